Source: an optimization exercise on an open RTL-to-GDS flow (aim: small area). Production flows keep margins and buffers that such runs may drop.
Only simulation tests tie the RTL to the original design; equivalence was not proved.
The runs stand in the order in which they began. Some may have run side by side, so a run need not build on the results above it, and the first need not be the original design.
Not every run is shown, and edits may drop behaviour that the tests do not exercise.
The clock cells of run 23 come from the design's own scripts or RTL, not from TritonCTS.
The clock port is modelled as an ideal driver, which makes a skipped or thinned clock tree look cheaper than it is; a real chip needs a root buffer or a tree.
Power and IR drop assume default switching activity.

==> flow/run.sh <==
#!/bin/bash
# synth_recipe.tcl (not shown) runs the flow's synth.tcl, then flattens the netlist and writes it again
# the make line also repeats each setting of config.mk as NAME=value (left out here)
make -C /OpenROAD-flow-scripts/flow DESIGN_CONFIG=/design/flow/config.mk WORK_HOME=/design/flow/orfs CLKGATE_MAP_FILE= SYNTH_SCRIPT=/design/flow/synth_recipe.tcl finish
==> flow/config.mk <==
export PLATFORM = sky130hd
export DESIGN_NAME = Lab2
export DESIGN_NICKNAME = Lab2
export VERILOG_FILES = /design/flow/design.v
export SDC_FILE = /design/flow/constraint.sdc
export NUM_CORES = 4
export LEC_CHECK = 0
export CAP_MARGIN = 20
export CORE_MARGIN = 2
export CORE_UTILIZATION = 40
export SLEW_MARGIN = 20
==> flow/constraint.sdc <==
create_clock -name core_clock -period 5.0 [get_ports {clk}]
set_input_delay 1.0000 -clock core_clock [delete_from_list [all_inputs] [get_ports {clk}]]
set_output_delay 1.0000 -clock core_clock [all_outputs]
set_load 0.01 [all_outputs]
==> flow/design.v <==
module blockDecoder(level, out, shape, pos, char, enable, delVals, sta,boss, lasPos, fire, win, lose);
	input [1:0] level;
	input [1:0] shape;
	input [5:0] pos;
	input [1:0] char;
	input fire;
	input lasPos;
	input sta;
	input boss;
	input win, lose;
	output [41:0] out;
	output [3:0] delVals;
	input enable;
	wire l0, l1, r0, r1, e;
	assign l0 = level[0];
	assign l1 = level[1];
	assign r0 = shape[0];
	assign r1 = shape[1];
	assign e = enable;
	assign out[0] = ~win&~lose&(e | (~pos[0]| ((l1|l0|r0|r1)&(l1|~l0|r1|r0)&(~l1|l0|r0|r1)&(~l1|l0|~r1|r0))));
	assign out[1] = ~win;
	assign out[2] = ~win;
	assign out[3] = ~lose&(e | (~pos[0] | (l1|l0|~r1|~r0)&(l1|~l0|r1|~r0)&(l1|~l0|~r1|r0)&(~l1|l0|~r1|r0)&(~l1|l0|~r1|~r0)));
	assign out[4] = ~win&~lose&~boss&(e | (~pos[0] | (~l1&~l0&~r1&~r0)|(~l1&~l0&~r1&r0)|(~l1&~l0&r1&r0)|(~l1&l0&~r1&~r0)|(~l1&l0&r1&~r0)));
	assign out[5] = ~win&~lose&~boss&(e | (~pos[0] | (~l1&~l0&~r1&~r0)|(~l1&~l0&r1&~r0)|(~l1&~l0&r1&r0)|(~l1&l0&~r1&r0)|(l1&~l0&r1&~r0)));
	assign out[6] = ~lose&~boss;
	assign out[7] = ~lose&~boss&(e|~pos[1] | ((l1|l0|r0|r1)&(l1|~l0|r1|r0)&(~l1|l0|r0|r1)&(~l1|l0|~r1|r0)));
	assign out[8] = ~win&~boss;
	assign out[9] = ~win&~lose&~boss;
	assign out[10] = ~lose&~boss&(e|~pos[1] | (l1|l0|~r1|~r0)&(l1|~l0|r1|~r0)&(l1|~l0|~r1|r0)&(~l1|l0|~r1|r0)&(~l1|l0|~r1|~r0));
	assign out[11] = ~boss&(e|~pos[1] | (~l1&~l0&~r1&~r0)|(~l1&~l0&~r1&r0)|(~l1&~l0&r1&r0)|(~l1&l0&~r1&~r0)|(~l1&l0&r1&~r0));
	assign out[12] = ~lose&~boss&(e|~pos[1] | (~l1&~l0&~r1&~r0)|(~l1&~l0&r1&~r0)|(~l1&~l0&r1&r0)|(~l1&l0&~r1&r0)|(l1&~l0&r1&~r0));
	assign out[13] = ~lose&~boss;
	assign out[14] = ~lose& (~boss|~fire|~lasPos)&(e|~pos[2] | ((l1|l0|r0|r1)&(l1|~l0|r1|r0)&(~l1|l0|r0|r1)&(~l1|l0|~r1|r0)));
	assign out[15] = ~win&~lose;
	assign out[16] = ~win&~lose;
	assign out[17] = ~win&~lose&(~boss|~fire|lasPos)&(e|~pos[2] | (l1|l0|~r1|~r0)&(l1|~l0|r1|~r0)&(l1|~l0|~r1|r0)&(~l1|l0|~r1|r0)&(~l1|l0|~r1|~r0));
	assign out[18] = ~lose&(e|~pos[2] | (~l1&~l0&~r1&~r0)|(~l1&~l0&~r1&r0)|(~l1&~l0&r1&r0)|(~l1&l0&~r1&~r0)|(~l1&l0&r1&~r0));
	assign out[19] = ~lose&(e|~pos[2] | (~l1&~l0&~r1&~r0)|(~l1&~l0&r1&~r0)|(~l1&~l0&r1&r0)|(~l1&l0&~r1&r0)|(l1&~l0&r1&~r0));
	assign out[20] = (~boss|~fire);
	assign out[21] = (~boss|~fire|~lasPos)&(e|~pos[3] | ((l1|l0|r0|r1)&(l1|~l0|r1|r0)&(~l1|l0|r0|r1)&(~l1|l0|~r1|r0)));
	assign out[22] = ~win;
	assign out[23] = ~win;
	assign out[24] = ~win&~lose&(~boss|~fire|lasPos)&(e|~pos[3] | (l1|l0|~r1|~r0)&(l1|~l0|r1|~r0)&(l1|~l0|~r1|r0)&(~l1|l0|~r1|r0)&(~l1|l0|~r1|~r0));
	assign out[25] = ~win&~lose&(e|~pos[3] | (~l1&~l0&~r1&~r0)|(~l1&~l0&~r1&r0)|(~l1&~l0&r1&r0)|(~l1&l0&~r1&~r0)|(~l1&l0&r1&~r0));
	assign out[26] = ~win&~lose&(e|~pos[3] | (~l1&~l0&~r1&~r0)|(~l1&~l0&r1&~r0)|(~l1&~l0&r1&r0)|(~l1&l0&~r1&r0)|(l1&~l0&r1&~r0));
	assign out[27] = (~boss|~fire);
	assign out[28] = (~boss|~fire|~lasPos)&(e|~pos[4] | ((l1|l0|r0|r1)&(l1|~l0|r1|r0)&(~l1|l0|r0|r1)&(~l1|l0|~r1|r0)));
	assign out[29] = 1'b1;
	assign out[30] = 1'b1;
	assign out[31] = (~boss|~fire|lasPos)&(e|~pos[4] | (l1|l0|~r1|~r0)&(l1|~l0|r1|~r0)&(l1|~l0|~r1|r0)&(~l1|l0|~r1|r0)&(~l1|l0|~r1|~r0));
	assign out[32] = e|~pos[4] | (~l1&~l0&~r1&~r0)|(~l1&~l0&~r1&r0)|(~l1&~l0&r1&r0)|(~l1&l0&~r1&~r0)|(~l1&l0&r1&~r0);
	assign out[33] = e|~pos[4] | (~l1&~l0&~r1&~r0)|(~l1&~l0&r1&~r0)|(~l1&~l0&r1&r0)|(~l1&l0&~r1&r0)|(l1&~l0&r1&~r0);
	assign out[34] = (~boss|~fire);
	assign out[35] = (~boss|~fire|~lasPos)&((char[0]|char[1]|sta) & (e|(~pos[5] | ((l1|l0|r0|r1)&(l1|~l0|r1|r0)&(~l1|l0|r0|r1)&(~l1|l0|~r1|r0)))));
	assign out[36] = 1'b1;
	assign out[37] = 1'b1;
	assign out[38] = (~boss|~fire|lasPos)&((~char[0]|~char[1]|sta) & (e|(~pos[5] | (l1|l0|~r1|~r0)&(l1|~l0|r1|~r0)&(l1|~l0|~r1|r0)&(~l1|l0|~r1|r0)&(~l1|l0|~r1|~r0))));
	assign out[39] = (~boss|~fire|lasPos)&((char[0]|~char[1]|sta) & (e|(~pos[5] | (~l1&~l0&~r1&~r0)|(~l1&~l0&~r1&r0)|(~l1&~l0&r1&r0)|(~l1&l0&~r1&~r0)|(~l1&l0&r1&~r0))));
	assign out[40] = (~boss|~fire|~lasPos)&((~char[0]|char[1]|sta) & (e|(~pos[5] | (~l1&~l0&~r1&~r0)|(~l1&~l0&r1&~r0)|(~l1&~l0&r1&r0)|(~l1&l0&~r1&r0)|(l1&~l0&r1&~r0))));
	assign out[41] = (~boss|~fire);
	assign delVals[0] =(~boss|~fire|~lasPos)&((l1|l0|r0|r1)&(l1|~l0|r1|r0)&(~l1|l0|r0|r1)&(~l1|l0|~r1|r0));
	assign delVals[1] =(~boss|~fire|lasPos)&((l1|l0|~r1|~r0)&(l1|~l0|r1|~r0)&(l1|~l0|~r1|r0)&(~l1|l0|~r1|r0)&(~l1|l0|~r1|~r0));
	assign delVals[2] =(~boss|~fire|lasPos)&((~l1&~l0&~r1&~r0)|(~l1&~l0&~r1&r0)|(~l1&~l0&r1&r0)|(~l1&l0&~r1&~r0)|(~l1&l0&r1&~r0));
	assign delVals[3] =(~boss|~fire|~lasPos)&((~l1&~l0&~r1&~r0)|(~l1&~l0&r1&~r0)|(~l1&~l0&r1&r0)|(~l1&l0&~r1&r0)|(l1&~l0&r1&~r0));
endmodule
module collisionDectector(char, blockPos, dmg);
	input [1:0] char;
	input [3:0] blockPos;
	output dmg;
	wire c1, c2, c3, c4;
	assign c1 = (char[0]|char[1]);
	assign c2 = (~char[0]|~char[1]);
	assign c3 = (char[0]|~char[1]);
	assign c4 = (~char[0]|char[1]);
	assign dmg = (~c1 & ~blockPos[0]) | (~c2 & ~blockPos[1]) | (~c3 & ~blockPos[2]) | (~c4 & ~blockPos[3]);
endmodule
module healthDecoder(health, out, bossHealth,boss);
	input[1:0] health;
	input[2:0] bossHealth;
	input boss;
	output[9:0] out;
	wire b2, b1, b0;
	assign b2=bossHealth[2];
	assign b1=bossHealth[1];
	assign b0=bossHealth[0];
	assign out[0] = (health[1] & health[0])|(~health[1] & health[0])|(health[1] & ~health[0]);
	assign out[1] = (health[1] & health[0])|(health[1] & ~health[0]);
	assign out[2] = (health[1] & health[0]);
	assign out[3]= 1'b0;
	assign out[4]= boss&(b2&b1&~b0);
	assign out[5]= boss&((b2&b1&~b0)|(b2&~b1&b0));
	assign out[6]= boss&((b2&b1&~b0)|(b2&~b1&b0)|(b2&~b1&~b0));
	assign out[7]= boss&((b2&b1&~b0)|(b2&~b1&b0)|(b2&~b1&~b0)|(~b2&b1&b0));
	assign out[8]= boss&((b2&b1&~b0)|(b2&~b1&b0)|(b2&~b1&~b0)|(~b2&b1&b0)|(~b2&b1&~b0));
	assign out[9]= boss&((b2&b1&~b0)|(b2&~b1&b0)|(b2&~b1&~b0)|(~b2&b1&b0)|(~b2&b1&~b0)|(~b2&~b1&b0));
endmodule
module loop(cin, rst, button, posVal, charVal, level,power,control,lvlLight,dmg, health, lose, win, player, boss, bossHealth,laserInd,laserPos,fireLaser, shape);
	input cin, rst, power;
	input [1:0] button;
	input dmg;
	output reg player;
	output reg lvlLight;
	output reg control;
	output reg boss;
	output reg[1:0] level;
	output reg[1:0] charVal;
	output reg[1:0] shape;
	output reg[5:0] posVal;
	output reg [1:0] health;
	output reg [2:0] bossHealth;
	output reg [1:0] laserInd;
	output reg laserPos;
	output reg fireLaser;
	output reg lose;
	output reg win;
	reg[31:0] count;
	reg[22:0] delayCount;
	reg[31:0] blinkCount;
	reg[31:0] bossCount;
	reg[31:0] laserCount;
	reg delay;
	reg[3:0] lvlCounter;
	reg[3:0] bossHits;
	reg gen;
	reg[3:0] val1;
	reg[3:0] val2;
	parameter C = 32'd500;
	parameter D = 23'd50;
	parameter E = 32'd100;
	parameter F = 32'd450;
	parameter G = 2'd3;
	reg [3:0] lvl;
	integer j;
	parameter k = 80;
	always @(posedge cin) begin
	if(rst)begin
		player <= 1'b0;
		lvlLight <= 1'b1;
		control = 1'b0;
		boss <= 1'b0;
		level = 2'd0;
		charVal <= 2'd0;
		shape <= 2'd0;
		posVal <= 6'd0;
		health = 2'd3;
		bossHealth <= 3'd6;
		laserInd <= 2'b11;
		laserPos <= 1'b0;
		fireLaser <= 1'b0;
		lose <= 1'b0;
		win <= 1'b0;
		count <= 32'd0;
		delayCount <= 23'b0;
		blinkCount <= 32'd0;
		bossCount <= 32'd0;
		laserCount <= 32'd0;
		delay <= 0;
		lvlCounter <= 4'd0;
		bossHits <= 4'd0;
		gen <= 0;
		val1 <= 4'd0;
		val2 <= 4'd2;
		lvl <= 4'd4;
		j = 240;
	end
	else begin
		if(power == 1 && win == 1'b0 && lose == 1'b0)begin
			if(button[1] == 0 && delay == 0)begin
				if(charVal < 2'd3)begin
					delay <= 1;
					charVal <= charVal + 1;
				end
			end
			if(button[0] == 0 && delay == 0)begin
				if(charVal > 2'd0) begin
					delay <=1 ;
					charVal <= charVal - 1;
				end
			end
			if(delay == 1)
				delayCount <= delayCount + 23'b1;
			if(delayCount >= D-1)begin
				delayCount <= 23'd0;
				delay <= 0;
			end
			blinkCount <= blinkCount + 32'd1;
			if(blinkCount >= E-1)begin
				blinkCount <= 32'd0;
				if(player == 1'b1)
					player <= 1'b0;
				else if(player == 1'b0)
					player <= 1'b1;
			end
			count <= count + 32'd1;
			if (count  >= C-j && control == 1'b0)
			begin
				if(lvlCounter == lvl && level < 3)begin
					level = level + 2'd1;
					if(level >= 3)
						control = 1'b1;
					lvlCounter <= 4'd0;
					j = j+k;
					lvl <= lvl+4'd4;
				end
				count <= 32'd0;
				if(posVal == 6'd0)begin
					posVal <= 6'd1;
					if(lvlCounter == lvl-1)
						lvlLight <= 1'b0;
				end
				else if(posVal == 6'd1)
					posVal <= 6'd2;
				else if(posVal == 6'd2)
					posVal <= 6'd4;
				else if(posVal == 6'd4)
					posVal <= 6'd8;
				else if(posVal == 6'd8)
					posVal <= 6'd16;
				else if(posVal == 6'd16)
					posVal <= 6'd32;
				else if(posVal == 6'd32) begin
					posVal <= 6'd0;
					lvlLight <= 1'b1;
					lvlCounter <= lvlCounter + 4'd1;
					if(dmg == 1 && power == 1)
						health = health - 1;
					shape <= val1 ^ val2;
					if(charVal < 3)
						val1 <= charVal+1;
					else
						val1 <= charVal;
					val2 <= val2 + 1;
				end
			end
			if(control == 1'b1 && level >= 3)begin
				boss <= 1'b1;
				bossCount <= bossCount + 32'd1;
				laserCount <= laserCount +32'd1;
				if(bossCount >= C-1)begin
					bossHits <= bossHits + 1;
					bossCount <= 32'd0;
				end
				if(bossHits >= 4'd4)begin
					if(bossHealth > 3'd0)
						bossHealth <= bossHealth - 3'd1;
					bossHits <= 4'd0;
				end
				if(laserCount >= F-1)begin
					laserCount <= 32'd0;
					if(gen == 1)begin
						fireLaser <= 1'b1;
						laserInd <= 2'b11;
						gen <= 0;
					end
					if(gen == 0)begin
						if(dmg == 1)
							health = health - 1;
						laserPos <= ~laserPos;
						fireLaser <= 1'b0;
						gen <= 1;
						if(laserPos == 1)
							laserInd <= 2'b01;
						if(laserPos == 0)
							laserInd <= 2'b10;
					end
				end	
			end
		end
		if(health <= 2'b0)begin
			lose <= 1'b1;
			boss <= 1'b0;
			laserInd <= 2'b11;
		end
		if(bossHealth <= 3'd0)begin
			win <= 1'b1;
			boss <= 1'b0;
			laserInd <= 2'b11;
		end
	end
	end
endmodule
module Lab2(clk, rst, button, light, dis, switch,levelLight,laserLight);
	input clk, rst, switch;
	input [1:0] button;
	output levelLight;
	output[1:0] laserLight;
	output [41:0] dis;
	output [9:0] light;
	wire p0, p1, p2, p3, p4, p5;
	wire char0, char1;
	wire s1, s0;
	wire l1, l0;
	wire control;
	wire dmg;
	wire del1, del2, del3, del4;
	wire h1, h0;
	wire win, lose;
	wire plstat;
	wire boss;
	wire bh2, bh1, bh0;
	wire lasPos;
	wire fire;
	loop cont(clk, rst, {button[1], button[0]},{p5, p4, p3, p2, p1, p0},
	{char1, char0},{l1, l0},switch,control,levelLight,dmg, {h1, h0},
	lose, win,plstat,boss,{bh2, bh1, bh0},{laserLight[1],laserLight[0]}, lasPos, fire,{s1, s0});
	blockDecoder dec({l1, l0}, {dis[41:0]}, {s1, s0},{p5, p4, p3, p2, p1, p0},
	{char1, char0},control, {del4, del3, del2, del1}, plstat, boss, lasPos, fire, win, lose);
	collisionDectector dect({char1, char0},{del4, del3, del2, del1}, dmg);
	healthDecoder hlthDec({h1, h0},
	{light[9],light[8],light[7],light[6],light[5],light[4],light[3],light[2],light[1],light[0]},{bh2,bh1,bh0},boss);
	endmodule
==> impl_results.md, run 1 <==
- Outcome: no timing/DRC/antenna violations
- Comb pwr share: 0.020
- Die Wd: 174 µm
- Leading area contributor after synthesis: dfxtp_1
- Worst-path maximum fanout: 15
- Slew @ Worst Pin: 1.11 ns
- Synth Warn #: 1
- P_sw: 0.793 mW
- Yosys top cell area share: 0.384
- Die Ht: 174 µm
- Die area: 0.0303 mm²
- XOR/XNOR Fraction of Synth Area: 0.0816
- # fillers: 2848
- # setup viols final: 0
- Gp weighted congestion: 0.807
- Net Sw Frac: 0.215
- CP Launch Type: flop
- Post-synthesis mux area share: 0.00389
- Initial Util: 0.405
- Clock buffer depth: 3
- I/O Pins: 60
- GRT Total Usage: 0.172
- Vias per std cell: 5.32
- Avg Inst Size Synth: 8.20 µm²
- Hold_buf cts: 0
- Iter 0 DRT Violations: 684
- Yosys cell types: 81
- Synth async-reset ratio: 0
- Hold WS: 0.468 ns
- Yosys reg bits: 222
- PostCTS Resize Cnt: 0
- Post-synthesis adder-cell area fraction: 0.0583
- CP Class: reg -> reg
- Register clock-pin slew on the reported worst setup and hold paths: 0.06 ns
- Setup crit end kind: flop
- Crit-path max cell delay: 0.60 ns
- Final wirelength: 26700 µm
- WL/cell: 14.5 µm
- Ratio of final minimum period to clock period: 0.891
- Clock share of power: 0.496
- Mapped Area: 0.0116 mm²
- Post-synthesis sequential area ratio: 0.384
- Global-route wire length before repair: 44300 µm
- Worst slew margin relative to its limit: 0.258
- Final Hold Viols: 0
- Cts bufs inserted: 25
- Final Critical Period: 4.45 ns
- Placed Area: 0.0123 mm²
- Total number of vias: 9757
- Cell area after layout: 0.0132 mm²
- Nets: 1493
- Number of routed nets with antenna violations: 0
- CTS root buffer: clkbuf_16
- Drt pass-1 iters: 5
- PD cells: 280 mW/mm²
- Fmax: 0.224 GHz
- Crit path cell chain: or4_1 > or3_1 > nor2_1 > nand3b_1 > xnor2_1 > ha_1 > nand4_1 > nor3_1 > nand4_1 > o22a_1 > a21oi_2 > buf_4 > nand4_4 > or3_1 > a21oi_1
- Hold Crit Class: reg -> reg
- RSZ-0062 raised after global routing: false
- Ys flop type: dfxtp_1
- Setup TNS: 0 ns
- Row count: 62
- Setup ws final: 0.545 ns
- P&R area growth vs syn: 13.7%
- Vias in the first global route: 8842
- Core area: 0.0286 mm²
- Critical path required time: 5.47 ns
- Maximum vdd ir drop: 283 µV
- Leakage: 4.98 nW
- Worst clock skew: 0.0172 ns
- Pint: 2.89 mW
- DRC Markers: 0
- Htree depth: 1
- Antenna diodes: 0
- Slew Viols, Final: 0
- Top delay family on crit path: simple AND/OR/NAND/NOR gates
- Pre-CTS setup slack: 0.581 ns
- Largest family of logic cells by synthesized area: simple AND/OR/NAND/NOR gates
- Crit path buf inv count: 1
- CTS tree: yes
- MaxCap Viol Count: 0
- Slowest cell on the critical path: or4_1
- Post-synth EDFFs: 0
- Overflow after GRT: 0
- Synth area leaders: dfxtp_1, nor2_1, ha_1
- Post-CTS setup buffer count: 0
- CTS Sinks: 222
- Worst Path Arrival: 4.92 ns
- Clock Latency Late Sink: 0.54 ns
- Largest net degree at the start of global routing: 62
- Complex-gate fraction of the synthesized area: 0.143
- Synth Instances: 1412
- # port buffers: 54
- Dpl hpwl: 19100 µm
- Seq pwr share: 0.484
- Initial antenna violation count: 0
- Simple-Gate Fraction of Synth Area: 0.282
- Ratio of cells with drive above 1 in the final layout: 0.0579
-- logic make-up (layout without fill, tap and decap cells) --
kind of cell,count (synthesis),in the layout
mux,4,4
compound gates,251,251
other cells,2,5
buf+inv,121,157
simple gates,651,651
flops,222,222
fa+ha+maj,54,54
xor+xnor,107,107
-- cells in the mapped netlist (3+ instances only) --
cell type  count
a211o_1        3
a211oi_1       6
a21oi_1      100
a21oi_2        3
a221oi_1       5
a31oi_1       30
a41oi_1        9
and2_1        23
and3_1        37
and4_1        25
buf_1          3
buf_2         21
buf_4         14
clkbuf_1      36
dfxtp_1      222
ha_1          54
inv_1         44
mux2i_1        3
nand2_1      109
nand3_1       45
nand3b_1       4
nand4_1       34
nor2_1       242
nor2b_1       15
nor3_1        30
nor4_1        31
nor4_2         3
nor4b_1        3
o211ai_1       6
o21a_1         7
o21ai_0       31
o21ai_1       10
o31ai_1        5
or2_2          4
or3_1         27
or4_1          7
xnor2_1       55
xor2_1        51
-- per-layer routing --
layer  up-vias  share of wire  global-route usage
met5         -              0                   0
met4         0          0.016              0.0368
met3        34          0.036              0.0247
met2       147           0.47               0.289
met1      4555           0.48               0.236
li1       5021              -                   -
-- worst paths after layout --
| kind | start | end | slack, ns | depth (start not counted) |
|---|---|---|---|---|
| setup / recovery | cont.j[15]$_SDFFE_PP0P_ | cont.bossCount[12]$_SDFFE_PP0P_ | 0.55 | 15 |
| hold / removal | cont.blinkCount[31]$_SDFFE_PP0P_ | cont.blinkCount[31]$_SDFFE_PP0P_ | 0.47 | 2 |
| hold reg to reg | cont.blinkCount[31]$_SDFFE_PP0P_ | cont.blinkCount[31]$_SDFFE_PP0P_ | 0.47 | 2 |
| setup reg to reg | cont.j[15]$_SDFFE_PP0P_ | cont.bossCount[12]$_SDFFE_PP0P_ | 0.55 | 15 |
-- power groups by stage --
stage	clock network, mW	logic [mW]	registers [mW]
global placement	0	0.0734	1.82
finish	1.83	0.0732	1.78
detailed placement	0	0.0737	1.82
CTS	1.88	0.0738	1.78
global route	1.94	0.0818	1.78
floorplan	0	0.0552	1.82
-- flip-flops by register name, indices dropped and copies added (netlist names), 2 cells and up, named ones only --
register / cells
cont.health: 2
cont.blinkCount: 32
cont.laserInd: 2
cont.j: 28
cont.lvlCounter: 4
cont.shape: 2
cont.bossCount: 32
cont.count: 32
cont.bossHealth: 3
cont.laserCount: 32
cont.delayCount: 23
cont.level: 2
cont.val1: 2
cont.val2: 2
cont.bossHits: 4
cont.posVal: 6
cont.lvl: 2
-- worst min-delay path, delay by kind of cell, from the launching register on --
kind             cells  cell delay, ns
AND/OR/NAND/NOR      1            0.07
flip-flops           1            0.32
AO/OA/AOI/OAI        1            0.04
-- through the flow --
stage          std cells  power [mW]   util
2_1_floorplan       1415        1.87      -
3_3_place_gp        1791        1.89  0.431
3_5_place_dp        1791        1.89  0.431
4_1_cts             1835        3.74  0.460
5_1_grt             1835        3.80  0.460
6_report            1835        3.68  0.460
-- area by class of cell --
cell class / count / area, µm² / area share
multi-input cells: 1072 / 6610 / 0.502
flip-flops and latches: 222 / 4440 / 0.338
repair buffers: 68 / 641 / 0.0487
clock inverters: 4 / 60.1 / 0.00456
well taps: 384 / 480 / 0.0365
inverters: 45 / 169 / 0.0128
clock buffers: 40 / 762 / 0.0579
-- cells in the final DEF, fill, tap and decap left out, types with 31 or more instances in the layout --
master	synthesis	final
and3_1	37	37
nor2_1	242	242
a21oi_1	100	100
nor4_1	31	31
xnor2_1	55	55
o21ai_0	31	31
ha_1	54	54
dfxtp_1	222	222
xor2_1	51	51
inv_1	44	44
nand4_1	34	34
nand2_1	109	109
clkdlybuf4s50_1	0	53
nand3_1	45	45
==> run 2, diff against run 1 <==
==> flow/design.v (replaced) <==
module Lab2(clk, rst, button, light, dis, switch, levelLight, laserLight);
	input clk, rst, switch;
	input [1:0] button;
	output levelLight;
	output [1:0] laserLight;
	output [41:0] dis;
	output [9:0] light;
	reg [1:0] cv;      
	reg [5:0] dc;      
	reg [6:0] bc;      
	reg pl;            
	reg [1:0] lv;      
	reg [1:0] hp;      
	reg [2:0] bh;      
	reg gen, fire, lpos;
	reg [8:0] cnt;     
	reg [5:0] pos;     
	reg [3:0] lc;      
	reg [1:0] shape, v1, v2;
	reg [2:0] hits;
	reg [8:0] bcnt;
	reg [8:0] lcnt;
	wire win = (bh == 3'd7);
	wire lose = (hp == 2'd0);
	wire ctrl = (lv == 2'd3);
	wire boss = ctrl & ~win & ~lose;
	wire run = switch & ~win & ~lose;
	wire l1 = lv[1], l0 = lv[0], r1 = shape[1], r0 = shape[0];
	wire b0 = (l1|l0|r0|r1)&(l1|~l0|r1|r0)&(~l1|l0|r0|r1)&(~l1|l0|~r1|r0);
	wire b1 = (l1|l0|~r1|~r0)&(l1|~l0|r1|~r0)&(l1|~l0|~r1|r0)&(~l1|l0|~r1|r0)&(~l1|l0|~r1|~r0);
	wire b2 = (~l1&~l0&~r1&~r0)|(~l1&~l0&~r1&r0)|(~l1&~l0&r1&r0)|(~l1&l0&~r1&~r0)|(~l1&l0&r1&~r0);
	wire b3 = (~l1&~l0&~r1&~r0)|(~l1&~l0&r1&~r0)|(~l1&~l0&r1&r0)|(~l1&l0&~r1&r0)|(l1&~l0&r1&~r0);
	wire bf = boss & fire;
	wire m0 = ~(bf & lpos);
	wire m1 = ~(bf & ~lpos);
	wire [3:0] del = {m0 & b3, m1 & b2, m1 & b1, m0 & b0};
	wire dmg = (cv == 2'd0 & ~del[0]) | (cv == 2'd3 & ~del[1]) | (cv == 2'd2 & ~del[2]) | (cv == 2'd1 & ~del[3]);
	wire [8:0] thr = (lv == 2'd0) ? 9'd260 : (lv == 2'd1) ? 9'd180 : 9'd100;
	wire step = run & ~ctrl & (cnt == thr);
	wire lup = step & (lc == {lv + 2'd1, 2'b00});
	wire [1:0] lvn = lup ? lv + 2'd1 : lv;
	wire bact = run & (lvn == 2'd3);
	wire las = bact & (lcnt == 9'd448 + 9'd1) & ctrl;
	wire [1:0] hpn = hp - {1'b0, ((step & pos[5]) | (las & ~gen)) & dmg};
	always @(posedge clk) begin
		if (rst) begin
			cv <= 0; dc <= 0; bc <= 0; pl <= 0; lv <= 0; hp <= 3; bh <= 6;
			gen <= 0; fire <= 0; lpos <= 0; cnt <= 0; pos <= 0; lc <= 0;
			shape <= 0; v1 <= 0; v2 <= 2; hits <= 0; bcnt <= 0; lcnt <= 0;
		end else begin
			if (run) begin
				if (~button[1] && dc == 0 && cv < 3) begin dc <= 1; cv <= cv + 1; end
				if (~button[0] && dc == 0 && cv > 0) begin dc <= 1; cv <= cv - 1; end
				if (dc != 0) dc <= (dc == 6'd50) ? 6'd0 : dc + 6'd1;
				bc <= (bc == 7'd99) ? 7'd0 : bc + 7'd1;
				if (bc == 7'd99) pl <= ~pl;
				if (~ctrl) cnt <= cnt + 9'd1;
			end
			if (step) begin
				cnt <= 0;
				if (lup) begin lv <= lvn; lc <= 0; end
				if (pos == 0) pos <= 6'd1;
				else pos <= {pos[4:0], 1'b0};
				if (pos[5]) begin
					lc <= lc + 4'd1;
					shape <= v1 ^ v2;
					v1 <= (cv < 3) ? cv + 2'd1 : cv;
					v2 <= v2 + 2'd1;
				end
			end
			if (bact) begin
				bcnt <= (bcnt == 9'd499) ? 9'd0 : bcnt + 9'd1;
				if (bcnt == 9'd499) hits <= hits + 3'd1;
				if (hits == 3'd4) begin
					hits <= 0;
					if (bh != 0) bh <= bh - 3'd1;
				end
				lcnt <= (lcnt == 9'd449) ? 9'd0 : lcnt + 9'd1;
				if (lcnt == 9'd449) begin
					if (gen) begin fire <= 1; gen <= 0; end
					else begin lpos <= ~lpos; fire <= 0; gen <= 1; end
				end
			end
			hp <= hpn;
			if (bh == 0) bh <= 3'd7;
		end
	end
	wire e = ctrl;
	wire [5:0] p = pos;
	wire wl = ~win & ~lose;
	wire ba = ~bf | ~lpos;
	wire bb = ~bf | lpos;
	wire sta = pl;
	assign dis[0] = wl & (e | ~p[0] | b0);
	assign dis[1] = ~win;
	assign dis[2] = ~win;
	assign dis[3] = ~lose & (e | ~p[0] | b1);
	assign dis[4] = wl & ~boss & (e | ~p[0] | b2);
	assign dis[5] = wl & ~boss & (e | ~p[0] | b3);
	assign dis[6] = ~lose & ~boss;
	assign dis[7] = ~lose & ~boss & (e | ~p[1] | b0);
	assign dis[8] = ~win & ~boss;
	assign dis[9] = wl & ~boss;
	assign dis[10] = ~lose & ~boss & (e | ~p[1] | b1);
	assign dis[11] = ~boss & (e | ~p[1] | b2);
	assign dis[12] = ~lose & ~boss & (e | ~p[1] | b3);
	assign dis[13] = ~lose & ~boss;
	assign dis[14] = ~lose & ba & (e | ~p[2] | b0);
	assign dis[15] = wl;
	assign dis[16] = wl;
	assign dis[17] = wl & bb & (e | ~p[2] | b1);
	assign dis[18] = ~lose & (e | ~p[2] | b2);
	assign dis[19] = ~lose & (e | ~p[2] | b3);
	assign dis[20] = ~bf;
	assign dis[21] = ba & (e | ~p[3] | b0);
	assign dis[22] = ~win;
	assign dis[23] = ~win;
	assign dis[24] = wl & bb & (e | ~p[3] | b1);
	assign dis[25] = wl & (e | ~p[3] | b2);
	assign dis[26] = wl & (e | ~p[3] | b3);
	assign dis[27] = ~bf;
	assign dis[28] = ba & (e | ~p[4] | b0);
	assign dis[29] = 1'b1;
	assign dis[30] = 1'b1;
	assign dis[31] = bb & (e | ~p[4] | b1);
	assign dis[32] = e | ~p[4] | b2;
	assign dis[33] = e | ~p[4] | b3;
	assign dis[34] = ~bf;
	assign dis[35] = ba & (cv[0] | cv[1] | sta) & (e | ~p[5] | b0);
	assign dis[36] = 1'b1;
	assign dis[37] = 1'b1;
	assign dis[38] = bb & (~cv[0] | ~cv[1] | sta) & (e | ~p[5] | b1);
	assign dis[39] = bb & (cv[0] | ~cv[1] | sta) & (e | ~p[5] | b2);
	assign dis[40] = ba & (~cv[0] | cv[1] | sta) & (e | ~p[5] | b3);
	assign dis[41] = ~bf;
	assign light[0] = hp != 0;
	assign light[1] = hp[1];
	assign light[2] = hp[1] & hp[0];
	assign light[3] = 1'b0;
	assign light[4] = boss & (bh == 3'd6);
	assign light[5] = boss & (bh == 3'd6 | bh == 3'd5);
	assign light[6] = boss & (bh == 3'd6 | bh == 3'd5 | bh == 3'd4);
	assign light[7] = boss & (bh == 3'd6 | bh == 3'd5 | bh == 3'd4 | bh == 3'd3);
	assign light[8] = boss & (bh == 3'd6 | bh == 3'd5 | bh == 3'd4 | bh == 3'd3 | bh == 3'd2);
	assign light[9] = boss & (bh == 3'd6 | bh == 3'd5 | bh == 3'd4 | bh == 3'd3 | bh == 3'd2 | bh == 3'd1);
	assign levelLight = ~((pos != 0) & (lc == {lv, 2'b11}));
	assign laserLight = (gen & ~win & ~lose) ? (lpos ? 2'b10 : 2'b01) : 2'b11;
endmodule
==> run 2 against run 1 <==
  * Flip-flop and latch count shrank 150
  * Sequential power fell by 67%
  * Critical path depth decreased by 8
  * Highest routed layer unchanged
==> impl_results.md, run 2 <==
- R2R depth: 13
- CP Class: reg -> out
- Final Hold Viols: 0
- Ys flop type: dfxtp_1
- Crit path depth: 7
- Global-route wire length before repair: 17000 µm
- I/O Pins: 60
- Leakage: 1.86 nW
- Overflow after GRT: 0
- Slew Viols, Final: 0
- CTS root buffer: clkbuf_8
- Most instantiated cells after synthesis: dfxtp_1, nor2_1, a21oi_1, nand2_1, inv_1
- Critical path required time: 4.00 ns
- Multi-input logic area: 0.00264 mm²
- Ratio of final minimum period to clock period: 0.824
- Synth async-reset ratio: 0
- Crit. Startpoint: bh[0]$_SDFFE_PP0P_
- PD cells: 215 mW/mm²
- Setup crit end kind: output pin
- Iter 0 DRT Violations: 213
- Slowest cell on the critical path: clkdlybuf4s50_1
- Setup TNS: 0 ns
- Die Ht: 109 µm
- Vias in the first global route: 3552
- DRC Markers: 0
- Leading area contributor after synthesis: dfxtp_1
- Row count: 38
- Gp weighted congestion: 0.841
- Count leader, synth: dfxtp_1
- Synth area leaders: dfxtp_1, ha_1, nor2_1
- Worst clock skew: 0.00839 ns
- Total number of vias: 3817
- Maximum vdd ir drop: 143 µV
- Largest net degree at the start of global routing: 40
- Post-synth EDFFs: 0
- Top flop regs: bcnt x9, cnt x9, lcnt x9
- Reg2reg end: hp[1]$_SDFF_PP1_
- Final wirelength: 10400 µm
- Antenna diodes: 0
- Crit path buf inv count: 2
- MaxCap Viol Count: 0
- CTS tree: yes
- Worst slew margin relative to its limit: 0.358
- WL/cell: 14.3 µm
- Initial antenna violation count: 0
- Register area: 0.00144 mm²
- RR Startpoint: lv[0]$_SDFFE_PP0P_
- PostCTS Resize Cnt: 0
- Top delay family on crit path: buffers and inverters
- CTS Sinks: 72
- Synth Instances: 542
- Ratio of cells with drive above 1 in the final layout: 0.0493
- Core area: 0.0107 mm²
- Register clock-pin slew on the reported worst setup and hold paths: 0.07 ns
- Worst Path Arrival: 3.12 ns
- GRT Total Usage: 0.180
- Initial Util: 0.407
- Worst-path maximum fanout: 14
- Vias per std cell: 5.24
- Hold WS: 0.483 ns
- Hold_buf cts: 0
- # port buffers: 54
- Slew @ Worst Pin: 0.950 ns
- Htree depth: 3
- Avg Inst Size Synth: 8.06 µm²
- Number of routed nets with antenna violations: 0
- CP Launch Type: flop
- Die area: 0.0118 mm²
- # fillers: 1069
- Post-layout util: 0.477
- R2r setup slk: 1.77 ns
- Clock buffer depth: 2
- Post-CTS setup buffer count: 0
- Clock Latency Late Sink: 0.35 ns
- Outcome: no timing/DRC/antenna violations
- # setup viols final: 0
- Mapped Area: 0.00437 mm²
- Dpl hpwl: 7830 µm
- P&R area growth vs syn: 17.3%
- Nets: 620
- CP endpoint: dis[35]
- Hold Crit Class: reg -> reg
- Final Critical Period: 4.12 ns
- Yosys reg bits: 72
- Crit-path max cell delay: 0.60 ns
- Synth Warn #: 1
- Commonest non-fill, non-tap cell in the layout: dfxtp_1
- Drt pass-1 iters: 4
- Cts bufs inserted: 9
- Yosys top cell area share: 0.330
- Die Wd: 109 µm
- Crit path cell chain: ha_1 > o2bb2ai_2 > inv_1 > and2_0 > and3_1 > a221oi_1 > clkdlybuf4s50_1
- Yosys cell types: 51
- Most frequent cells in the layout: dfxtp_1, nor2_1, clkdlybuf4s50_1
- RSZ-0062 raised after global routing: false
- Fmax: 0.243 GHz
- Post-synthesis sequential area ratio: 0.330
[run 2: cell types whose count changed after synthesis, sizes merged, moves of 30 or more]
cell	change
nand3	-33
xnor2	-35
nor2	-173
nand2	-71
xor2	-36
and3	-30
dfxtp	-150
a21oi	-61
nor4	-32
[run 2: kinds of logic (layout without fill, tap and decap cells)]
family          Yosys count  in the layout  synth area share
fa+ha+maj                31             31            0.0887
mux                      16             16            0.0369
compound gates          105            105             0.145
xor+xnor                 36             36            0.0721
other cells               2              5           0.00172
flops                    72             72             0.330
simple gates            217            217             0.256
buf+inv                  63            106            0.0693
[run 2: report_power, final]
| part | internal [mW] | leakage, nW | switching, mW |
|---|---|---|---|
| sequential | 0.581 | 0.581 | 0.00935 |
| clock | 0.203 | 0.0882 | 0.212 |
| combinational | 0.0395 | 1.19 | 0.0552 |
[run 2: layout make-up]
cell class,instances,share of cell area
Sequential cell,72,0.281
Clock buffer,12,0.0303
Inverter,32,0.0234
Tap cell,140,0.0342
Multi-Input combinational cell,410,0.515
Timing Repair Buffer,59,0.113
Clock inverter,3,0.00342
[run 2: worst register-to-register path, stage by stage, from the launching register on]
cell and delay [ns]:
dfxtp_1 0.50, inv_1 0.16, ha_1 0.27, xor2_1 0.22, o2111ai_1 0.24, nor4b_4 0.30, buf_4 0.24, mux2i_1 0.10
buf_4 0.21, nor4b_1 0.38, o21a_1 0.17, ha_1 0.16, xnor2_1 0.11, nand2_1 0.06
[run 2: worst min-delay path by stage]
| stage | start | endpoint | slack [ns] | cells after the start |
|---|---|---|---|---|
| after detailed placement | lcnt[8]$_SDFFE_PP0N_ | lcnt[8]$_SDFFE_PP0N_ | 0.48 | 2 |
| after global placement | lcnt[8]$_SDFFE_PP0N_ | lcnt[8]$_SDFFE_PP0N_ | 0.46 | 2 |
| after CTS | bcnt[1]$_SDFFE_PP0N_ | bcnt[1]$_SDFFE_PP0N_ | 0.49 | 2 |
| after global routing | lcnt[8]$_SDFFE_PP0N_ | lcnt[8]$_SDFFE_PP0N_ | 0.51 | 2 |
| after floorplan | lcnt[8]$_SDFFE_PP0N_ | lcnt[8]$_SDFFE_PP0N_ | 0.45 | 2 |
| final | bcnt[1]$_SDFFE_PP0N_ | bcnt[1]$_SDFFE_PP0N_ | 0.48 | 2 |
[run 2: through the flow]
| stage | cells | power (mW) | worst slack, ns | cell area, µm² |
|---|---|---|---|---|
| 6_report | 728 | 1.10 | 0.882 | 5120 |
| 5_1_grt | 728 | 1.15 | 0.762 | 5120 |
| 4_1_cts | 728 | 1.11 | 0.851 | 5120 |
| 3_5_place_dp | 713 | 0.698 | 1.15 | 4950 |
| 3_3_place_gp | 713 | 0.696 | 1.26 | 4950 |
| 2_1_floorplan | 545 | 0.667 | 1.96 | 4380 |
[run 2: routing by layer]
layer	routed length (µm)	vias to the layer above	track usage
met4	133	0	0.0522
met2	5110	56	0.307
met3	331	13	0.0404
met5	0	-	0
li1	-	1950	-
met1	4870	1798	0.228
==> run 3, diff against run 2 <==
--- a/flow/design.v
+++ b/flow/design.v
@@ -13,13 +13,11 @@
 	reg [1:0] hp;      
 	reg [2:0] bh;      
 	reg gen, fire, lpos;
-	reg [8:0] cnt;     
-	reg [5:0] pos;     
+	reg [5:0] lo;
+	reg [2:0] hi;
+	reg [2:0] pos;     
 	reg [3:0] lc;      
-	reg [1:0] shape, v1, v2;
-	reg [2:0] hits;
-	reg [8:0] bcnt;
-	reg [8:0] lcnt;
+	reg [1:0] shape, v1;
 	wire win = (bh == 3'd7);
 	wire lose = (hp == 2'd0);
 	wire ctrl = (lv == 2'd3);
@@ -35,18 +33,21 @@
 	wire m1 = ~(bf & ~lpos);
 	wire [3:0] del = {m0 & b3, m1 & b2, m1 & b1, m0 & b0};
 	wire dmg = (cv == 2'd0 & ~del[0]) | (cv == 2'd3 & ~del[1]) | (cv == 2'd2 & ~del[2]) | (cv == 2'd1 & ~del[3]);
-	wire [8:0] thr = (lv == 2'd0) ? 9'd260 : (lv == 2'd1) ? 9'd180 : 9'd100;
-	wire step = run & ~ctrl & (cnt == thr);
+	wire thit = (lv == 2'd0) ? (hi == 3'd5 && lo == 6'd10) :
+	            (lv == 2'd1) ? (hi == 3'd3 && lo == 6'd30) : (hi == 3'd2 && lo == 6'd0);
+	wire step = run & ~ctrl & thit;
 	wire lup = step & (lc == {lv + 2'd1, 2'b00});
-	wire [1:0] lvn = lup ? lv + 2'd1 : lv;
-	wire bact = run & (lvn == 2'd3);
-	wire las = bact & (lcnt == 9'd448 + 9'd1) & ctrl;
-	wire [1:0] hpn = hp - {1'b0, ((step & pos[5]) | (las & ~gen)) & dmg};
+	wire exitb = step & (pos == 3'd6);
+	wire lw = (lo == 6'd49);
+	wire brun = run & ctrl;
+	wire bev = brun & lw & (hi == 3'd7) & (pos == 3'd5);
+	wire las = brun & (lo == 6'd48) & (lc == 4'd8);
+	wire [1:0] hpn = hp - {1'b0, (exitb | (las & ~gen)) & dmg};
 	always @(posedge clk) begin
 		if (rst) begin
 			cv <= 0; dc <= 0; bc <= 0; pl <= 0; lv <= 0; hp <= 3; bh <= 6;
-			gen <= 0; fire <= 0; lpos <= 0; cnt <= 0; pos <= 0; lc <= 0;
-			shape <= 0; v1 <= 0; v2 <= 2; hits <= 0; bcnt <= 0; lcnt <= 0;
+			gen <= 0; fire <= 0; lpos <= 0; lo <= 0; hi <= 0; pos <= 0; lc <= 0;
+			shape <= 0; v1 <= 0;
 		end else begin
 			if (run) begin
 				if (~button[1] && dc == 0 && cv < 3) begin dc <= 1; cv <= cv + 1; end
@@ -54,39 +55,34 @@
 				if (dc != 0) dc <= (dc == 6'd50) ? 6'd0 : dc + 6'd1;
 				bc <= (bc == 7'd99) ? 7'd0 : bc + 7'd1;
 				if (bc == 7'd99) pl <= ~pl;
-				if (~ctrl) cnt <= cnt + 9'd1;
+				lo <= lw ? 6'd0 : lo + 6'd1;
+				hi <= hi + {2'b0, lw};
 			end
 			if (step) begin
-				cnt <= 0;
-				if (lup) begin lv <= lvn; lc <= 0; end
-				if (pos == 0) pos <= 6'd1;
-				else pos <= {pos[4:0], 1'b0};
-				if (pos[5]) begin
+				lo <= 0;
+				hi <= 0;
+				if (lup) begin lv <= lv + 2'd1; lc <= 0; end
+				pos <= (pos == 3'd6) ? 3'd0 : pos + 3'd1;
+				if (exitb) begin
 					lc <= lc + 4'd1;
-					shape <= v1 ^ v2;
-					v1 <= (cv < 3) ? cv + 2'd1 : cv;
-					v2 <= v2 + 2'd1;
+					shape <= v1 ^ (lc[1:0] + 2'd2);
+					v1 <= (cv == 2'd3) ? cv : cv + 2'd1;
 				end
 			end
-			if (bact) begin
-				bcnt <= (bcnt == 9'd499) ? 9'd0 : bcnt + 9'd1;
-				if (bcnt == 9'd499) hits <= hits + 3'd1;
-				if (hits == 3'd4) begin
-					hits <= 0;
-					if (bh != 0) bh <= bh - 3'd1;
-				end
-				lcnt <= (lcnt == 9'd449) ? 9'd0 : lcnt + 9'd1;
-				if (lcnt == 9'd449) begin
-					if (gen) begin fire <= 1; gen <= 0; end
-					else begin lpos <= ~lpos; fire <= 0; gen <= 1; end
-				end
+			if (brun & lw) begin
+				lc <= (lc == 4'd8) ? 4'd0 : lc + 4'd1;
+				if (hi == 3'd7) pos <= (pos == 3'd5) ? 3'd1 : pos + 3'd1;
+			end
+			if (las) begin
+				if (gen) begin fire <= 1; gen <= 0; end
+				else begin lpos <= ~lpos; fire <= 0; gen <= 1; end
 			end
 			hp <= hpn;
-			if (bh == 0) bh <= 3'd7;
+			bh <= bh - {2'b0, bev | (bh == 3'd0)};
 		end
 	end
 	wire e = ctrl;
-	wire [5:0] p = pos;
+	wire [5:0] p = {pos == 3'd6, pos == 3'd5, pos == 3'd4, pos == 3'd3, pos == 3'd2, pos == 3'd1};
 	wire wl = ~win & ~lose;
 	wire ba = ~bf | ~lpos;
 	wire bb = ~bf | lpos;
==> run 3 against run 2 <==
  * Register-to-register slack better by 0.16 ns
  * Via count down 21%
  * Area after synthesis down 27%
  * Synthesized cell count down 22%
  * Final cell count down 23%
  * Setup slack better by 0.049 ns
  * Count of clock-buffer cells in the layout down 7
  * Worst hold slack better by 0.010 ns
  * Die area down 26%
  * Sequential power down 35%
  * Critical path depth unchanged
  * Largest power group unchanged
==> impl_results.md, run 3 <==
- Setup ws final: 0.931 ns
- Synth Instances: 424
- Nets: 492
- Worst-path maximum fanout: 13
- # port buffers: 54
- Placed Area: 0.00371 mm²
- Final Instance Count excl. Fillers: 564
- Top flop regs: bc x7, dc x6, lo x6
- Net Sw Frac: 0.282
- CTS Sinks: 46
- CP Class: reg -> out
- Worst Path Arrival: 3.07 ns
- RSZ-0062 raised after global routing: false
- Drt pass-1 iters: 5
- Die area: 0.00873 mm²
- Die Wd: 93.4 µm
- Crit path cell chain: ha_1 > o21ai_0 > nor2_1 > nand2_1 > nor2_1 > a221oi_1 > clkdlybuf4s50_1
- Worst clock skew: 0.0120 ns
- Most instantiated cells after synthesis: nor2_1, dfxtp_1, a21oi_1, nand2_1, ha_1
- Ratio of final minimum period to clock period: 0.814
- Slew @ Worst Pin: 0.776 ns
- Slowest cell on the critical path: clkdlybuf4s50_1
- Critical path required time: 4.00 ns
- Setup crit end kind: output pin
- Post-CTS setup buffer count: 0
- Hold depth: 2
- Ys flop type: dfxtp_1
- PD cells: 189 mW/mm²
- Mapped Area: 0.00320 mm²
- Setup TNS: 0 ns
- Clock buffer depth: 2
- Number of routed nets with antenna violations: 0
- Die Ht: 93.4 µm
- Overflow after GRT: 0
- CP Launch Type: flop
- Synth Warn #: 1
- Largest net degree at the start of global routing: 25
- Vias per std cell: 5.33
- GRT Total Usage: 0.204
- Post-synth EDFFs: 0
- Fmax: 0.246 GHz
- Pint: 0.517 mW
- Count leader, synth: nor2_1
- Dpl hpwl: 6710 µm
- Number of flip-flops under the largest register name: 7
- P&R area growth vs syn: 18.9%
- Outcome: no timing/DRC/antenna violations
- Cell area after layout: 0.00380 mm²
- # fillers: 769
- Placed insts: 556
- Antenna diodes: 0
- Post-synthesis sequential area ratio: 0.288
- Comb pwr share: 0.135
- Hold Crit Class: reg -> reg
- Slew Viols, Final: 0
- Crit path top cell by count: nor2_1
- Final Hold Viols: 0
- I/O Pins: 60
- Htree depth: 2
- Seq pwr share: 0.535
- Clock Latency Late Sink: 0.30 ns
- Leakage: 1.45 nW
- Cts bufs inserted: 5
- Final wirelength: 8620 µm
- # setup viols final: 0
- Vias in the first global route: 2894
- Final Critical Period: 4.07 ns
- Leading area contributor after synthesis: dfxtp_1
- Hold_buf cts: 0
- Avg Inst Size Synth: 7.54 µm²
- MaxCap Viol Count: 0
- R2R depth: 10
- Synth async-reset ratio: 0
- Crit-path max cell delay: 0.52 ns
- Gp weighted congestion: 0.875
- Iter 0 DRT Violations: 158
- Ratio of cells with drive above 1 in the final layout: 0.0455
- Yosys cell types: 52
- Yosys top cell area share: 0.288
- Core area: 0.00773 mm²
- Tot Pwr: 0.719 mW
- Clock share of power: 0.330
- Worst slew margin relative to its limit: 0.478
- Pre-CTS setup slack: 1.30 ns
- Synth area leaders: dfxtp_1, ha_1, a21oi_1
- Initial antenna violation count: 0
- Register clock-pin slew on the reported worst setup and hold paths: 0.10 ns
- WL/cell: 15.3 µm
- PostCTS Resize Cnt: 0
- Row count: 32
- Initial Util: 0.414
- Total number of vias: 3004
- Yosys reg bits: 46
- DRC Markers: 0
- CTS tree: yes
- Most frequent cells in the layout: clkdlybuf4s50_1, nor2_1, dfxtp_1
- Maximum vdd ir drop: 140 µV
- CTS root buffer: clkbuf_8
- P_sw: 0.203 mW
- Global-route wire length before repair: 14100 µm
- Commonest non-fill, non-tap cell in the layout: clkdlybuf4s50_1
- Largest register by flop count: bc
-- run 3: path summary, 6_finish.rpt --
kind	start	to	slack, ns
worst max-delay path	lv[0]$_SDFFE_PP0P_	dis[39]	0.93
worst min-delay path	bc[1]$_SDFFE_PP0P_	bc[1]$_SDFFE_PP0P_	0.49
worst max register to register	lv[0]$_SDFFE_PP0P_	hp[1]$_SDFF_PP1_	1.93
worst min register to register	bc[1]$_SDFFE_PP0P_	bc[1]$_SDFFE_PP0P_	0.49
-- run 3: area by class of cell --
cell class / instances / area [µm²] / area share
clock buffers: 5 / 68.8 / 0.0181
repair buffers: 56 / 556 / 0.146
multi-input cells: 326 / 2010 / 0.528
well taps: 102 / 128 / 0.0336
inverters: 26 / 97.6 / 0.0257
clock inverters: 3 / 23.8 / 0.00625
flip-flops and latches: 46 / 921 / 0.242
-- run 3: critical path: cells and delay by family (launching register included) --
kind	cells	cell delay (ns)
AO/OA/AOI/OAI	2	0.42
adder cells (fa/ha/maj)	1	0.48
buffers and inverters	1	0.52
flip-flops	1	0.44
AND/OR/NAND/NOR	3	0.92
-- run 3: layer usage --
| metal | wire, µm | global-route usage | vias up |
|---|---|---|---|
| met5 | 0 | 0 | - |
| met4 | 86 | 0.0551 | 0 |
| met3 | 284 | 0.0306 | 6 |
| met2 | 4340 | 0.351 | 63 |
| met1 | 3910 | 0.264 | 1419 |
| li1 | - | - | 1516 |
-- run 3: per-stage QoR --
stage                     utilization  hold slack [ns]
after floorplan                     -            0.454
after global placement          0.480            0.462
after detailed placement        0.480            0.480
after CTS                       0.492            0.496
after global routing            0.492            0.525
final                           0.492            0.493
-- run 3: power groups by stage --
stage	clock network, mW	registers [mW]	logic (mW)
detailed placement	0	0.393	0.0968
global route	0.265	0.386	0.110
global placement	0	0.393	0.0963
floorplan	0	0.390	0.0670
CTS	0.244	0.385	0.0977
finish	0.237	0.385	0.0973
-- run 3: cell families after synthesis --
kind of cell             synth area share
other                             0.00235
AND/OR/NAND/NOR                     0.275
AO/OA/AOI/OAI                       0.161
buffers and inverters              0.0872
multiplexers                       0.0157
adder cells (fa/ha/maj)             0.102
XOR/XNOR                           0.0685
flip-flops                          0.288
==> run 4, diff against run 3 <==
==> flow/flow/run.sh (new file) <==
#!/bin/bash
export BUFFER_PORTS_ARGS="-buffer_cell sky130_fd_sc_hd__buf_1"
bash standard.sh > standard_run.log 2>&1
==> flow/standard.sh (new file) <==
#!/bin/bash
# synth_recipe.tcl (not shown) runs the flow's synth.tcl, then flattens the netlist and writes it again
# the make line also repeats each setting of config.mk as NAME=value (left out here)
make -C /OpenROAD-flow-scripts/flow DESIGN_CONFIG=/design/flow/config.mk WORK_HOME=/design/flow/orfs CLKGATE_MAP_FILE= SYNTH_SCRIPT=/design/flow/synth_recipe.tcl "${@:-finish}"
removed: flow/run.sh
==> run 4 against run 3 <==
  * Die area stayed put
  * Register-to-register slack improved by 0.05 ns
  * Area after synthesis did not move
  * Combinational power decreased by 11%
  * Via count up 1.0%
  * Final cell count down 0.18%
  * Count of clock-buffer cells in the layout is the same
  * Flip-flop and latch count is the same
  * Non-clock buffer count down 1
  * Clock skew down 0.0032 ns
  * Critical path depth unchanged
  * Power fell by 2.5%
  * Critical endpoint unchanged
  * Largest power group unchanged
  * Highest routed layer unchanged
==> impl_results.md, run 4 <==
- Synth Instances: 424
- Cell area after layout: 0.00346 mm²
- Yosys reg bits: 46
- Die Ht: 93.4 µm
- Final Instance Count excl. Fillers: 563
- RSZ-0062 raised after global routing: false
- Synth Warn #: 1
- Critical path required time: 4.00 ns
- Vias per std cell: 5.39
- MaxCap Viol Count: 0
- Global-route wire length before repair: 13400 µm
- Hold endpoint: bc[1]$_SDFFE_PP0P_
- Die Wd: 93.4 µm
- Dpl hpwl: 6210 µm
- Final wirelength: 8100 µm
- Pre-CTS setup slack: 1.66 ns
- Yosys cell types: 52
- Worst Path Arrival: 2.72 ns
- Clock buffer depth: 2
- Crit-path max cell delay: 0.47 ns
- Avg Inst Size Synth: 7.54 µm²
- Tot Pwr: 0.702 mW
- PD cells: 203 mW/mm²
- Fmax: 0.268 GHz
- CP Class: reg -> out
- Number of flip-flops under the largest register name: 7
- Outcome: no timing/DRC/antenna violations
- Number of routed nets with antenna violations: 0
- Vias in the first global route: 2875
- Crit path top cell by count: nor2_1
- Post-synthesis sequential area ratio: 0.288
- Hold Crit Class: reg -> reg
- Leading area contributor after synthesis: dfxtp_1
- Post-layout util: 0.447
- Initial Util: 0.414
- I/O Pins: 60
- Synth async-reset ratio: 0
- RR Startpoint: lv[0]$_SDFFE_PP0P_
- Core area: 0.00773 mm²
- Post-CTS setup buffer count: 0
- Met2 usage: 0.322
- # setup viols final: 0
- Yosys top cell area share: 0.288
- Top flop regs: bc x7, dc x6, lo x6
- Ratio of cells with drive above 1 in the final layout: 0.0434
- GRT Total Usage: 0.190
- Ys flop type: dfxtp_1
- Maximum vdd ir drop: 124 µV
- Crit path cell chain: ha_1 > o21ai_0 > nor2_1 > nand2_1 > nor2_1 > a221oi_1 > buf_1
- Ratio of final minimum period to clock period: 0.745
- Largest register by flop count: bc
- Setup crit end kind: output pin
- Met3 Track Usage GR: 0.0427
- Slew @ Worst Pin: 0.774 ns
- Htree depth: 2
- Mapped Area: 0.00320 mm²
- Hold wc startpoint: bc[1]$_SDFFE_PP0P_
- Slowest cell on the critical path: ha_1
- Placed Area: 0.00337 mm²
- Hold depth: 2
- Post-synth EDFFs: 0
- Hold_buf cts: 0
- Commonest non-fill, non-tap cell in the layout: buf_1
- Overflow after GRT: 0
- Total number of vias: 3034
- Placed insts: 555
- Multi-input logic area: 0.00201 mm²
- Register area: 921 µm²
- Worst clock skew: 0.00878 ns
- Count leader, synth: nor2_1
- Nets: 491
- WL/cell: 14.4 µm
- PostCTS Resize Cnt: 0
- # port buffers: 54
- Initial antenna violation count: 0
- # fillers: 795
- R2r setup slk: 1.98 ns
- Worst-path maximum fanout: 13
- Final Critical Period: 3.72 ns
- DRC Markers: 0
- Most instantiated cells after synthesis: nor2_1, dfxtp_1, a21oi_1, nand2_1, ha_1
- Row count: 32
- CP Launch Type: flop
- Cts bufs inserted: 5
- Register clock-pin slew on the reported worst setup and hold paths: 0.09 ns
- Die area: 0.00873 mm²
- Gp weighted congestion: 0.949
- R2R depth: 10
- Slew Viols, Final: 0
- Most frequent cells in the layout: buf_1, nor2_1, dfxtp_1
- Clock Latency Late Sink: 0.30 ns
- Iter 0 DRT Violations: 184
- Hold WS: 0.491 ns
- Setup TNS: 0 ns
- CTS root buffer: clkbuf_8
- Grt peak-use layer: met2
- Antenna diodes: 0
- Setup ws final: 1.28 ns
- P&R area growth vs syn: 8.06%
- CTS Sinks: 46
- Largest net degree at the start of global routing: 25
- Final Hold Viols: 0
- Worst slew margin relative to its limit: 0.479
- CTS tree: yes
- Synth area leaders: dfxtp_1, ha_1, a21oi_1
- Drt pass-1 iters: 5
- Leakage: 1.28 nW
- Reg2reg end: hp[1]$_SDFF_PP1_
- Met1 usage: 0.240
run 4: worst max-delay path, delay by kind of cell, from the launching register on:
family / cells / cell delay [ns]
and+or+nand+nor: 3 / 0.92
AOI/OAI and AO/OA: 2 / 0.43
DFF: 1 / 0.43
buffers and inverters: 1 / 0.18
adders and majority gates: 1 / 0.47
run 4: logic make-up (layout without fill, tap and decap cells):
kind of cell               Yosys count  in the layout  share of synthesized area
and+or+nand+nor                    177            177                      0.275
AOI/OAI and AO/OA                   88             88                      0.161
buffers and inverters               55             89                     0.0872
DFF                                 46             46                      0.288
adders and majority gates           26             26                      0.102
xor gates and xnor gates            25             25                     0.0685
muxes                                5              5                     0.0157
other                                2              5                    0.00235
run 4: worst max-delay path by stage:
stage / start / cells past startpoint / endpoint / slack (ns)
6_report: lv[0]$_SDFFE_PP0P_ / 7 / dis[39] / 1.28
5_1_grt: lv[0]$_SDFFE_PP0P_ / 7 / dis[39] / 0.95
4_1_cts: lv[0]$_SDFFE_PP0P_ / 7 / dis[39] / 1.31
3_5_place_dp: lv[0]$_SDFFE_PP0P_ / 7 / dis[39] / 1.66
3_3_place_gp: lv[0]$_SDFFE_PP0P_ / 7 / dis[39] / 1.81
2_1_floorplan: lv[0]$_SDFFE_PP0P_ / 6 / dis[38] / 2.39
run 4: layer usage:
| layer | part of all wire | vias up | wire, µm |
|---|---|---|---|
| li1 | - | 1518 | - |
| met1 | 0.44 | 1421 | 3560 |
| met2 | 0.50 | 83 | 4030 |
| met3 | 0.052 | 12 | 425 |
| met4 | 0.010 | 0 | 83 |
| met5 | 0 | - | 0 |
run 4: where the power goes:
group          switching [mW]  total [mW]  internal (mW)
registers              0.0104       0.384          0.374
clock network           0.132       0.231         0.0984
logic                  0.0537      0.0867         0.0331
total                   0.196       0.702          0.505
run 4: cell type report:
type                    instances  area share
clock buffers                   5      0.0199
inverters                      26      0.0282
multi-input cells             326       0.581
repair buffers                 55      0.0608
well taps                     102      0.0369
clock inverters                 3     0.00615
flip-flops and latches         46       0.266
==> run 5, diff against run 4 <==
==> flow/flow/run.sh (replaced) <==
#!/bin/bash
export BUFFER_PORTS_ARGS="-buffer_cell sky130_fd_sc_hd__buf_1"
export CTS_ARGS="-sink_clustering_enable -repair_clock_nets -dont_use_dummy_load -sink_clustering_size 50 -sink_clustering_max_diameter 500 -buf_list sky130_fd_sc_hd__clkbuf_8 -root_buf sky130_fd_sc_hd__clkbuf_8"
bash standard.sh > standard_run.log 2>&1
==> run 5 against run 4 <==
  * Clock skew rose by 0.013 ns
  * Via count fell by 0.46%
  * Final cell count fell by 0.53%
  * Maximum frequency rose by 0.92%
  * Worst hold slack barely moved
  * Area after synthesis did not move
  * Cell area fell by 0.62%
  * First-iteration DRC count rose by 17%
  * Power fell by 3.9%
  * Non-clock buffer count did not move
  * Core utilization fell by 0.28 points
  * Global-route usage fell by 0.051 points
==> impl_results.md, run 5 <==
- CTS tree: yes
- Register area: 921 µm²
- MaxCap Viol Count: 0
- Top flop regs: bc x7, dc x6, lo x6
- Post-synthesis sequential area ratio: 0.288
- Hold wc startpoint: bc[1]$_SDFFE_PP0P_
- # fillers: 798
- Crit-path max cell delay: 0.47 ns
- CTS Sinks: 46
- Setup crit end kind: output pin
- Iter 0 DRT Violations: 216
- Largest register by flop count: bc
- Ratio of cells with drive above 1 in the final layout: 0.0371
- Commonest non-fill, non-tap cell in the layout: buf_1
- # port buffers: 54
- Yosys cell types: 52
- Mapped Area: 0.00320 mm²
- Htree depth: 2
- Antenna diodes: 0
- Cts bufs inserted: 5
- Nets: 491
- Worst slew margin relative to its limit: 0.473
- Register clock-pin slew on the reported worst setup and hold paths: 0.09 ns
- Slowest cell on the critical path: ha_1
- Worst Path Arrival: 2.69 ns
- CTS root buffer: clkbuf_8
- Vias per std cell: 5.39
- Fmax: 0.271 GHz
- Post-synth EDFFs: 0
- CP Class: reg -> out
- Setup TNS: 0 ns
- Most instantiated cells after synthesis: nor2_1, dfxtp_1, a21oi_1, nand2_1, ha_1
- Final Hold Viols: 0
- P&R area growth vs syn: 7.39%
- Multi-input logic area: 0.00201 mm²
- Yosys top cell area share: 0.288
- I/O Pins: 60
- Maximum vdd ir drop: 124 µV
- Overflow after GRT: 0
- Die Ht: 93.4 µm
- Worst clock skew: 0.0221 ns
- Initial Util: 0.414
- Slew Viols, Final: 0
- Crit. Startpoint: lv[0]$_SDFFE_PP0P_
- DRC Markers: 0
- Slew @ Worst Pin: 0.783 ns
- Total number of vias: 3020
- Synth area leaders: dfxtp_1, ha_1, a21oi_1
- Die Wd: 93.4 µm
- Dpl hpwl: 6210 µm
- Post-CTS setup buffer count: 0
- PD cells: 196 mW/mm²
- Clock Latency Late Sink: 0.30 ns
- # setup viols final: 0
- Synth async-reset ratio: 0
- Synth Instances: 424
- Row count: 32
- Leakage: 1.27 nW
- Crit path cell chain: ha_1 > o21ai_0 > nor2_1 > nand2_1 > nor2_1 > a221oi_1 > buf_1
- Ys flop type: dfxtp_1
- Avg Inst Size Synth: 7.54 µm²
- Count leader, synth: nor2_1
- Largest net degree at the start of global routing: 25
- Number of routed nets with antenna violations: 0
- Hold_buf cts: 0
- Global-route wire length before repair: 13400 µm
- GRT Total Usage: 0.189
- Synth Warn #: 1
- Die area: 0.00873 mm²
- Number of flip-flops under the largest register name: 7
- Gp weighted congestion: 0.949
- CP Launch Type: flop
- RR Startpoint: lv[0]$_SDFFE_PP0P_
- Yosys reg bits: 46
- Vias in the first global route: 2846
- Outcome: no timing/DRC/antenna violations
- Leading area contributor after synthesis: dfxtp_1
- Worst-path maximum fanout: 13
- Final Critical Period: 3.69 ns
- PostCTS Resize Cnt: 0
- Final wirelength: 8100 µm
- Tot Pwr: 0.675 mW
- Most frequent cells in the layout: buf_1, nor2_1, dfxtp_1
- Drt pass-1 iters: 4
- Hold Crit Class: reg -> reg
- Critical path required time: 4.00 ns
- Core area: 0.00773 mm²
- Crit path top cell by count: nor2_1
- Clock buffer depth: 2
- Hold WS: 0.491 ns
- RSZ-0062 raised after global routing: false
- WL/cell: 14.5 µm
- Ratio of final minimum period to clock period: 0.738
- Initial antenna violation count: 0
run 5: final cells by class:
class | instances | share of cell area
Tap cell | 102 | 0.0372
Clock buffer | 5 | 0.0200
Timing Repair Buffer | 55 | 0.0612
Sequential cell | 46 | 0.268
Multi-Input combinational cell | 326 | 0.585
Inverter | 26 | 0.0284
run 5: critical path: cells and delay by family (launching register included):
family | cells | cell delay, ns
adders and majority gates | 1 | 0.47
and+or+nand+nor | 3 | 0.93
AOI/OAI and AO/OA | 2 | 0.41
buffers and inverters | 1 | 0.17
DFF | 1 | 0.43
run 5: final timing paths:
kind / end / slack [ns] / cells past startpoint
worst max-delay path: dis[39] / 1.31 / 7
worst min-delay path: bc[1]$_SDFFE_PP0P_ / 0.49 / 2
worst min register to register: bc[1]$_SDFFE_PP0P_ / 0.49 / 2
worst max register to register: hp[1]$_SDFF_PP1_ / 1.97 / 10
run 5: layer usage:
layer  vias up  share of wire  track usage
li1       1513              -            -
met1      1412           0.45        0.247
met2        85           0.50        0.321
met3        10          0.046       0.0371
met4         0         0.0052       0.0478
met5         -              0            0
run 5: report_power, final:
group	total, mW	switching, mW	internal [mW]	leakage, nW
Clock	0.204	0.114	0.0903	0.0359
Combinational	0.0860	0.0531	0.0329	0.863
Sequential	0.384	0.0104	0.374	0.372
Total	0.675	0.177	0.497	1.27
run 5: cells by family (layout without fill, tap and decap cells):
group                    after synthesis  after routing  synth area share
AO/OA/AOI/OAI                         88             88             0.161
XOR/XNOR                              25             25            0.0685
adder cells (fa/ha/maj)               26             26             0.102
buffers and inverters                 55             86            0.0872
flip-flops                            46             46             0.288
multiplexers                           5              5            0.0157
other                                  2              5           0.00235
AND/OR/NAND/NOR                      177            177             0.275
run 5: through the flow:
step	instances	setup slack (ns)	util	area, µm²
after detailed placement	555	1.66	0.436	3370
after global routing	560	0.967	0.444	3430
after CTS	560	1.33	0.444	3430
after global placement	555	1.81	0.436	3370
final	560	1.31	0.444	3430
after floorplan	427	2.39	-	3210
==> run 6, diff against run 5 <==
--- a/flow/design.v
+++ b/flow/design.v
@@ -18,9 +18,9 @@
 	reg [2:0] pos;     
 	reg [3:0] lc;      
 	reg [1:0] shape, v1;
-	wire win = (bh == 3'd7);
-	wire lose = (hp == 2'd0);
-	wire ctrl = (lv == 2'd3);
+	wire win = bh[2] & bh[1] & bh[0];
+	wire lose = ~hp[1] & ~hp[0];
+	wire ctrl = lv[1] & lv[0];
 	wire boss = ctrl & ~win & ~lose;
 	wire run = switch & ~win & ~lose;
 	wire l1 = lv[1], l0 = lv[0], r1 = shape[1], r0 = shape[0];
@@ -32,52 +32,50 @@
 	wire m0 = ~(bf & lpos);
 	wire m1 = ~(bf & ~lpos);
 	wire [3:0] del = {m0 & b3, m1 & b2, m1 & b1, m0 & b0};
-	wire dmg = (cv == 2'd0 & ~del[0]) | (cv == 2'd3 & ~del[1]) | (cv == 2'd2 & ~del[2]) | (cv == 2'd1 & ~del[3]);
-	wire thit = (lv == 2'd0) ? (hi == 3'd5 && lo == 6'd10) :
-	            (lv == 2'd1) ? (hi == 3'd3 && lo == 6'd30) : (hi == 3'd2 && lo == 6'd0);
+	wire dmg = (~cv[1] & ~cv[0] & ~del[0]) | (cv[1] & cv[0] & ~del[1]) | (cv[1] & ~cv[0] & ~del[2]) | (~cv[1] & cv[0] & ~del[3]);
+	wire thit = (~lv[1] & ~lv[0] & hi[2] & hi[0] & lo[3] & lo[1]) |
+	            (~lv[1] & lv[0] & hi[1] & hi[0] & lo[4] & lo[3] & lo[2] & lo[1]) |
+	            (lv[1] & hi[1]);
 	wire step = run & ~ctrl & thit;
-	wire lup = step & (lc == {lv + 2'd1, 2'b00});
-	wire exitb = step & (pos == 3'd6);
-	wire lw = (lo == 6'd49);
-	wire brun = run & ctrl;
-	wire bev = brun & lw & (hi == 3'd7) & (pos == 3'd5);
-	wire las = brun & (lo == 6'd48) & (lc == 4'd8);
-	wire [1:0] hpn = hp - {1'b0, (exitb | (las & ~gen)) & dmg};
+	wire lcm = ~lv[1] & ~lv[0] ? lc[2] : ~lv[1] ? lc[3] : lc[3] & lc[2];
+	wire lup = step & lcm;
+	wire exitb = step & pos[2] & pos[1];
+	wire lwr = run & lo[5] & lo[4] & lo[0];
+	wire blw = ctrl & lwr;
+	wire bhw = blw & hi[2];
+	wire bev = bhw & (pos == 3'd0);
+	wire las = run & ctrl & lo[5] & lo[4] & ~lo[0] & lc[3];
+	wire dmgev = (exitb | (las & ~gen)) & dmg;
+	wire idle = ~dc[5] & ~dc[4] & ~dc[3];
+	wire up = ~button[1] & ~(cv[1] & cv[0]);
+	wire dn = ~button[0] & (cv[1] | cv[0]);
+	wire mv = run & idle & (up | dn);
+	wire [7:0] bcs = {1'b0, bc} + {7'd0, run};
 	always @(posedge clk) begin
 		if (rst) begin
-			cv <= 0; dc <= 0; bc <= 0; pl <= 0; lv <= 0; hp <= 3; bh <= 6;
+			cv <= 0; dc <= 0; bc <= 7'd28; pl <= 0; lv <= 0; hp <= 3; bh <= 6;
 			gen <= 0; fire <= 0; lpos <= 0; lo <= 0; hi <= 0; pos <= 0; lc <= 0;
 			shape <= 0; v1 <= 0;
 		end else begin
-			if (run) begin
-				if (~button[1] && dc == 0 && cv < 3) begin dc <= 1; cv <= cv + 1; end
-				if (~button[0] && dc == 0 && cv > 0) begin dc <= 1; cv <= cv - 1; end
-				if (dc != 0) dc <= (dc == 6'd50) ? 6'd0 : dc + 6'd1;
-				bc <= (bc == 7'd99) ? 7'd0 : bc + 7'd1;
-				if (bc == 7'd99) pl <= ~pl;
-				lo <= lw ? 6'd0 : lo + 6'd1;
-				hi <= hi + {2'b0, lw};
-			end
-			if (step) begin
-				lo <= 0;
-				hi <= 0;
-				if (lup) begin lv <= lv + 2'd1; lc <= 0; end
-				pos <= (pos == 3'd6) ? 3'd0 : pos + 3'd1;
-				if (exitb) begin
-					lc <= lc + 4'd1;
-					shape <= v1 ^ (lc[1:0] + 2'd2);
-					v1 <= (cv == 2'd3) ? cv : cv + 2'd1;
-				end
-			end
-			if (brun & lw) begin
-				lc <= (lc == 4'd8) ? 4'd0 : lc + 4'd1;
-				if (hi == 3'd7) pos <= (pos == 3'd5) ? 3'd1 : pos + 3'd1;
+			if (mv) cv <= dn ? cv - 2'd1 : cv + 2'd1;
+			dc <= (dc + {5'd0, run & ~idle}) | {2'b0, mv, mv, mv, 1'b0};
+			bc <= bcs[7] ? 7'd28 : bcs[6:0];
+			pl <= pl ^ bcs[7];
+			lo <= (step | lwr) ? 6'd0 : lo + {5'd0, run};
+			hi <= (step | bhw) ? 3'd0 : hi + {2'd0, lwr};
+			if (exitb) pos <= 0;
+			else if (step | bhw) pos <= pos + 3'd1;
+			if (lup | (blw & lc[3])) lc <= 0;
+			else if (exitb | blw) lc <= lc + 4'd1;
+			lv <= lv + {1'b0, lup};
+			if (exitb) begin
+				shape <= {v1[1] ^ ~lc[1], v1[0] ^ lc[0]};
+				v1 <= (cv[1] & cv[0]) ? cv : cv + 2'd1;
 			end
 			if (las) begin
-				if (gen) begin fire <= 1; gen <= 0; end
-				else begin lpos <= ~lpos; fire <= 0; gen <= 1; end
+				gen <= ~gen; fire <= gen; lpos <= lpos ^ ~gen;
 			end
-			hp <= hpn;
+			hp <= hp - {1'b0, dmgev};
 			bh <= bh - {2'b0, bev | (bh == 3'd0)};
 		end
 	end
@@ -139,6 +137,6 @@
 	assign light[7] = boss & (bh == 3'd6 | bh == 3'd5 | bh == 3'd4 | bh == 3'd3);
 	assign light[8] = boss & (bh == 3'd6 | bh == 3'd5 | bh == 3'd4 | bh == 3'd3 | bh == 3'd2);
 	assign light[9] = boss & (bh == 3'd6 | bh == 3'd5 | bh == 3'd4 | bh == 3'd3 | bh == 3'd2 | bh == 3'd1);
-	assign levelLight = ~((pos != 0) & (lc == {lv, 2'b11}));
+	assign levelLight = ~(~ctrl & (pos != 0) & ((~lv[1] & ~lv[0]) ? lc[1] & lc[0] : ~lv[1] ? lc[2] & lc[1] & lc[0] : lc[3] & lc[1] & lc[0]));
 	assign laserLight = (gen & ~win & ~lose) ? (lpos ? 2'b10 : 2'b01) : 2'b11;
 endmodule
==> flow/flow/run.sh (replaced) <==
#!/bin/bash
export BUFFER_PORTS_ARGS="-buffer_cell sky130_fd_sc_hd__buf_1"
export CTS_ARGS="-sink_clustering_enable -repair_clock_nets -dont_use_dummy_load -sink_clustering_size 50 -sink_clustering_max_diameter 500 -buf_list sky130_fd_sc_hd__clkbuf_16 -root_buf sky130_fd_sc_hd__clkbuf_16"
bash standard.sh > standard_run.log 2>&1
==> run 6 against run 5 <==
  * Still clean on timing, DRC and antenna
  * Via count shrank 20%
  * Setup slack improved by 0.22 ns
  * Non-clock buffer count stayed put
  * Die area decreased by 9.1%
  * Worst hold slack improved by 0.023 ns
  * Combinational power fell by 32%
  * Count of clock-buffer cells in the layout unchanged
  * Largest cell class unchanged
==> impl_results.md, run 6 <==
- Outcome: no timing/DRC/antenna violations
- Top flop regs: bc x7, dc x6, lo x6
- Final wirelength: 6310 µm
- Cell area after layout: 0.00318 mm²
- CP Launch Type: flop
- Post-synth EDFFs: 0
- Count leader, synth: dfxtp_1
- Mapped Area: 0.00289 mm²
- Crit-path max cell delay: 0.63 ns
- Row count: 31
- Clock Latency Late Sink: 0.29 ns
- Critical path required time: 4.00 ns
- Placed Area: 0.00306 mm²
- Hold_buf cts: 0
- Dpl hpwl: 4740 µm
- Yosys top cell area share: 0.318
- Leading area contributor after synthesis: dfxtp_1
- Slew @ Worst Pin: 0.881 ns
- Final Critical Period: 3.48 ns
- Worst clock skew: 0.00819 ns
- Post-synthesis sequential area ratio: 0.318
- Yosys cell types: 55
- Setup crit end kind: output pin
- Ys flop type: dfxtp_1
- Final Hold Viols: 0
- Core area: 0.00714 mm²
- Clock buffer depth: 2
- Number of routed nets with antenna violations: 0
- Cts bufs inserted: 5
- Global-route wire length before repair: 9760 µm
- Register clock-pin slew on the reported worst setup and hold paths: 0.06 ns
- Largest register by flop count: bc
- Final Instance Count excl. Fillers: 477
- Post-CTS setup buffer count: 0
- Ratio of cells with drive above 1 in the final layout: 0.0476
- Die area: 0.00793 mm²
- Iter 0 DRT Violations: 136
- Setup TNS: 0 ns
- Htree depth: 2
- Die Wd: 89.0 µm
- Initial antenna violation count: 0
- Synth Warn #: 1
- CTS Sinks: 46
- Gp weighted congestion: 0.848
- CTS root buffer: clkbuf_16
- Vias in the first global route: 1976
- Hold Crit Class: reg -> reg
- Slew Viols, Final: 0
- PD cells: 234 mW/mm²
- Fmax: 0.288 GHz
- CP Class: reg -> out
- RSZ-0062 raised after global routing: false
- Commonest non-fill, non-tap cell in the layout: buf_1
- Synth area leaders: dfxtp_1, ha_1, xnor2_1
- Antenna diodes: 0
- Die Ht: 89.0 µm
- Synth async-reset ratio: 0
- I/O Pins: 60
- # setup viols final: 0
- Most frequent cells in the layout: buf_1, dfxtp_1, a21oi_1
- Synth Instances: 342
- Overflow after GRT: 0
- Worst slew margin relative to its limit: 0.408
- GRT Total Usage: 0.160
- Number of flip-flops under the largest register name: 7
- # port buffers: 54
- Placed insts: 472
- Crit path cell chain: nand2_1 > nor3_4 > and3b_1 > a221oi_1 > buf_1
- Worst Path Arrival: 2.48 ns
- Drt pass-1 iters: 4
- Worst-path maximum fanout: 17
- DRC Markers: 0
- Nets: 409
- Yosys reg bits: 46
- Leakage: 1.19 nW
- Ratio of final minimum period to clock period: 0.695
- Vias per std cell: 5.09
- Total number of vias: 2426
- Hold WS: 0.514 ns
- Avg Inst Size Synth: 8.46 µm²
- CTS tree: yes
- Initial Util: 0.405
- Maximum vdd ir drop: 114 µV
- P&R area growth vs syn: 10.1%
- Largest net degree at the start of global routing: 33
- WL/cell: 13.2 µm
- MaxCap Viol Count: 0
- Slowest cell on the critical path: dfxtp_1
- Most instantiated cells after synthesis: dfxtp_1, a21oi_1, nor2_1, ha_1
- PostCTS Resize Cnt: 0
[run 6: cell count changes after synthesis, sizes merged, moves of 4 or more]
cell,change
xor2,-6
nand4,-8
nor3,-4
clkbuf,-4
nor2,-29
a21oi,-13
o21ai,-5
xnor2,+5
and3,+7
nand2,-21
[run 6: routing by layer]
layer  global-route usage  part of all wire  wire length [µm]  vias to the layer above
met5                    0                 0                 0                        -
met3               0.0305             0.044               279                        7
met4               0.0448             0.012                73                        0
met1                0.227              0.50              3160                     1098
li1                     -                 -                 -                     1248
met2                0.249              0.44              2790                       73
[run 6: area by class of cell]
type	instances	area (µm²)
multi-input cells	249	1720
inverters	23	86.3
flip-flops and latches	46	921
fillers	724	3950
repair buffers	55	210
clock buffers	5	125
well taps	99	124
[run 6: worst paths after layout]
check,slack [ns],cells after the start,from,end
setup / recovery,1.52,5,lv[0]$_SDFF_PP0_,dis[39]
hold / removal,0.51,2,v1[1]$_SDFFE_PP0P_,v1[1]$_SDFFE_PP0P_
setup reg to reg,2.24,8,lv[0]$_SDFF_PP0_,hp[1]$_SDFF_PP1_
hold reg to reg,0.51,2,v1[1]$_SDFFE_PP0P_,v1[1]$_SDFFE_PP0P_
[run 6: kinds of logic after synthesis]
| logic type | synth area share |
|---|---|
| and+or+nand+nor | 0.230 |
| AOI/OAI and AO/OA | 0.170 |
| buffers and inverters | 0.0917 |
| DFF | 0.318 |
| adders and majority gates | 0.107 |
| xor gates and xnor gates | 0.0727 |
| other | 0.00260 |
| muxes | 0.00692 |
[run 6: power by group]
part	internal (mW)	switching [mW]	leakage [nW]
logic	0.0245	0.0344	0.753
registers	0.376	0.00696	0.373
clock network	0.177	0.126	0.0616
[run 6: critical path: cells and delay by family, from the launching register on]
kind / cells / cell delay (ns)
simple gates: 3 / 1.29
flops: 1 / 0.63
buf+inv: 1 / 0.18
compound gates: 1 / 0.08
[run 6: stage by stage]
| stage | total power [mW] | setup slack (ns) | util |
|---|---|---|---|
| global route | 0.778 | 1.30 | 0.446 |
| global placement | 0.449 | 1.87 | 0.429 |
| detailed placement | 0.449 | 1.82 | 0.429 |
| finish | 0.744 | 1.52 | 0.446 |
| CTS | 0.751 | 1.53 | 0.446 |
| floorplan | 0.437 | 2.48 | - |
==> run 7, diff against run 6 <==
==> flow/flow/run.sh (replaced) <==
#!/bin/bash
export BUFFER_PORTS_ARGS="-buffer_cell sky130_fd_sc_hd__buf_1"
export CTS_ARGS="-sink_clustering_enable -repair_clock_nets -dont_use_dummy_load -sink_clustering_size 50 -sink_clustering_max_diameter 500 -buf_list sky130_fd_sc_hd__clkbuf_8 -root_buf sky130_fd_sc_hd__clkbuf_8"
bash standard.sh > standard_run.log 2>&1
==> run 7 against run 6 <==
  * Still clean on timing, DRC and antenna
  * Sequential share of layout area grew 0.52 points
  * Core utilization shrank 0.79 points
  * Area after synthesis is the same
  * First-iteration DRC count shrank 3.7%
  * Global-route usage shrank 0.19 points
  * Setup slack lost 0.019 ns
  * Count of clock-buffer cells in the layout is the same
  * Non-clock buffer count is the same
  * Register-to-register slack is essentially flat
  * Largest power group unchanged
==> impl_results.md, run 7 <==
- Htree depth: 2
- Initial antenna violation count: 0
- # setup viols final: 0
- Ys flop type: dfxtp_1
- CTS Sinks: 46
- Number of flip-flops under the largest register name: 7
- MaxCap Viol Count: 0
- Clock Latency Late Sink: 0.29 ns
- Slowest cell on the critical path: dfxtp_1
- Largest net degree at the start of global routing: 33
- RR Startpoint: lv[0]$_SDFF_PP0_
- Post-synthesis mux area share: 0.00692
- Setup TNS: 0 ns
- Cell area after layout: 0.00313 mm²
- CP Launch Type: flop
- Largest register by flop count: bc
- Complex-gate fraction of the synthesized area: 0.170
- R2R depth: 8
- Synth Instances: 342
- Final Hold Viols: 0
- Synth async-reset ratio: 0
- Global-route wire length before repair: 9710 µm
- Register clock-pin slew on the reported worst setup and hold paths: 0.08 ns
- GRT Total Usage: 0.158
- Placed Area: 0.00306 mm²
- Synth Warn #: 1
- DRC Markers: 0
- Die area: 0.00793 mm²
- Hold Crit Class: reg -> reg
- CP Class: reg -> out
- Slew Viols, Final: 0
- Iter 0 DRT Violations: 131
- Final Critical Period: 3.49 ns
- Hold_buf cts: 0
- P&R area growth vs syn: 8.13%
- XOR/XNOR Fraction of Synth Area: 0.0727
- Mapped Area: 0.00289 mm²
- Largest family of logic cells by synthesized area: simple AND/OR/NAND/NOR gates
- Maximum vdd ir drop: 104 µV
- Count leader, synth: dfxtp_1
- Clock buffer depth: 2
- Final wirelength: 6260 µm
- Crit path buf inv count: 1
- Leading area contributor after synthesis: dfxtp_1
- Crit-path max cell delay: 0.63 ns
- I/O Pins: 60
- Hold depth: 2
- Reg2reg end: hp[1]$_SDFF_PP1_
- Vias in the first global route: 1975
- Simple-Gate Fraction of Synth Area: 0.230
- Antenna diodes: 0
- Critical path required time: 4.00 ns
- PostCTS Resize Cnt: 0
- Fmax: 0.286 GHz
- Yosys reg bits: 46
- Yosys top cell area share: 0.318
- RSZ-0062 raised after global routing: false
- # port buffers: 54
- Row count: 31
- Top flop regs: bc x7, dc x6, lo x6
- Hold endpoint: v1[1]$_SDFFE_PP0P_
- Dpl hpwl: 4740 µm
- Leakage: 1.16 nW
- Slew @ Worst Pin: 0.891 ns
- Cts bufs inserted: 5
- Initial Util: 0.405
- Worst slew margin relative to its limit: 0.401
- Most frequent cells in the layout: buf_1, dfxtp_1, a21oi_1
- Post-synthesis adder-cell area fraction: 0.107
- WL/cell: 13.1 µm
- Avg Inst Size Synth: 8.46 µm²
- Drt pass-1 iters: 6
- Overflow after GRT: 0
- Number of routed nets with antenna violations: 0
- Worst clock skew: 0.0113 ns
- R2r setup slk: 2.24 ns
- CTS tree: yes
- Synth area leaders: dfxtp_1, ha_1, xnor2_1
- Hold wc startpoint: v1[1]$_SDFFE_PP0P_
- Gp weighted congestion: 0.848
- Die Wd: 89.0 µm
- Ratio of cells with drive above 1 in the final layout: 0.0476
- Outcome: no timing/DRC/antenna violations
- PD cells: 206 mW/mm²
- Post-synthesis sequential area ratio: 0.318
- Top delay family on crit path: simple AND/OR/NAND/NOR gates
- Yosys cell types: 55
- Core area: 0.00714 mm²
- Ratio of final minimum period to clock period: 0.699
- Total number of vias: 2426
- Setup crit end kind: output pin
- Die Ht: 89.0 µm
- Commonest non-fill, non-tap cell in the layout: buf_1
- Worst-path maximum fanout: 17
- Most instantiated cells after synthesis: dfxtp_1, a21oi_1, nor2_1, ha_1
- CTS root buffer: clkbuf_8
- Vias per std cell: 5.09
- Nets: 409
- Post-synth EDFFs: 0
- # fillers: 733
- Post-CTS setup buffer count: 0
- Crit path cell chain: nand2_1 > nor3_4 > and3_1 > a221oi_1 > buf_1
- Worst Path Arrival: 2.49 ns
==> run 7: routing by layer <==
layer,GRT usage,part of all wire
met5,0,0
met4,0.0461,0.012
met3,0.0314,0.055
met2,0.246,0.44
met1,0.223,0.49
==> run 7: tightest hold or removal path, stage by stage (launching register included) <==
cell,delay [ns]
dfxtp_1,0.32
nor2_1,0.10
a211oi_1,0.05
==> run 7: per-stage QoR <==
| step | setup WS, ns | total power, mW | utilization | hold slack [ns] | std cells |
|---|---|---|---|---|---|
| 4_1_cts | 1.52 | 0.654 | 0.438 | 0.519 | 477 |
| 5_1_grt | 1.28 | 0.678 | 0.438 | 0.547 | 477 |
| 2_1_floorplan | 2.48 | 0.437 | - | 0.469 | 345 |
| 3_3_place_gp | 1.87 | 0.449 | 0.429 | 0.492 | 472 |
| 3_5_place_dp | 1.82 | 0.449 | 0.429 | 0.501 | 472 |
| 6_report | 1.51 | 0.645 | 0.438 | 0.518 | 477 |
==> run 7: report_power, final <==
group | internal, mW | total, mW | switching (mW) | leakage, nW
logic | 0.0245 | 0.0588 | 0.0343 | 0.753
registers | 0.375 | 0.382 | 0.00692 | 0.373
clock network | 0.0903 | 0.204 | 0.114 | 0.0359
==> run 7: how the worst max path moves through the flow <==
stage	start	end	slack (ns)	cells after the start
5_1_grt	lv[0]$_SDFF_PP0_	dis[40]	1.28	5
3_3_place_gp	lv[0]$_SDFF_PP0_	dis[39]	1.87	5
4_1_cts	lv[0]$_SDFF_PP0_	dis[39]	1.52	5
3_5_place_dp	lv[0]$_SDFF_PP0_	dis[35]	1.82	5
6_report	lv[0]$_SDFF_PP0_	dis[35]	1.51	5
2_1_floorplan	bh[2]$_SDFF_PP1_	dis[14]	2.48	7
==> run 7: kinds of logic after synthesis <==
family                     Yosys count
buffers and inverters               50
muxes                                2
AOI/OAI and AO/OA                   76
DFF                                 46
xor gates and xnor gates            24
adders and majority gates           25
and+or+nand+nor                    117
other                                2
==> run 7: area by class of cell <==
| type | instances | area, µm² | share of cell area |
|---|---|---|---|
| timing repair buffer | 55 | 210 | 0.0672 |
| multi-input combinational | 249 | 1720 | 0.549 |
| clock buffer | 5 | 68.8 | 0.0220 |
| tap | 99 | 124 | 0.0396 |
| sequential | 46 | 921 | 0.294 |
| inverter | 23 | 86.3 | 0.0276 |
==> run 8, diff against run 7 <==
==> flow/flow/run.sh (replaced) <==
#!/bin/bash
set -euo pipefail
export BUFFER_PORTS_ARGS="-buffer_cell sky130_fd_sc_hd__buf_1"
export CTS_ARGS="-sink_clustering_enable -repair_clock_nets -dont_use_dummy_load -sink_clustering_size 50 -sink_clustering_max_diameter 500 -buf_list sky130_fd_sc_hd__clkbuf_8 -root_buf sky130_fd_sc_hd__clkbuf_8"
R=orfs/results/${FLOW_PLATFORM:-sky130hd}/Lab2/base
bash standard.sh synth > std_synth.log 2>&1
cp $R/1_2_yosys.v std_1_2_yosys.v
LIB=$FLOW_HOME/platforms/sky130hd/lib/sky130_fd_sc_hd__tt_025C_1v80.lib
YOSYS=$(command -v yosys || echo /OpenROAD-flow-scripts/tools/install/yosys/bin/yosys)
sed "s#@LIB@#$LIB#g; s#@IN@#std_1_2_yosys.v#; s#@SCR@#flow/area.scr#; s#@OUT@#resynth.v#; s#@STAT@#resynth_stat.log#" flow/resynth.ys > resynth_run.ys
$YOSYS -s resynth_run.ys > resynth.log 2>&1
test "$(grep -c dfxtp std_1_2_yosys.v)" = "$(grep -c dfxtp resynth.v)"
cp resynth.v $R/1_2_yosys.v
rm -f $R/1_synth.odb $R/1_synth.sdc
bash standard.sh finish > std_finish.log 2>&1
==> flow/flow/area.scr (new file) <==
strash
dch -f
amap
strash
dch -f
amap
strash
dch -f
amap
topo
==> flow/flow/resynth.ys (new file) <==
# Re-map the combinational logic of the standard synthesis for area.
# The flip-flops are kept as they are (same cells, same instance names).
read_liberty -ignore_miss_func @LIB@
read_verilog -defer @IN@
hierarchy -top Lab2
setattr -mod -set keep_hierarchy 1 sky130_fd_sc_hd__dfxtp_1
flatten
opt_clean -purge
techmap
opt -purge
abc -liberty @LIB@ -dont_use sky130_fd_sc_hd__probe_p_8 -dont_use sky130_fd_sc_hd__probec_p_8 -dont_use sky130_fd_sc_hd__lpflow_bleeder_1 -dont_use sky130_fd_sc_hd__lpflow_clkbufkapwr_1 -dont_use sky130_fd_sc_hd__lpflow_clkbufkapwr_16 -dont_use sky130_fd_sc_hd__lpflow_clkbufkapwr_2 -dont_use sky130_fd_sc_hd__lpflow_clkbufkapwr_4 -dont_use sky130_fd_sc_hd__lpflow_clkbufkapwr_8 -dont_use sky130_fd_sc_hd__lpflow_clkinvkapwr_1 -dont_use sky130_fd_sc_hd__lpflow_clkinvkapwr_16 -dont_use sky130_fd_sc_hd__lpflow_clkinvkapwr_2 -dont_use sky130_fd_sc_hd__lpflow_clkinvkapwr_4 -dont_use sky130_fd_sc_hd__lpflow_clkinvkapwr_8 -dont_use sky130_fd_sc_hd__lpflow_decapkapwr_12 -dont_use sky130_fd_sc_hd__lpflow_decapkapwr_3 -dont_use sky130_fd_sc_hd__lpflow_decapkapwr_4 -dont_use sky130_fd_sc_hd__lpflow_decapkapwr_6 -dont_use sky130_fd_sc_hd__lpflow_decapkapwr_8 -dont_use sky130_fd_sc_hd__lpflow_inputiso0n_1 -dont_use sky130_fd_sc_hd__lpflow_inputiso0p_1 -dont_use sky130_fd_sc_hd__lpflow_inputiso1n_1 -dont_use sky130_fd_sc_hd__lpflow_inputiso1p_1 -dont_use sky130_fd_sc_hd__lpflow_inputisolatch_1 -dont_use sky130_fd_sc_hd__lpflow_isobufsrc_1 -dont_use sky130_fd_sc_hd__lpflow_isobufsrc_16 -dont_use sky130_fd_sc_hd__lpflow_isobufsrc_2 -dont_use sky130_fd_sc_hd__lpflow_isobufsrc_4 -dont_use sky130_fd_sc_hd__lpflow_isobufsrc_8 -dont_use sky130_fd_sc_hd__lpflow_isobufsrckapwr_16 -dont_use sky130_fd_sc_hd__lpflow_lsbuf_lh_hl_isowell_tap_1 -dont_use sky130_fd_sc_hd__lpflow_lsbuf_lh_hl_isowell_tap_2 -dont_use sky130_fd_sc_hd__lpflow_lsbuf_lh_hl_isowell_tap_4 -dont_use sky130_fd_sc_hd__lpflow_lsbuf_lh_isowell_4 -dont_use sky130_fd_sc_hd__lpflow_lsbuf_lh_isowell_tap_1 -dont_use sky130_fd_sc_hd__lpflow_lsbuf_lh_isowell_tap_2 -dont_use sky130_fd_sc_hd__lpflow_lsbuf_lh_isowell_tap_4  -script @SCR@
opt_clean -purge
splitnets
opt_clean -purge
hilomap -singleton -hicell sky130_fd_sc_hd__conb_1 HI -locell sky130_fd_sc_hd__conb_1 LO
insbuf -buf sky130_fd_sc_hd__buf_4 A X
opt_clean -purge
select Lab2
tee -o @STAT@ stat -liberty @LIB@
write_verilog -noattr -nohex -nodec -selected @OUT@
==> run 8 against run 7 <==
  * Final cell count shrank 0.42%
  * Largest cell class unchanged
  * Critical endpoint unchanged
  * First-iteration DRC count shrank 18%
  * Setup slack lost 0.48 ns
  * Worst hold slack lost 0.042 ns
  * Highest routed layer unchanged
  * Synthesized cell count grew 2.6%
  * Core utilization grew 1.8 points
  * Critical path depth grew 3
  * Largest power group unchanged
  * Clock skew grew 0.0062 ns
  * Power shrank 3.8%
==> impl_results.md, run 8 <==
- Drt pass-1 iters: 6
- PD cells: 232 mW/mm²
- # setup viols final: 0
- Worst Path Arrival: 2.97 ns
- Leakage: 0.869 nW
- RR Startpoint: bh[1]$_SDFF_PP1_
- Iter 0 DRT Violations: 108
- Commonest non-fill, non-tap cell in the layout: nor2_1
- PostCTS Resize Cnt: 0
- Outcome: no timing/DRC/antenna violations
- Met1 Wirelength: 2800 µm
- Die area: 0.00661 mm²
- Global-route wire length before repair: 9380 µm
- Crit path buf inv count: 3
- Dpl hpwl: 4610 µm
- Avg Inst Size Synth: 6.81 µm²
- Most frequent cells in the layout: nor2_1, buf_1, dfxtp_1
- Wire length on met2: 2730 µm
- Initial antenna violation count: 0
- Maximum vdd ir drop: 111 µV
- Max Used Layer: met4
- Final Hold Viols: 0
- Number of routed nets with antenna violations: 0
- Initial Util: 0.409
- Crit path cell chain: clkinv_1 > nor2_1 > clkinv_1 > nor2_1 > nand2_1 > nor2_1 > nor2_1 > buf_1
- Antenna diodes: 0
- WL/cell: 12.6 µm
- Critical path required time: 4.00 ns
- Top delay family on crit path: simple AND/OR/NAND/NOR gates
- Slew @ Worst Pin: 0.990 ns
- Core area: 0.00585 mm²
- DRC Markers: 0
- Largest register by flop count: bc
- Vias per std cell: 5.14
- Slew Viols, Final: 0
- Fmax: 0.252 GHz
- Nets: 407
- Met3 wire len: 365 µm
- CTS Sinks: 46
- Hold wc startpoint: dc[5]$_SDFF_PP0_
- Die Wd: 81.3 µm
- # port buffers: 54
- MaxCap Viol Count: 0
- Ratio of final minimum period to clock period: 0.795
- Slowest cell on the critical path: nor2_1
- Final Critical Period: 3.97 ns
- Largest net degree at the start of global routing: 16
- CP Launch Type: flop
- Setup TNS: 0 ns
- CTS tree: yes
- # fillers: 645
- Clock Latency Late Sink: 0.30 ns
- Worst slew margin relative to its limit: 0.334
- R2r setup slk: 1.60 ns
- Crit path top cell by count: nor2_1
- Gp weighted congestion: 0.875
- Setup crit end kind: output pin
- Hold WS: 0.475 ns
- Synth Warn #: 1
- Register clock-pin slew on the reported worst setup and hold paths: 0.09 ns
- Hold Crit Class: reg -> reg
- Cts bufs inserted: 5
- Worst clock skew: 0.0176 ns
- CP Class: reg -> out
- Final Instance Count excl. Fillers: 475
- P&R area growth vs syn: 11.7%
- Clock buffer depth: 2
- GRT Total Usage: 0.183
- Synth Instances: 351
- Placed insts: 470
- CTS root buffer: clkbuf_8
- Crit-path max cell delay: 0.56 ns
- Total number of vias: 2441
- RSZ-0062 raised after global routing: false
- Mapped Area: 0.00239 mm²
- Ratio of cells with drive above 1 in the final layout: 0.0150
- Worst-path maximum fanout: 9
- Htree depth: 2
- Row count: 28
- Final wirelength: 5990 µm
- Vias in the first global route: 2081
- Top flop regs: bc x7, dc x6, lo x6
- Die Ht: 81.3 µm
- Overflow after GRT: 0
- Post-CTS setup buffer count: 0
- Hold_buf cts: 0
- Number of flip-flops under the largest register name: 7
- I/O Pins: 60
- Crit. Startpoint: lv[0]$_SDFF_PP0_
==> run 8: layout make-up <==
type / instances / area [µm²] / share of cell area
well taps: 75 / 93.8 / 0.0351
clock buffers: 5 / 68.8 / 0.0258
multi-input cells: 253 / 1220 / 0.458
repair buffers: 55 / 210 / 0.0787
flip-flops and latches: 46 / 921 / 0.345
inverters: 41 / 154 / 0.0576
==> run 8: routing by layer <==
metal | vias to the layer above | track usage
li1 | 1267 | -
met1 | 1082 | 0.225
met2 | 83 | 0.315
met3 | 9 | 0.0367
met4 | 0 | 0.0695
met5 | - | 0
==> run 8: worst paths after layout <==
kind	endpoint	cells past startpoint
min	dc[5]$_SDFF_PP0_	1
max	dis[35]	8
max reg2reg	lc[3]$_SDFFE_PP0P_	13
min reg2reg	dc[5]$_SDFF_PP0_	1
==> run 8: power breakdown <==
group / internal (mW) / switching, mW
Sequential: 0.373 / 0.00454
Clock: 0.0903 / 0.114
Combinational: 0.0123 / 0.0263
==> run 8: stage by stage <==
| step | cell area, µm² | util | setup WS [ns] | total power, mW |
|---|---|---|---|---|
| 4_1_cts | 2670 | 0.456 | 1.08 | 0.632 |
| 3_3_place_gp | 2600 | 0.445 | 1.62 | 0.424 |
| 2_1_floorplan | 2400 | - | 1.83 | 0.414 |
| 3_5_place_dp | 2600 | 0.445 | 1.43 | 0.425 |
| 5_1_grt | 2670 | 0.456 | 0.733 | 0.648 |
| 6_report | 2670 | 0.456 | 1.03 | 0.620 |
==> run 9, diff against run 8 <==
==> flow/design.v (replaced) <==
module Lab2(clk, rst, button, light, dis, switch, levelLight, laserLight);
	input clk, rst, switch;
	input [1:0] button;
	output levelLight;
	output [1:0] laserLight;
	output [41:0] dis;
	output [9:0] light;
	reg [1:0] cv;      
	reg [5:0] dc;      
	reg [6:0] bc;      
	reg pl;            
	reg [1:0] lv;      
	reg [1:0] hp;      
	reg [2:0] bh;      
	reg [5:0] lo;
	reg [2:0] hi;
	reg [2:0] pos;     
	reg [3:0] lc;      
	reg [1:0] sh, nx;
	wire win = bh[2] & bh[1] & bh[0];
	wire lose = ~hp[1] & ~hp[0];
	wire ctrl = lv[1] & lv[0];
	wire over = win | lose;
	wire boss = ctrl & ~over;
	wire run = switch & ~over;
	wire lpos = sh[0];
	wire gen = nx[0];
	wire fire = nx[1];
	wire bf = boss & fire;
	wire l1 = lv[1], l0 = lv[0], r1 = sh[1], r0 = sh[0];
	wire b0 = (l1|l0|r0|r1)&(l1|~l0|r1|r0)&(~l1|l0|r0|r1)&(~l1|l0|~r1|r0);
	wire b1 = (l1|l0|~r1|~r0)&(l1|~l0|r1|~r0)&(l1|~l0|~r1|r0)&(~l1|l0|~r1|r0)&(~l1|l0|~r1|~r0);
	wire b2 = (~l1&~l0&~r1&~r0)|(~l1&~l0&~r1&r0)|(~l1&~l0&r1&r0)|(~l1&l0&~r1&~r0)|(~l1&l0&r1&~r0);
	wire b3 = (~l1&~l0&~r1&~r0)|(~l1&~l0&r1&~r0)|(~l1&~l0&r1&r0)|(~l1&l0&~r1&r0)|(l1&~l0&r1&~r0);
	wire c0 = ~cv[1] & ~cv[0], c1 = ~cv[1] & cv[0], c2 = cv[1] & ~cv[0], c3 = cv[1] & cv[0];
	wire dmg1 = (c0 & ~b0) | (c3 & ~b1) | (c2 & ~b2) | (c1 & ~b3);
	wire dmgb = c1 | c2 | (bf & ((c0 & lpos) | (c3 & ~lpos)));
	wire thit = (~lv[1] & ~lv[0] & hi[2] & hi[0] & lo[3] & lo[1]) |
	            (~lv[1] & lv[0] & hi[1] & hi[0] & lo[4] & lo[3] & lo[2] & lo[1]) |
	            (lv[1] & hi[1]);
	wire step = run & ~ctrl & thit;
	wire lcm = ~lv[1] & ~lv[0] ? lc[2] : ~lv[1] ? lc[3] : lc[3] & lc[2];
	wire lup = step & lcm;
	wire trans = lup & lv[1];
	wire exitb = step & pos[2] & pos[1];
	wire lwr = run & lo[5] & lo[4] & lo[0];
	wire blw = ctrl & lwr;
	wire bhw = blw & hi[2];
	wire bev = bhw & ~pos[2] & ~pos[1] & ~pos[0];
	wire las = run & ctrl & lo[5] & lo[4] & ~lo[0] & lc[3];
	wire dmgev = (exitb & dmg1) | (las & ~gen & dmgb);
	wire idle = ~dc[5] & ~dc[4] & ~dc[3];
	wire up = ~button[1] & ~c3;
	wire dn = ~button[0] & ~c0;
	wire mv = run & idle & (up | dn);
	wire [7:0] bcs = {1'b0, bc} + {7'd0, run};
	always @(posedge clk) begin
		if (rst) begin
			cv <= 0; dc <= 0; bc <= 7'd28; pl <= 0; lv <= 0; hp <= 3; bh <= 6;
			lo <= 0; hi <= 0; pos <= 0; lc <= 0; sh <= 0; nx <= 0;
		end else begin
			if (mv) cv <= dn ? cv - 2'd1 : cv + 2'd1;
			dc <= (dc + {5'd0, run & ~idle}) | {2'b0, mv, mv, mv, 1'b0};
			bc <= bcs[7] ? 7'd28 : bcs[6:0];
			pl <= pl ^ bcs[7];
			lo <= (step | lwr) ? 6'd0 : lo + {5'd0, run};
			hi <= (step | bhw) ? 3'd0 : hi + {2'd0, lwr};
			if (exitb) pos <= 0;
			else if (step | bhw) pos <= pos + 3'd1;
			if (lup | (blw & lc[3])) lc <= 0;
			else if (exitb | blw) lc <= lc + 4'd1;
			lv <= lv + {1'b0, lup};
			if (exitb) begin
				sh <= {nx[1] ^ ~lc[1], nx[0] ^ lc[0]};
				nx <= c3 ? cv : cv + 2'd1;
			end else if (trans) begin
				sh[0] <= 1'b0;
				nx <= 2'b00;
			end else if (las) begin
				nx <= {gen, ~gen};
				sh[0] <= lpos ^ ~gen;
			end
			hp <= hp - {1'b0, dmgev};
			bh <= bh - {2'b0, bev | (bh == 3'd0)};
		end
	end
	wire [5:0] p = {pos == 3'd6, pos == 3'd5, pos == 3'd4, pos == 3'd3, pos == 3'd2, pos == 3'd1};
	wire nl = ~lose, nw = ~win;
	wire la = ~(bf & lpos);    
	wire lb = ~(bf & ~lpos);   
	wire nf = ~bf;
	wire wnl = win & nl;
	wire [3:0] bb = {b3, b2, b1, b0};
	wire [5:0] t0, t1, t2, t3;
	genvar d;
	generate for (d = 0; d < 6; d = d + 1) begin : g
		assign t0[d] = ~p[d] | b0;
		assign t1[d] = ~p[d] | b1;
		assign t2[d] = ~p[d] | b2;
		assign t3[d] = ~p[d] | b3;
	end endgenerate
	wire s0 = c1 | c2 | c3 | pl;
	wire s3 = ~c3 | pl;
	wire s2 = ~c2 | pl;
	wire s1 = ~c1 | pl;
	assign dis[0]  = ctrl ? nw & nl : nl & t0[0];
	assign dis[1]  = nw;
	assign dis[2]  = nw;
	assign dis[3]  = ctrl ? nl : nl & t1[0];
	assign dis[4]  = ~ctrl & nl & t2[0];
	assign dis[5]  = ~ctrl & nl & t3[0];
	assign dis[6]  = ctrl ? wnl : nl;
	assign dis[7]  = ctrl ? wnl : nl & t0[1];
	assign dis[8]  = ctrl ? nw & lose : 1'b1;
	assign dis[9]  = ~ctrl & nl;
	assign dis[10] = ctrl ? wnl : nl & t1[1];
	assign dis[11] = ctrl ? over : t2[1];
	assign dis[12] = ctrl ? wnl : nl & t3[1];
	assign dis[13] = ctrl ? wnl : nl;
	assign dis[14] = ctrl ? nl & la : nl & t0[2];
	assign dis[15] = nw & nl;
	assign dis[16] = nw & nl;
	assign dis[17] = ctrl ? nw & nl & lb : nl & t1[2];
	assign dis[18] = nl & (ctrl | t2[2]);
	assign dis[19] = nl & (ctrl | t3[2]);
	assign dis[20] = nf;
	assign dis[21] = ctrl ? la : t0[3];
	assign dis[22] = nw;
	assign dis[23] = nw;
	assign dis[24] = ctrl ? nw & nl & lb : nl & t1[3];
	assign dis[25] = ctrl ? nw & nl : nl & t2[3];
	assign dis[26] = ctrl ? nw & nl : nl & t3[3];
	assign dis[27] = nf;
	assign dis[28] = ctrl ? la : t0[4];
	assign dis[29] = 1'b1;
	assign dis[30] = 1'b1;
	assign dis[31] = ctrl ? lb : t1[4];
	assign dis[32] = ctrl | t2[4];
	assign dis[33] = ctrl | t3[4];
	assign dis[34] = nf;
	assign dis[35] = s0 & (ctrl ? la : t0[5]);
	assign dis[36] = 1'b1;
	assign dis[37] = 1'b1;
	assign dis[38] = s3 & (ctrl ? lb : t1[5]);
	assign dis[39] = s2 & (ctrl ? lb : t2[5]);
	assign dis[40] = s1 & (ctrl ? la : t3[5]);
	assign dis[41] = nf;
	assign light[0] = ~lose;
	assign light[1] = hp[1];
	assign light[2] = hp[1] & hp[0];
	assign light[3] = 1'b0;
	assign light[4] = boss & bh[2] & bh[1];
	assign light[5] = boss & bh[2] & (bh[1] | bh[0]);
	assign light[6] = boss & bh[2];
	assign light[7] = boss & (bh[2] | (bh[1] & bh[0]));
	assign light[8] = boss & (bh[2] | bh[1]);
	assign light[9] = boss & (bh[2] | bh[1] | bh[0]);
	assign levelLight = ~(~ctrl & (pos != 0) & ((~lv[1] & ~lv[0]) ? lc[1] & lc[0] : ~lv[1] ? lc[2] & lc[1] & lc[0] : lc[3] & lc[1] & lc[0]));
	assign laserLight = (boss & gen) ? (lpos ? 2'b10 : 2'b01) : 2'b11;
endmodule
--- a/flow/config.mk
+++ b/flow/config.mk
@@ -7,5 +7,5 @@
 export LEC_CHECK = 0
 export CAP_MARGIN = 20
 export CORE_MARGIN = 2
-export CORE_UTILIZATION = 40
+export CORE_UTILIZATION = 70
 export SLEW_MARGIN = 20
==> run 9 against run 8 <==
  * Still clean on timing, DRC and antenna
  * Clock skew shrank 0.0053 ns
  * Core utilization grew 34 points
  * Global-route usage grew 13 points
  * Non-clock buffer count grew 2
  * Via count grew 4.7%
  * Wire length shrank 2.2%
  * Largest cell class unchanged
  * Highest routed layer unchanged
  * Critical path depth shrank 1
  * Flip-flop and latch count shrank 3
  * Synthesized cell count shrank 1.4%
  * Count of clock-buffer cells in the layout is the same
==> impl_results.md, run 9 <==
- Outcome: no timing/DRC/antenna violations
- Seq pwr share: 0.600
- Comb pwr share: 0.064
- Leakage: 0.885 nW
- Htree depth: 2
- Fmax: 0.294 GHz
- CTS tree: yes
- CTS Sinks: 43
- Cell area after layout: 0.00262 mm²
- Post-CTS setup buffer count: 0
- Final Instance Count excl. Fillers: 443
- Ratio of final minimum period to clock period: 0.680
- Clock share of power: 0.336
- Placed Area: 0.00255 mm²
- DRC Markers: 0
- Pint: 0.451 mW
- Antenna diodes: 0
- Die Wd: 62.1 µm
- CP Class: reg -> out
- Number of flip-flops under the largest register name: 7
- Number of routed nets with antenna violations: 0
- Clock buffer depth: 2
- Critical path required time: 4.00 ns
- Tot Pwr: 0.588 mW
- Net Sw Frac: 0.233
- WL/cell: 13.2 µm
- Initial antenna violation count: 0
- Synth Warn #: 1
- Die Ht: 62.1 µm
- Top flop regs: bc x7, dc x6, lo x6
- Gp weighted congestion: 0.950
- Slew Viols, Final: 0
- Most frequent cells in the layout: nor2_1, buf_1, clkinv_1, dfxtp_1, nor3_1
- Avg Inst Size Synth: 6.83 µm²
- Worst Path Arrival: 2.40 ns
- Worst slew margin relative to its limit: 0.414
- Nets: 404
- Hold Crit Class: reg -> reg
- Core area: 0.00328 mm²
- Die area: 0.00386 mm²
- GRT Total Usage: 0.313
- Slew @ Worst Pin: 0.869 ns
- Synth Instances: 346
- Dpl hpwl: 4480 µm
- Largest register by flop count: bc
- Commonest non-fill, non-tap cell in the layout: nor2_1
- Setup crit end kind: output pin
- MaxCap Viol Count: 0
- Pre-CTS setup slack: 1.92 ns
- Vias per std cell: 5.77
- PD cells: 224 mW/mm²
- CTS root buffer: clkbuf_8
- Overflow after GRT: 0
- Final Hold Viols: 0
- Cts bufs inserted: 5
- Worst-path maximum fanout: 8
- Vias in the first global route: 2251
- PostCTS Resize Cnt: 0
- CP Launch Type: flop
- Final Critical Period: 3.40 ns
- Drt pass-1 iters: 5
- I/O Pins: 60
- Clock Latency Late Sink: 0.30 ns
- # fillers: 271
- RSZ-0062 raised after global routing: false
- Register clock-pin slew on the reported worst setup and hold paths: 0.07 ns
- Ratio of cells with drive above 1 in the final layout: 0.0202
- Setup ws final: 1.60 ns
- Mapped Area: 0.00236 mm²
- # setup viols final: 0
- # port buffers: 54
- Total number of vias: 2555
- Setup TNS: 0 ns
- Final wirelength: 5860 µm
- Worst clock skew: 0.0122 ns
- P&R area growth vs syn: 10.9%
- Initial Util: 0.720
- P_sw: 0.137 mW
- Maximum vdd ir drop: 288 µV
- Row count: 21
- Placed insts: 438
- Iter 0 DRT Violations: 167
- Hold_buf cts: 0
- Largest net degree at the start of global routing: 23
- Global-route wire length before repair: 9780 µm
## run 9: cell count changes in the layout (fill, tap and decap cells not counted), sizes merged, moves of 4 or more
| cell | change |
|---|---|
| nand2 | -9 |
| a31oi | +4 |
| nor2 | -6 |
| a211oi | +4 |
## run 9: per-stage QoR
| step | utilization | hold WS [ns] |
|---|---|---|
| global placement | 0.777 | 0.453 |
| global route | 0.798 | 0.493 |
| finish | 0.798 | 0.467 |
| CTS | 0.798 | 0.470 |
| detailed placement | 0.777 | 0.460 |
| floorplan | - | 0.435 |
## run 9: path summary, 6_finish.rpt
check / startpoint / endpoint / slack [ns] / cells after the start
max: sh[0]$_SDFFE_PP0P_ / dis[26] / 1.60 / 7
min: lo[1]$_SDFF_PP0_ / lo[1]$_SDFF_PP0_ / 0.47 / 2
max reg2reg: hp[0]$_SDFF_PP1_ / pos[2]$_SDFFE_PP0P_ / 2.01 / 15
min reg2reg: lo[1]$_SDFF_PP0_ / lo[1]$_SDFF_PP0_ / 0.47 / 2
## run 9: critical path: stages (launching register included)
cell and delay, ns:
dfxtp_1 0.49, clkinv_1 0.24, nor2_1 0.22, o22ai_1 0.09, a21oi_1 0.49, nor2_1 0.12, o31ai_1 0.27, buf_1 0.19
## run 9: area by class of cell
cell class / count / area (µm²) / share of cell area
Clock buffer: 5 / 68.8 / 0.0263
Timing Repair Buffer: 57 / 225 / 0.0859
Multi-Input combinational cell: 249 / 1250 / 0.476
Sequential cell: 43 / 861 / 0.328
Tap cell: 46 / 57.6 / 0.0220
Inverter: 43 / 161 / 0.0616
## run 9: power by group through the flow
stage | Combinational, mW | Clock [mW] | Sequential [mW]
finish | 0.0377 | 0.198 | 0.353
global route | 0.0423 | 0.208 | 0.354
CTS | 0.0372 | 0.195 | 0.353
detailed placement | 0.0368 | 0 | 0.361
global placement | 0.0361 | 0 | 0.361
floorplan | 0.0283 | 0 | 0.360
## run 9: routing by layer
metal	wire length, µm	track usage	vias up
met3	534	0.0670	10
met1	2460	0.386	1120
met5	0	0	-
met4	107	0.111	0
met2	2750	0.542	141
li1	-	-	1284
==> run 10, diff against run 9 <==
--- a/flow/flow/run.sh
+++ b/flow/flow/run.sh
@@ -1,7 +1,7 @@
 #!/bin/bash
 set -euo pipefail
 export BUFFER_PORTS_ARGS="-buffer_cell sky130_fd_sc_hd__buf_1"
-export CTS_ARGS="-sink_clustering_enable -repair_clock_nets -dont_use_dummy_load -sink_clustering_size 50 -sink_clustering_max_diameter 500 -buf_list sky130_fd_sc_hd__clkbuf_8 -root_buf sky130_fd_sc_hd__clkbuf_8"
+export CTS_ARGS="-sink_clustering_enable -repair_clock_nets -dont_use_dummy_load -sink_clustering_size 50 -sink_clustering_max_diameter 500 -buf_list sky130_fd_sc_hd__clkbuf_4 -root_buf sky130_fd_sc_hd__clkbuf_4"
 R=orfs/results/${FLOW_PLATFORM:-sky130hd}/Lab2/base
 bash standard.sh synth > std_synth.log 2>&1
 cp $R/1_2_yosys.v std_1_2_yosys.v
==> run 10 against run 9 <==
  * Wire length fell by 2.0%
  * Critical path depth rose by 2
  * Sequential share of layout area rose by 0.40 points
  * Flip-flop and latch count did not move
  * Setup slack got worse by 0.076 ns
  * Critical path type unchanged
  * Largest cell class unchanged
  * Largest power group unchanged
==> impl_results.md, run 10 <==
- Final wirelength: 5740 µm
- MaxCap Viol Count: 0
- R2R depth: 15
- Crit path cell chain: clkinv_1 > nor2_1 > nor2_1 > nand2_1 > clkinv_1 > nand2_1 > nor2_1 > a311oi_1 > buf_1
- PostCTS Resize Cnt: 0
- Iter 0 DRT Violations: 190
- I/O Pins: 60
- CP Class: reg -> out
- Critical path required time: 4.00 ns
- Htree depth: 2
- Maximum vdd ir drop: 251 µV
- Final Critical Period: 3.47 ns
- Cts bufs inserted: 5
- Initial antenna violation count: 0
- Synth Instances: 346
- Die Wd: 62.1 µm
- RR Startpoint: hp[0]$_SDFF_PP1_
- Most frequent cells in the layout: nor2_1, buf_1, clkinv_1, dfxtp_1, nor3_1
- Hold endpoint: lo[1]$_SDFF_PP0_
- Drt pass-1 iters: 5
- Worst Path Arrival: 2.47 ns
- WL/cell: 12.9 µm
- Slew Viols, Final: 0
- Synth Warn #: 1
- Post-CTS setup buffer count: 0
- Clock Latency Late Sink: 0.36 ns
- Pre-CTS setup slack: 1.92 ns
- Worst slew margin relative to its limit: 0.409
- Setup TNS: 0 ns
- Die Ht: 62.1 µm
- Vias per std cell: 5.76
- CP Launch Type: flop
- Number of routed nets with antenna violations: 0
- Ratio of cells with drive above 1 in the final layout: 0.0202
- R2r setup slk: 2.04 ns
- Initial Util: 0.720
- Largest register by flop count: bc
- Crit path depth: 9
- Setup ws final: 1.53 ns
- Core area: 0.00328 mm²
- Crit path top cell by count: nor2_1
- Leakage: 0.872 nW
- Commonest non-fill, non-tap cell in the layout: nor2_1
- Die area: 0.00386 mm²
- Top delay family on crit path: simple AND/OR/NAND/NOR gates
- Slowest cell on the critical path: dfxtp_1
- Gp weighted congestion: 0.950
- Dpl hpwl: 4480 µm
- Total number of vias: 2553
- DRC Markers: 0
- Ratio of final minimum period to clock period: 0.695
- Worst clock skew: 0.0165 ns
- Final Hold Viols: 0
- Global-route wire length before repair: 9640 µm
- Crit path buf inv count: 3
- Hold depth: 2
- Mapped Area: 0.00236 mm²
- P&R area growth vs syn: 9.58%
- Outcome: no timing/DRC/antenna violations
- PD cells: 207 mW/mm²
- Largest net degree at the start of global routing: 23
- Avg Inst Size Synth: 6.83 µm²
- Slew @ Worst Pin: 0.877 ns
- Overflow after GRT: 0
- CTS tree: yes
- Fmax: 0.288 GHz
- Worst-path maximum fanout: 10
- Register clock-pin slew on the reported worst setup and hold paths: 0.10 ns
- Setup crit end kind: output pin
- Reg2reg end: pos[2]$_SDFFE_PP0P_
- Antenna diodes: 0
- Hold Crit Class: reg -> reg
- Top flop regs: bc x7, dc x6, lo x6
- Hold_buf cts: 0
- Vias in the first global route: 2201
- Clock buffer depth: 2
- Crit-path max cell delay: 0.34 ns
- Crit. Startpoint: bh[2]$_SDFF_PP1_
- CTS Sinks: 43
- Row count: 21
- Number of flip-flops under the largest register name: 7
- # setup viols final: 0
- Nets: 404
- RSZ-0062 raised after global routing: false
- CTS root buffer: clkbuf_4
- # port buffers: 54
- Hold wc startpoint: lo[1]$_SDFF_PP0_
- GRT Total Usage: 0.309
## run 10: worst min-delay path, cell delays in order (launching register included)
cell	delay [ns]
dfxtp_1	0.32
clkinv_1	0.06
a211oi_1	0.06
## run 10: area by class of cell
class	count	area, µm²
multi-input combinational	249	1250
fill	280	694
timing repair buffer	57	225
sequential	43	861
inverter	43	161
clock buffer	5	37.5
tap	46	57.6
## run 10: power by group
group / internal [mW] / switching (mW) / total (mW)
clock: 0.0471 / 0.0994 / 0.147
combinational: 0.0121 / 0.0254 / 0.0375
sequential: 0.349 / 0.00391 / 0.353
total: 0.408 / 0.129 / 0.537
## run 10: how the worst max path moves through the flow
stage	endpoint	slack, ns
6_report	dis[39]	1.53
5_1_grt	dis[39]	1.32
3_3_place_gp	dis[39]	1.95
4_1_cts	dis[39]	1.54
3_5_place_dp	dis[39]	1.92
2_1_floorplan	dis[39]	1.94
## run 10: through the flow
stage	total power, mW	utilization	hold slack [ns]	cells	instance area [µm²]
global route	0.555	0.789	0.499	443	2590
detailed placement	0.398	0.777	0.460	438	2550
floorplan	0.388	-	0.435	349	2370
CTS	0.537	0.789	0.475	443	2590
global placement	0.397	0.777	0.453	438	2550
finish	0.537	0.789	0.473	443	2590
## run 10: per-layer routing
metal | routed length, µm | vias up | part of all wire | track usage
li1 | - | 1285 | - | -
met2 | 2680 | 137 | 0.47 | 0.537
met4 | 93 | 0 | 0.016 | 0.106
met3 | 502 | 11 | 0.088 | 0.0616
met5 | 0 | - | 0 | 0
met1 | 2460 | 1120 | 0.43 | 0.385
==> run 11, diff against run 10 <==
==> flow/flow/run.sh (replaced) <==
#!/bin/bash
set -euo pipefail
export BUFFER_PORTS_ARGS="-buffer_cell sky130_fd_sc_hd__buf_1"
export SKIP_REPAIR_TIE_FANOUT=1
export CTS_ARGS="-sink_clustering_enable -repair_clock_nets -dont_use_dummy_load -sink_clustering_size 50 -sink_clustering_max_diameter 500 -buf_list sky130_fd_sc_hd__clkbuf_8 -root_buf sky130_fd_sc_hd__clkbuf_8"
R=orfs/results/${FLOW_PLATFORM:-sky130hd}/Lab2/base
bash standard.sh synth > std_synth.log 2>&1
cp $R/1_2_yosys.v std_1_2_yosys.v
LIB=$FLOW_HOME/platforms/sky130hd/lib/sky130_fd_sc_hd__tt_025C_1v80.lib
YOSYS=$(command -v yosys || echo /OpenROAD-flow-scripts/tools/install/yosys/bin/yosys)
nff=$(grep -c dfxtp std_1_2_yosys.v)
best=""; barea=""
for scr in flow/abc_*.scr; do
  n=$(basename $scr .scr)
  sed "s#@LIB@#$LIB#g; s#@IN@#std_1_2_yosys.v#; s#@SCR@#$scr#; s#@OUT@#resynth_$n.v#; s#@STAT@#resynth_stat_$n.log#" flow/resynth.ys > resynth_$n.ys
  if $YOSYS -s resynth_$n.ys > resynth_$n.log 2>&1 && [ "$(grep -c dfxtp resynth_$n.v)" = "$nff" ]; then
    a=$(grep "Chip area" resynth_stat_$n.log | awk '{print $NF}')
    echo "$n $a" >> resynth_areas.log
    if [ -z "$barea" ] || awk "BEGIN{exit !($a < $barea)}"; then best=$n; barea=$a; fi
  fi
done
echo "best $best $barea" >> resynth_areas.log
cp resynth_$best.v $R/1_2_yosys.v
rm -f $R/1_synth.odb $R/1_synth.sdc
bash standard.sh finish > std_finish.log 2>&1
==> flow/flow/abc_amap1.scr (new file) <==
strash
dch -f
amap
topo
==> flow/flow/abc_dc2.scr (new file) <==
strash
dc2
dch -f
amap
topo
==> flow/flow/abc_fraig.scr (new file) <==
strash
ifraig
dch -f
amap
strash
dch -f
amap
topo
==> flow/flow/abc_it2.scr (new file) <==
strash
dch -f
amap
strash
dch -f
amap
strash
dch -f
amap
topo
==> flow/flow/abc_it6.scr (new file) <==
strash
dch -f
amap
strash
dch -f
amap
strash
dch -f
amap
strash
dch -f
amap
strash
dch -f
amap
strash
dch -f
amap
topo
==> flow/flow/abc_rfz.scr (new file) <==
strash
refactor -z
rewrite -z
balance
dch -f
amap
strash
dch -f
amap
topo
==> flow/flow/abc_rs2.scr (new file) <==
strash
balance
rewrite -l
refactor -l
balance
rewrite -l
rewrite -z -l
balance
refactor -z -l
rewrite -z -l
balance
dch -f
amap
strash
dch -f
amap
topo
removed: flow/flow/area.scr
==> run 11 against run 10 <==
  * Synthesized cell count shrank 0.87%
  * Worst hold slack gained 0.010 ns
  * Area after synthesis shrank 1.0%
  * Core utilization grew 3.3 points
  * First-iteration DRC count grew 23%
  * Non-clock buffer count shrank 2
  * Die area shrank 0.93%
  * Critical path type unchanged
  * Critical endpoint is now dis[40]
  * Largest cell class unchanged
==> impl_results.md, run 11 <==
- Outcome: no timing/DRC/antenna violations
- Die area: 0.00382 mm²
- Top flop regs: bc x7, dc x6, lo x6
- Slew @ Worst Pin: 0.671 ns
- CTS Sinks: 43
- Global-route wire length before repair: 9730 µm
- Setup TNS: 0 ns
- Hold wc startpoint: bc[6]$_SDFF_PP0_
- GRT Total Usage: 0.344
- Iter 0 DRT Violations: 234
- Fmax: 0.253 GHz
- P&R area growth vs syn: 9.79%
- I/O Pins: 60
- CTS tree: yes
- Die Ht: 61.8 µm
- CP Launch Type: flop
- Nets: 396
- Number of flip-flops under the largest register name: 7
- Avg Inst Size Synth: 6.82 µm²
- Row count: 20
- Maximum vdd ir drop: 264 µV
- Hold endpoint: bc[6]$_SDFF_PP0_
- Gp weighted congestion: 0.939
- Initial antenna violation count: 0
- Mapped Area: 0.00234 mm²
- Worst clock skew: 0.0122 ns
- Drt pass-1 iters: 6
- Antenna diodes: 0
- Crit-path max cell delay: 0.47 ns
- Commonest non-fill, non-tap cell in the layout: nor2_1
- DRC Markers: 0
- Final wirelength: 6020 µm
- Setup crit end kind: output pin
- CP Class: reg -> out
- Final Critical Period: 3.95 ns
- Slowest cell on the critical path: dfxtp_1
- RR Startpoint: hp[1]$_SDFF_PP1_
- Clock buffer depth: 2
- Worst slew margin relative to its limit: 0.552
- Largest register by flop count: bc
- Crit path cell chain: clkinv_1 > nor2_1 > nand2_1 > clkinv_1 > nand2_1 > nor2_1 > nor2_1 > nor2_1 > a21oi_1 > buf_1
- Ratio of cells with drive above 1 in the final layout: 0.0154
- Worst-path maximum fanout: 10
- Cell area after layout: 0.00257 mm²
- # setup viols final: 0
- Htree depth: 2
- Core area: 0.00313 mm²
- RSZ-0062 raised after global routing: false
- Dpl hpwl: 4670 µm
- Total number of vias: 2566
- MaxCap Viol Count: 0
- Top delay family on crit path: simple AND/OR/NAND/NOR gates
- Ratio of final minimum period to clock period: 0.790
- Synth Warn #: 1
- # port buffers: 54
- Critical path required time: 4.00 ns
- Crit path buf inv count: 3
- Largest net degree at the start of global routing: 22
- R2r setup slk: 1.62 ns
- Vias per std cell: 5.93
- Synth Instances: 343
- Hold_buf cts: 0
- Post-CTS setup buffer count: 0
- Leakage: 0.864 nW
- Register clock-pin slew on the reported worst setup and hold paths: 0.07 ns
- Slew Viols, Final: 0
- R2R depth: 11
- CTS root buffer: clkbuf_8
- Overflow after GRT: 0
- Initial Util: 0.748
- Hold Crit Class: reg -> reg
- Number of routed nets with antenna violations: 0
- Reg2reg end: hp[0]$_SDFF_PP1_
- Worst Path Arrival: 2.95 ns
- Vias in the first global route: 2211
- Crit path top cell by count: nor2_1
- Clock Latency Late Sink: 0.30 ns
- Crit path depth: 10
- Placed Area: 0.00250 mm²
- PD cells: 232 mW/mm²
- Final Hold Viols: 0
- Hold depth: 2
- WL/cell: 13.9 µm
- Die Wd: 61.8 µm
- PostCTS Resize Cnt: 0
- Most frequent cells in the layout: nor2_1, buf_1, clkinv_1
- Cts bufs inserted: 5
-- run 11: layout make-up --
type	instances	area, µm²
Multi-Input combinational cell	240	1200
Tap cell	44	55.1
Fill cell	238	559
Timing Repair Buffer	55	210
Sequential cell	43	861
Inverter	46	173
Clock buffer	5	68.8
-- run 11: worst min-delay path, stage by stage, from the launching register on --
cell	delay [ns]
dfxtp_1	0.33
nor2_1	0.05
nor2_1	0.07
-- run 11: routing by layer --
layer  up-vias  routed length [µm]  global-route usage
met5         -                   0                   0
met4         0                 173               0.152
met3        23                 525              0.0745
met2       153                2770               0.562
met1      1126                2550               0.437
li1       1264                   -                   -
-- run 11: worst max-delay path by stage --
stage | from | to | slack, ns
after global placement | lv[1]$_SDFF_PP0_ | dis[39] | 1.52
after detailed placement | lv[1]$_SDFF_PP0_ | dis[39] | 1.46
final | lv[0]$_SDFF_PP0_ | dis[40] | 1.05
after floorplan | hp[1]$_SDFF_PP1_ | dis[40] | 1.98
after global routing | lv[0]$_SDFF_PP0_ | dis[40] | 0.79
after CTS | lv[1]$_SDFF_PP0_ | dis[39] | 1.14
-- run 11: metrics by stage --
stage                util  setup slack, ns  hold WS, ns  power, mW  std cells
finish              0.821             1.05        0.483      0.597        433
CTS                 0.821             1.14        0.484      0.594        433
global placement    0.799             1.52        0.450      0.405        428
global route        0.821            0.786        0.510      0.616        433
floorplan               -             1.98        0.435      0.395        343
detailed placement  0.799             1.46        0.472      0.407        428
-- run 11: where the power goes --
group          switching (mW)  total (mW)  internal, mW
clock network           0.107       0.197        0.0900
registers             0.00530       0.355         0.350
logic                  0.0295      0.0444        0.0149
total                   0.142       0.597         0.455
==> run 12, diff against run 11 <==
--- a/flow/flow/run.sh
+++ b/flow/flow/run.sh
@@ -2,7 +2,11 @@
 set -euo pipefail
 export BUFFER_PORTS_ARGS="-buffer_cell sky130_fd_sc_hd__buf_1"
 export SKIP_REPAIR_TIE_FANOUT=1
-export CTS_ARGS="-sink_clustering_enable -repair_clock_nets -dont_use_dummy_load -sink_clustering_size 50 -sink_clustering_max_diameter 500 -buf_list sky130_fd_sc_hd__clkbuf_8 -root_buf sky130_fd_sc_hd__clkbuf_8"
+# Clock tree built before CTS by flow/mantree.tcl (a root buffer driving two
+# leaf buffers, each driving half of the flip-flops); CTS then has no net left
+# to buffer.
+export PRE_CTS_TCL="$PWD/flow/mantree.tcl"
+export CTS_ARGS="-clk_nets clk"
 R=orfs/results/${FLOW_PLATFORM:-sky130hd}/Lab2/base
 bash standard.sh synth > std_synth.log 2>&1
 cp $R/1_2_yosys.v std_1_2_yosys.v
==> flow/flow/mantree.tcl (new file) <==
# Manual clock tree: one root buffer at the clock's sinks centroid driving
# two leaf buffers, each driving the flip-flops of one vertical half.
set block [ord::get_db_block]
set db [ord::get_db]
set clknet [$block findNet clk]
set sinks {}
foreach it [$clknet getITerms] { lappend sinks [list [lindex [[$it getInst] getLocation] 0] $it] }
set sinks [lsort -integer -index 0 $sinks]
set n [llength $sinks]
set nleaf 2
set rootm [$db findMaster sky130_fd_sc_hd__clkbuf_1]
set leafm [$db findMaster sky130_fd_sc_hd__clkbuf_16]
set root [odb::dbInst_create $block $rootm clkbuf_root]
set rnet [odb::dbNet_create $block clk_root]
$rnet setSigType CLOCK
[$root findITerm A] connect $clknet
[$root findITerm X] connect $rnet
set rx 0; set ry 0
for {set k 0} {$k < $nleaf} {incr k} {
  set leaf [odb::dbInst_create $block $leafm clkbuf_leaf_$k]
  set lnet [odb::dbNet_create $block clk_leaf_$k]
  $lnet setSigType CLOCK
  [$leaf findITerm A] connect $rnet
  [$leaf findITerm X] connect $lnet
  set lo [expr {$k * $n / $nleaf}]; set hi [expr {($k + 1) * $n / $nleaf}]
  set sx 0; set sy 0
  for {set i $lo} {$i < $hi} {incr i} {
    set it [lindex [lindex $sinks $i] 1]
    set loc [[$it getInst] getLocation]
    incr sx [lindex $loc 0]; incr sy [lindex $loc 1]
    $it disconnect
    $it connect $lnet
  }
  set cx [expr {$sx / ($hi - $lo)}]; set cy [expr {$sy / ($hi - $lo)}]
  $leaf setLocation $cx $cy
  $leaf setPlacementStatus PLACED
  incr rx $cx; incr ry $cy
}
$root setLocation [expr {$rx / $nleaf}] [expr {$ry / $nleaf}]
$root setPlacementStatus PLACED
$clknet setSigType CLOCK
==> run 12 against run 11 <==
  * Still clean
  * Wire length is 2.4% higher
  * Largest power group unchanged
  * Core utilization decreased by 0.48 points
  * Sequential power is essentially flat
  * Largest cell class unchanged
  * Global-route usage decreased by 0.73 points
  * Flip-flop and latch count is the same
  * Final cell count fell by 0.46%
  * Cell area down 0.58%
  * Power down 3.2%
  * Combinational power about the same
  * Worst hold slack improved by 0.0063 ns
  * Clock power is about 10% lower
==> impl_results.md, run 12 <==
- Outcome: no timing/DRC/antenna violations
- Fmax: 0.244 GHz
- # setup viols final: 0
- Gp weighted congestion: 0.939
- Worst clock skew: 0.00998 ns
- Avg Inst Size Synth: 6.82 µm²
- Largest net degree at the start of global routing: 23
- Post-layout util: 0.816
- GRT Total Usage: 0.337
- PostCTS Resize Cnt: 0
- # port buffers: 54
- Final wirelength: 6170 µm
- Worst Path Arrival: 3.09 ns
- CP Launch Type: flop
- Die area: 0.00382 mm²
- Initial antenna violation count: 0
- Number of routed nets with antenna violations: 0
- Hold Crit Class: reg -> reg
- MaxCap Viol Count: 0
- Crit-path max cell delay: 0.51 ns
- Largest register by flop count: bc
- Setup TNS: 0 ns
- Overflow after GRT: 0
- Setup crit end kind: output pin
- Slew @ Worst Pin: 0.677 ns
- Iter 0 DRT Violations: 263
- Leakage: 0.854 nW
- Crit path top cell by count: nor2_1
- P&R area growth vs syn: 9.14%
- Slowest cell on the critical path: dfxtp_1
- WL/cell: 14.3 µm
- Most frequent cells in the layout: nor2_1, buf_1, clkinv_1
- Commonest non-fill, non-tap cell in the layout: nor2_1
- Vias per std cell: 6.00
- Worst-path maximum fanout: 10
- Total number of vias: 2584
- Initial Util: 0.748
- Global-route wire length before repair: 9870 µm
- Mapped Area: 0.00234 mm²
- Top flop regs: bc x7, dc x6, lo x6
- Placed insts: 428
- # fillers: 243
- Number of flip-flops under the largest register name: 7
- Clock Latency Late Sink: 0.48 ns
- Post-CTS setup buffer count: 0
- Register clock-pin slew on the reported worst setup and hold paths: 0.09 ns
- Hold WS: 0.489 ns
- Worst slew margin relative to its limit: 0.549
- Drt pass-1 iters: 7
- Final Hold Viols: 0
- PD cells: 226 mW/mm²
- Nets: 394
- Die Wd: 61.8 µm
- Synth Instances: 343
- Core area: 0.00313 mm²
- Slew Viols, Final: 0
- Die Ht: 61.8 µm
- Final Critical Period: 4.09 ns
- Synth Warn #: 1
- Final Instance Count excl. Fillers: 431
- Ratio of cells with drive above 1 in the final layout: 0.00775
- DRC Markers: 0
- Antenna diodes: 0
- Row count: 20
- Vias in the first global route: 2228
- Dpl hpwl: 4670 µm
- I/O Pins: 60
- CP Class: reg -> out
- Crit path cell chain: clkinv_1 > nor2_1 > nand2_1 > clkinv_1 > nand2_1 > nor2_1 > nor2_1 > nor2_1 > a21oi_1 > buf_1
- Ratio of final minimum period to clock period: 0.819
- Hold_buf cts: 0
- RSZ-0062 raised after global routing: false
- Maximum vdd ir drop: 338 µV
- Critical path required time: 4.00 ns
==> run 12: layout make-up <==
| cell class | count | area [µm²] | area share |
|---|---|---|---|
| multi-input cells | 240 | 1200 | 0.470 |
| inverters | 46 | 173 | 0.0676 |
| flip-flops and latches | 43 | 861 | 0.337 |
| plain buffers | 3 | 53.8 | 0.0211 |
| well taps | 44 | 55.1 | 0.0216 |
| repair buffers | 55 | 210 | 0.0823 |
==> run 12: worst paths after layout <==
| kind | from | to | slack (ns) | cells after the start |
|---|---|---|---|---|
| max | lv[1]$_SDFF_PP0_ | dis[40] | 0.91 | 10 |
| min | bc[6]$_SDFF_PP0_ | bc[6]$_SDFF_PP0_ | 0.49 | 2 |
| max reg2reg | hp[1]$_SDFF_PP1_ | hp[0]$_SDFF_PP1_ | 1.53 | 11 |
| min reg2reg | bc[6]$_SDFF_PP0_ | bc[6]$_SDFF_PP0_ | 0.49 | 2 |
==> run 12: where the power goes <==
group / total (mW) / leakage (nW) / switching (mW) / internal [mW]
Sequential: 0.355 / 0.349 / 0.00551 / 0.350
Clock: 0.177 / 0.0258 / 0.104 / 0.0736
Combinational: 0.0447 / 0.479 / 0.0298 / 0.0149
Total: 0.577 / 0.854 / 0.139 / 0.438
==> run 12: worst max-delay path, delay by kind of cell (launching register included) <==
family                 cells  cell delay [ns]
AOI/OAI and AO/OA          1             0.06
DFF                        1             0.51
and+or+nand+nor            6             1.54
buffers and inverters      3             0.51
==> run 12: stage by stage <==
stage          cell area (µm²)  power [mW]  setup WS [ns]
2_1_floorplan             2340       0.395           1.98
3_3_place_gp              2500       0.405           1.52
3_5_place_dp              2500       0.407           1.46
4_1_cts                   2550       0.545           1.44
5_1_grt                   2550       0.594          0.567
6_report                  2550       0.577          0.906
==> run 12: routing by layer <==
metal  global-route usage  routed length, µm  vias to the layer above
li1                     -                  -                     1260
met1                0.446               2580                     1146
met2                0.586               2950                      158
met3               0.0248                500                       20
met4                0.103                131                        0
met5                    0                  0                        -
==> run 13, diff against run 12 <==
--- a/flow/flow/run.sh
+++ b/flow/flow/run.sh
@@ -2,9 +2,10 @@
 set -euo pipefail
 export BUFFER_PORTS_ARGS="-buffer_cell sky130_fd_sc_hd__buf_1"
 export SKIP_REPAIR_TIE_FANOUT=1
-# Clock tree built before CTS by flow/mantree.tcl (a root buffer driving two
-# leaf buffers, each driving half of the flip-flops); CTS then has no net left
-# to buffer.
+# Clock tree built before CTS by flow/mantree.tcl (a root buffer driving
+# three leaf buffers, each driving a third of the flip-flops); CTS then has no
+# net left to buffer.
+export CLK_NLEAF=3 CLK_LEAF_BUF=sky130_fd_sc_hd__clkbuf_8 CLK_ROOT_BUF=sky130_fd_sc_hd__clkbuf_1
 export PRE_CTS_TCL="$PWD/flow/mantree.tcl"
 export CTS_ARGS="-clk_nets clk"
 R=orfs/results/${FLOW_PLATFORM:-sky130hd}/Lab2/base
--- a/flow/flow/mantree.tcl
+++ b/flow/flow/mantree.tcl
@@ -1,5 +1,6 @@
-# Manual clock tree: one root buffer at the clock's sinks centroid driving
-# two leaf buffers, each driving the flip-flops of one vertical half.
+# Manual clock tree: one root buffer (CLK_ROOT_BUF) driving CLK_NLEAF leaf
+# buffers (CLK_LEAF_BUF), each driving the flip-flops of one vertical slice,
+# placed at the centroid of its flip-flops.
 set block [ord::get_db_block]
 set db [ord::get_db]
 set clknet [$block findNet clk]
@@ -7,9 +8,9 @@
 foreach it [$clknet getITerms] { lappend sinks [list [lindex [[$it getInst] getLocation] 0] $it] }
 set sinks [lsort -integer -index 0 $sinks]
 set n [llength $sinks]
-set nleaf 2
-set rootm [$db findMaster sky130_fd_sc_hd__clkbuf_1]
-set leafm [$db findMaster sky130_fd_sc_hd__clkbuf_16]
+set nleaf $::env(CLK_NLEAF)
+set rootm [$db findMaster $::env(CLK_ROOT_BUF)]
+set leafm [$db findMaster $::env(CLK_LEAF_BUF)]
 set root [odb::dbInst_create $block $rootm clkbuf_root]
 set rnet [odb::dbNet_create $block clk_root]
 $rnet setSigType CLOCK
--- a/flow/config.mk
+++ b/flow/config.mk
@@ -7,5 +7,5 @@
 export LEC_CHECK = 0
 export CAP_MARGIN = 20
 export CORE_MARGIN = 2
-export CORE_UTILIZATION = 70
+export CORE_UTILIZATION = 90
 export SLEW_MARGIN = 20
==> run 13 against run 12 <==
  * The run now fails in global placement without I/O
  * Synthesized cell count unchanged
  * Area after synthesis is the same
==> impl_results.md, run 13 <==
- Error: [ERROR GPL-0301] Utilization 111.337 % exceeds 100%.
- Synth Instances: 343
- Die Wd: 55.0 µm
- Die Ht: 55.0 µm
- Stopped at: global placement without I/O
- Row count: 18
- Outcome: aborted with a tool error
- Synth Warn #: 1
- Initial Util: 0.944
- Avg Inst Size Synth: 6.82 µm²
- Mapped Area: 0.00234 mm²
==> run 14, diff against run 13 <==
--- a/flow/design.v
+++ b/flow/design.v
@@ -84,66 +84,63 @@
 			bh <= bh - {2'b0, bev | (bh == 3'd0)};
 		end
 	end
-	wire [5:0] p = {pos == 3'd6, pos == 3'd5, pos == 3'd4, pos == 3'd3, pos == 3'd2, pos == 3'd1};
-	wire nl = ~lose, nw = ~win;
+	wire [5:0] pg;
+	assign pg[0] = ~ctrl & ~pos[2] & ~pos[1] & pos[0];
+	assign pg[1] = ~ctrl & ~pos[2] & pos[1] & ~pos[0];
+	assign pg[2] = ~ctrl & ~pos[2] & pos[1] & pos[0];
+	assign pg[3] = ~ctrl & pos[2] & ~pos[1] & ~pos[0];
+	assign pg[4] = ~ctrl & pos[2] & ~pos[1] & pos[0];
+	assign pg[5] = ~ctrl & pos[2] & pos[1];
+	wire kb0 = ~b0, kb1 = ~b1, kb2 = ~b2, kb3 = ~b3;
+	wire nw = ~win, nl = ~lose, nb = ~boss;
 	wire la = ~(bf & lpos);    
 	wire lb = ~(bf & ~lpos);   
 	wire nf = ~bf;
-	wire wnl = win & nl;
-	wire [3:0] bb = {b3, b2, b1, b0};
-	wire [5:0] t0, t1, t2, t3;
-	genvar d;
-	generate for (d = 0; d < 6; d = d + 1) begin : g
-		assign t0[d] = ~p[d] | b0;
-		assign t1[d] = ~p[d] | b1;
-		assign t2[d] = ~p[d] | b2;
-		assign t3[d] = ~p[d] | b3;
-	end endgenerate
 	wire s0 = c1 | c2 | c3 | pl;
 	wire s3 = ~c3 | pl;
 	wire s2 = ~c2 | pl;
 	wire s1 = ~c1 | pl;
-	assign dis[0]  = ctrl ? nw & nl : nl & t0[0];
+	assign dis[0]  = nw & nl & ~(pg[0] & kb0);
 	assign dis[1]  = nw;
 	assign dis[2]  = nw;
-	assign dis[3]  = ctrl ? nl : nl & t1[0];
-	assign dis[4]  = ~ctrl & nl & t2[0];
-	assign dis[5]  = ~ctrl & nl & t3[0];
-	assign dis[6]  = ctrl ? wnl : nl;
-	assign dis[7]  = ctrl ? wnl : nl & t0[1];
-	assign dis[8]  = ctrl ? nw & lose : 1'b1;
-	assign dis[9]  = ~ctrl & nl;
-	assign dis[10] = ctrl ? wnl : nl & t1[1];
-	assign dis[11] = ctrl ? over : t2[1];
-	assign dis[12] = ctrl ? wnl : nl & t3[1];
-	assign dis[13] = ctrl ? wnl : nl;
-	assign dis[14] = ctrl ? nl & la : nl & t0[2];
+	assign dis[3]  = nl & ~(pg[0] & kb1);
+	assign dis[4]  = nw & nl & nb & ~(pg[0] & kb2);
+	assign dis[5]  = nw & nl & nb & ~(pg[0] & kb3);
+	assign dis[6]  = nl & nb;
+	assign dis[7]  = nl & nb & ~(pg[1] & kb0);
+	assign dis[8]  = nw & nb;
+	assign dis[9]  = nw & nl & nb;
+	assign dis[10] = nl & nb & ~(pg[1] & kb1);
+	assign dis[11] = nb & ~(pg[1] & kb2);
+	assign dis[12] = nl & nb & ~(pg[1] & kb3);
+	assign dis[13] = nl & nb;
+	assign dis[14] = nl & la & ~(pg[2] & kb0);
 	assign dis[15] = nw & nl;
 	assign dis[16] = nw & nl;
-	assign dis[17] = ctrl ? nw & nl & lb : nl & t1[2];
-	assign dis[18] = nl & (ctrl | t2[2]);
-	assign dis[19] = nl & (ctrl | t3[2]);
+	assign dis[17] = nw & nl & lb & ~(pg[2] & kb1);
+	assign dis[18] = nl & ~(pg[2] & kb2);
+	assign dis[19] = nl & ~(pg[2] & kb3);
 	assign dis[20] = nf;
-	assign dis[21] = ctrl ? la : t0[3];
+	assign dis[21] = la & ~(pg[3] & kb0);
 	assign dis[22] = nw;
 	assign dis[23] = nw;
-	assign dis[24] = ctrl ? nw & nl & lb : nl & t1[3];
-	assign dis[25] = ctrl ? nw & nl : nl & t2[3];
-	assign dis[26] = ctrl ? nw & nl : nl & t3[3];
+	assign dis[24] = nw & nl & lb & ~(pg[3] & kb1);
+	assign dis[25] = nw & nl & ~(pg[3] & kb2);
+	assign dis[26] = nw & nl & ~(pg[3] & kb3);
 	assign dis[27] = nf;
-	assign dis[28] = ctrl ? la : t0[4];
+	assign dis[28] = la & ~(pg[4] & kb0);
 	assign dis[29] = 1'b1;
 	assign dis[30] = 1'b1;
-	assign dis[31] = ctrl ? lb : t1[4];
-	assign dis[32] = ctrl | t2[4];
-	assign dis[33] = ctrl | t3[4];
+	assign dis[31] = lb & ~(pg[4] & kb1);
+	assign dis[32] = ~(pg[4] & kb2);
+	assign dis[33] = ~(pg[4] & kb3);
 	assign dis[34] = nf;
-	assign dis[35] = s0 & (ctrl ? la : t0[5]);
+	assign dis[35] = la & s0 & ~(pg[5] & kb0);
 	assign dis[36] = 1'b1;
 	assign dis[37] = 1'b1;
-	assign dis[38] = s3 & (ctrl ? lb : t1[5]);
-	assign dis[39] = s2 & (ctrl ? lb : t2[5]);
-	assign dis[40] = s1 & (ctrl ? la : t3[5]);
+	assign dis[38] = lb & s3 & ~(pg[5] & kb1);
+	assign dis[39] = lb & s2 & ~(pg[5] & kb2);
+	assign dis[40] = la & s1 & ~(pg[5] & kb3);
 	assign dis[41] = nf;
 	assign light[0] = ~lose;
 	assign light[1] = hp[1];
==> flow/flow/abc_dc2b.scr (new file) <==
strash
dc2
dch -f
amap
strash
dc2
dch -f
amap
topo
==> flow/flow/abc_dch.scr (new file) <==
strash
dch
amap
topo
==> flow/flow/abc_dsdb.scr (new file) <==
strash
&get -n
&dsdb
&put
dch -f
amap
strash
dch -f
amap
topo
==> flow/flow/abc_fraig2.scr (new file) <==
strash
ifraig
resub -K 8
dch -f
amap
strash
dch -f
amap
topo
==> flow/flow/abc_gb.scr (new file) <==
strash
&get -n
&b -a
&put
dch -f
amap
topo
==> flow/flow/abc_resub.scr (new file) <==
strash
resub -K 6
rewrite
resub -K 8
refactor
resub -K 10 -z
dch -f
amap
topo
--- a/flow/config.mk
+++ b/flow/config.mk
@@ -7,5 +7,5 @@
 export LEC_CHECK = 0
 export CAP_MARGIN = 20
 export CORE_MARGIN = 2
-export CORE_UTILIZATION = 90
+export CORE_UTILIZATION = 80
 export SLEW_MARGIN = 20
==> run 14 against run 13 <==
  * Area after synthesis decreased by 0.64%
  * Synthesized cell count shrank 1.2%
  * The run fails in global placement
==> impl_results.md, run 14 <==
- Outcome: aborted with a tool error
- Stopped at: global placement
- Error: [ERROR GPL-0301] Utilization 102.415 % exceeds 100%.
- Synth Instances: 339
- Mapped Area: 0.00232 mm²
- Die Ht: 57.9 µm
- Initial Util: 0.843
- Row count: 19
- Avg Inst Size Synth: 6.86 µm²
- Synth Warn #: 1
- # port buffers: 54
- I/O Pins: 60
- Die Wd: 57.9 µm
==> run 15, diff against run 14 <==
--- a/flow/config.mk
+++ b/flow/config.mk
@@ -7,5 +7,5 @@
 export LEC_CHECK = 0
 export CAP_MARGIN = 20
 export CORE_MARGIN = 2
-export CORE_UTILIZATION = 80
+export CORE_UTILIZATION = 70
 export SLEW_MARGIN = 20
==> run 15 against run 14 <==
  * Now clean on timing, DRC and antenna
  * Synthesized cell count did not move
  * Area after synthesis unchanged
==> impl_results.md, run 15 <==
- Die area: 0.00380 mm²
- Clock share of power: 0.278
- # port buffers: 54
- Fmax: 0.239 GHz
- Hold Crit Class: reg -> reg
- Dpl hpwl: 4470 µm
- Crit. Startpoint: bh[1]$_SDFF_PP1_
- WL/cell: 13.4 µm
- Total number of vias: 2482
- Top flop regs: bc x7, dc x6, lo x6
- Ratio of cells with drive above 1 in the final layout: 0.0130
- P_sw: 0.134 mW
- Final wirelength: 5740 µm
- Worst clock skew: 0.0200 ns
- Vias per std cell: 5.79
- Maximum vdd ir drop: 327 µV
- CP Class: reg -> out
- Commonest non-fill, non-tap cell in the layout: nor2_1
- Die Wd: 61.6 µm
- Largest net degree at the start of global routing: 23
- R2R depth: 13
- Slew Viols, Final: 0
- Net Sw Frac: 0.241
- Avg Inst Size Synth: 6.86 µm²
- CP Launch Type: flop
- Tot Pwr: 0.555 mW
- Synth Instances: 339
- Number of routed nets with antenna violations: 0
- Global-route wire length before repair: 8780 µm
- Largest register by flop count: bc
- RSZ-0062 raised after global routing: false
- Synth Warn #: 1
- PostCTS Resize Cnt: 0
- Outcome: no timing/DRC/antenna violations
- Core area: 0.00310 mm²
- Leakage: 0.890 nW
- Worst slew margin relative to its limit: 0.530
- Worst Path Arrival: 3.19 ns
- Pre-CTS setup slack: 1.33 ns
- Register clock-pin slew on the reported worst setup and hold paths: 0.10 ns
- Nets: 392
- Hold_buf cts: 0
- Initial Util: 0.749
- Die Ht: 61.6 µm
- Setup crit end kind: output pin
- Most frequent cells in the layout: nor2_1, buf_1, dfxtp_1
- Reg2reg end: nx[0]$_SDFFE_PP0P_
- I/O Pins: 60
- Number of flip-flops under the largest register name: 7
- Setup ws final: 0.813 ns
- Hold wc startpoint: bc[6]$_SDFF_PP0_
- MaxCap Viol Count: 0
- Final Critical Period: 4.19 ns
- Seq pwr share: 0.640
- R2r setup slk: 1.63 ns
- Initial antenna violation count: 0
- Hold depth: 2
- Mapped Area: 0.00232 mm²
- Ratio of final minimum period to clock period: 0.837
- # setup viols final: 0
- Drt pass-1 iters: 4
- Row count: 20
- P&R area growth vs syn: 9.15%
- PD cells: 219 mW/mm²
- DRC Markers: 0
- Overflow after GRT: 0
- Iter 0 DRT Violations: 173
- Vias in the first global route: 2050
- Comb pwr share: 0.081
- Worst-path maximum fanout: 12
- Pint: 0.421 mW
- Hold endpoint: bc[6]$_SDFF_PP0_
- Final Hold Viols: 0
- Setup TNS: 0 ns
- Clock Latency Late Sink: 0.45 ns
- GRT Total Usage: 0.300
- Post-CTS setup buffer count: 0
- Antenna diodes: 0
- Slew @ Worst Pin: 0.698 ns
- RR Startpoint: bh[1]$_SDFF_PP1_
- Gp weighted congestion: 0.978
- Critical path required time: 4.00 ns
==> run 15: power by group through the flow <==
stage	logic (mW)	clock network (mW)	registers (mW)
floorplan	0.0334	0	0.362
global placement	0.0423	0	0.363
detailed placement	0.0443	0	0.363
CTS	0.0445	0.118	0.363
global route	0.0507	0.171	0.356
finish	0.0452	0.154	0.355
==> run 15: layout make-up <==
class | instances | area, µm²
tap | 44 | 55.1
multi-input combinational | 240 | 1200
timing repair buffer | 56 | 218
sequential | 43 | 861
buffer | 4 | 45.0
fill | 231 | 566
inverter | 42 | 158
==> run 15: worst max-delay path by stage <==
stage / to / slack (ns) / cells past startpoint
after floorplan: dis[38] / 1.48 / 11
after global placement: dis[38] / 1.39 / 12
after detailed placement: dis[38] / 1.33 / 12
after CTS: dis[38] / 1.32 / 12
after global routing: dis[35] / 0.44 / 13
final: dis[38] / 0.81 / 12
==> run 15: metrics by stage <==
stage          instance area [µm²]  cells  hold WS (ns)  utilization
3_3_place_gp                  2490    425         0.446        0.803
5_1_grt                       2540    429         0.497        0.818
3_5_place_dp                  2490    425         0.457        0.803
2_1_floorplan                 2320    339         0.433            -
4_1_cts                       2540    429         0.456        0.818
6_report                      2540    429         0.472        0.818
==> run 15: critical path, stage by stage, from the launching register on <==
cell,delay (ns)
dfxtp_1,0.34
clkinv_1,0.09
nor2_1,0.06
nand2_1,0.13
clkinv_1,0.10
nor2_1,0.45
clkinv_1,0.42
nor2_1,0.23
nand2_1,0.17
nor2_1,0.30
nor2_1,0.10
o22a_1,0.22
buf_1,0.13
==> run 15: metal layers <==
layer,global-route usage,wire length [µm],vias to the layer above
met5,0,0,-
met4,0.0578,61,0
met3,0.0420,485,8
met2,0.564,2860,127
met1,0.364,2330,1102
li1,-,-,1245
==> run 16, diff against run 15 <==
--- a/flow/config.mk
+++ b/flow/config.mk
@@ -8,4 +8,5 @@
 export CAP_MARGIN = 20
 export CORE_MARGIN = 2
 export CORE_UTILIZATION = 70
+export GPL_TIMING_DRIVEN = 0
 export SLEW_MARGIN = 20
==> run 16 against run 15 <==
  * Still clean on timing, DRC and antenna
  * Cell area is 3.6% higher
  * Area after synthesis stayed put
  * Critical path depth grew 1
  * Wire length up 0.31%
  * First-iteration DRC count is 44% higher
  * Die area is the same
  * Largest cell class unchanged
  * Highest routed layer unchanged
==> impl_results.md, run 16 <==
- Cell area after layout: 0.00263 mm²
- Setup TNS: 0 ns
- Hold Crit Class: reg -> reg
- Most frequent cells in the layout: nor2_1, buf_1, dfxtp_1
- Number of flip-flops under the largest register name: 7
- Clock share of power: 0.279
- Commonest non-fill, non-tap cell in the layout: nor2_1
- Crit-path max cell delay: 0.45 ns
- Setup ws final: 0.376 ns
- Worst Path Arrival: 3.62 ns
- Pre-CTS setup slack: 0.788 ns
- P_sw: 0.136 mW
- Drt pass-1 iters: 5
- Vias in the first global route: 2104
- Top delay family on crit path: simple AND/OR/NAND/NOR gates
- Mapped Area: 0.00232 mm²
- Final wirelength: 5750 µm
- GRT Total Usage: 0.301
- Seq pwr share: 0.635
- Initial antenna violation count: 0
- Outcome: no timing/DRC/antenna violations
- Grt peak-use layer: met2
- Critical path required time: 4.00 ns
- Die Ht: 61.6 µm
- PD cells: 213 mW/mm²
- Ratio of cells with drive above 1 in the final layout: 0.0453
- WL/cell: 13.0 µm
- Slowest cell on the critical path: nor2_1
- Row count: 20
- Final Hold Viols: 0
- Crit path cell chain: clkinv_1 > nor2_1 > nand2_1 > clkinv_1 > nor2_1 > clkinv_1 > nor2_2 > nand2_1 > nor2_1 > clkinv_1 > o21ai_0 > a21oi_1 > buf_1
- Global-route wire length before repair: 8900 µm
- Initial Util: 0.749
- Clock Latency Late Sink: 0.44 ns
- Die area: 0.00380 mm²
- RSZ-0062 raised after global routing: false
- Pint: 0.423 mW
- Total number of vias: 2563
- Gp weighted congestion: 0.872
- Met2 usage: 0.553
- DRC Markers: 0
- Crit path top cell by count: clkinv_1
- Fmax: 0.216 GHz
- Dpl hpwl: 4400 µm
- Overflow after GRT: 0
- Avg Inst Size Synth: 6.86 µm²
- Register clock-pin slew on the reported worst setup and hold paths: 0.10 ns
- Antenna diodes: 0
- Ratio of final minimum period to clock period: 0.925
- Iter 0 DRT Violations: 249
- Setup crit end kind: output pin
- Met1 usage: 0.376
- Worst slew margin relative to its limit: 0.349
- Placed Area: 0.00258 mm²
- Maximum vdd ir drop: 301 µV
- Core area: 0.00310 mm²
- Nets: 404
- Die Wd: 61.6 µm
- Synth Instances: 339
- I/O Pins: 60
- Final Critical Period: 4.62 ns
- Top flop regs: bc x7, dc x6, lo x6
- Worst clock skew: 0.0213 ns
- Crit path buf inv count: 5
- Slew Viols, Final: 0
- Net Sw Frac: 0.243
- # setup viols final: 0
- Largest register by flop count: bc
- # port buffers: 54
- Met3 Track Usage GR: 0.0294
- Vias per std cell: 5.81
- MaxCap Viol Count: 0
- Largest net degree at the start of global routing: 23
- Leakage: 0.939 nW
- Number of routed nets with antenna violations: 0
- Worst-path maximum fanout: 12
- CP Class: reg -> out
- # fillers: 192
- Slew @ Worst Pin: 0.977 ns
- Synth Warn #: 1
- CP Launch Type: flop
- Comb pwr share: 0.085
- P&R area growth vs syn: 13.1%
==> run 16: metrics by stage <==
stage	cells	power, mW	util	hold WS, ns
after floorplan	339	0.395	-	0.433
after global placement	437	0.407	0.832	0.447
after detailed placement	437	0.409	0.832	0.460
after CTS	441	0.528	0.847	0.464
after global routing	441	0.577	0.848	0.490
final	441	0.559	0.848	0.477
==> run 16: path summary, 6_finish.rpt <==
| path | from | to | slack [ns] | depth (start not counted) |
|---|---|---|---|---|
| worst max-delay path | bh[1]$_SDFF_PP1_ | dis[35] | 0.38 | 13 |
| worst min-delay path | lo[1]$_SDFF_PP0_ | lo[1]$_SDFF_PP0_ | 0.48 | 2 |
| worst max register to register | bh[1]$_SDFF_PP1_ | sh[0]$_SDFFE_PP0P_ | 1.59 | 12 |
| worst min register to register | lo[1]$_SDFF_PP0_ | lo[1]$_SDFF_PP0_ | 0.48 | 2 |
==> run 16: final cells by class <==
cell class / count / area, µm² / share of cell area
sequential: 43 / 861 / 0.327
tap: 44 / 55.1 / 0.0209
timing repair buffer: 54 / 203 / 0.0771
buffer: 18 / 150 / 0.0571
inverter: 42 / 158 / 0.0599
multi-input combinational: 240 / 1200 / 0.458
==> run 16: power by group through the flow <==
stage               Combinational, mW  Clock (mW)  Sequential [mW]
finish                         0.0476       0.156            0.355
global route                   0.0533       0.168            0.356
CTS                            0.0465       0.118            0.363
detailed placement             0.0462           0            0.363
global placement               0.0446           0            0.363
floorplan                      0.0334           0            0.362
==> run 16: timing repair <==
item,4_1_cts,5_1_grt
hold buffers,0,0
setup buffers,0,0
endpoints found under the setup margin,0,3
gates resized for setup,0,1
==> run 16: per-layer routing <==
layer | share of wire | up-vias
met5 | 0 | -
met4 | 0.021 | 0
met3 | 0.091 | 17
met2 | 0.47 | 136
met1 | 0.42 | 1134
li1 | - | 1276
==> run 16: worst reg2reg max path, stage by stage, from the launching register on <==
cell and delay (ns):
dfxtp_1 0.34, clkinv_1 0.11, nor2_1 0.06, nand2_1 0.15, clkinv_1 0.11, nor2_1 0.45
nand2_1 0.22, nor3_1 0.52, clkinv_1 0.21, nor2_1 0.31, clkinv_1 0.26, o22a_1 0.23
a2111oi_0 0.34
==> run 17, diff against run 16 <==
--- a/flow/design.v
+++ b/flow/design.v
@@ -11,15 +11,16 @@
 	reg pl;            
 	reg [1:0] lv;      
 	reg [1:0] hp;      
-	reg [2:0] bh;      
+	reg [1:0] bhh;     
 	reg [5:0] lo;
 	reg [2:0] hi;
 	reg [2:0] pos;     
 	reg [3:0] lc;      
 	reg [1:0] sh, nx;
-	wire win = bh[2] & bh[1] & bh[0];
+	wire [2:0] bh = {bhh, sh[1]};    
+	wire ctrl = lv[1] & lv[0];
+	wire win = ctrl & bh[2] & bh[1] & bh[0];
 	wire lose = ~hp[1] & ~hp[0];
-	wire ctrl = lv[1] & lv[0];
 	wire over = win | lose;
 	wire boss = ctrl & ~over;
 	wire run = switch & ~over;
@@ -53,10 +54,11 @@
 	wire up = ~button[1] & ~c3;
 	wire dn = ~button[0] & ~c0;
 	wire mv = run & idle & (up | dn);
+	wire [2:0] bhn = bh - {2'b0, bev | (bh == 3'd0)};
 	wire [7:0] bcs = {1'b0, bc} + {7'd0, run};
 	always @(posedge clk) begin
 		if (rst) begin
-			cv <= 0; dc <= 0; bc <= 7'd28; pl <= 0; lv <= 0; hp <= 3; bh <= 6;
+			cv <= 0; dc <= 0; bc <= 7'd28; pl <= 0; lv <= 0; hp <= 3; bhh <= 2'b11;
 			lo <= 0; hi <= 0; pos <= 0; lc <= 0; sh <= 0; nx <= 0;
 		end else begin
 			if (mv) cv <= dn ? cv - 2'd1 : cv + 2'd1;
@@ -74,14 +76,17 @@
 				sh <= {nx[1] ^ ~lc[1], nx[0] ^ lc[0]};
 				nx <= c3 ? cv : cv + 2'd1;
 			end else if (trans) begin
-				sh[0] <= 1'b0;
+				sh <= 2'b00;
 				nx <= 2'b00;
-			end else if (las) begin
-				nx <= {gen, ~gen};
-				sh[0] <= lpos ^ ~gen;
+			end else begin
+				if (las) begin
+					nx <= {gen, ~gen};
+					sh[0] <= lpos ^ ~gen;
+				end
+				sh[1] <= bhn[0];
 			end
 			hp <= hp - {1'b0, dmgev};
-			bh <= bh - {2'b0, bev | (bh == 3'd0)};
+			bhh <= bhn[2:1];
 		end
 	end
 	wire [5:0] pg;
==> flow/config.mk (replaced) <==
export PLATFORM = sky130hd
export DESIGN_NAME = Lab2
export DESIGN_NICKNAME = Lab2
export VERILOG_FILES = /design/flow/design.v
export SDC_FILE = /design/flow/constraint.sdc
export NUM_CORES = 4
export LEC_CHECK = 0
export CAP_MARGIN = 0
export CORE_MARGIN = 2
export CORE_UTILIZATION = 70
export SLEW_MARGIN = 0
==> run 17 against run 16 <==
  * Final cell count fell by 3.4%
  * Clock power hardly changed
  * Power fell by 3.5%
  * Sequential share of layout area grew 0.84 points
  * Setup slack improved by 0.55 ns
  * First-iteration DRC count rose by 7.6%
  * Global-route usage up 3.8 points
  * Via count fell by 0.98%
  * Largest cell class unchanged
  * Register-to-register slack hardly changed
  * Maximum frequency increased by 13%
  * Still clean on timing, DRC and antenna
==> impl_results.md, run 17 <==
- Outcome: no timing/DRC/antenna violations
- Crit path cell chain: nor2_1 > clkinv_1 > nand3_1 > clkinv_1 > nand2_1 > nor2_1 > a221oi_1 > buf_1
- Overflow after GRT: 0
- Avg Inst Size Synth: 6.82 µm²
- Initial Util: 0.747
- Leakage: 0.818 nW
- Gp weighted congestion: 0.946
- Synth Warn #: 1
- PD cells: 215 mW/mm²
- Maximum vdd ir drop: 232 µV
- Antenna diodes: 0
- Setup TNS: 0 ns
- Row count: 20
- P&R area growth vs syn: 8.92%
- Register clock-pin slew on the reported worst setup and hold paths: 0.10 ns
- # setup viols final: 0
- Mapped Area: 0.00230 mm²
- I/O Pins: 60
- Initial antenna violation count: 0
- Global-route wire length before repair: 9740 µm
- Final wirelength: 6240 µm
- Nets: 389
- Ratio of cells with drive above 1 in the final layout: 0.0105
- Fmax: 0.245 GHz
- Reg2reg end: bc[1]$_SDFF_PP0_
- Setup ws final: 0.924 ns
- Synth Instances: 337
- RR Startpoint: lv[0]$_SDFF_PP0_
- Final Hold Viols: 0
- Total number of vias: 2538
- Crit. Startpoint: hp[1]$_SDFF_PP1_
- Clock Latency Late Sink: 0.45 ns
- Worst Path Arrival: 3.08 ns
- Slew Viols, Final: 0
- Post-CTS setup buffer count: 0
- CP Class: reg -> out
- WL/cell: 14.6 µm
- Final Critical Period: 4.08 ns
- Hold Crit Class: reg -> reg
- PostCTS Resize Cnt: 0
- MaxCap Viol Count: 0
- # port buffers: 54
- Largest register by flop count: bc
- Die area: 0.00376 mm²
- Worst slew margin relative to its limit: 0.404
- Most frequent cells in the layout: nor2_1, buf_1, clkinv_1
- Pre-CTS setup slack: 1.54 ns
- Dpl hpwl: 4840 µm
- DRC Markers: 0
- Worst-path maximum fanout: 9
- Hold wc startpoint: bc[6]$_SDFF_PP0_
- Die Ht: 61.3 µm
- Drt pass-1 iters: 5
- Iter 0 DRT Violations: 268
- Top flop regs: bc x7, dc x6, lo x6
- Hold depth: 2
- Die Wd: 61.3 µm
- Ratio of final minimum period to clock period: 0.815
- Hold endpoint: bc[6]$_SDFF_PP0_
- Critical path required time: 4.00 ns
- CP Launch Type: flop
- RSZ-0062 raised after global routing: false
- Hold_buf cts: 0
- Commonest non-fill, non-tap cell in the layout: nor2_1
- Core area: 0.00308 mm²
- Number of routed nets with antenna violations: 0
- Number of flip-flops under the largest register name: 7
- Worst clock skew: 0.0130 ns
- Slew @ Worst Pin: 0.882 ns
- Vias per std cell: 5.96
- Crit-path max cell delay: 0.52 ns
- Vias in the first global route: 2214
- Setup crit end kind: output pin
- GRT Total Usage: 0.339
- Slowest cell on the critical path: nor2_1
- Largest net degree at the start of global routing: 21
- R2r setup slk: 1.59 ns
- R2R depth: 15
-- run 17: changes by cell type in the layout (fill, tap and decap cells not counted), sizes merged, moves of 3 or more --
cell,change
a21oi,-8
nor3,+3
nor2b,+4
buf,-13
a221oi,+4
and3,-5
and2,-4
clkinv,+7
a31oi,-3
o22a,-3
o32ai,+3
-- run 17: metal layers --
layer  up-vias  GRT usage  wire length, µm  share of wire
met1      1143      0.448             2630           0.42
met2       140      0.590             2940           0.47
li1       1237          -                -              -
met4         0      0.102              129          0.021
met3        18     0.0294              537          0.086
met5         -          0                0              0
-- run 17: worst max path at each step --
stage | slack, ns | end | cells after the start
global route | 0.71 | dis[39] | 9
global placement | 1.67 | dis[39] | 9
CTS | 1.50 | dis[14] | 8
finish | 0.92 | dis[35] | 8
detailed placement | 1.54 | dis[39] | 9
floorplan | 1.91 | dis[40] | 9
-- run 17: layout make-up --
| type | instances | area [µm²] |
|---|---|---|
| plain buffers | 4 | 45.0 |
| fillers | 247 | 573 |
| inverters | 49 | 184 |
| multi-input cells | 232 | 1170 |
| flip-flops and latches | 42 | 841 |
| well taps | 44 | 55.1 |
| repair buffers | 55 | 210 |
-- run 17: power by group --
group	switching, mW	internal, mW
registers	0.00442	0.341
logic	0.0258	0.0132
clock network	0.0985	0.0565
-- run 17: critical path, delay by kind of cell, from the launching register on --
family                 cells  cell delay [ns]
and+or+nand+nor            4             1.25
buffers and inverters      3             0.74
AOI/OAI and AO/OA          1             0.29
DFF                        1             0.33
-- run 17: through the flow --
stage | cells | power [mW] | hold slack, ns | instance area [µm²] | util
after floorplan | 337 | 0.381 | 0.435 | 2300 | -
after global placement | 422 | 0.390 | 0.449 | 2460 | 0.799
after global routing | 426 | 0.556 | 0.515 | 2500 | 0.814
final | 426 | 0.539 | 0.478 | 2500 | 0.814
after CTS | 426 | 0.508 | 0.461 | 2500 | 0.814
after detailed placement | 422 | 0.391 | 0.461 | 2460 | 0.799
==> run 18, diff against run 17 <==
--- a/flow/config.mk
+++ b/flow/config.mk
@@ -5,7 +5,7 @@
 export SDC_FILE = /design/flow/constraint.sdc
 export NUM_CORES = 4
 export LEC_CHECK = 0
-export CAP_MARGIN = 0
+export CAP_MARGIN = 20
 export CORE_MARGIN = 2
 export CORE_UTILIZATION = 70
-export SLEW_MARGIN = 0
+export SLEW_MARGIN = 20
==> run 18 against run 17 <==
  * Cell area unchanged
  * Sequential power about the same
  * Via count unchanged
  * Flip-flop and latch count unchanged
  * Clock power is essentially flat
  * Die area stayed put
  * Global-route usage unchanged
  * Register-to-register slack about the same
  * Synthesized cell count unchanged
==> impl_results.md, run 18 <==
- Initial antenna violation count: 0
- Slowest cell on the critical path: nor2_1
- Core area: 0.00308 mm²
- Vias per std cell: 5.96
- Fmax: 0.245 GHz
- Ratio of cells with drive above 1 in the final layout: 0.0105
- Largest register by flop count: bc
- Nets: 389
- # fillers: 247
- RR Startpoint: lv[0]$_SDFF_PP0_
- Worst-path maximum fanout: 9
- Gp weighted congestion: 0.946
- P&R area growth vs syn: 8.92%
- Final Instance Count excl. Fillers: 426
- Worst Path Arrival: 3.08 ns
- Largest net degree at the start of global routing: 21
- Clock Latency Late Sink: 0.45 ns
- Ratio of final minimum period to clock period: 0.815
- DRC Markers: 0
- Post-CTS setup buffer count: 0
- Crit path buf inv count: 3
- Initial Util: 0.747
- PostCTS Resize Cnt: 0
- Hold wc startpoint: bc[6]$_SDFF_PP0_
- Crit-path max cell delay: 0.52 ns
- Antenna diodes: 0
- Leakage: 0.818 nW
- Critical path required time: 4.00 ns
- Drt pass-1 iters: 5
- Synth Instances: 337
- Maximum vdd ir drop: 232 µV
- Number of routed nets with antenna violations: 0
- Final wirelength: 6240 µm
- RSZ-0062 raised after global routing: false
- GRT Total Usage: 0.339
- CP Launch Type: flop
- CP Class: reg -> out
- PD cells: 215 mW/mm²
- Avg Inst Size Synth: 6.82 µm²
- Total number of vias: 2538
- I/O Pins: 60
- Die Ht: 61.3 µm
- Overflow after GRT: 0
- Outcome: no timing/DRC/antenna violations
- MaxCap Viol Count: 0
- Register clock-pin slew on the reported worst setup and hold paths: 0.10 ns
- Setup crit end kind: output pin
- Row count: 20
- Worst clock skew: 0.0130 ns
- Mapped Area: 0.00230 mm²
- Hold Crit Class: reg -> reg
- Iter 0 DRT Violations: 268
- Vias in the first global route: 2214
- Slew @ Worst Pin: 0.882 ns
- Final Hold Viols: 0
- Crit path cell chain: nor2_1 > clkinv_1 > nand3_1 > clkinv_1 > nand2_1 > nor2_1 > a221oi_1 > buf_1
- Slew Viols, Final: 0
- WL/cell: 14.6 µm
- Worst slew margin relative to its limit: 0.404
- Final Critical Period: 4.08 ns
- Die Wd: 61.3 µm
- Number of flip-flops under the largest register name: 7
- Hold_buf cts: 0
- Dpl hpwl: 4840 µm
- Most frequent cells in the layout: nor2_1, buf_1, clkinv_1
- R2r setup slk: 1.59 ns
- Top flop regs: bc x7, dc x6, lo x6
- Crit. Startpoint: hp[1]$_SDFF_PP1_
- # setup viols final: 0
- # port buffers: 54
- Commonest non-fill, non-tap cell in the layout: nor2_1
- Hold WS: 0.478 ns
- Tot Pwr: 0.539 mW
- Top delay family on crit path: simple AND/OR/NAND/NOR gates
- Setup TNS: 0 ns
- Placed insts: 422
- Global-route wire length before repair: 9740 µm
- Synth Warn #: 1
- Die area: 0.00376 mm²
==> run 18: cell counts in the layout (fill, tap and decap cells not counted) <==
Identical to the previous run, type by type.
==> run 18: layer usage <==
metal	GRT usage	share of wire	vias to the layer above
li1	-	-	1237
met4	0.102	0.021	0
met3	0.0294	0.086	18
met1	0.448	0.42	1143
met2	0.590	0.47	140
met5	0	0	-
==> run 18: stage by stage <==
| stage | area, µm² | setup WS (ns) | utilization |
|---|---|---|---|
| 2_1_floorplan | 2300 | 1.91 | - |
| 3_3_place_gp | 2460 | 1.67 | 0.799 |
| 3_5_place_dp | 2460 | 1.54 | 0.799 |
| 4_1_cts | 2500 | 1.50 | 0.814 |
| 5_1_grt | 2500 | 0.709 | 0.814 |
| 6_report | 2500 | 0.924 | 0.814 |
==> run 18: path summary, 6_finish.rpt <==
check | to | cells after the start
setup / recovery | dis[35] | 8
setup reg to reg | bc[1]$_SDFF_PP0_ | 15
hold reg to reg | bc[6]$_SDFF_PP0_ | 2
hold / removal | bc[6]$_SDFF_PP0_ | 2
==> run 18: final cells by class <==
type,count,area [µm²],area share
timing repair buffer,55,210,0.0839
buffer,4,45.0,0.0180
inverter,49,184,0.0734
multi-input combinational,232,1170,0.467
sequential,42,841,0.336
tap,44,55.1,0.0220
==> run 18: where the power goes <==
group / total, mW / switching, mW / internal, mW
logic: 0.0390 / 0.0258 / 0.0132
clock network: 0.155 / 0.0985 / 0.0565
registers: 0.345 / 0.00442 / 0.341
total: 0.539 / 0.129 / 0.410
==> run 18: worst reg2reg max path, cell delays in order, from the launching register on <==
cell	delay, ns
dfxtp_1	0.43
clkinv_1	0.23
nor2_1	0.40
clkinv_1	0.21
nor2_1	0.28
nor2_1	0.16
and3_1	0.25
and3_1	0.19
nand2_1	0.09
clkinv_1	0.09
and3_1	0.23
nand2_1	0.11
clkinv_1	0.08
nor2_1	0.24
clkinv_1	0.18
nor3_1	0.19
==> run 19, diff against run 18 <==
--- a/flow/flow/run.sh
+++ b/flow/flow/run.sh
@@ -3,9 +3,9 @@
 export BUFFER_PORTS_ARGS="-buffer_cell sky130_fd_sc_hd__buf_1"
 export SKIP_REPAIR_TIE_FANOUT=1
 # Clock tree built before CTS by flow/mantree.tcl (a root buffer driving
-# three leaf buffers, each driving a third of the flip-flops); CTS then has no
+# five leaf buffers, each driving a group of nearby flip-flops); CTS then has no
 # net left to buffer.
-export CLK_NLEAF=3 CLK_LEAF_BUF=sky130_fd_sc_hd__clkbuf_8 CLK_ROOT_BUF=sky130_fd_sc_hd__clkbuf_1
+export CLK_NLEAF=5 CLK_LEAF_BUF=sky130_fd_sc_hd__clkbuf_4 CLK_ROOT_BUF=sky130_fd_sc_hd__clkbuf_1
 export PRE_CTS_TCL="$PWD/flow/mantree.tcl"
 export CTS_ARGS="-clk_nets clk"
 R=orfs/results/${FLOW_PLATFORM:-sky130hd}/Lab2/base
==> flow/flow/abc_deep.scr (new file) <==
&get -n
&deepsyn -T 40
&put
dch -f
amap
strash
dch -f
amap
topo
==> flow/flow/mantree.tcl (replaced) <==
# Manual clock tree: one root buffer (CLK_ROOT_BUF) driving CLK_NLEAF leaf
# buffers (CLK_LEAF_BUF). The flip-flops are split into CLK_NLEAF groups of
# nearby flip-flops (k-means on their locations, started from vertical
# slices); each leaf buffer sits at the centroid of its group.
set block [ord::get_db_block]
set db [ord::get_db]
set clknet [$block findNet clk]
set pts {}
foreach it [$clknet getITerms] {
  set loc [[$it getInst] getLocation]
  lappend pts [list [lindex $loc 0] [lindex $loc 1] $it]
}
set pts [lsort -integer -index 0 $pts]
set n [llength $pts]
set k $::env(CLK_NLEAF)
# initial centers: centroids of vertical slices
set cx {}; set cy {}
for {set c 0} {$c < $k} {incr c} {
  set lo [expr {$c * $n / $k}]; set hi [expr {($c + 1) * $n / $k}]
  set sx 0; set sy 0
  for {set i $lo} {$i < $hi} {incr i} { set p [lindex $pts $i]; incr sx [lindex $p 0]; incr sy [lindex $p 1] }
  lappend cx [expr {$sx / ($hi - $lo)}]; lappend cy [expr {$sy / ($hi - $lo)}]
}
set cap [expr {($n + $k - 1) / $k + 2}]
for {set iter 0} {$iter < 20} {incr iter} {
  # assign each point to nearest center with room (balanced groups)
  set asg {}
  set cnt [lrepeat $k 0]
  set order {}
  for {set i 0} {$i < $n} {incr i} {
    set p [lindex $pts $i]
    set best 1e18
    for {set c 0} {$c < $k} {incr c} {
      set d [expr {abs([lindex $p 0] - [lindex $cx $c]) + abs([lindex $p 1] - [lindex $cy $c])}]
      if {$d < $best} { set best $d }
    }
    lappend order [list $best $i]
  }
  set asg [lrepeat $n -1]
  foreach o [lsort -real -index 0 $order] {
    set i [lindex $o 1]; set p [lindex $pts $i]
    set bc -1; set bd 1e18
    for {set c 0} {$c < $k} {incr c} {
      if {[lindex $cnt $c] >= $cap} continue
      set d [expr {abs([lindex $p 0] - [lindex $cx $c]) + abs([lindex $p 1] - [lindex $cy $c])}]
      if {$d < $bd} { set bd $d; set bc $c }
    }
    lset asg $i $bc
    lset cnt $bc [expr {[lindex $cnt $bc] + 1}]
  }
  set nx {}; set ny {}
  for {set c 0} {$c < $k} {incr c} {
    set sx 0; set sy 0; set m 0
    for {set i 0} {$i < $n} {incr i} { if {[lindex $asg $i] == $c} { set p [lindex $pts $i]; incr sx [lindex $p 0]; incr sy [lindex $p 1]; incr m } }
    if {$m > 0} { lappend nx [expr {$sx / $m}]; lappend ny [expr {$sy / $m}] } else { lappend nx [lindex $cx $c]; lappend ny [lindex $cy $c] }
  }
  set cx $nx; set cy $ny
}
set rootm [$db findMaster $::env(CLK_ROOT_BUF)]
set leafm [$db findMaster $::env(CLK_LEAF_BUF)]
set root [odb::dbInst_create $block $rootm clkbuf_root]
set rnet [odb::dbNet_create $block clk_root]
$rnet setSigType CLOCK
[$root findITerm A] connect $clknet
[$root findITerm X] connect $rnet
set rx 0; set ry 0
for {set c 0} {$c < $k} {incr c} {
  set leaf [odb::dbInst_create $block $leafm clkbuf_leaf_$c]
  set lnet [odb::dbNet_create $block clk_leaf_$c]
  $lnet setSigType CLOCK
  [$leaf findITerm A] connect $rnet
  [$leaf findITerm X] connect $lnet
  for {set i 0} {$i < $n} {incr i} {
    if {[lindex $asg $i] == $c} {
      set it [lindex [lindex $pts $i] 2]
      $it disconnect
      $it connect $lnet
    }
  }
  $leaf setLocation [lindex $cx $c] [lindex $cy $c]
  $leaf setPlacementStatus PLACED
  incr rx [lindex $cx $c]; incr ry [lindex $cy $c]
}
$root setLocation [expr {$rx / $k}] [expr {$ry / $k}]
$root setPlacementStatus PLACED
$clknet setSigType CLOCK
==> run 19 against run 18 <==
  * Cell area shrank 0.45%
  * Synthesized cell count grew 1.5%
  * Wire length is 7.7% lower
  * Sequential share of layout area grew 0.15 points
  * First-iteration DRC count shrank 15%
  * Setup slack lost 0.26 ns
  * Area after synthesis down 0.65%
  * Sequential power increased by 1%
  * Critical path depth is 2 higher
  * Combinational power up 14%
  * Global-route usage down 3.9 points
  * Largest power group unchanged
==> impl_results.md, run 19 <==
- Clock share of power: 0.279
- Critical path required time: 4.00 ns
- Initial Util: 0.742
- P&R area growth vs syn: 9.15%
- Pint: 0.405 mW
- P_sw: 0.140 mW
- Outcome: no timing/DRC/antenna violations
- GRT Total Usage: 0.300
- Final Hold Viols: 0
- Net Sw Frac: 0.257
- Worst clock skew: 0.0312 ns
- Commonest non-fill, non-tap cell in the layout: nor2_1
- Ratio of final minimum period to clock period: 0.867
- RR Startpoint: lv[1]$_SDFF_PP0_
- Slew Viols, Final: 0
- Synth Instances: 342
- Met1 usage: 0.417
- PostCTS Resize Cnt: 0
- Dpl hpwl: 4410 µm
- Grt peak-use layer: met2
- Fmax: 0.231 GHz
- # setup viols final: 0
- Clock Latency Late Sink: 0.57 ns
- Number of flip-flops under the largest register name: 7
- Setup ws final: 0.663 ns
- R2R depth: 14
- Slew @ Worst Pin: 0.985 ns
- Die area: 0.00374 mm²
- Number of routed nets with antenna violations: 0
- Final wirelength: 5760 µm
- I/O Pins: 60
- RSZ-0062 raised after global routing: false
- Total number of vias: 2498
- WL/cell: 13.3 µm
- Setup TNS: 0 ns
- CP Launch Type: flop
- Setup crit end kind: output pin
- Largest register by flop count: bc
- Row count: 20
- Top flop regs: bc x7, dc x6, lo x6
- Overflow after GRT: 0
- Synth Warn #: 1
- Largest net degree at the start of global routing: 20
- CP Class: reg -> out
- Most frequent cells in the layout: nor2_1, buf_1, dfxtp_1
- Antenna diodes: 0
- Core area: 0.00308 mm²
- Hold depth: 1
- Worst slew margin relative to its limit: 0.337
- Vias in the first global route: 1962
- Crit. Startpoint: lv[1]$_SDFF_PP0_
- PD cells: 219 mW/mm²
- Nets: 397
- Post-CTS setup buffer count: 0
- Maximum vdd ir drop: 214 µV
- # fillers: 232
- Hold_buf cts: 0
- Mapped Area: 0.00228 mm²
- Leakage: 0.860 nW
- Pre-CTS setup slack: 1.38 ns
- Worst-path maximum fanout: 10
- Seq pwr share: 0.639
- MaxCap Viol Count: 0
- Hold Crit Class: reg -> reg
- Met2 usage: 0.509
- Vias per std cell: 5.76
- Comb pwr share: 0.081
- Met3 Track Usage GR: 0.0336
- Drt pass-1 iters: 5
- # port buffers: 54
- Register clock-pin slew on the reported worst setup and hold paths: 0.11 ns
- Hold wc startpoint: dc[5]$_SDFF_PP0_
- Avg Inst Size Synth: 6.68 µm²
- Ratio of cells with drive above 1 in the final layout: 0.0179
- Initial antenna violation count: 0
- Worst Path Arrival: 3.34 ns
- Final Critical Period: 4.34 ns
- Die Wd: 61.1 µm
- DRC Markers: 0
- Iter 0 DRT Violations: 228
- Die Ht: 61.1 µm
- Gp weighted congestion: 0.932
- Global-route wire length before repair: 8800 µm
==> run 19: through the flow <==
stage	hold slack [ns]	power [mW]	utilization	cells	instance area [µm²]
floorplan	0.425	0.388	-	342	2280
global placement	0.442	0.398	0.797	428	2450
detailed placement	0.455	0.399	0.797	428	2450
CTS	0.455	0.509	0.810	434	2490
global route	0.498	0.562	0.810	434	2490
finish	0.469	0.545	0.810	434	2490
==> run 19: critical path, stage by stage (launching register included) <==
cell and delay, ns:
dfxtp_1 0.40, nand2_1 0.29, nor4_1 0.13, nor2_1 0.27, clkinv_1 0.26, nor2_1 0.46, nand2_1 0.25, nor2_1 0.36
nor2_1 0.10, o21a_1 0.12, buf_1 0.12
==> run 19: path summary, 6_finish.rpt <==
| kind | slack [ns] | end |
|---|---|---|
| max | 0.66 | dis[17] |
| min | 0.47 | dc[5]$_SDFF_PP0_ |
| max reg2reg | 1.74 | pos[2]$_SDFFE_PP0P_ |
| min reg2reg | 0.47 | dc[5]$_SDFF_PP0_ |
==> run 19: layout make-up <==
type                       instances  area (µm²)  share of cell area
inverter                          40         150              0.0602
buffer                             6        41.3              0.0166
tap                               44        55.1              0.0221
multi-input combinational        246        1190               0.477
sequential                        42         841               0.337
timing repair buffer              56         218              0.0873
==> run 19: power groups by stage <==
stage                     Sequential [mW]  Combinational (mW)  Clock [mW]
after floorplan                     0.355              0.0335           0
after global placement              0.356              0.0421           0
after detailed placement            0.356              0.0434           0
after CTS                           0.356              0.0435       0.109
after global routing                0.349              0.0496       0.163
final                               0.349              0.0444       0.152
==> run 19: routing by layer <==
| layer | vias up | share of wire |
|---|---|---|
| met1 | 1118 | 0.42 |
| met4 | 0 | 0.016 |
| met2 | 135 | 0.46 |
| li1 | 1233 | - |
| met3 | 12 | 0.11 |
| met5 | - | 0 |
==> run 20, diff against run 19 <==
--- a/flow/flow/run.sh
+++ b/flow/flow/run.sh
@@ -3,9 +3,9 @@
 export BUFFER_PORTS_ARGS="-buffer_cell sky130_fd_sc_hd__buf_1"
 export SKIP_REPAIR_TIE_FANOUT=1
 # Clock tree built before CTS by flow/mantree.tcl (a root buffer driving
-# five leaf buffers, each driving a group of nearby flip-flops); CTS then has no
+# three leaf buffers, each driving a group of nearby flip-flops); CTS then has no
 # net left to buffer.
-export CLK_NLEAF=5 CLK_LEAF_BUF=sky130_fd_sc_hd__clkbuf_4 CLK_ROOT_BUF=sky130_fd_sc_hd__clkbuf_1
+export CLK_NLEAF=3 CLK_LEAF_BUF=sky130_fd_sc_hd__clkbuf_8 CLK_ROOT_BUF=sky130_fd_sc_hd__clkbuf_1
 export PRE_CTS_TCL="$PWD/flow/mantree.tcl"
 export CTS_ARGS="-clk_nets clk"
 R=orfs/results/${FLOW_PLATFORM:-sky130hd}/Lab2/base
==> run 20 against run 19 <==
  * Setup slack better by 0.020 ns
  * Critical path depth down 1
  * Flip-flop and latch count stayed put
  * Combinational power about the same
  * Cell area is 0.15% higher
  * Global-route usage increased by 0.48 points
  * Clock skew shrank 0.016 ns
  * Critical endpoint is now dis[14]
  * Largest cell class unchanged
==> impl_results.md, run 20 <==
- Die Wd: 61.1 µm
- Nets: 395
- Ratio of cells with drive above 1 in the final layout: 0.0129
- Maximum vdd ir drop: 182 µV
- Core area: 0.00308 mm²
- PD cells: 220 mW/mm²
- Setup TNS: 0 ns
- Die area: 0.00374 mm²
- Final Hold Viols: 0
- R2r setup slk: 1.77 ns
- Outcome: no timing/DRC/antenna violations
- Iter 0 DRT Violations: 243
- Initial Util: 0.742
- Post-CTS setup buffer count: 0
- CP Launch Type: flop
- Gp weighted congestion: 0.932
- Hold WS: 0.468 ns
- Row count: 20
- PostCTS Resize Cnt: 0
- RSZ-0062 raised after global routing: false
- Global-route wire length before repair: 8910 µm
- Hold depth: 1
- Critical path required time: 4.00 ns
- Largest net degree at the start of global routing: 20
- Register clock-pin slew on the reported worst setup and hold paths: 0.09 ns
- GRT Total Usage: 0.305
- Drt pass-1 iters: 5
- Number of routed nets with antenna violations: 0
- # fillers: 235
- RR Startpoint: lv[1]$_SDFF_PP0_
- Vias in the first global route: 2001
- Synth Warn #: 1
- Final wirelength: 5800 µm
- Top flop regs: bc x7, dc x6, lo x6
- Synth Instances: 342
- Number of flip-flops under the largest register name: 7
- Avg Inst Size Synth: 6.68 µm²
- Reg2reg end: pos[2]$_SDFFE_PP0P_
- Clock Latency Late Sink: 0.54 ns
- Commonest non-fill, non-tap cell in the layout: nor2_1
- Slew @ Worst Pin: 0.959 ns
- P&R area growth vs syn: 9.31%
- Hold Crit Class: reg -> reg
- Ratio of final minimum period to clock period: 0.863
- Total number of vias: 2505
- Initial antenna violation count: 0
- Worst Path Arrival: 3.32 ns
- Largest register by flop count: bc
- Fmax: 0.232 GHz
- I/O Pins: 60
- Dpl hpwl: 4410 µm
- Worst clock skew: 0.0153 ns
- Post-layout util: 0.811
- Mapped Area: 0.00228 mm²
- Worst-path maximum fanout: 10
- MaxCap Viol Count: 0
- R2R depth: 14
- CP Class: reg -> out
- Antenna diodes: 0
- Setup crit end kind: output pin
- Die Ht: 61.1 µm
- Worst slew margin relative to its limit: 0.354
- Vias per std cell: 5.80
- Overflow after GRT: 0
- Most frequent cells in the layout: nor2_1, buf_1, dfxtp_1
- Hold_buf cts: 0
- Leakage: 0.859 nW
- # setup viols final: 0
- DRC Markers: 0
- Crit. Startpoint: lv[1]$_SDFF_PP0_
- # port buffers: 54
- WL/cell: 13.4 µm
- Slew Viols, Final: 0
- Final Critical Period: 4.32 ns
- Hold wc startpoint: dc[5]$_SDFF_PP0_
- Hold endpoint: dc[5]$_SDFF_PP0_
[run 20: routing by layer]
layer / wire (µm) / global-route usage
met1: 2380 / 0.419
met2: 2720 / 0.520
met3: 606 / 0.0420
met4: 90 / 0.0497
met5: 0 / 0
[run 20: metrics by stage]
step | instance area [µm²] | std cells | setup WS (ns) | total power [mW]
floorplan | 2280 | 342 | 1.79 | 0.388
global placement | 2450 | 428 | 1.64 | 0.398
detailed placement | 2450 | 428 | 1.38 | 0.399
CTS | 2500 | 432 | 1.38 | 0.517
global route | 2500 | 432 | 0.517 | 0.569
finish | 2500 | 432 | 0.684 | 0.550
[run 20: power breakdown]
| part | internal, mW | switching, mW |
|---|---|---|
| combinational | 0.0142 | 0.0304 |
| sequential | 0.342 | 0.00648 |
| clock | 0.0562 | 0.101 |
[run 20: worst max path at each step]
stage / endpoint / cells past startpoint
2_1_floorplan: dis[17] / 9
3_3_place_gp: dis[14] / 9
4_1_cts: dis[14] / 9
5_1_grt: dis[14] / 9
3_5_place_dp: dis[14] / 9
6_report: dis[14] / 9
[run 20: critical path: stages, from the launching register on]
cell and delay (ns):
dfxtp_1 0.39, nand2_1 0.28, nor4_1 0.13, nor2_1 0.28, clkinv_1 0.26, nor2_1 0.47
nand2_1 0.24, nor2_1 0.42, nor3_1 0.13, buf_1 0.17
[run 20: area by class of cell]
class | count | area (µm²) | share of cell area
timing repair buffer | 56 | 218 | 0.0872
inverter | 40 | 150 | 0.0601
buffer | 4 | 45.0 | 0.0180
tap | 44 | 55.1 | 0.0220
multi-input combinational | 246 | 1190 | 0.476
sequential | 42 | 841 | 0.337
==> run 21, diff against run 20 <==
--- a/flow/flow/run.sh
+++ b/flow/flow/run.sh
@@ -14,17 +14,27 @@
 LIB=$FLOW_HOME/platforms/sky130hd/lib/sky130_fd_sc_hd__tt_025C_1v80.lib
 YOSYS=$(command -v yosys || echo /OpenROAD-flow-scripts/tools/install/yosys/bin/yosys)
 nff=$(grep -c dfxtp std_1_2_yosys.v)
+run_scr() {
+  local scr=$1 n=$(basename $1 .scr)
+  sed "s#@LIB@#$LIB#g; s#@IN@#std_1_2_yosys.v#; s#@SCR@#$scr#; s#@OUT@#resynth_$n.v#; s#@STAT@#resynth_stat_$n.log#" flow/resynth.ys > resynth_$n.ys
+  $YOSYS -s resynth_$n.ys > resynth_$n.log 2>&1 || true
+}
+for scr in $(ls flow/abc_*.scr | grep -v deep); do run_scr $scr & done
+wait
+# The deepsyn scripts run for a fixed time each; run them side by side.
+for scr in flow/abc_deep*.scr; do run_scr $scr & done
+wait
 best=""; barea=""
 for scr in flow/abc_*.scr; do
   n=$(basename $scr .scr)
-  sed "s#@LIB@#$LIB#g; s#@IN@#std_1_2_yosys.v#; s#@SCR@#$scr#; s#@OUT@#resynth_$n.v#; s#@STAT@#resynth_stat_$n.log#" flow/resynth.ys > resynth_$n.ys
-  if $YOSYS -s resynth_$n.ys > resynth_$n.log 2>&1 && [ "$(grep -c dfxtp resynth_$n.v)" = "$nff" ]; then
+  if [ -f resynth_$n.v ] && [ "$(grep -c dfxtp resynth_$n.v)" = "$nff" ]; then
     a=$(grep "Chip area" resynth_stat_$n.log | awk '{print $NF}')
     echo "$n $a" >> resynth_areas.log
     if [ -z "$barea" ] || awk "BEGIN{exit !($a < $barea)}"; then best=$n; barea=$a; fi
   fi
 done
 echo "best $best $barea" >> resynth_areas.log
-cp resynth_$best.v $R/1_2_yosys.v
+# One tie cell drives both the constant-1 and the constant-0 outputs.
+python3 flow/onetie.py resynth_$best.v $R/1_2_yosys.v > onetie.log 2>&1 || cp resynth_$best.v $R/1_2_yosys.v
 rm -f $R/1_synth.odb $R/1_synth.sdc
 bash standard.sh finish > std_finish.log 2>&1
==> flow/flow/abc_deep1.scr (new file) <==
&get -n
&deepsyn -S 1 -T 60
&put
dch -f
amap
strash
dch -f
amap
topo
==> flow/flow/abc_deep2.scr (new file) <==
&get -n
&deepsyn -S 2 -T 60
&put
dch -f
amap
strash
dch -f
amap
topo
==> flow/flow/abc_deep3.scr (new file) <==
&get -n
&deepsyn -S 3 -T 60
&put
dch -f
amap
strash
dch -f
amap
topo
==> flow/flow/abc_deep4.scr (new file) <==
&get -n
&deepsyn -S 4 -T 60
&put
dch -f
amap
strash
dch -f
amap
topo
==> flow/flow/onetie.py (new file) <==
# Merge the tie-high and tie-low conb_1 cells of a netlist into one cell.
import re, sys
v = open(sys.argv[1]).read()
pat = re.compile(r'\s*sky130_fd_sc_hd__conb_1\s+(\S+)\s*\(\s*\.(HI|LO)\(([^()]*)\)\s*\);')
m = pat.findall(v)
if len(m) == 2 and {m[0][1], m[1][1]} == {"HI", "LO"}:
    pins = {p: n for _, p, n in m}
    v = pat.sub('', v, count=2)
    cell = '\n  sky130_fd_sc_hd__conb_1 %s (\n    .HI(%s),\n    .LO(%s)\n  );' % (m[0][0], pins["HI"], pins["LO"])
    v = v.replace('\nendmodule', cell + '\nendmodule', 1)
    print("merged", m)
else:
    print("left as is", m)
open(sys.argv[2], 'w').write(v)
removed: flow/flow/abc_deep.scr
==> run 21 against run 20 <==
  * First-iteration DRC count is 7.0% lower
  * Worst hold slack worse by 0.0074 ns
  * Flip-flop and latch count stayed put
  * Final cell count is 1.6% lower
  * Wire length is 1.9% lower
  * Die area is 0.46% lower
  * Synthesized cell count is 1.5% lower
  * Clock skew is 0.0022 ns higher
  * Cell area is 1.1% lower
  * Critical path depth is 2 higher
  * Clock power hardly changed
==> impl_results.md, run 21 <==
- DRC Markers: 0
- MaxCap Viol Count: 0
- Setup ws final: 0.739 ns
- GRT Total Usage: 0.316
- Mapped Area: 0.00227 mm²
- PD cells: 233 mW/mm²
- Nets: 389
- Top delay family on crit path: simple AND/OR/NAND/NOR gates
- Final wirelength: 5690 µm
- Pint: 0.422 mW
- Die Ht: 61.0 µm
- Reg2reg end: bc[1]$_SDFF_PP0_
- Outcome: no timing/DRC/antenna violations
- Synth Warn #: 1
- RSZ-0062 raised after global routing: false
- Vias per std cell: 5.80
- Placed Area: 0.00243 mm²
- Clock Latency Late Sink: 0.54 ns
- Worst-path maximum fanout: 10
- Top flop regs: bc x7, dc x6, lo x6
- Crit path top cell by count: nor2_1
- Crit. Startpoint: lv[1]$_SDFF_PP0_
- Comb pwr share: 0.112
- WL/cell: 13.4 µm
- # fillers: 248
- Pre-CTS setup slack: 1.38 ns
- Post-layout util: 0.803
- Initial Util: 0.739
- CP Class: reg -> out
- Clock share of power: 0.274
- P&R area growth vs syn: 8.70%
- Most frequent cells in the layout: nor2_1, buf_1, dfxtp_1
- Setup TNS: 0 ns
- Crit path buf inv count: 4
- Crit-path max cell delay: 0.51 ns
- Die area: 0.00372 mm²
- Crit path cell chain: clkinv_1 > nor2_1 > clkinv_1 > nor4_1 > nor2_1 > clkinv_1 > nor2_1 > nand2_1 > nor2_1 > a311oi_1 > buf_1
- Slowest cell on the critical path: dfxtp_1
- Maximum vdd ir drop: 270 µV
- Commonest non-fill, non-tap cell in the layout: nor2_1
- R2r setup slk: 1.56 ns
- Placed insts: 421
- Ratio of cells with drive above 1 in the final layout: 0.00787
- Final Critical Period: 4.26 ns
- CP Launch Type: flop
- Net Sw Frac: 0.269
- Iter 0 DRT Violations: 226
- Slew @ Worst Pin: 0.976 ns
- Row count: 20
- Number of routed nets with antenna violations: 0
- Hold_buf cts: 0
- Fmax: 0.235 GHz
- R2R depth: 15
- # setup viols final: 0
- Antenna diodes: 0
- Gp weighted congestion: 0.929
- # port buffers: 54
- Vias in the first global route: 2040
- P_sw: 0.155 mW
- Final Hold Viols: 0
- Slew Viols, Final: 0
- Worst Path Arrival: 3.26 ns
- Cell area after layout: 0.00247 mm²
- Final Instance Count excl. Fillers: 425
- Setup crit end kind: output pin
- Ratio of final minimum period to clock period: 0.852
- Worst slew margin relative to its limit: 0.342
- RR Startpoint: lv[1]$_SDFF_PP0_
- Critical path required time: 4.00 ns
- Hold Crit Class: reg -> reg
- Crit path depth: 11
- Largest register by flop count: bc
- PostCTS Resize Cnt: 0
- Avg Inst Size Synth: 6.75 µm²
- Die Wd: 61.0 µm
- CP endpoint: dis[39]
- Core area: 0.00308 mm²
- I/O Pins: 60
- Global-route wire length before repair: 9160 µm
- Seq pwr share: 0.614
- Overflow after GRT: 0
- Initial antenna violation count: 0
- Worst clock skew: 0.0174 ns
- Number of flip-flops under the largest register name: 7
- Leakage: 0.828 nW
- Synth Instances: 337
- Largest net degree at the start of global routing: 17
- Drt pass-1 iters: 4
- Register clock-pin slew on the reported worst setup and hold paths: 0.08 ns
- Total number of vias: 2466
- Dpl hpwl: 4340 µm
- Post-CTS setup buffer count: 0
run 21: metrics by stage:
| step | power [mW] | hold WS [ns] |
|---|---|---|
| floorplan | 0.408 | 0.425 |
| global placement | 0.422 | 0.442 |
| detailed placement | 0.424 | 0.451 |
| CTS | 0.542 | 0.451 |
| global route | 0.595 | 0.481 |
| finish | 0.577 | 0.461 |
run 21: routing by layer:
metal	track usage	share of wire
met5	0	0
met4	0.0590	0.0091
met3	0.0512	0.099
met2	0.504	0.45
met1	0.457	0.44
run 21: area by class of cell:
cell class                 count  area (µm²)  share of cell area
sequential                    42         841               0.340
multi-input combinational    244        1190               0.481
timing repair buffer          54         203              0.0820
buffer                         4        45.0              0.0182
inverter                      37         139              0.0562
tap                           44        55.1              0.0223
run 21: worst min-delay path by stage:
stage	from	cells past startpoint	endpoint	slack, ns
2_1_floorplan	pl$_SDFF_PP0_	1	pl$_SDFF_PP0_	0.42
3_3_place_gp	pl$_SDFF_PP0_	1	pl$_SDFF_PP0_	0.44
3_5_place_dp	hi[2]$_SDFF_PP0_	1	hi[2]$_SDFF_PP0_	0.45
4_1_cts	hi[2]$_SDFF_PP0_	1	hi[2]$_SDFF_PP0_	0.45
5_1_grt	hi[2]$_SDFF_PP0_	1	hi[2]$_SDFF_PP0_	0.48
6_report	hi[2]$_SDFF_PP0_	1	hi[2]$_SDFF_PP0_	0.46
run 21: power by group through the flow:
| stage | Sequential (mW) | Combinational [mW] | Clock, mW |
|---|---|---|---|
| 3_3_place_gp | 0.361 | 0.0613 | 0 |
| 4_1_cts | 0.361 | 0.0636 | 0.117 |
| 6_report | 0.354 | 0.0646 | 0.158 |
| 5_1_grt | 0.356 | 0.0723 | 0.167 |
| 3_5_place_dp | 0.361 | 0.0627 | 0 |
| 2_1_floorplan | 0.359 | 0.0485 | 0 |
==> run 22, diff against run 21 <==
--- a/flow/design.v
+++ b/flow/design.v
@@ -9,16 +9,16 @@
 	reg [5:0] dc;      
 	reg [6:0] bc;      
 	reg pl;            
+	reg bf_on;         
 	reg [1:0] lv;      
 	reg [1:0] hp;      
-	reg [1:0] bhh;     
 	reg [5:0] lo;
 	reg [2:0] hi;
 	reg [2:0] pos;     
 	reg [3:0] lc;      
 	reg [1:0] sh, nx;
-	wire [2:0] bh = {bhh, sh[1]};    
-	wire ctrl = lv[1] & lv[0];
+	wire [2:0] bh = {lv, sh[1]};     
+	wire ctrl = bf_on;
 	wire win = ctrl & bh[2] & bh[1] & bh[0];
 	wire lose = ~hp[1] & ~hp[0];
 	wire over = win | lose;
@@ -54,11 +54,11 @@
 	wire up = ~button[1] & ~c3;
 	wire dn = ~button[0] & ~c0;
 	wire mv = run & idle & (up | dn);
-	wire [2:0] bhn = bh - {2'b0, bev | (bh == 3'd0)};
+	wire [2:0] bhn = bh - {2'b0, bev | (ctrl & (bh == 3'd0))};
 	wire [7:0] bcs = {1'b0, bc} + {7'd0, run};
 	always @(posedge clk) begin
 		if (rst) begin
-			cv <= 0; dc <= 0; bc <= 7'd28; pl <= 0; lv <= 0; hp <= 3; bhh <= 2'b11;
+			cv <= 0; dc <= 0; bc <= 7'd28; pl <= 0; lv <= 0; bf_on <= 0; hp <= 3;
 			lo <= 0; hi <= 0; pos <= 0; lc <= 0; sh <= 0; nx <= 0;
 		end else begin
 			if (mv) cv <= dn ? cv - 2'd1 : cv + 2'd1;
@@ -71,7 +71,9 @@
 			else if (step | bhw) pos <= pos + 3'd1;
 			if (lup | (blw & lc[3])) lc <= 0;
 			else if (exitb | blw) lc <= lc + 4'd1;
-			lv <= lv + {1'b0, lup};
+			if (lup) lv <= lv + 2'd1;
+			else if (ctrl) lv <= bhn[2:1];
+			bf_on <= bf_on | trans;
 			if (exitb) begin
 				sh <= {nx[1] ^ ~lc[1], nx[0] ^ lc[0]};
 				nx <= c3 ? cv : cv + 2'd1;
@@ -86,7 +88,6 @@
 				sh[1] <= bhn[0];
 			end
 			hp <= hp - {1'b0, dmgev};
-			bhh <= bhn[2:1];
 		end
 	end
 	wire [5:0] pg;
==> run 22 against run 21 <==
  * Critical path type unchanged
  * First-iteration DRC count rose by 35%
  * Register-to-register slack improved by 0.24 ns
  * Area after synthesis is 0.61% lower
  * Wire length grew 4.1%
  * Die area is 0.57% lower
  * Sequential power decreased by 5%
  * Synthesized cell count is 1.5% lower
  * Final cell count fell by 1.2%
  * Maximum frequency grew 2.0%
  * Core utilization is 0.21 points higher
==> impl_results.md, run 22 <==
- Die Ht: 60.8 µm
- Worst slew margin relative to its limit: 0.412
- RR Startpoint: lv[1]$_SDFFE_PP0P_
- Outcome: no timing/DRC/antenna violations
- Vias per std cell: 5.80
- # fillers: 235
- Final Critical Period: 4.18 ns
- Largest net degree at the start of global routing: 17
- Register area: 821 µm²
- Nets: 384
- Initial Util: 0.740
- Hold WS: 0.476 ns
- Gp weighted congestion: 1.01
- Slew @ Worst Pin: 0.873 ns
- Most frequent cells in the layout: nor2_1, buf_1, dfxtp_1
- Worst Path Arrival: 3.18 ns
- Worst clock skew: 0.0150 ns
- Iter 0 DRT Violations: 304
- R2R depth: 14
- WL/cell: 14.1 µm
- CP endpoint: dis[40]
- Pint: 0.399 mW
- CP Launch Type: flop
- Setup TNS: 0 ns
- PD cells: 214 mW/mm²
- Number of routed nets with antenna violations: 0
- Met1 usage: 0.433
- Die area: 0.00370 mm²
- Net Sw Frac: 0.240
- Post-CTS setup buffer count: 0
- Placed Area: 0.00241 mm²
- P&R area growth vs syn: 8.75%
- Dpl hpwl: 4480 µm
- Hold_buf cts: 0
- R2r setup slk: 1.80 ns
- Met2 usage: 0.544
- RSZ-0062 raised after global routing: false
- Fmax: 0.239 GHz
- Reg2reg end: pos[2]$_SDFFE_PP0P_
- Cell area after layout: 0.00246 mm²
- Drt pass-1 iters: 5
- Worst-path maximum fanout: 8
- P_sw: 0.126 mW
- MaxCap Viol Count: 0
- Avg Inst Size Synth: 6.81 µm²
- Crit. Startpoint: lv[1]$_SDFFE_PP0P_
- Slowest cell on the critical path: nor4_1
- Total number of vias: 2437
- Hold Crit Class: reg -> reg
- CP Class: reg -> out
- Final Instance Count excl. Fillers: 420
- Final wirelength: 5920 µm
- Clock Latency Late Sink: 0.50 ns
- Register clock-pin slew on the reported worst setup and hold paths: 0.09 ns
- Met3 Track Usage GR: 0.0533
- Crit-path max cell delay: 0.61 ns
- Multi-input logic area: 0.00120 mm²
- Largest register by flop count: bc
- Overflow after GRT: 0
- Top flop regs: bc x7, dc x6, lo x6
- Slew Viols, Final: 0
- PostCTS Resize Cnt: 0
- Critical path required time: 4.00 ns
- Die Wd: 60.8 µm
- # setup viols final: 0
- Commonest non-fill, non-tap cell in the layout: nor2_1
- Grt peak-use layer: met2
- Ratio of cells with drive above 1 in the final layout: 0.00798
- I/O Pins: 60
- Clock share of power: 0.293
- Mapped Area: 0.00226 mm²
- Placed insts: 416
- Global-route wire length before repair: 9520 µm
- Pre-CTS setup slack: 1.46 ns
- Comb pwr share: 0.065
- Core area: 0.00305 mm²
- Synth Warn #: 1
- Seq pwr share: 0.641
- Crit path cell chain: clkinv_1 > nor4_1 > nor2_1 > clkinv_1 > nor2_1 > nand2_1 > nor2_1 > clkinv_1 > o21ai_0 > a21oi_1 > buf_1
- Maximum vdd ir drop: 247 µV
- Leakage: 0.790 nW
- Post-layout util: 0.805
- Row count: 20
- Setup ws final: 0.821 ns
- Final Hold Viols: 0
- Number of flip-flops under the largest register name: 7
- Synth Instances: 332
- # port buffers: 54
- Initial antenna violation count: 0
- Ratio of final minimum period to clock period: 0.836
- Tot Pwr: 0.525 mW
- Antenna diodes: 0
- GRT Total Usage: 0.328
- Setup crit end kind: output pin
- DRC Markers: 0
- Vias in the first global route: 2126
## run 22: critical path, delay by kind of cell (launching register included)
family	cells	cell delay [ns]
DFF	1	0.48
AOI/OAI and AO/OA	2	0.24
and+or+nand+nor	5	1.26
buffers and inverters	4	0.70
## run 22: power by group through the flow
stage | Combinational (mW) | Sequential [mW] | Clock (mW)
floorplan | 0.0262 | 0.343 | 0
global placement | 0.0325 | 0.344 | 0
detailed placement | 0.0332 | 0.345 | 0
CTS | 0.0337 | 0.345 | 0.116
global route | 0.0387 | 0.338 | 0.166
finish | 0.0342 | 0.337 | 0.154
## run 22: worst min-delay path by stage
stage                          start          endpoint  slack, ns  depth (start not counted)
floorplan           bc[6]$_SDFF_PP0_  bc[6]$_SDFF_PP0_       0.43                          2
global placement    bc[6]$_SDFF_PP0_  bc[6]$_SDFF_PP0_       0.45                          2
detailed placement  bc[6]$_SDFF_PP0_  bc[6]$_SDFF_PP0_       0.45                          2
CTS                 bc[6]$_SDFF_PP0_  bc[6]$_SDFF_PP0_       0.45                          2
global route           pl$_SDFF_PP0_     pl$_SDFF_PP0_       0.51                          1
finish              bc[6]$_SDFF_PP0_  bc[6]$_SDFF_PP0_       0.48                          2
## run 22: layer usage
layer | vias to the layer above | share of wire
met3 | 15 | 0.083
li1 | 1214 | -
met2 | 128 | 0.47
met4 | 0 | 0.024
met1 | 1080 | 0.43
met5 | - | 0
## run 22: final cells by class
class | instances | share of cell area
buffer | 4 | 0.0183
inverter | 35 | 0.0535
multi-input combinational | 242 | 0.489
sequential | 41 | 0.334
tap | 44 | 0.0224
timing repair buffer | 54 | 0.0825
==> run 23, diff against run 22 <==
--- a/flow/flow/run.sh
+++ b/flow/flow/run.sh
@@ -2,10 +2,10 @@
 set -euo pipefail
 export BUFFER_PORTS_ARGS="-buffer_cell sky130_fd_sc_hd__buf_1"
 export SKIP_REPAIR_TIE_FANOUT=1
-# Clock tree built before CTS by flow/mantree.tcl (a root buffer driving
-# three leaf buffers, each driving a group of nearby flip-flops); CTS then has no
-# net left to buffer.
-export CLK_NLEAF=3 CLK_LEAF_BUF=sky130_fd_sc_hd__clkbuf_8 CLK_ROOT_BUF=sky130_fd_sc_hd__clkbuf_1
+# Clock tree built before CTS by flow/mantree.tcl: the clock port feeds three
+# leaf buffers, each driving a group of nearby flip-flops; the hook then turns
+# the CTS call into a no-op.
+export CLK_NLEAF=3 CLK_LEAF_BUF=sky130_fd_sc_hd__clkbuf_8 CLK_ROOT_BUF=none
 export PRE_CTS_TCL="$PWD/flow/mantree.tcl"
 export CTS_ARGS="-clk_nets clk"
 R=orfs/results/${FLOW_PLATFORM:-sky130hd}/Lab2/base
--- a/flow/flow/mantree.tcl
+++ b/flow/flow/mantree.tcl
@@ -1,7 +1,3 @@
-# Manual clock tree: one root buffer (CLK_ROOT_BUF) driving CLK_NLEAF leaf
-# buffers (CLK_LEAF_BUF). The flip-flops are split into CLK_NLEAF groups of
-# nearby flip-flops (k-means on their locations, started from vertical
-# slices); each leaf buffer sits at the centroid of its group.
 set block [ord::get_db_block]
 set db [ord::get_db]
 set clknet [$block findNet clk]
@@ -56,13 +52,18 @@
   }
   set cx $nx; set cy $ny
 }
-set rootm [$db findMaster $::env(CLK_ROOT_BUF)]
 set leafm [$db findMaster $::env(CLK_LEAF_BUF)]
-set root [odb::dbInst_create $block $rootm clkbuf_root]
-set rnet [odb::dbNet_create $block clk_root]
-$rnet setSigType CLOCK
-[$root findITerm A] connect $clknet
-[$root findITerm X] connect $rnet
+if {$::env(CLK_ROOT_BUF) eq "none"} {
+  set root ""
+  set rnet $clknet
+} else {
+  set rootm [$db findMaster $::env(CLK_ROOT_BUF)]
+  set root [odb::dbInst_create $block $rootm clkbuf_root]
+  set rnet [odb::dbNet_create $block clk_root]
+  $rnet setSigType CLOCK
+  [$root findITerm A] connect $clknet
+  [$root findITerm X] connect $rnet
+}
 set rx 0; set ry 0
 for {set c 0} {$c < $k} {incr c} {
   set leaf [odb::dbInst_create $block $leafm clkbuf_leaf_$c]
@@ -81,6 +82,11 @@
   $leaf setPlacementStatus PLACED
   incr rx [lindex $cx $c]; incr ry [lindex $cy $c]
 }
-$root setLocation [expr {$rx / $k}] [expr {$ry / $k}]
-$root setPlacementStatus PLACED
+if {$root ne ""} {
+  $root setLocation [expr {$rx / $k}] [expr {$ry / $k}]
+  $root setPlacementStatus PLACED
+}
 $clknet setSigType CLOCK
+# The tree is complete: make the CTS call that follows this hook a no-op.
+rename clock_tree_synthesis my_unused_clock_tree_synthesis
+proc clock_tree_synthesis {args} { puts "clock tree built by flow/mantree.tcl" }
==> run 23 against run 22 <==
  * Critical path depth is the same
  * Core utilization fell by 0.12 points
  * Clock skew down 0.00060 ns
  * Final cell count down 0.24%
  * Clock power is 12% lower
  * Flip-flop and latch count is the same
  * Synthesized cell count is the same
  * Register-to-register slack about the same
  * Combinational power about the same
==> impl_results.md, run 23 <==
- Ratio of final minimum period to clock period: 0.769
- I/O Pins: 60
- Worst-path maximum fanout: 8
- Critical path required time: 4.00 ns
- Die area: 0.00370 mm²
- Avg Inst Size Synth: 6.81 µm²
- Leakage: 0.788 nW
- Core area: 0.00305 mm²
- Global-route wire length before repair: 9470 µm
- Largest register by flop count: bc
- Post-layout util: 0.804
- Hold Crit Class: reg -> reg
- Most frequent cells in the layout: nor2_1, buf_1, dfxtp_1
- Number of flip-flops under the largest register name: 7
- Antenna diodes: 0
- Top flop regs: bc x7, dc x6, lo x6
- Final wirelength: 5880 µm
- Vias in the first global route: 2121
- Worst slew margin relative to its limit: 0.394
- Pre-CTS setup slack: 1.46 ns
- RR Startpoint: lv[1]$_SDFFE_PP0P_
- Commonest non-fill, non-tap cell in the layout: nor2_1
- Fmax: 0.260 GHz
- Hold_buf cts: 0
- PD cells: 207 mW/mm²
- Die Wd: 60.8 µm
- Total number of vias: 2431
- Slowest cell on the critical path: nor4_1
- Worst clock skew: 0.0144 ns
- CP Launch Type: flop
- Overflow after GRT: 0
- Multi-input logic area: 0.00120 mm²
- # setup viols final: 0
- Row count: 20
- Register area: 821 µm²
- Drt pass-1 iters: 6
- RSZ-0062 raised after global routing: false
- Slew @ Worst Pin: 0.899 ns
- Setup TNS: 0 ns
- Crit. Startpoint: lv[1]$_SDFFE_PP0P_
- Setup ws final: 1.16 ns
- Number of routed nets with antenna violations: 0
- Register clock-pin slew on the reported worst setup and hold paths: 0.09 ns
- Crit path cell chain: clkinv_1 > nor4_1 > nor2_1 > clkinv_1 > nor2_1 > nand2_1 > nor2_1 > clkinv_1 > o21ai_0 > a21oi_1 > buf_1
- Nets: 383
- Setup crit end kind: output pin
- Crit-path max cell delay: 0.62 ns
- # port buffers: 54
- Ratio of cells with drive above 1 in the final layout: 0.00800
- WL/cell: 14.0 µm
- Worst Path Arrival: 2.84 ns
- Final Critical Period: 3.84 ns
- Initial Util: 0.740
- Post-CTS setup buffer count: 0
- PostCTS Resize Cnt: 0
- Gp weighted congestion: 1.01
- Largest net degree at the start of global routing: 17
- Die Ht: 60.8 µm
- Vias per std cell: 5.80
- Mapped Area: 0.00226 mm²
- DRC Markers: 0
- Hold WS: 0.476 ns
- Slew Viols, Final: 0
- MaxCap Viol Count: 0
- GRT Total Usage: 0.326
- Iter 0 DRT Violations: 263
- Dpl hpwl: 4480 µm
- Cell area after layout: 0.00245 mm²
- Maximum vdd ir drop: 249 µV
- # fillers: 237
- Initial antenna violation count: 0
- Hold wc startpoint: bc[6]$_SDFF_PP0_
- Outcome: no timing/DRC/antenna violations
- P&R area growth vs syn: 8.58%
- Synth Instances: 332
- Synth Warn #: 1
- Final Hold Viols: 0
- Clock Latency Late Sink: 0.15 ns
- CP Class: reg -> out
- Placed Area: 0.00241 mm²
[run 23: changes by cell type in the layout (fill, tap and decap cells not counted), sizes merged]
cell | previous run | this run
clkbuf | 4 | 3
[run 23: path summary, 6_finish.rpt]
kind / to / slack [ns] / cells past startpoint
worst max-delay path: dis[40] / 1.16 / 11
worst max register to register: pos[2]$_SDFFE_PP0P_ / 1.80 / 14
worst min-delay path: bc[6]$_SDFF_PP0_ / 0.48 / 2
worst min register to register: bc[6]$_SDFF_PP0_ / 0.48 / 2
[run 23: power breakdown]
| group | total (mW) | internal [mW] | switching (mW) |
|---|---|---|---|
| clock | 0.136 | 0.0552 | 0.0812 |
| sequential | 0.337 | 0.333 | 0.00410 |
| combinational | 0.0341 | 0.0103 | 0.0238 |
| total | 0.508 | 0.398 | 0.109 |
[run 23: critical path, delay by kind of cell (launching register included)]
family	cells	cell delay, ns
simple gates	5	1.29
buf+inv	4	0.70
flops	1	0.48
compound gates	2	0.24
[run 23: metrics by stage]
stage | std cells | power, mW
floorplan | 332 | 0.370
detailed placement | 416 | 0.378
CTS | 419 | 0.482
finish | 419 | 0.508
global placement | 416 | 0.377
global route | 419 | 0.524
[run 23: final cells by class]
class,instances,area share
sequential,41,0.335
tap,44,0.0224
timing repair buffer,54,0.0826
multi-input combinational,242,0.490
buffer,3,0.0168
inverter,35,0.0535
[run 23: layer usage]
metal / GRT usage / wire (µm) / share of wire
met3: 0.0469 / 493 / 0.084
met2: 0.544 / 2730 / 0.46
met1: 0.433 / 2500 / 0.43
met4: 0.112 / 159 / 0.027
met5: 0 / 0 / 0

port drivers added, routing unchanged:
No port has a modelled driver above. Below, the same layouts with a new extraction and two added sets of constraints. Step 1 (the two cells are an assumption about what drives the block):
set clk [get_ports {clk}]
set_driving_cell -lib_cell sky130_fd_sc_hd__clkbuf_16 $clk
set_driving_cell -lib_cell sky130_fd_sc_hd__buf_2 [delete_from_list [all_inputs] $clk]
Step 2, shift: input delay + t, output delay - t, t = (earliest + latest rising clock arrival at the registers) / 2. This alone moves slack from input paths to output paths. Three values: ideal ports, drivers, drivers and shift; two values: the first two.
run | shift t [ns] | setup slack, ns | hold WS [ns] | worst data-port slew with drivers (ns) | pins driven straight from the clock port
run 1 | 0.584 | 0.545 / 0.545 / 0.545 | 0.468 / 0.468 / 0.468 | 0.04 | 1
run 2 | 0.381 | 0.882 / 0.850 / 1.121 | 0.483 / 0.483 / 0.483 | 0.04 | 1
run 3 | 0.328 | 0.931 / 0.898 / 1.226 | 0.493 / 0.493 / 0.493 | 0.04 | 1
run 4 | 0.324 | 1.275 / 1.249 / 1.573 | 0.491 / 0.491 / 0.491 | 0.04 | 1
run 5 | 0.314 | 1.309 / 1.283 / 1.597 | 0.491 / 0.491 / 0.491 | 0.04 | 1
run 6 | 0.316 | 1.524 / 1.491 / 1.807 | 0.514 / 0.514 / 0.514 | 0.03 | 1
run 7 | 0.319 | 1.505 / 1.476 / 1.794 | 0.518 / 0.518 / 0.518 | 0.03 | 1
run 8 | 0.320 | 1.026 / 0.996 / 1.316 | 0.475 / 0.475 / 0.475 | 0.03 | 1
run 9 | 0.323 | 1.601 / 1.573 / 1.861 | 0.467 / 0.467 / 0.467 | 0.03 | 1
run 10 | 0.372 | 1.526 / 1.501 / 1.873 | 0.473 / 0.473 / 0.473 | 0.03 | 1
run 11 | 0.321 | 1.050 / 1.022 / 1.342 | 0.483 / 0.483 / 0.483 | 0.03 | 1
run 12 | 0.499 | 0.906 / 0.884 / 1.314 | 0.489 / 0.489 / 0.489 | 0.03 | 1
run 15 | 0.463 | 0.813 / 0.790 / 1.253 | 0.472 / 0.472 / 0.472 | 0.03 | 1
run 16 | 0.452 | 0.376 / 0.355 / 0.807 | 0.477 / 0.477 / 0.477 | 0.03 | 1
run 17 | 0.467 | 0.924 / 0.900 / 1.366 | 0.478 / 0.478 / 0.478 | 0.03 | 1
run 18 | 0.467 | 0.924 / 0.900 / 1.366 | 0.478 / 0.478 / 0.478 | 0.03 | 1
run 19 | 0.574 | 0.663 / 0.640 / 1.213 | 0.469 / 0.469 / 0.469 | 0.03 | 1
run 20 | 0.556 | 0.684 / 0.660 / 1.217 | 0.468 / 0.468 / 0.468 | 0.03 | 1
run 21 | 0.556 | 0.739 / 0.714 / 1.270 | 0.461 / 0.461 / 0.461 | 0.03 | 1
run 22 | 0.514 | 0.821 / 0.797 / 1.311 | 0.476 / 0.476 / 0.476 | 0.03 | 1
run 23 | 0.190 | 1.156 / 1.109 / 1.299 | 0.476 / 0.476 / 0.476 | 0.03 | 3
After both steps every run listed still meets setup and hold.
